Context: an optimization exercise on an open-source flow, tuned for small area. The choices shown serve that exercise and are no tape-out recipe. Only simulation tests tie the RTL to the original design; equivalence was not proved. Runs are listed by start time; runs that overlapped did not see each other's results, and the first one shown may already differ from the original design. Not every run is shown, and edits may drop behaviour that the tests do not exercise. The clock port is modelled as an ideal driver; clocking choices that lean on that would not hold on a real chip. Power figures rest on the tool's default switching activity, not on a simulated workload.

===== flow/design.v =====
module  bcd_8421
(
    input   wire        sys_clk     ,
    input   wire        sys_rst_n   ,
    input   wire [19:0] data        ,    
    output  reg  [3:0]  unit        ,
    output  reg  [3:0]  ten         ,
    output  reg  [3:0]  hun         ,
    output  reg  [3:0]  tho         ,
    output  reg  [3:0]  t_tho       ,
    output  reg  [3:0]  h_hun       
);
reg     [4:0]   cnt_shitf   ;
reg     [43:0]  data_shift  ;
reg             shift_flag  ;
always@(posedge sys_clk or negedge sys_rst_n)
    if(sys_rst_n == 1'b0)
        cnt_shitf <= 5'd0;
    else    if((cnt_shitf == 5'd21)&&(shift_flag == 1'b1))
        cnt_shitf <= 5'd0;
    else    if(shift_flag == 1'b1 )
        cnt_shitf  <= cnt_shitf + 5'd1;
    else
        cnt_shitf <= cnt_shitf;
always@(posedge sys_clk or negedge sys_rst_n)
    if(sys_rst_n == 1'b0)
        data_shift <= 44'b0; 
    else    if(cnt_shitf == 5'd0)
        data_shift <= {24'b0,data};
    else    if(( cnt_shitf <= 20 ) && ( shift_flag == 1'b0 ))
        begin
            data_shift[23:20]    <= (data_shift[23:20]>4) ? (data_shift[23:20] + 2'd3) : (data_shift[23:20]);
            data_shift[27:24]    <= (data_shift[27:24]>4) ? (data_shift[27:24] +2'd3 ) : (data_shift[27:24]);
            data_shift[31:28]    <= (data_shift[31:28]>4) ? (data_shift[31:28] +2'd3 ) : (data_shift[31:28]);
            data_shift[35:32]    <= (data_shift[35:32]>4) ? (data_shift[35:32] +2'd3 ) : (data_shift[35:32]);
            data_shift[39:36]    <= (data_shift[39:36]>4) ? (data_shift[39:36] +2'd3 ) : (data_shift[39:36]);
            data_shift[43:40]    <= (data_shift[43:40]>4) ? (data_shift[43:40] +2'd3 ) : (data_shift[43:40]);
        end
    else    if(( cnt_shitf <= 20 ) && ( shift_flag == 1'b1 ))
        data_shift <= data_shift << 1;
    else
        data_shift <= data_shift;
always@(posedge sys_clk or negedge sys_rst_n)
    if(sys_rst_n == 1'b0)
        shift_flag <= 1'b0;
    else
        shift_flag <= ~shift_flag;
always@(posedge sys_clk or negedge sys_rst_n)
    if(sys_rst_n == 1'b0)        
        begin
            unit   <= 4'b0;
            ten    <= 4'b0;
            hun    <= 4'b0;
            tho    <= 4'b0;
            t_tho  <= 4'b0;
            h_hun  <= 4'b0;
        end
    else    if(cnt_shitf == 5'd21)
        begin
            unit   <= data_shift[23:20];
            ten    <= data_shift[27:24];
            hun    <= data_shift[31:28];
            tho    <= data_shift[35:32];
            t_tho  <= data_shift[39:36];
            h_hun  <= data_shift[43:40];
        end
endmodule
module seg_dynamic
(
    input   wire        sys_clk     ,
    input   wire        sys_rst_n   ,
    input   wire [19:0] data        ,  
    input   wire [5:0]  point       ,
    input   wire        sign        ,
    input   wire        seg_en      ,
    output  reg  [5:0]  sel         , 
    output  reg  [7:0]  seg          
);
parameter   CNT_MAX = 16'd49_999;
wire    [3:0]   unit        ;
wire    [3:0]   ten         ;
wire    [3:0]   hun         ;
wire    [3:0]   tho         ;
wire    [3:0]   t_tho       ;    
wire    [3:0]   h_hun       ;
reg     [23:0]  data_reg    ;
reg     [15:0]  cnt_1ms     ;
reg             flag_1ms    ;
reg     [2:0]   cnt_sel     ;
reg     [5:0]   sel_reg     ;
reg     [3:0]   data_disp   ;
reg             dot_disp    ;
always@(posedge sys_clk or negedge sys_rst_n)
    if(sys_rst_n == 1'b0)
        data_reg <= 24'b0;
    else    if( ( h_hun ) || ( point[5] ) )
        data_reg <= {h_hun,t_tho,tho,hun,ten,unit};  
    else    if(( ( t_tho ) || ( point[4] ) )  && ( sign == 1'b1 ) )
        data_reg <= {4'd10,t_tho,tho,hun,ten,unit};
    else    if(( ( t_tho ) || ( point[4] ) )  && ( sign == 1'b0 ) )
        data_reg <= {4'd11,t_tho,tho,hun,ten,unit};  
    else    if(( ( tho ) || ( point[3] ) )  && ( sign == 1'b1 ) )
        data_reg <= {4'd11,4'd10,tho,hun,ten,unit};
    else    if(( ( tho ) || ( point[3] ) )  && ( sign == 1'b0 ) )
        data_reg <= {4'd11,4'd11,tho,hun,ten,unit};  
    else    if(( ( hun ) || ( point[2] ) )  && ( sign == 1'b1 ) )
        data_reg <= {4'd11,4'd11,4'd10,hun,ten,unit};
    else    if(( ( hun ) || ( point[2] ) )  && ( sign == 1'b0 ) )
        data_reg <= {4'd11,4'd11,4'd11,hun,ten,unit};  
    else    if(( ( ten ) || ( point[1] ) )  && ( sign == 1'b1 ) )
        data_reg <= {4'd11,4'd11,4'd11,4'd10,ten,unit};
    else    if(( ( ten ) || ( point[1] ) )  && ( sign == 1'b0 ) )
        data_reg <= {4'd11,4'd11,4'd11,4'd11,ten,unit};  
    else    if(( ( unit ) || ( point[1] ) )  && ( sign == 1'b1 ) )
        data_reg <= {4'd11,4'd11,4'd11,4'd11,4'd10,unit};
    else    if(( ( unit ) || ( point[1] ) )  && ( sign == 1'b0 ) )
        data_reg <= {4'd11,4'd11,4'd11,4'd11,4'd11,unit};  
always@(posedge sys_clk or negedge sys_rst_n)
    if(sys_rst_n == 1'b0)
        cnt_1ms <= 16'd0;
    else    if(cnt_1ms == CNT_MAX)
        cnt_1ms <= 16'd0;
    else
        cnt_1ms <= cnt_1ms + 1'b1;
always@(posedge sys_clk or negedge sys_rst_n)
    if(sys_rst_n == 1'b0)    
        flag_1ms <= 1'b0;
    else    if(cnt_1ms == CNT_MAX)
        flag_1ms <= 1'b1;
    else
        flag_1ms <= 1'b0;
always@(posedge sys_clk or negedge sys_rst_n)
    if(sys_rst_n == 1'b0)        
        cnt_sel <= 3'd0;
    else    if((cnt_sel == 3'd5) && (flag_1ms == 1'b1))
        cnt_sel <= 3'd0;
    else    if(flag_1ms == 1'b1)
        cnt_sel <= cnt_sel + 3'd1;
    else
        cnt_sel <= cnt_sel;
always@(posedge sys_clk or negedge sys_rst_n)
    if(sys_rst_n == 1'b0)         
        sel_reg <= 6'b000_000;
    else    if((cnt_sel == 3'd0) && (flag_1ms == 1'b1))
        sel_reg <= 6'b000_001;
    else    if(flag_1ms == 1'b1)    
        sel_reg <= sel_reg << 1'b1;
    else   
        sel_reg <= sel_reg;
always@(posedge sys_clk or negedge sys_rst_n)
    if(sys_rst_n == 1'b0)  
        data_disp <= 4'b0;
    else    if((seg_en == 1'b1)&&(flag_1ms == 1'b1))
        case(cnt_sel)
            3'd0:   data_disp <= data_reg[3:0]  ;
            3'd1:   data_disp <= data_reg[7:4]  ;    
            3'd2:   data_disp <= data_reg[11:8] ;
            3'd3:   data_disp <= data_reg[15:12];
            3'd4:   data_disp <= data_reg[19:16];
            3'd5:   data_disp <= data_reg[23:20];
        default:    data_disp <= 4'b0;
        endcase
    else
        data_disp <= data_disp;
always@(posedge sys_clk or negedge sys_rst_n)
    if(sys_rst_n == 1'b0)          
        dot_disp <= 1'b1;
    else    if(flag_1ms == 1'b1)
        dot_disp <= ~point[cnt_sel];     
    else
        dot_disp <= dot_disp;
always@(posedge sys_clk or negedge sys_rst_n)
    if(sys_rst_n == 1'b0)       
        seg <= 8'b1111_1111;
    else   
        case(data_disp)
            4'd0:   seg <= {dot_disp,7'b100_0000};
            4'd1:   seg <= {dot_disp,7'b111_1001};
            4'd2:   seg <= {dot_disp,7'b010_0100};
            4'd3:   seg <= {dot_disp,7'b011_0000};
            4'd4:   seg <= {dot_disp,7'b001_1001};
            4'd5:   seg <= {dot_disp,7'b001_0010};
            4'd6:   seg <= {dot_disp,7'b000_0010};
            4'd7:   seg <= {dot_disp,7'b111_1000};
            4'd8:   seg <= {dot_disp,7'b000_0000};
            4'd9:   seg <= {dot_disp,7'b001_0000};
            4'd10:  seg <= 8'b1011_1111;
            4'd11:  seg <= 8'b1111_1111;
        default:    seg <= 8'b1100_0000;
        endcase
always@(posedge sys_clk or negedge sys_rst_n)
    if(sys_rst_n == 1'b0)   
        sel <= 6'b000_000;
    else    
        sel <= sel_reg;
bcd_8421    bcd_8421_inst
(
  .sys_clk    (sys_clk    ),
  .sys_rst_n  (sys_rst_n  ),
  .data       (data       ),  
  .unit       (unit       ),
  .ten        (ten        ),
  .hun        (hun        ),
  .tho        (tho        ),
  .t_tho      (t_tho      ),
  .h_hun      (h_hun      )
);
endmodule
module hc595_ctrl
(
    input   wire        sys_clk     ,
    input   wire        sys_rst_n   ,
    input   wire    [5:0]   sel     ,
    input   wire    [7:0]   seg     ,
    output  reg         ds          ,
    output  reg         shcp        ,
    output  reg         stcp        ,
    output  wire        oe          
);
wire    [13:0]  data    ;
reg     [1:0]   cnt     ;
reg     [3:0]   cnt_bit ;
assign data = {seg[0],seg[1],seg[2],seg[3],seg[4],seg[5],seg[6],seg[7],sel};
always@(posedge sys_clk or negedge  sys_rst_n)
    if(sys_rst_n == 1'b0)   
        cnt <= 2'd0;
    else    if(cnt == 2'd3)
        cnt <= 2'd0;
    else
        cnt <= cnt + 1'b1;
always@(posedge sys_clk or negedge  sys_rst_n)
    if(sys_rst_n == 1'b0)   
        cnt_bit <= 4'd0;
    else if((cnt_bit == 4'd13)&&(cnt == 2'd3))
        cnt_bit <= 4'd0;
    else if(cnt == 2'd3)
        cnt_bit <= cnt_bit + 1'b1;
    else
        cnt_bit <= cnt_bit;
always@(posedge sys_clk or negedge  sys_rst_n)
    if(sys_rst_n == 1'b0)   
        ds <= 1'b0;
    else    if(cnt == 2'd0)
        ds <= data[cnt_bit];
    else
        ds <= ds;
always@(posedge sys_clk or negedge  sys_rst_n)
    if(sys_rst_n == 1'b0)   
        shcp <= 1'b0;
    else    if (cnt== 2'd2)
        shcp <= 1'b1;
    else    if(cnt == 2'd0)
        shcp <= 1'b0;
    else
        shcp <= shcp;
always@(posedge sys_clk or negedge  sys_rst_n)
    if(sys_rst_n == 1'b0)   
        stcp <= 1'b0;
    else    if( (cnt_bit == 4'd0) && (cnt == 2'd0) )
        stcp <= 1'b1;
    else    if( (cnt_bit == 4'd0) && (cnt == 2'd2) )
        stcp <= 1'b0;
    else
        stcp <= stcp;
assign oe = 1'b0;
endmodule   
module seg_595_dynamic
(
    input   wire        sys_clk     ,
    input   wire        sys_rst_n   ,
    input   wire [19:0] data        ,  
    input   wire [5:0]  point       ,
    input   wire        sign        ,
    input   wire        seg_en      ,
    output  wire        ds          ,
    output  wire        shcp        ,
    output  wire        stcp        ,
    output  wire        oe          
);
wire    [5:0]   sel ;
wire    [7:0]   seg ;
seg_dynamic seg_dynamic_inst
(
   .sys_clk   (sys_clk  ),
   .sys_rst_n (sys_rst_n),
   .data      (data     ),  
   .point     (point    ),
   .sign      (sign     ),
   .seg_en    (seg_en   ),
   .sel       (sel      ), 
   .seg       (seg      )  
);
hc595_ctrl  hc595_ctrl
(
   .sys_clk   ( sys_clk   ) ,
   .sys_rst_n ( sys_rst_n ) ,
   .sel       ( sel       ) ,
   .seg       ( seg       ) ,
   .ds        ( ds        ) ,
   .shcp      ( shcp      ) ,
   .stcp      ( stcp      ) ,
   .oe        ( oe        ) 
);
endmodule

===== flow/run.sh =====
#!/bin/bash
# synth_recipe.tcl (not shown) runs the flow's synth.tcl, then flattens the netlist and writes it again
# the make line also repeats each setting of config.mk as NAME=value (left out here)
make -C /OpenROAD-flow-scripts/flow DESIGN_CONFIG=/design/flow/config.mk WORK_HOME=/design/flow/orfs CLKGATE_MAP_FILE= SYNTH_SCRIPT=/design/flow/synth_recipe.tcl finish

===== flow/config.mk =====
export PLATFORM = sky130hd
export DESIGN_NAME = seg_595_dynamic
export DESIGN_NICKNAME = seg_595_dynamic
export VERILOG_FILES = /design/flow/design.v
export SDC_FILE = /design/flow/constraint.sdc
export NUM_CORES = 4
export LEC_CHECK = 0
export CAP_MARGIN = 20
export CORE_MARGIN = 2
export CORE_UTILIZATION = 40
export SLEW_MARGIN = 20

===== flow/constraint.sdc =====
create_clock -name core_clock -period 5.0 [get_ports {sys_clk}]
set_input_delay 1.0000 -clock core_clock [delete_from_list [all_inputs] [get_ports {sys_clk}]]
set_output_delay 1.0000 -clock core_clock [all_outputs]
set_load 0.01 [all_outputs]

==> results of run 1 <==
## layer usage
layer	vias to the layer above	GRT usage (%)	share of wire [%]
li1	2680	-	-
met3	26	3.23	3.3
met2	130	27.2	48
met4	0	7.21	2.3
met5	-	0	0
met1	2659	22.0	46
## worst register-to-register path, cell delays in order, from the launching register on
cell and delay, ps:
sky130_fd_sc_hd__dfrtp_1 390, sky130_fd_sc_hd__inv_1 90, sky130_fd_sc_hd__ha_1 230, sky130_fd_sc_hd__nor4b_4 160
sky130_fd_sc_hd__buf_4 280, sky130_fd_sc_hd__a2111oi_0 800, sky130_fd_sc_hd__nor2_1 160, sky130_fd_sc_hd__nand2_1 150
sky130_fd_sc_hd__o22ai_1 100
## report_power, final
| group | internal (mW) | switching, mW |
|---|---|---|
| combinational | 0.0702 | 0.0738 |
| clock | 0.837 | 0.517 |
| sequential | 1.28 | 0.0439 |
## worst max path at each step
| stage | start | endpoint | slack [ps] | cells past startpoint |
|---|---|---|---|---|
| 2_1_floorplan | point[5] | seg_dynamic_inst.data_reg[11] | 2540 | 6 |
| 3_3_place_gp | point[5] | seg_dynamic_inst.data_reg[12] | 1910 | 6 |
| 3_5_place_dp | point[5] | seg_dynamic_inst.data_reg[16] | 1820 | 6 |
| 4_1_cts | point[5] | seg_dynamic_inst.data_reg[16] | 2270 | 6 |
| 5_1_grt | point[5] | seg_dynamic_inst.data_reg[20] | 2090 | 6 |
| 6_report | point[5] | seg_dynamic_inst.data_reg[16] | 2230 | 6 |
## kinds of logic (layout without fill, tap and decap cells)
kind of cell	count (synthesis)	count (layout)	share of synthesized area, %
muxes	34	34	5.25
AOI/OAI and AO/OA	212	212	18.2
xor gates and xnor gates	15	15	1.78
other	1	1	0.0509
adders and majority gates	26	26	4.42
DFF	152	152	51.8
buffers and inverters	83	116	4.62
and+or+nand+nor	212	212	13.8
## placed cells by master (no fill, tap or decap), types with 5 or more instances in the layout
cell	count
sky130_fd_sc_hd__dfrtp_1	143
sky130_fd_sc_hd__nand2_1	98
sky130_fd_sc_hd__o21ai_0	70
sky130_fd_sc_hd__inv_1	45
sky130_fd_sc_hd__a21oi_1	44
sky130_fd_sc_hd__clkdlybuf4s50_1	31
sky130_fd_sc_hd__nor2_1	30
sky130_fd_sc_hd__ha_1	26
sky130_fd_sc_hd__mux2i_1	24
sky130_fd_sc_hd__o22ai_1	19
sky130_fd_sc_hd__nor3_1	17
sky130_fd_sc_hd__nand3_1	17
sky130_fd_sc_hd__clkbuf_16	17
sky130_fd_sc_hd__a21o_1	13
sky130_fd_sc_hd__a22o_1	11
sky130_fd_sc_hd__o211ai_1	9
sky130_fd_sc_hd__xnor2_1	9
sky130_fd_sc_hd__nor4_1	9
sky130_fd_sc_hd__dfstp_2	9
sky130_fd_sc_hd__mux2_2	7
sky130_fd_sc_hd__buf_4	7
sky130_fd_sc_hd__and3_1	6
sky130_fd_sc_hd__xor2_1	6
sky130_fd_sc_hd__o311ai_0	6
sky130_fd_sc_hd__nor2b_1	5
sky130_fd_sc_hd__nand2b_1	5
sky130_fd_sc_hd__a311oi_1	5
sky130_fd_sc_hd__a22oi_1	5
sky130_fd_sc_hd__o22a_2	5
sky130_fd_sc_hd__o22a_1	5
sky130_fd_sc_hd__clkinvlp_4	5
## layout make-up
type	instances	area, um^2	share of cell area (%)
clock buffers	17	425	5.01
clock inverters	15	201	2.37
inverters	45	169	1.99
multi-input cells	500	3220	37.9
flip-flops and latches	152	3810	44.9
well taps	229	287	3.37
repair buffers	39	374	4.40
## metrics by stage
stage / cells / util, % / setup slack (ps)
detailed placement: 965 / 43.6 / 1820
global route: 997 / 47.1 / 2090
finish: 997 / 47.1 / 2230
global placement: 965 / 43.6 / 1910
CTS: 997 / 47.1 / 2270
floorplan: 735 / - / 2540
==> Implementation_results.wiki, run 1 <==
{| class="wikitable"
! Metric !! Value
|-
| Count of buffering cells on the critical path with inverters included || 1
|-
| Startpoint of the most critical register-to-register path || seg_dynamic_inst.bcd_8421_inst.cnt_shitf[0]
|-
| Core area || 18000 um^2
|-
| Power per cell area || 333 nW/um^2
|-
| Average via count per standard cell || 5.51
|-
| Largest net degree at the start of global routing || 62
|-
| Share of cells above drive strength 1 || 9.51%
|-
| Worst hold path startpoint || seg_dynamic_inst.sel_reg[5]
|-
| Die outline area || 19500 um^2
|-
| Wire length of the first global-routing pass || 26900 um
|-
| Max reg flops || 44
|-
| Sum of negative setup slack || 0 ps
|-
| Residual DRC count || 0
|-
| Number of hold-repair buffers added at the cts stage || 0
|-
| Tcrit/Tclk final || 55.4%
|-
| Count of nets left with antenna violations after detail routing || 0
|-
| Setup repair after global routing missed its margin || false
|-
| Ranking of synthesized cells by instance count || 143 x sky130_fd_sc_hd__dfrtp_1, 98 x sky130_fd_sc_hd__nand2_1, 70 x sky130_fd_sc_hd__o21ai_0
|-
| Number of cells upsized or downsized after cts || 0
|-
| Dominant register cell in the synthesized netlist || sky130_fd_sc_hd__dfrtp_1
|-
| Area share of the leading cell type in the synthesized netlist || 48.6%
|-
| Most common cell in the netlist || sky130_fd_sc_hd__dfrtp_1
|-
| Number of buffers created by CTS || 17
|-
| Routability Congestion || 0.843
|-
| Cell depth of the worst flop-to-flop path || 8
|-
| Final hold violations || 0
|-
| Relative max-transition margin || 26.5%
|-
| Diodes inserted || 0
|-
| Outcome || finished clean
|-
| Total number of yosys warnings || 3
|-
| Shortest period the worst path allows || 2770 ps
|-
| Remaining Overflow, GRT || 0
|-
| Setup Viol. Count Final || 0
|-
| Number of enable flip-flop cells after synthesis || 0
|-
| Buffers added on ports || 32
|-
| Per-cell routed wire length || 15.7 um
|-
| Worst-skew pair later-pin latency || 420 ps
|-
| Number of levels the H-tree was split into || 4
|-
| Class of the most critical setup path || primary input to register
|-
| Yosys cell types || 60
|-
| Sequential cell area fraction in the yosys report || 51.8%
|-
| I/O pin total || 34
|-
| Hold-critical path endpoint || seg_dynamic_inst.sel[5]
|-
| Largest cells by area after synthesis || sky130_fd_sc_hd__dfrtp_1 49%, sky130_fd_sc_hd__nand2_1 5.0%, sky130_fd_sc_hd__o21ai_0 4.8%
|-
| Worst Tran Pin Value || 1080 ps
|-
| Total GRT Usage || 16.8%
|-
| Cell chosen for the clock root || sky130_fd_sc_hd__clkbuf_16
|-
| Achievable clock frequency || 361 MHz
|-
| Slack of the worst reg-to-reg path || 2500 ps
|-
| DP HPWL || 10800 um
|-
| Cells traversed along the worst timing path || clkdlybuf4s50_1, or4_4, nor4_4, nand3_1, nor2_2, a21oi_1
|-
| DIE WIDTH || 140 um
|-
| Average instance area after synthesis || 10.0 um^2
|-
| Vias || 5495
|-
| Count of state elements after synthesis || 152
|-
| Path type of the worst min-delay path || register to register
|-
| Worst hold stages || 0
|-
| Initial core utilization || 40.9%
|-
| Post-synthesis cell type with the largest combined area || sky130_fd_sc_hd__dfrtp_1
|-
| Pins Over Slew Limit || 0
|-
| Placement-stage cell area || 7870 um^2
|-
| Synthesized Nets || 791
|-
| Routed Wire Length || 15600 um
|-
| Initial antenna violation count || 0
|-
| Clock-pin slew reported for the worst setup and hold paths after clock tree synthesis || 60 ps
|-
| Max-cap viol count || 0
|-
| Gate count after technology mapping || 735
|-
| Peak per-stage delay on the critical path || 450 ps
|-
| Signed area change from the synthesized netlist to the final layout || 15.3%
|-
| Tot Pwr || 2.83 mW
|-
| Clock tree from TritonCTS || yes
|-
| Required arrival time at the worst endpoint || 5280 ps
|-
| Leakage || 3.70 nW
|-
| Arr. time, crit path || 3060 ps
|-
| Vias in the first global route || 5516
|-
| Worst hold slack || 375 ps
|-
| Worst IR drop on VDD || 0.000251 V
|-
| Cell family with most CP delay || simple AND/OR/NAND/NOR gates
|-
| Cell with the largest stage delay on the worst path || sky130_fd_sc_hd__or4_4
|-
| Biggest fanout along the worst timing path || 12
|-
| Final nets || 811
|-
| TritonCTS sink count || 152
|-
| Buffer depth of the longest clock path || 2
|-
| Capturing point of the worst reg2reg path || seg_dynamic_inst.bcd_8421_inst.data_shift[26]
|-
| Setup repair bufs after CTS || 0
|-
| Final Cell Area || 8490 um^2
|-
| Initial detailed-routing violation count || 346
|-
| Setup crit start kind || primary input
|-
| Netlist Area Pre-Place || 7360 um^2
|-
| Fill cell count || 1638
|-
| Total number of placement rows || 49
|-
| DRT Pass-1 Iters || 5
|-
| Worst clock skew || 7.68 ps
|-
| Die extent in y || 140 um
|-
| Critical Path Sink Type || register
|-
| Fraction of registers with async set/reset || 100%
|}
==> run 2, diff against run 1 <==
==> flow/design.v (replaced) <==
module seg_595_dynamic
(
    input   wire        sys_clk     ,
    input   wire        sys_rst_n   ,
    input   wire [19:0] data        ,
    input   wire [5:0]  point       ,
    input   wire        sign        ,
    input   wire        seg_en      ,
    output  reg         ds          ,
    output  reg         shcp        ,
    output  wire        stcp        ,
    output  wire        oe
);
reg     [15:0]  tm      ;
reg             flag    ;    
reg     [3:0]   u       ;    
reg     [3:0]   cb      ;    
wire    [1:0]   cnt     = tm[1:0];
wire            tm_end  = (tm == 16'd49_999);
always@(posedge sys_clk or negedge sys_rst_n)
    if(sys_rst_n == 1'b0)
        tm <= 16'd0;
    else if(tm_end)
        tm <= 16'd0;
    else
        tm <= tm + 16'd1;
always@(posedge sys_clk or negedge sys_rst_n)
    if(sys_rst_n == 1'b0)
        flag <= 1'b0;
    else
        flag <= tm_end;
always@(posedge sys_clk or negedge sys_rst_n)
    if(sys_rst_n == 1'b0)
        u <= 4'd0;
    else if(cnt == 2'd3)
        u <= (u == 4'd10) ? 4'd0 : u + 4'd1;
always@(posedge sys_clk or negedge sys_rst_n)
    if(sys_rst_n == 1'b0)
        cb <= 4'd0;
    else if(cnt == 2'd3)
        cb <= (cb == 4'd13) ? 4'd0 : cb + 4'd1;
wire    s_load  = (u == 4'd0)  && (cnt == 2'd1);   
wire    s_done  = (u == 4'd10) && (cnt == 2'd2);   
wire    s_read  = (u == 4'd10) && (cnt == 2'd3);   
wire    s_conv  = (u != 4'd0)  && (u <= 4'd5);     
reg     [23:0]  W       ;
reg             conv    ;
wire            ld_ok   = (data != 20'd0) && (data != 20'd1_000_000);
reg     [23:0]  A       ;
integer         k       ;
always@(*) begin
    A = W;
    for(k = 0; k < 5; k = k + 1)
        if((u > k) && (W[4*k +: 4] > 4'd4))
            A[4*k +: 4] = W[4*k +: 4] + 4'd3;
    if((u == 4'd5) && (cnt == 2'd3) && (W[22:20] > 3'd4))
        A[22:20] = W[22:20] + 3'd3;
end
always@(posedge sys_clk)
    if(s_load)
        conv <= ld_ok;
always@(posedge sys_clk)
    if(s_load && ld_ok)
        W <= {data, 4'b0};
    else if(s_conv && conv)
        W <= {A[22:0], A[23]};
reg     [2:0]   rlv     ;
wire    [5:0]   wnz     ;
genvar g;
generate for(g = 0; g < 6; g = g + 1) begin: nzg
    assign wnz[g] = |W[4*g +: 4];
end endgenerate
always@(posedge sys_clk or negedge sys_rst_n)
    if(sys_rst_n == 1'b0)
        rlv <= 3'd0;
    else if(s_done)
        rlv <= !conv   ? 3'd0 :
               wnz[5]  ? 3'd6 :
               wnz[4]  ? 3'd5 :
               wnz[3]  ? 3'd4 :
               wnz[2]  ? 3'd3 :
               wnz[1]  ? 3'd2 : 3'd1;
reg     [2:0]   lv      ;
reg             sg      ;
reg             zr      ;
wire    [2:0]   plv     = point[5] ? 3'd6 :
                          point[4] ? 3'd5 :
                          point[3] ? 3'd4 :
                          point[2] ? 3'd3 :
                          point[1] ? 3'd2 : 3'd0;
wire            hold    = (rlv == 3'd0) && (plv == 3'd0);
always@(posedge sys_clk or negedge sys_rst_n)
    if(sys_rst_n == 1'b0) begin
        lv <= 3'd6;
        zr <= 1'b1;
    end else if(!hold) begin
        lv <= (rlv > plv) ? rlv : plv;
        zr <= (rlv == 3'd0);
    end
always@(posedge sys_clk)
    if(!hold)
        sg <= sign;
reg     [2:0]   q       ;
wire    [2:0]   c       = (q == 3'd6) ? 3'd0 : q;
reg     [3:0]   S       ;    
reg     [3:0]   data_disp;
reg             dot_disp;
always@(posedge sys_clk or negedge sys_rst_n)
    if(sys_rst_n == 1'b0)
        q <= 3'd6;
    else if(flag)
        q <= (q == 3'd5) ? 3'd0 : (q == 3'd6) ? 3'd1 : q + 3'd1;
always@(posedge sys_clk)
    if(s_read)
        S <= W[4*c +: 4];
always@(posedge sys_clk or negedge sys_rst_n)
    if(sys_rst_n == 1'b0)
        data_disp <= 4'd0;
    else if(seg_en && flag)
        data_disp <= (c < lv)            ? (zr ? 4'd0 : S) :
                     ((c == lv) && sg)   ? 4'd10 : 4'd11;
always@(posedge sys_clk or negedge sys_rst_n)
    if(sys_rst_n == 1'b0)
        dot_disp <= 1'b1;
    else if(flag)
        dot_disp <= ~point[c];
reg     [7:0]   seg     ;
always@(*)
    case(data_disp)
        4'd0:   seg = {dot_disp,7'b100_0000};
        4'd1:   seg = {dot_disp,7'b111_1001};
        4'd2:   seg = {dot_disp,7'b010_0100};
        4'd3:   seg = {dot_disp,7'b011_0000};
        4'd4:   seg = {dot_disp,7'b001_1001};
        4'd5:   seg = {dot_disp,7'b001_0010};
        4'd6:   seg = {dot_disp,7'b000_0010};
        4'd7:   seg = {dot_disp,7'b111_1000};
        4'd8:   seg = {dot_disp,7'b000_0000};
        4'd9:   seg = {dot_disp,7'b001_0000};
        4'd10:  seg = 8'b1011_1111;
        4'd11:  seg = 8'b1111_1111;
        default:seg = 8'b1100_0000;
    endcase
reg     [5:0]   sel     ;
always@(*)
    case(q)
        3'd0:   sel = 6'b100_000;
        3'd1:   sel = 6'b000_001;
        3'd2:   sel = 6'b000_010;
        3'd3:   sel = 6'b000_100;
        3'd4:   sel = 6'b001_000;
        3'd5:   sel = 6'b010_000;
        default:sel = 6'b000_000;
    endcase
wire    [13:0]  sdata   = {seg[0],seg[1],seg[2],seg[3],seg[4],seg[5],seg[6],seg[7],sel};
always@(posedge sys_clk or negedge sys_rst_n)
    if(sys_rst_n == 1'b0)
        ds <= 1'b0;
    else if(cnt == 2'd0)
        ds <= sdata[cb];
always@(posedge sys_clk or negedge sys_rst_n)
    if(sys_rst_n == 1'b0)
        shcp <= 1'b0;
    else
        shcp <= tm[1];
assign stcp = (cb == 4'd0) && (tm[1] ^ tm[0]);
assign oe   = 1'b0;
endmodule
==> Implementation_results.wiki, run 2 <==
{| class="wikitable"
! Metric !! Value
|-
| Outcome || finished clean
|-
| Initial core utilization || 41.0% (+0.16 points)
|-
| Number of hold-repair buffers added at the cts stage || 0 (unchanged)
|-
| Buffers added on ports || 32 (unchanged)
|-
| Worst Tran Pin Value || 962 ps (-113 ps)
|-
| Arr. time, crit path || 1830 ps (-1230 ps)
|-
| Average via count per standard cell || 5.59 (+1.4%)
|-
| Gate count after technology mapping || 493 (-33%)
|-
| Signed area change from the synthesized netlist to the final layout || 13.9%
|-
| Relative max-transition margin || 35.9% (+9.4 points)
|-
| Number of levels the H-tree was split into || 3 (-1)
|-
| I/O pin total || 34 (unchanged)
|-
| Vias in the first global route || 3604 (-35%)
|-
| Setup crit start kind || register
|-
| Compound-gate portion of the synthesized area || 18.7% (+0.47 points)
|-
| Capturing point of the worst reg2reg path || W[6]
|-
| Max-cap viol count || 0 (unchanged)
|-
| Remaining Overflow, GRT || 0 (unchanged)
|-
| Cell chosen for the clock root || sky130_fd_sc_hd__clkbuf_16
|-
| Area share of the leading cell type in the synthesized netlist || 19.2% (-29 points)
|-
| Clock tree from TritonCTS || yes
|-
| Count of nets left with antenna violations after detail routing || 0 (unchanged)
|-
| Netlist Area Pre-Place || 4700 um^2 (-36%)
|-
| Buffer depth of the longest clock path || 2 (unchanged)
|-
| Worst IR drop on VDD || 0.000153 V (-39%)
|-
| Parity-gate share of the synthesized area counting xor and xnor cells || 4.84% (+3.1 points)
|-
| Total number of yosys warnings || 1 (-2)
|-
| TritonCTS sink count || 72 (-53%)
|-
| Ranking of synthesized cells by instance count || 44 x sky130_fd_sc_hd__nand2_1, 38 x sky130_fd_sc_hd__nor2_1, 38 x sky130_fd_sc_hd__o21ai_0
|-
| Die outline area || 12600 um^2 (-35%)
|-
| Leakage || 2.17 nW (-41%)
|-
| Vias || 3684 (-33%)
|-
| Fill cell count || 1088 (-34%)
|-
| Largest net degree at the start of global routing || 43 (-31%)
|-
| Die extent in y || 112 um (-20%)
|-
| DIE WIDTH || 112 um (-20%)
|-
| Critical Path Sink Type || output pin
|-
| Initial detailed-routing violation count || 246 (-29%)
|-
| Required arrival time at the worst endpoint || 4000 ps (-1280 ps)
|-
| Core area || 11500 um^2 (-36%)
|-
| Sequential cell area fraction in the yosys report || 40.8% (-11 points)
|-
| Total GRT Usage || 17.6% (+0.80 points)
|-
| Number of cells upsized or downsized after cts || 0 (unchanged)
|-
| Final hold violations || 0 (unchanged)
|-
| Routed Wire Length || 10400 um (-33%)
|-
| Total number of placement rows || 39 (-20%)
|-
| Cells traversed along the worst timing path || inv_1, ha_1, and3_1, clkdlybuf4s50_1
|-
| Pins Over Slew Limit || 0 (unchanged)
|-
| Post-synthesis cell type with the largest combined area || sky130_fd_sc_hd__dfrtp_1
|-
| Initial antenna violation count || 0 (unchanged)
|-
| Worst hold path startpoint || tm[10]
|-
| Wire length of the first global-routing pass || 17800 um (-34%)
|-
| Setup Viol. Count Final || 0 (unchanged)
|-
| Worst hold stages || 1 (+1)
|-
| Multi-input gate area in the final layout || 2450 um^2 (-24%)
|-
| Worst-skew pair later-pin latency || 330 ps (-90 ps)
|-
| Count of state elements after synthesis || 72 (-53%)
|-
| Clock-pin slew reported for the worst setup and hold paths after clock tree synthesis || 60 ps (about the same)
|-
| Reg with most FFs || W
|-
| Path type of the worst min-delay path || register to register
|-
| Final nets || 560 (-31%)
|-
| Tot Pwr || 1.37 mW (-52%)
|-
| Area share of and/or/nand/nor cells after synthesis || 18.7% (+4.9 points)
|-
| Cell depth of the worst flop-to-flop path || 4 (-4)
|-
| Average instance area after synthesis || 9.54 um^2 (-4.8%)
|-
| Number of buffers created by CTS || 9 (-8)
|-
| Most common cell in the netlist || sky130_fd_sc_hd__nand2_1
|-
| Residual DRC count || 0 (unchanged)
|-
| Worst hold slack || 490 ps (+115 ps)
|-
| Sum of negative setup slack || 0 ps (unchanged)
|-
| Achievable clock frequency || 354 MHz (-1.9%)
|-
| Tcrit/Tclk final || 56.5% (+1.1 points)
|-
| Final Non-Filler Cells || 659 (-34%)
|-
| Diodes inserted || 0 (unchanged)
|-
| Power per cell area || 256 nW/um^2 (-23%)
|-
| Yosys cell types || 77 (+28%)
|-
| Class of the most critical setup path || register to output pin
|-
| Setup repair after global routing missed its margin || false
|-
| Synthesized Nets || 542 (-31%)
|-
| FF+latch area || 1920 um^2 (-50%)
|-
| Biggest fanout along the worst timing path || 6 (-6)
|-
| Shortest period the worst path allows || 2830 ps (+53.7 ps)
|-
| Max reg flops || 24 (-45%)
|-
| Most used cells in the layout excluding fill and tap cells || 44 x sky130_fd_sc_hd__nand2_1, 38 x sky130_fd_sc_hd__nor2_1, 37 x sky130_fd_sc_hd__inv_1, 37 x sky130_fd_sc_hd__o21ai_0, 36 x sky130_fd_sc_hd__dfrtp_1
|-
| Commonest non-fill, non-tap cell in the layout || sky130_fd_sc_hd__nand2_1
|-
| Setup repair bufs after CTS || 0 (unchanged)
|-
| Largest cells by area after synthesis || sky130_fd_sc_hd__dfrtp_1 19%, sky130_fd_sc_hd__edfxtp_1 17%, sky130_fd_sc_hd__ha_1 5.1%
|-
| DP HPWL || 7630 um (-29%)
|-
| Routability Congestion || 0.850 (+0.77%)
|-
| Proportion of synthesized area in mux cells || 4.63% (-0.62 points)
|-
| Per-cell routed wire length || 15.8 um (+0.85%)
|-
| Hold-critical path endpoint || tm[10]
|-
| Synthesized-area fraction occupied by adder cells || 5.05% (+0.64 points)
|-
| Peak per-stage delay on the critical path || 530 ps (+80 ps)
|-
| Share of cells above drive strength 1 || 8.72% (-0.78 points)
|-
| Worst clock skew || 6.47 ps (-1.20 ps)
|-
| Cell with the largest stage delay on the worst path || sky130_fd_sc_hd__clkdlybuf4s50_1
|-
| Dominant combinational cell family by area after synthesis || simple AND/OR/NAND/NOR gates
|-
| Dominant register cell in the synthesized netlist || sky130_fd_sc_hd__dfrtp_1
|-
| Slack of the worst reg-to-reg path || 2330 ps (-170 ps)
|-
| Fraction of registers with async set/reset || 58.3% (-42 points)
|-
| Startpoint of the most critical register-to-register path || u[1]
|-
| DRT Pass-1 Iters || 4 (-1)
|-
| Number of enable flip-flop cells after synthesis || 26 (+26)
|-
| Post-Place Cells || 643 (-33%)
|}
==> run 2: worst max-delay path by stage <==
stage / cells after the start / slack, ps / end / start
2_1_floorplan: 4 / 1720 / W[10] / data[6]
3_3_place_gp: 10 / 1850 / lv[0] / point[2]
3_5_place_dp: 10 / 1820 / lv[0] / point[2]
4_1_cts: 4 / 2130 / stcp / tm[0]
5_1_grt: 10 / 1970 / lv[0] / point[2]
6_report: 4 / 2170 / stcp / tm[0]
==> run 2: layout make-up <==
class / instances / share of cell area (%)
Multi-Input combinational cell: 355 / 45.7
Sequential cell: 72 / 35.8
Timing Repair Buffer: 34 / 6.17
Clock buffer: 11 / 5.14
Tap cell: 143 / 3.34
Inverter: 39 / 2.76
Clock inverter: 5 / 1.05
==> run 2: kinds of logic after synthesis <==
group                      count (synthesis)
DFF                                       72
muxes                                     16
buffers and inverters                     66
adders and majority gates                 19
AOI/OAI and AO/OA                        129
other                                      1
and+or+nand+nor                          164
xor gates and xnor gates                  26
==> run 2: report_power, final <==
| part | internal (mW) | switching [mW] |
|---|---|---|
| Combinational | 0.0290 | 0.0257 |
| Sequential | 0.612 | 0.00135 |
| Clock | 0.448 | 0.253 |
| Total | 1.09 | 0.280 |
==> run 2: worst max-delay path, delay by kind of cell, from the launching register on <==
kind,cells,cell delay (ps)
and+or+nand+nor,1,140
adders and majority gates,1,300
buffers and inverters,2,620
DFF,1,440
==> run 2: per-layer routing <==
metal,wire length [um],vias to the layer above,GRT usage [%]
li1,-,1836,-
met1,4890,1755,23.8
met2,4920,79,28.2
met3,413,14,3.67
met4,189,0,6.10
met5,0,-,0
==> run 2: through the flow <==
stage                     setup WS [ps]  util (%)  instance area (um^2)
after floorplan                    1720         -                  4700
after global placement             1850      43.8                  5020
after detailed placement           1820      43.8                  5020
after CTS                          2130      46.7                  5360
after global routing               1970      46.7                  5360
final                              2170      46.7                  5360
==> run 3, diff against run 2 <==
--- a/flow/config.mk
+++ b/flow/config.mk
@@ -8,4 +8,7 @@
 export CAP_MARGIN = 20
 export CORE_MARGIN = 2
 export CORE_UTILIZATION = 40
+export CTS_BUF_LIST = sky130_fd_sc_hd__clkbuf_16
+export CTS_CLUSTER_DIAMETER = 500
+export CTS_CLUSTER_SIZE = 100
 export SLEW_MARGIN = 20
==> Implementation_results.wiki, run 3 <==
{| class="wikitable"
! Metric !! Value
|-
| Outcome || finished clean
|-
| Number of hold-repair buffers added at the cts stage || 0 (unchanged)
|-
| DP HPWL || 7630 um (unchanged)
|-
| Ranking of synthesized cells by instance count || 44 x sky130_fd_sc_hd__nand2_1, 38 x sky130_fd_sc_hd__nor2_1, 38 x sky130_fd_sc_hd__o21ai_0
|-
| Shortest period the worst path allows || 2830 ps (unchanged)
|-
| Count of state elements after synthesis || 72 (unchanged)
|-
| Parity-gate share of the synthesized area counting xor and xnor cells || 4.84% (unchanged)
|-
| Worst hold slack || 490 ps (unchanged)
|-
| Setup repair bufs after CTS || 0 (unchanged)
|-
| Largest cells by area after synthesis || sky130_fd_sc_hd__dfrtp_1 19%, sky130_fd_sc_hd__edfxtp_1 17%, sky130_fd_sc_hd__ha_1 5.1%
|-
| Netlist Area Pre-Place || 4700 um^2 (unchanged)
|-
| Setup crit start kind || register
|-
| Launching instance or port of the critical path || tm[0]
|-
| Signed area change from the synthesized netlist to the final layout || 13.9% (unchanged)
|-
| Final hold violations || 0 (unchanged)
|-
| Relative max-transition margin || 35.9% (unchanged)
|-
| Compound-gate portion of the synthesized area || 18.7% (unchanged)
|-
| Buffer depth of the longest clock path || 2 (unchanged)
|-
| Total GRT Usage || 17.6% (unchanged)
|-
| Buffers added on ports || 32 (unchanged)
|-
| Vias in the first global route || 3604 (unchanged)
|-
| Fraction of registers with async set/reset || 58.3% (unchanged)
|-
| Clock tree from TritonCTS || yes
|-
| Synthesized-area fraction occupied by adder cells || 5.05% (unchanged)
|-
| Total number of yosys warnings || 1 (unchanged)
|-
| Number of levels the H-tree was split into || 3 (unchanged)
|-
| Most common cell in the netlist || sky130_fd_sc_hd__nand2_1
|-
| Class of the most critical setup path || register to output pin
|-
| DRT Pass-1 Iters || 4 (unchanged)
|-
| Dominant register cell in the synthesized netlist || sky130_fd_sc_hd__dfrtp_1
|-
| Worst hold path startpoint || tm[10]
|-
| Fill cell count || 1088 (unchanged)
|-
| Worst IR drop on VDD || 0.000153 V (unchanged)
|-
| Count of buffering cells on the critical path with inverters included || 2 (unchanged)
|-
| Routed Wire Length || 10400 um (unchanged)
|-
| Reg with most FFs || W
|-
| Core area || 11500 um^2 (unchanged)
|-
| Final nets || 560 (unchanged)
|-
| Routability Congestion || 0.850 (unchanged)
|-
| Share of cells above drive strength 1 || 8.72% (unchanged)
|-
| Yosys cell types || 77 (unchanged)
|-
| Number of cells upsized or downsized after cts || 0 (unchanged)
|-
| Required arrival time at the worst endpoint || 4000 ps (about the same)
|-
| Wire length of the first global-routing pass || 17800 um (unchanged)
|-
| Critical Path Sink Type || output pin
|-
| Sequential cell area fraction in the yosys report || 40.8% (unchanged)
|-
| Total number of placement rows || 39 (unchanged)
|-
| Die outline area || 12600 um^2 (unchanged)
|-
| Most used cells in the layout excluding fill and tap cells || 44 x sky130_fd_sc_hd__nand2_1, 38 x sky130_fd_sc_hd__nor2_1, 37 x sky130_fd_sc_hd__inv_1, 37 x sky130_fd_sc_hd__o21ai_0, 36 x sky130_fd_sc_hd__dfrtp_1
|-
| Power per cell area || 256 nW/um^2 (unchanged)
|-
| Startpoint of the most critical register-to-register path || u[1]
|-
| Count of nets left with antenna violations after detail routing || 0 (unchanged)
|-
| Die extent in y || 112 um (unchanged)
|-
| Sum of negative setup slack || 0 ps (unchanged)
|-
| Gate count after technology mapping || 493 (unchanged)
|-
| DIE WIDTH || 112 um (unchanged)
|-
| DP Worst Slack || 1820 ps (unchanged)
|-
| Area share of and/or/nand/nor cells after synthesis || 18.7% (unchanged)
|-
| Clock-pin slew reported for the worst setup and hold paths after clock tree synthesis || 60 ps (about the same)
|-
| Average via count per standard cell || 5.59 (unchanged)
|-
| Initial detailed-routing violation count || 246 (unchanged)
|-
| Leakage || 2.17 nW (unchanged)
|-
| Commonest non-fill, non-tap cell in the layout || sky130_fd_sc_hd__nand2_1
|-
| Peak per-stage delay on the critical path || 530 ps (about the same)
|-
| Final standard cell utilization of the core || 46.7% (unchanged)
|-
| Area share of the leading cell type in the synthesized netlist || 19.2% (unchanged)
|-
| Initial antenna violation count || 0 (unchanged)
|-
| Worst Tran Pin Value || 962 ps (unchanged)
|-
| Worst clock skew || 6.47 ps (unchanged)
|-
| Cell family with most CP delay || buffers and inverters
|-
| Residual DRC count || 0 (unchanged)
|-
| Diodes inserted || 0 (unchanged)
|-
| Cell with the largest stage delay on the worst path || sky130_fd_sc_hd__clkdlybuf4s50_1
|-
| Synthesized Nets || 542 (unchanged)
|-
| Max-cap viol count || 0 (unchanged)
|-
| Setup repair after global routing missed its margin || false
|-
| Remaining Overflow, GRT || 0 (unchanged)
|-
| Average instance area after synthesis || 9.54 um^2 (unchanged)
|-
| Setup Viol. Count Final || 0 (unchanged)
|-
| Cell chosen for the clock root || sky130_fd_sc_hd__clkbuf_16
|-
| Pins Over Slew Limit || 0 (unchanged)
|-
| Initial core utilization || 41.0% (unchanged)
|-
| Max reg flops || 24 (unchanged)
|-
| Path type of the worst min-delay path || register to register
|-
| Biggest fanout along the worst timing path || 6 (unchanged)
|-
| Setup ws final || 2170 ps (unchanged)
|-
| Worst-skew pair later-pin latency || 330 ps (about the same)
|-
| Number of enable flip-flop cells after synthesis || 26 (unchanged)
|-
| Cells traversed along the worst timing path || inv_1, ha_1, and3_1, clkdlybuf4s50_1
|-
| Proportion of synthesized area in mux cells || 4.63% (unchanged)
|-
| Per-cell routed wire length || 15.8 um (unchanged)
|-
| Dominant combinational cell family by area after synthesis || simple AND/OR/NAND/NOR gates
|-
| I/O pin total || 34 (unchanged)
|-
| Post-synthesis cell type with the largest combined area || sky130_fd_sc_hd__dfrtp_1
|-
| TritonCTS sink count || 72 (unchanged)
|-
| Number of buffers created by CTS || 9 (unchanged)
|-
| Tcrit/Tclk final || 56.5% (unchanged)
|-
| Largest net degree at the start of global routing || 43 (unchanged)
|-
| Arr. time, crit path || 1830 ps (about the same)
|-
| Vias || 3684 (unchanged)
|-
| Achievable clock frequency || 354 MHz (unchanged)
|}
[run 3: cells by family after synthesis]
group | after synthesis
XOR/XNOR | 26
multiplexers | 16
flip-flops | 72
AO/OA/AOI/OAI | 129
other | 1
adder cells (fa/ha/maj) | 19
AND/OR/NAND/NOR | 164
buffers and inverters | 66
[run 3: metal layers]
metal  global-route usage [%]  vias up  wire [um]
met2                     28.2       79       4920
met3                     3.67       14        413
met1                     23.8     1755       4890
li1                         -     1836          -
met5                        0        -          0
met4                     6.10        0        189
[run 3: metrics by stage]
| stage | area, um^2 | total power [mW] | instances |
|---|---|---|---|
| final | 5360 | 1.37 | 659 |
| after global routing | 5360 | 1.42 | 659 |
| after CTS | 5360 | 1.39 | 659 |
| after detailed placement | 5020 | 0.680 | 643 |
| after global placement | 5020 | 0.678 | 643 |
| after floorplan | 4700 | 0.642 | 493 |
[run 3: path summary, 6_finish.rpt]
check | end | slack (ps) | depth (start not counted)
setup / recovery | stcp | 2170 | 4
hold / removal | tm[10] | 490 | 1
setup reg to reg | W[6] | 2330 | 4
hold reg to reg | tm[10] | 490 | 1
max in group asynchronous | rlv[1] | 3570 | 1
min in group asynchronous | tm[5] | 810 | 1
[run 3: final cells by class]
cell class / instances / area (um^2) / share of cell area (%)
Clock inverter: 5 / 56.3 / 1.05
Tap cell: 143 / 179 / 3.34
Multi-Input combinational cell: 355 / 2450 / 45.7
Clock buffer: 11 / 275 / 5.14
Timing Repair Buffer: 34 / 330 / 6.17
Sequential cell: 72 / 1920 / 35.8
Inverter: 39 / 148 / 2.76
[run 3: report_power, final]
group          internal (mW)  total, mW  switching, mW
Combinational         0.0290     0.0547         0.0257
Clock                  0.448      0.702          0.253
Sequential             0.612      0.614        0.00135
==> run 4, diff against run 3 <==
--- a/flow/config.mk
+++ b/flow/config.mk
@@ -8,7 +8,7 @@
 export CAP_MARGIN = 20
 export CORE_MARGIN = 2
 export CORE_UTILIZATION = 40
-export CTS_BUF_LIST = sky130_fd_sc_hd__clkbuf_16
-export CTS_CLUSTER_DIAMETER = 500
-export CTS_CLUSTER_SIZE = 100
+export CTS_BUF_LIST = sky130_fd_sc_hd__clkbuf_8
+export CTS_CLUSTER_DIAMETER = 100
+export CTS_CLUSTER_SIZE = 40
 export SLEW_MARGIN = 20
==> Implementation_results.wiki, run 4 <==
{| class="wikitable"
! Metric !! Value
|-
| Outcome || finished clean
|-
| Most common cell in the netlist || sky130_fd_sc_hd__nand2_1
|-
| Met1 track utilization from global routing || 23.9% (+0.14 points)
|-
| Cells traversed along the worst timing path || inv_1, ha_1, and3_1, clkdlybuf4s50_1
|-
| Vias in the first global route || 3602 (-0.055%)
|-
| Die outline area || 12600 um^2 (unchanged)
|-
| Final Cell Area || 5260 um^2 (-1.7%)
|-
| Class of the most critical setup path || register to output pin
|-
| Global routing usage on met2 || 27.8% (-0.36 points)
|-
| Number of cells upsized or downsized after cts || 0 (unchanged)
|-
| Signed area change from the synthesized netlist to the final layout || 11.9%
|-
| Placement-stage cell area || 5020 um^2 (unchanged)
|-
| Wire length of the first global-routing pass || 17900 um (about the same)
|-
| Largest net degree at the start of global routing || 43 (unchanged)
|-
| Busiest layer in global routing || met2
|-
| Gate count after technology mapping || 493 (unchanged)
|-
| Pins Over Slew Limit || 0 (unchanged)
|-
| Initial core utilization || 41.0% (unchanged)
|-
| Count of nets left with antenna violations after detail routing || 0 (unchanged)
|-
| Worst IR drop on VDD || 0.000157 V (+2.6%)
|-
| Post-synthesis cell type with the largest combined area || sky130_fd_sc_hd__dfrtp_1
|-
| Max-cap viol count || 0 (unchanged)
|-
| Setup crit start kind || register
|-
| Number of enable flip-flop cells after synthesis || 26 (unchanged)
|-
| Dominant register cell in the synthesized netlist || sky130_fd_sc_hd__dfrtp_1
|-
| Routability Congestion || 0.850 (unchanged)
|-
| Sum of negative setup slack || 0 ps (unchanged)
|-
| Achievable clock frequency || 350 MHz (-0.96%)
|-
| Setup ws final || 2150 ps (-27.4 ps)
|-
| Most used cells in the layout excluding fill and tap cells || 44 x sky130_fd_sc_hd__nand2_1, 38 x sky130_fd_sc_hd__nor2_1, 37 x sky130_fd_sc_hd__inv_1, 37 x sky130_fd_sc_hd__o21ai_0, 36 x sky130_fd_sc_hd__dfrtp_1
|-
| Reg with most FFs || W
|-
| Fraction of registers with async set/reset || 58.3% (unchanged)
|-
| Total number of placement rows || 39 (unchanged)
|-
| Met3 track demand over resource in global routing || 3.51% (-0.16 points)
|-
| Share of cells above drive strength 1 || 8.72% (unchanged)
|-
| Required arrival time at the worst endpoint || 4000 ps (about the same)
|-
| Final hold violations || 0 (unchanged)
|-
| Multi-input gate area in the final layout || 2450 um^2 (unchanged)
|-
| Critical Path Sink Type || output pin
|-
| Leakage || 2.13 nW (-2.0%)
|-
| Worst-skew pair later-pin latency || 350 ps (+20 ps)
|-
| Number of hold-repair buffers added at the cts stage || 0 (unchanged)
|-
| Final nets || 560 (unchanged)
|-
| Cell chosen for the clock root || sky130_fd_sc_hd__clkbuf_8
|-
| DIE WIDTH || 112 um (unchanged)
|-
| Setup repair bufs after CTS || 0 (unchanged)
|-
| Buffers added on ports || 32 (unchanged)
|-
| Remaining Overflow, GRT || 0 (unchanged)
|-
| Yosys cell types || 77 (unchanged)
|-
| Die extent in y || 112 um (unchanged)
|-
| Total number of yosys warnings || 1 (unchanged)
|-
| Count of state elements after synthesis || 72 (unchanged)
|-
| Setup repair after global routing missed its margin || false
|-
| Clock-pin slew reported for the worst setup and hold paths after clock tree synthesis || 90 ps (+30 ps)
|-
| Worst clock skew || 10.8 ps (+4.35 ps)
|-
| Power per cell area || 235 nW/um^2 (-8.2%)
|-
| Cell with the largest stage delay on the worst path || sky130_fd_sc_hd__clkdlybuf4s50_1
|-
| Synthesized Nets || 542 (unchanged)
|-
| Biggest fanout along the worst timing path || 6 (unchanged)
|-
| Worst hold path startpoint || tm[10]
|-
| Vias || 3690 (+0.16%)
|-
| Tcrit/Tclk final || 57.1% (+0.55 points)
|-
| Commonest non-fill, non-tap cell in the layout || sky130_fd_sc_hd__nand2_1
|-
| Peak per-stage delay on the critical path || 530 ps (about the same)
|-
| Setup Viol. Count Final || 0 (unchanged)
|-
| DRT Pass-1 Iters || 4 (unchanged)
|-
| Total GRT Usage || 17.5% (-0.092 points)
|-
| Buffer depth of the longest clock path || 2 (unchanged)
|-
| Average via count per standard cell || 5.60 (+0.16%)
|-
| Launching instance or port of the critical path || tm[1]
|-
| FF+latch area || 1920 um^2 (unchanged)
|-
| Fill cell count || 1098 (+0.92%)
|-
| Per-cell routed wire length || 15.8 um (about the same)
|-
| Startpoint of the most critical register-to-register path || u[1]
|-
| Routed Wire Length || 10400 um (about the same)
|-
| DP HPWL || 7630 um (unchanged)
|-
| I/O pin total || 34 (unchanged)
|-
| Area share of the leading cell type in the synthesized netlist || 19.2% (unchanged)
|-
| Clock tree from TritonCTS || yes
|-
| Initial detailed-routing violation count || 254 (+3.3%)
|-
| Worst Tran Pin Value || 947 ps (-15.3 ps)
|-
| Netlist Area Pre-Place || 4700 um^2 (unchanged)
|-
| Core area || 11500 um^2 (unchanged)
|-
| Initial antenna violation count || 0 (unchanged)
|-
| Residual DRC count || 0 (unchanged)
|-
| TritonCTS sink count || 72 (unchanged)
|-
| Arr. time, crit path || 1850 ps (+20 ps)
|-
| Diodes inserted || 0 (unchanged)
|-
| DP Worst Slack || 1820 ps (unchanged)
|-
| Worst hold slack || 493 ps (+3.22 ps)
|-
| Shortest period the worst path allows || 2850 ps (+27.4 ps)
|-
| Ranking of synthesized cells by instance count || 44 x sky130_fd_sc_hd__nand2_1, 38 x sky130_fd_sc_hd__nor2_1, 38 x sky130_fd_sc_hd__o21ai_0
|-
| Slack of the worst reg-to-reg path || 2330 ps (about the same)
|-
| Path type of the worst min-delay path || register to register
|-
| Relative max-transition margin || 36.9% (+1.0 points)
|-
| Sequential cell area fraction in the yosys report || 40.8% (unchanged)
|-
| Tot Pwr || 1.24 mW (-9.8%)
|-
| Number of levels the H-tree was split into || 3 (unchanged)
|-
| Average instance area after synthesis || 9.54 um^2 (unchanged)
|-
| Number of buffers created by CTS || 9 (unchanged)
|-
| Max reg flops || 24 (unchanged)
|-
| Largest cells by area after synthesis || sky130_fd_sc_hd__dfrtp_1 19%, sky130_fd_sc_hd__edfxtp_1 17%, sky130_fd_sc_hd__ha_1 5.1%
|}
-- run 4: logic make-up after synthesis --
kind of cell    share of synthesized area, %
fa+ha+maj                               5.05
xor+xnor                                4.84
mux                                     4.63
buf+inv                                 7.16
flops                                   40.8
simple gates                            18.7
other cells                           0.0797
compound gates                          18.7
-- run 4: worst paths after layout --
kind                            depth (start not counted)           end
worst max-delay path                                    4          stcp
worst min-delay path                                    1        tm[10]
worst max register to register                          4          W[6]
worst min register to register                          1        tm[10]
max in group asynchronous                               1  data_disp[2]
min in group asynchronous                               1         tm[5]
-- run 4: stage by stage --
step / util (%) / cells
5_1_grt: 45.9 / 659
4_1_cts: 45.9 / 659
3_5_place_dp: 43.8 / 643
6_report: 45.9 / 659
2_1_floorplan: - / 493
3_3_place_gp: 43.8 / 643
-- run 4: power breakdown --
| group | internal, mW | switching [mW] | leakage, nW |
|---|---|---|---|
| Sequential | 0.611 | 0.00139 | 0.823 |
| Clock | 0.333 | 0.235 | 0.124 |
| Combinational | 0.0290 | 0.0257 | 1.18 |
-- run 4: routing by layer --
metal / part of all wire, % / wire length, um
met1: 48 / 4950
met5: 0 / 0
met3: 3.3 / 348
met4: 2.4 / 255
met2: 47 / 4860
-- run 4: critical path: cells and delay by family (launching register included) --
kind                     cells  cell delay [ps]
adder cells (fa/ha/maj)      1              300
AND/OR/NAND/NOR              1              140
buffers and inverters        2              620
flip-flops                   1              450
-- run 4: cell type report --
class	instances	share of cell area, %
Multi-Input combinational cell	355	46.5
Inverter	39	2.80
Tap cell	143	3.40
Timing Repair Buffer	34	6.28
Sequential cell	72	36.5
Clock buffer	9	2.35
Clock inverter	7	2.21
==> run 5, diff against run 4 <==
--- a/flow/design.v
+++ b/flow/design.v
@@ -11,19 +11,26 @@
     output  wire        stcp        ,
     output  wire        oe
 );
-reg     [15:0]  tm      ;
+reg     [1:0]   j       ;
+reg     [15:0]  lf      ;
 reg             flag    ;    
 reg     [3:0]   u       ;    
 reg     [3:0]   cb      ;    
-wire    [1:0]   cnt     = tm[1:0];
-wire            tm_end  = (tm == 16'd49_999);
+wire            ph0     = ~j[1] & ~j[0];
+wire            ph1     = ~j[1] &  j[0];
+wire            ph2     =  j[1] &  j[0];
+wire            ph3     =  j[1] & ~j[0];
+wire            tm_end  = (lf == 16'h1af2);
 always@(posedge sys_clk or negedge sys_rst_n)
     if(sys_rst_n == 1'b0)
-        tm <= 16'd0;
-    else if(tm_end)
-        tm <= 16'd0;
+        j <= 2'b00;
     else
-        tm <= tm + 16'd1;
+        j <= {j[0], ~j[1]};
+always@(posedge sys_clk or negedge sys_rst_n)
+    if(sys_rst_n == 1'b0)
+        lf <= 16'h35e4;
+    else
+        lf <= {lf[14:0], lf[15] ^ lf[13] ^ lf[12] ^ lf[10] ^ tm_end};
 always@(posedge sys_clk or negedge sys_rst_n)
     if(sys_rst_n == 1'b0)
         flag <= 1'b0;
@@ -32,30 +39,36 @@
 always@(posedge sys_clk or negedge sys_rst_n)
     if(sys_rst_n == 1'b0)
         u <= 4'd0;
-    else if(cnt == 2'd3)
+    else if(ph3)
         u <= (u == 4'd10) ? 4'd0 : u + 4'd1;
 always@(posedge sys_clk or negedge sys_rst_n)
     if(sys_rst_n == 1'b0)
         cb <= 4'd0;
-    else if(cnt == 2'd3)
+    else if(ph3)
         cb <= (cb == 4'd13) ? 4'd0 : cb + 4'd1;
-wire    s_load  = (u == 4'd0)  && (cnt == 2'd1);   
-wire    s_done  = (u == 4'd10) && (cnt == 2'd2);   
-wire    s_read  = (u == 4'd10) && (cnt == 2'd3);   
+wire    s_load  = (u == 4'd0)  && (ph1);   
+wire    s_done  = (u == 4'd10) && (ph2);   
+wire    s_read  = (u == 4'd10) && (ph3);   
 wire    s_conv  = (u != 4'd0)  && (u <= 4'd5);     
 reg     [23:0]  W       ;
 reg             conv    ;
 wire            ld_ok   = (data != 20'd0) && (data != 20'd1_000_000);
-reg     [23:0]  A       ;
-integer         k       ;
-always@(*) begin
-    A = W;
-    for(k = 0; k < 5; k = k + 1)
-        if((u > k) && (W[4*k +: 4] > 4'd4))
-            A[4*k +: 4] = W[4*k +: 4] + 4'd3;
-    if((u == 4'd5) && (cnt == 2'd3) && (W[22:20] > 3'd4))
-        A[22:20] = W[22:20] + 3'd3;
-end
+wire    [23:0]  A       ;
+wire    [4:0]   ge      = {u > 4'd4, u > 4'd3, u > 4'd2, u > 4'd1, u > 4'd0};
+genvar n;
+generate for(n = 0; n < 5; n = n + 1) begin: a3
+    wire [3:0] d = W[4*n +: 4];
+    wire       e = ge[n];
+    assign A[4*n+3] = d[3] | (e & d[2] & (d[1] | d[0]));
+    assign A[4*n+2] = (d[2] & ~(e & (d[1] | d[0]))) | (e & d[3] & d[0]);
+    assign A[4*n+1] = (d[1] & ~(e & d[2] & ~d[0])) | (e & d[3] & ~d[0]);
+    assign A[4*n+0] = (d[0] & ~(e & (d[2] | d[3]))) | (e & ~d[0] & (d[3] | (d[2] & d[1])));
+end endgenerate
+wire            e5      = (u == 4'd5) && (ph3);
+assign A[20]    = W[20] & ~(e5 & W[22]);
+assign A[21]    = W[21];
+assign A[22]    = W[22] & ~(e5 & W[20]);
+assign A[23]    = W[23];
 always@(posedge sys_clk)
     if(s_load)
         conv <= ld_ok;
@@ -156,13 +169,13 @@
 always@(posedge sys_clk or negedge sys_rst_n)
     if(sys_rst_n == 1'b0)
         ds <= 1'b0;
-    else if(cnt == 2'd0)
+    else if(ph0)
         ds <= sdata[cb];
 always@(posedge sys_clk or negedge sys_rst_n)
     if(sys_rst_n == 1'b0)
         shcp <= 1'b0;
     else
-        shcp <= tm[1];
-assign stcp = (cb == 4'd0) && (tm[1] ^ tm[0]);
+        shcp <= j[1];
+assign stcp = (cb == 4'd0) && j[0];
 assign oe   = 1'b0;
 endmodule
==> Implementation_results.wiki, run 5 <==
{| class="wikitable"
! Metric !! Value
|-
| Signed area change from the synthesized netlist to the final layout || 14.3%
|-
| Pins Over Slew Limit || 0 (unchanged)
|-
| Placement-stage cell area || 4510 um^2 (-10%)
|-
| Number of enable flip-flop cells after synthesis || 26 (unchanged)
|-
| Achievable clock frequency || 282 MHz (-20%)
|-
| Wire length of the first global-routing pass || 15200 um (-15%)
|-
| Worst Tran Pin Value || 979 ps (+32.0 ps)
|-
| Setup ws final || 1450 ps (-694 ps)
|-
| Synthesized Nets || 469 (-13%)
|-
| Clock-pin slew reported for the worst setup and hold paths after clock tree synthesis || 70 ps (-20 ps)
|-
| Reg with most FFs || W
|-
| Average via count per standard cell || 5.58 (-0.43%)
|-
| Power per cell area || 259 nW/um^2 (+10%)
|-
| Fill cell count || 972 (-11%)
|-
| TritonCTS sink count || 74 (+2.8%)
|-
| Routability Congestion || 0.848 (-0.24%)
|-
| Worst IR drop on VDD || 0.000121 V (-23%)
|-
| Dominant register cell in the synthesized netlist || sky130_fd_sc_hd__dfrtp_1
|-
| Most common cell in the netlist || sky130_fd_sc_hd__nand2_1
|-
| Required arrival time at the worst endpoint || 4910 ps (+910 ps)
|-
| Most used cells in the layout excluding fill and tap cells || 42 x sky130_fd_sc_hd__nand2_1, 34 x sky130_fd_sc_hd__a21oi_1, 31 x sky130_fd_sc_hd__clkdlybuf4s50_1
|-
| DRT Pass-1 Iters || 4 (unchanged)
|-
| Largest net degree at the start of global routing || 45 (+4.7%)
|-
| Relative max-transition margin || 34.7% (-2.1 points)
|-
| DP HPWL || 6820 um (-11%)
|-
| Path type of the worst min-delay path || register to register
|-
| Area share of the leading cell type in the synthesized netlist || 18.8% (-0.35 points)
|-
| Number of buffers created by CTS || 9 (unchanged)
|-
| Initial detailed-routing violation count || 220 (-13%)
|-
| FF+latch area || 1980 um^2 (+3.1%)
|-
| Initial antenna violation count || 0 (unchanged)
|-
| Setup crit start kind || primary input
|-
| Share of cells above drive strength 1 || 9.05% (+0.33 points)
|-
| Max reg flops || 24 (unchanged)
|-
| Total number of yosys warnings || 1 (unchanged)
|-
| Peak per-stage delay on the critical path || 690 ps (+160 ps)
|-
| Total GRT Usage || 17.4% (-0.095 points)
|-
| Biggest fanout along the worst timing path || 23 (+17)
|-
| Routed Wire Length || 9350 um (-10%)
|-
| Residual DRC count || 0 (unchanged)
|-
| Die outline area || 11200 um^2 (-11%)
|-
| Per-cell routed wire length || 15.9 um (+0.47%)
|-
| Die extent in y || 106 um (-5.8%)
|-
| Class of the most critical setup path || primary input to register
|-
| Largest cells by area after synthesis || sky130_fd_sc_hd__edfxtp_1 19%, sky130_fd_sc_hd__dfrtp_1 18%, sky130_fd_sc_hd__dfstp_2 8.9%
|-
| Count of nets left with antenna violations after detail routing || 0 (unchanged)
|-
| Final Non-Filler Cells || 589 (-11%)
|-
| Worst clock skew || 3.36 ps (-7.47 ps)
|-
| DP Worst Slack || 1080 ps (-739 ps)
|-
| Vias in the first global route || 3087 (-14%)
|-
| Number of hold-repair buffers added at the cts stage || 0 (unchanged)
|-
| Final nets || 485 (-13%)
|-
| Setup Viol. Count Final || 0 (unchanged)
|-
| Netlist Area Pre-Place || 4150 um^2 (-12%)
|-
| Commonest non-fill, non-tap cell in the layout || sky130_fd_sc_hd__nand2_1
|-
| Sum of negative setup slack || 0 ps (unchanged)
|-
| Setup repair after global routing missed its margin || false
|-
| Clock tree from TritonCTS || yes
|-
| Max-cap viol count || 0 (unchanged)
|-
| I/O pin total || 34 (unchanged)
|-
| Gate count after technology mapping || 432 (-12%)
|-
| Cell family with most CP delay || simple AND/OR/NAND/NOR gates
|-
| Number of cells upsized or downsized after cts || 0 (unchanged)
|-
| Yosys cell types || 68 (-12%)
|-
| Leakage || 1.79 nW (-16%)
|-
| Shortest period the worst path allows || 3550 ps (+694 ps)
|-
| Core area || 10200 um^2 (-11%)
|-
| Initial core utilization || 40.8% (-0.25 points)
|-
| Fraction of registers with async set/reset || 59.5% (+1.1 points)
|-
| Setup repair bufs after CTS || 0 (unchanged)
|-
| Final Cell Area || 4750 um^2 (-9.8%)
|-
| Number of levels the H-tree was split into || 3 (unchanged)
|-
| Total number of placement rows || 37 (-5.1%)
|-
| Ranking of synthesized cells by instance count || 42 x sky130_fd_sc_hd__nand2_1, 34 x sky130_fd_sc_hd__a21oi_1, 30 x sky130_fd_sc_hd__dfrtp_1
|-
| Multi-input gate area in the final layout || 1970 um^2 (-19%)
|-
| Cells traversed along the worst timing path || clkdlybuf4s50_1, or4_1, nor4_2, o2111ai_1, and2_1, nand2b_1
|-
| Cell with the largest stage delay on the worst path || sky130_fd_sc_hd__nand2b_1
|-
| Outcome || finished clean
|-
| Buffer depth of the longest clock path || 2 (unchanged)
|-
| Final hold violations || 0 (unchanged)
|-
| Post-Place Cells || 573 (-11%)
|-
| Cell chosen for the clock root || sky130_fd_sc_hd__clkbuf_8
|-
| Sequential cell area fraction in the yosys report || 47.7% (+6.9 points)
|-
| Post-synthesis cell type with the largest combined area || sky130_fd_sc_hd__edfxtp_1
|-
| Worst-skew pair later-pin latency || 350 ps (about the same)
|-
| Count of state elements after synthesis || 74 (+2.8%)
|-
| Critical Path Sink Type || register
|-
| Vias || 3284 (-11%)
|-
| Buffers added on ports || 32 (unchanged)
|-
| Average instance area after synthesis || 9.61 um^2 (+0.73%)
|-
| DIE WIDTH || 106 um (-5.8%)
|-
| Arr. time, crit path || 3450 ps (+1600 ps)
|-
| Tcrit/Tclk final || 70.9% (+14 points)
|-
| Remaining Overflow, GRT || 0 (unchanged)
|-
| Diodes inserted || 0 (unchanged)
|-
| Worst hold slack || 369 ps (-125 ps)
|-
| Count of buffering cells on the critical path with inverters included || 1 (-1)
|}
[run 5: path summary, 6_finish.rpt]
kind                       startpoint     end  slack [ps]  cells past startpoint
max in group asynchronous   sys_rst_n  rlv[2]        3580                      1
setup / recovery             data[17]   W[13]        1450                      6
min in group asynchronous   sys_rst_n   lf[9]         810                      1
hold reg to reg                 lf[7]   lf[8]         370                      0
hold / removal                  lf[7]   lf[8]         370                      0
setup reg to reg                 u[1]   W[13]        1520                      4
[run 5: cell type report]
class | count | share of cell area, %
Sequential cell | 74 | 41.7
Multi-Input combinational cell | 312 | 41.6
Timing Repair Buffer | 33 | 6.80
Tap cell | 136 | 3.59
Clock buffer | 9 | 2.61
Clock inverter | 7 | 2.32
Inverter | 18 | 1.42
[run 5: per-stage QoR]
step	util, %	total power [mW]
2_1_floorplan	-	0.658
6_report	46.6	1.23
5_1_grt	46.6	1.27
3_5_place_dp	44.3	0.696
3_3_place_gp	44.3	0.695
4_1_cts	46.6	1.24
[run 5: cells by family (layout without fill, tap and decap cells)]
kind of cell	after synthesis	after routing	synth area share, %
simple gates	146	146	18.7
other cells	1	1	0.0903
fa+ha+maj	7	7	2.11
mux	13	13	3.22
compound gates	139	139	22.1
xor+xnor	6	6	1.27
buf+inv	46	67	4.82
flops	74	74	47.7
[run 5: per-layer routing]
layer	share of wire [%]	up-vias	track usage, %
met2	45	60	27.0
met3	3.6	8	3.96
met5	0	-	0
met1	50	1570	23.6
li1	-	1646	-
met4	1.1	0	6.58
[run 5: report_power, final]
part	total, mW	switching [mW]	internal, mW
Sequential	0.630	0.00135	0.628
Clock	0.544	0.217	0.327
Combinational	0.0543	0.0258	0.0285
Total	1.23	0.244	0.984
==> run 6, diff against run 5 <==
==> flow/flow/run.sh (new file) <==
#!/bin/bash
# Own layout flow: the standard ORFS flow with
#  - input/output port buffers of the smallest buffer cell,
#  - clock tree synthesis without dummy loads, from clkbuf_8 buffers,
#  - after placement resizing, every cell set to the smallest-area variant of
#    its function (later repair steps upsize again where timing needs it).
# Each tool's output goes to the ORFS logs under orfs/logs; make's own output
# goes to flow_make.log here.
set -euo pipefail
W=$(pwd)
export BUFFER_PORTS_ARGS="-buffer_cell sky130_fd_sc_hd__buf_1"
export CTS_ARGS="-sink_clustering_enable -repair_clock_nets -dont_use_dummy_load -buf_list sky130_fd_sc_hd__clkbuf_8"
export POST_RESIZE_TCL="$W/flow/downsize.tcl"
bash standard.sh > "$W/flow_make.log" 2>&1
==> flow/flow/downsize.tcl (new file) <==
# Set every standard cell to the smallest-area variant with the same base name
# (e.g. mux2_2 -> mux2_1). Tap, fill and decap cells are left alone.
set db [ord::get_db]
array set best_area {}
array set best_name {}
foreach lib [$db getLibs] {
  foreach m [$lib getMasters] {
    set n [$m getName]
    if {![regexp {^(sky130_fd_sc_hd__[a-z0-9]+)_([0-9]+)$} $n -> base sz]} { continue }
    if {[regexp {lpflow|probe|tap|fill|decap|clkdly|dlygate|dlymetal} $n]} { continue }
    set a [expr {[$m getWidth] * [$m getHeight]}]
    if {![info exists best_area($base)] || $a < $best_area($base)} {
      set best_area($base) $a
      set best_name($base) $n
    }
  }
}
set count 0
foreach inst [[ord::get_db_block] getInsts] {
  set n [[$inst getMaster] getName]
  if {![regexp {^(sky130_fd_sc_hd__[a-z0-9]+)_([0-9]+)$} $n -> base sz]} { continue }
  if {![info exists best_name($base)]} { continue }
  set b $best_name($base)
  if {$b ne $n} {
    set m [[ord::get_db_block] findInst [$inst getName]]
    replace_cell [$inst getName] $b
    incr count
  }
}
puts "downsize: replaced $count cells"
==> flow/standard.sh (new file) <==
#!/bin/bash
# synth_recipe.tcl (not shown) runs the flow's synth.tcl, then flattens the netlist and writes it again
# the make line also repeats each setting of config.mk as NAME=value (left out here)
make -C /OpenROAD-flow-scripts/flow DESIGN_CONFIG=/design/flow/config.mk WORK_HOME=/design/flow/orfs CLKGATE_MAP_FILE= SYNTH_SCRIPT=/design/flow/synth_recipe.tcl "${@:-finish}"
--- a/flow/config.mk
+++ b/flow/config.mk
@@ -8,7 +8,4 @@
 export CAP_MARGIN = 20
 export CORE_MARGIN = 2
 export CORE_UTILIZATION = 40
-export CTS_BUF_LIST = sky130_fd_sc_hd__clkbuf_8
-export CTS_CLUSTER_DIAMETER = 100
-export CTS_CLUSTER_SIZE = 40
 export SLEW_MARGIN = 20
removed: flow/run.sh
==> Implementation_results.wiki, run 6 <==
{| class="wikitable"
! Metric !! Value
|-
| Buffers added on ports || 32 (unchanged)
|-
| Share of total power in the clock network || 34.2% (-10 points)
|-
| Final nets || 486 (+0.21%)
|-
| Clock tree from TritonCTS || yes
|-
| Tcrit/Tclk final || 74.9% (+4.0 points)
|-
| I/O pin total || 34 (unchanged)
|-
| Worst Tran Pin Value || 954 ps (-24.5 ps)
|-
| Remaining Overflow, GRT || 0 (unchanged)
|-
| Register share of total power || 61.9% (+11 points)
|-
| Sequential cell area fraction in the yosys report || 47.7% (unchanged)
|-
| Arr. time, crit path || 3700 ps (+250 ps)
|-
| Required arrival time at the worst endpoint || 4950 ps (+40 ps)
|-
| Per-cell routed wire length || 15.9 um (about the same)
|-
| Switching component of the power || 0.213 mW (-13%)
|-
| Die outline area || 11200 um^2 (unchanged)
|-
| DP HPWL || 6850 um (+0.42%)
|-
| Average via count per standard cell || 5.66 (+1.4%)
|-
| Average instance area after synthesis || 9.61 um^2 (unchanged)
|-
| Commonest non-fill, non-tap cell in the layout || sky130_fd_sc_hd__nand2_1
|-
| Class of the most critical setup path || register to register
|-
| Ranking of synthesized cells by instance count || 42 x sky130_fd_sc_hd__nand2_1, 34 x sky130_fd_sc_hd__a21oi_1, 30 x sky130_fd_sc_hd__dfrtp_1
|-
| Largest net degree at the start of global routing || 45 (unchanged)
|-
| Yosys cell types || 68 (unchanged)
|-
| Most common cell in the netlist || sky130_fd_sc_hd__nand2_1
|-
| Initial core utilization || 40.8% (unchanged)
|-
| Final Cell Area || 4420 um^2 (-6.8%)
|-
| Vias || 3297 (+0.40%)
|-
| Sum of negative setup slack || 0 ps (unchanged)
|-
| Placement-stage cell area || 4290 um^2 (-4.8%)
|-
| Gate count after technology mapping || 432 (unchanged)
|-
| Area share of the leading cell type in the synthesized netlist || 18.8% (unchanged)
|-
| Worst clock skew || 13.3 ps (+9.98 ps)
|-
| Vias in the first global route || 3041 (-1.5%)
|-
| Initial antenna violation count || 0 (unchanged)
|-
| Netlist Area Pre-Place || 4150 um^2 (unchanged)
|-
| Dominant register cell in the synthesized netlist || sky130_fd_sc_hd__dfrtp_1
|-
| Worst-skew pair later-pin latency || 340 ps (about the same)
|-
| Critical Path Sink Type || register
|-
| Outcome || finished clean
|-
| Number of buffers created by CTS || 9 (unchanged)
|-
| Wire length of the first global-routing pass || 15100 um (-1.0%)
|-
| Internal power summed over all cells || 0.802 mW (-18%)
|-
| Achievable clock frequency || 267 MHz (-5.3%)
|-
| Setup ws final || 1250 ps (-200 ps)
|-
| Signed area change from the synthesized netlist to the final layout || 6.51%
|-
| Buffer depth of the longest clock path || 2 (unchanged)
|-
| Share of total power in combinational logic || 3.9% (-0.5 points)
|-
| Count of nets left with antenna violations after detail routing || 0 (unchanged)
|-
| Count of state elements after synthesis || 74 (unchanged)
|-
| Worst IR drop on VDD || 0.0000819 V (-32%)
|-
| Pins Over Slew Limit || 0 (unchanged)
|-
| Number of cells upsized or downsized after cts || 0 (unchanged)
|-
| Routability Congestion || 0.833 (-1.7%)
|-
| Largest cells by area after synthesis || sky130_fd_sc_hd__edfxtp_1 19%, sky130_fd_sc_hd__dfrtp_1 18%, sky130_fd_sc_hd__dfstp_2 8.9%
|-
| Max-cap viol count || 0 (unchanged)
|-
| Shortest period the worst path allows || 3750 ps (+200 ps)
|-
| Switching part of the total power || 21.0% (+1.1 points)
|-
| Setup repair bufs after CTS || 0 (unchanged)
|-
| Clock-pin slew reported for the worst setup and hold paths after clock tree synthesis || 70 ps (about the same)
|-
| DP Worst Slack || 1080 ps (-1.71 ps)
|-
| Number of enable flip-flop cells after synthesis || 26 (unchanged)
|-
| Number of hold-repair buffers added at the cts stage || 0 (unchanged)
|-
| Most used cells in the layout excluding fill and tap cells || 42 x sky130_fd_sc_hd__nand2_1, 35 x sky130_fd_sc_hd__o21ai_0, 34 x sky130_fd_sc_hd__a21oi_1
|-
| Initial detailed-routing violation count || 237 (+7.7%)
|-
| Total GRT Usage || 17.1% (-0.22 points)
|-
| Relative max-transition margin || 36.4% (+1.6 points)
|-
| DRT Pass-1 Iters || 4 (unchanged)
|-
| Final hold violations || 0 (unchanged)
|-
| TritonCTS sink count || 74 (unchanged)
|-
| Core area || 10200 um^2 (unchanged)
|-
| Cell chosen for the clock root || sky130_fd_sc_hd__clkbuf_8
|-
| Setup Viol. Count Final || 0 (unchanged)
|-
| Setup repair after global routing missed its margin || false
|-
| Final Non-Filler Cells || 583 (-1.0%)
|-
| Fraction of registers with async set/reset || 59.5% (unchanged)
|-
| Leakage || 1.63 nW (-9.0%)
|-
| Power per cell area || 230 nW/um^2 (-11%)
|-
| Number of levels the H-tree was split into || 3 (unchanged)
|-
| Max reg flops || 24 (unchanged)
|-
| Biggest fanout along the worst timing path || 23 (unchanged)
|-
| Path type of the worst min-delay path || register to register
|-
| DIE WIDTH || 106 um (unchanged)
|-
| Diodes inserted || 0 (unchanged)
|-
| Residual DRC count || 0 (unchanged)
|-
| Setup crit start kind || register
|-
| Reg with most FFs || W
|-
| Cells traversed along the worst timing path || or4_1, nor3b_1, and2_1, nand2b_1
|-
| Die extent in y || 106 um (unchanged)
|-
| Peak per-stage delay on the critical path || 830 ps (+140 ps)
|-
| Tot Pwr || 1.01 mW (-17%)
|-
| Post-Place Cells || 574 (+0.17%)
|-
| Routed Wire Length || 9250 um (-1.0%)
|-
| Post-synthesis cell type with the largest combined area || sky130_fd_sc_hd__edfxtp_1
|-
| Total number of placement rows || 37 (unchanged)
|-
| Cell with the largest stage delay on the worst path || sky130_fd_sc_hd__nand2b_1
|-
| Share of cells above drive strength 1 || 2.24% (-6.8 points)
|-
| Total number of yosys warnings || 1 (unchanged)
|-
| Synthesized Nets || 469 (unchanged)
|}
## run 6: area by class of cell
class | instances | area, um^2
fillers | 1005 | 5760
multi-input cells | 312 | 1950
well taps | 136 | 170
inverters | 18 | 67.6
flip-flops and latches | 74 | 1980
clock buffers | 9 | 124
repair buffers | 34 | 131
## run 6: critical path, delay by kind of cell (launching register included)
family	cells	cell delay, ps
DFF	1	520
and+or+nand+nor	4	2820
## run 6: worst paths after layout
check	start	to	depth (start not counted)	slack, ps
setup / recovery	u[0]	W[21]	4	1250
hold / removal	lf[3]	lf[4]	0	380
setup reg to reg	u[0]	W[21]	4	1250
hold reg to reg	lf[3]	lf[4]	0	380
max in group asynchronous	sys_rst_n	data_disp[1]	2	3820
min in group asynchronous	sys_rst_n	lf[11]	2	770
## run 6: power groups by stage
| stage | clock, mW | sequential [mW] | combinational (mW) |
|---|---|---|---|
| 6_report | 0.347 | 0.628 | 0.0398 |
| 5_1_grt | 0.385 | 0.629 | 0.0455 |
| 4_1_cts | 0.360 | 0.628 | 0.0402 |
| 3_5_place_dp | 0 | 0.640 | 0.0400 |
| 3_3_place_gp | 0 | 0.641 | 0.0396 |
| 2_1_floorplan | 0 | 0.641 | 0.0168 |
## run 6: cells by family (layout without fill, tap and decap cells)
logic type                 Yosys count  in the layout  share of synthesized area (%)
xor gates and xnor gates             6              6                           1.27
buffers and inverters               46             61                           4.82
other                                1              1                         0.0903
DFF                                 74             74                           47.7
muxes                               13             13                           3.22
adders and majority gates            7              7                           2.11
AOI/OAI and AO/OA                  139            139                           22.1
and+or+nand+nor                    146            146                           18.7
## run 6: metrics by stage
stage          util (%)  hold WS (ps)
2_1_floorplan         -           347
3_5_place_dp       42.2           358
5_1_grt            43.4           383
4_1_cts            43.4           376
6_report           43.4           376
3_3_place_gp       42.5           357
## run 6: layer usage
metal,wire length [um],share of wire (%),global-route usage (%)
met3,304,3.3,3.22
met1,4650,50,24.1
met2,4240,46,26.9
met5,0,0,0
met4,59,0.64,5.36
==> run 7, diff against run 6 <==
--- a/flow/flow/run.sh
+++ b/flow/flow/run.sh
@@ -9,6 +9,6 @@
 set -euo pipefail
 W=$(pwd)
 export BUFFER_PORTS_ARGS="-buffer_cell sky130_fd_sc_hd__buf_1"
-export CTS_ARGS="-sink_clustering_enable -repair_clock_nets -dont_use_dummy_load -buf_list sky130_fd_sc_hd__clkbuf_8"
+export CTS_ARGS="-sink_clustering_enable -repair_clock_nets -dont_use_dummy_load -buf_list sky130_fd_sc_hd__clkbuf_16 -sink_clustering_size 50 -sink_clustering_max_diameter 300"
 export POST_RESIZE_TCL="$W/flow/downsize.tcl"
 bash standard.sh > "$W/flow_make.log" 2>&1
==> Implementation_results.wiki, run 7 <==
{| class="wikitable"
! Metric !! Value
|-
| Area share of and/or/nand/nor cells after synthesis || 18.7% (unchanged)
|-
| Number of enable flip-flop cells after synthesis || 26 (unchanged)
|-
| Initial antenna violation count || 0 (unchanged)
|-
| Relative max-transition margin || 38.2% (+1.8 points)
|-
| Reg with most FFs || W
|-
| Synthesized-area fraction occupied by adder cells || 2.11% (unchanged)
|-
| Final Non-Filler Cells || 583 (unchanged)
|-
| Vias in the first global route || 3050 (+0.30%)
|-
| Dominant register cell in the synthesized netlist || sky130_fd_sc_hd__dfrtp_1
|-
| Number of cells upsized or downsized after cts || 0 (unchanged)
|-
| Count of nets left with antenna violations after detail routing || 0 (unchanged)
|-
| Worst-skew pair later-pin latency || 330 ps (about the same)
|-
| Most common cell in the netlist || sky130_fd_sc_hd__nand2_1
|-
| Biggest fanout along the worst timing path || 23 (unchanged)
|-
| Power per cell area || 264 nW/um^2 (+15%)
|-
| Average via count per standard cell || 5.70 (+0.73%)
|-
| Parity-gate share of the synthesized area counting xor and xnor cells || 1.27% (unchanged)
|-
| Die extent in y || 106 um (unchanged)
|-
| Initial detailed-routing violation count || 247 (+4.2%)
|-
| TritonCTS sink count || 74 (unchanged)
|-
| Max reg flops || 24 (unchanged)
|-
| Largest net degree at the start of global routing || 45 (unchanged)
|-
| Busiest layer in global routing || met2
|-
| Wire length of the first global-routing pass || 15200 um (+0.55%)
|-
| Final hold violations || 0 (unchanged)
|-
| Gate count after technology mapping || 432 (unchanged)
|-
| Post-synthesis cell type with the largest combined area || sky130_fd_sc_hd__edfxtp_1
|-
| DRT Pass-1 Iters || 5 (+1)
|-
| Worst IR drop on VDD || 0.000110 V (+35%)
|-
| Final nets || 486 (unchanged)
|-
| Achievable clock frequency || 268 MHz (+0.58%)
|-
| Pins Over Slew Limit || 0 (unchanged)
|-
| Shortest period the worst path allows || 3730 ps (-21.5 ps)
|-
| Number of buffers created by CTS || 9 (unchanged)
|-
| Global routing usage on met2 || 27.0% (+0.092 points)
|-
| Residual DRC count || 0 (unchanged)
|-
| Worst Tran Pin Value || 927 ps (-27.4 ps)
|-
| Setup repair bufs after CTS || 0 (unchanged)
|-
| Setup crit start kind || register
|-
| Sum of negative setup slack || 0 ps (unchanged)
|-
| Synthesized Nets || 469 (unchanged)
|-
| Initial core utilization || 40.8% (unchanged)
|-
| Average instance area after synthesis || 9.61 um^2 (unchanged)
|-
| I/O pin total || 34 (unchanged)
|-
| Buffers added on ports || 32 (unchanged)
|-
| Number of levels the H-tree was split into || 3 (unchanged)
|-
| DIE WIDTH || 106 um (unchanged)
|-
| Number of hold-repair buffers added at the cts stage || 0 (unchanged)
|-
| Ranking of synthesized cells by instance count || 42 x sky130_fd_sc_hd__nand2_1, 34 x sky130_fd_sc_hd__a21oi_1, 30 x sky130_fd_sc_hd__dfrtp_1
|-
| Total number of placement rows || 37 (unchanged)
|-
| Most used cells in the layout excluding fill and tap cells || 42 x sky130_fd_sc_hd__nand2_1, 35 x sky130_fd_sc_hd__o21ai_0, 34 x sky130_fd_sc_hd__a21oi_1
|-
| Signed area change from the synthesized netlist to the final layout || 8.95%
|-
| Yosys cell types || 68 (unchanged)
|-
| Met1 track utilization from global routing || 24.2% (+0.098 points)
|-
| Max-cap viol count || 0 (unchanged)
|-
| DP HPWL || 6850 um (unchanged)
|-
| Path type of the worst min-delay path || register to register
|-
| Clock tree from TritonCTS || yes
|-
| Worst hold slack || 374 ps (-2.47 ps)
|-
| Dominant combinational cell family by area after synthesis || compound AO/OA/AOI/OAI gates
|-
| Class of the most critical setup path || register to register
|-
| Tcrit/Tclk final || 74.5% (-0.43 points)
|-
| Diodes inserted || 0 (unchanged)
|-
| Setup Viol. Count Final || 0 (unchanged)
|-
| Vias || 3321 (+0.73%)
|-
| Leakage || 1.67 nW (+2.8%)
|-
| Outcome || finished clean
|-
| Area share of the leading cell type in the synthesized netlist || 18.8% (unchanged)
|-
| Clock-pin slew reported for the worst setup and hold paths after clock tree synthesis || 60 ps (about the same)
|-
| Cell chosen for the clock root || sky130_fd_sc_hd__clkbuf_16
|-
| Post-Place Cells || 574 (unchanged)
|-
| Routability Congestion || 0.833 (unchanged)
|-
| Die outline area || 11200 um^2 (unchanged)
|-
| Total GRT Usage || 17.2% (+0.057 points)
|-
| Core area || 10200 um^2 (unchanged)
|-
| Total number of yosys warnings || 1 (unchanged)
|-
| Worst clock skew || 11.3 ps (-2.05 ps)
|-
| Buffer depth of the longest clock path || 2 (unchanged)
|-
| Share of cells above drive strength 1 || 2.24% (unchanged)
|-
| Per-cell routed wire length || 15.9 um (+0.43%)
|-
| Required arrival time at the worst endpoint || 4940 ps (about the same)
|-
| Critical Path Sink Type || register
|-
| Largest cells by area after synthesis || sky130_fd_sc_hd__edfxtp_1 19%, sky130_fd_sc_hd__dfrtp_1 18%, sky130_fd_sc_hd__dfstp_2 8.9%
|-
| Commonest non-fill, non-tap cell in the layout || sky130_fd_sc_hd__nand2_1
|-
| Netlist Area Pre-Place || 4150 um^2 (unchanged)
|-
| Routed Wire Length || 9290 um (+0.43%)
|-
| Met3 track demand over resource in global routing || 3.03% (-0.19 points)
|-
| Proportion of synthesized area in mux cells || 3.22% (unchanged)
|-
| Count of state elements after synthesis || 74 (unchanged)
|-
| Fraction of registers with async set/reset || 59.5% (unchanged)
|-
| Sequential cell area fraction in the yosys report || 47.7% (unchanged)
|-
| Compound-gate portion of the synthesized area || 22.1% (unchanged)
|-
| Remaining Overflow, GRT || 0 (unchanged)
|-
| Arr. time, crit path || 3670 ps (-30 ps)
|-
| Setup repair after global routing missed its margin || false
|}
==> run 7: cell families after synthesis <==
| logic type | after synthesis |
|---|---|
| buffers and inverters | 46 |
| flip-flops | 74 |
| AO/OA/AOI/OAI | 139 |
| adder cells (fa/ha/maj) | 7 |
| AND/OR/NAND/NOR | 146 |
| multiplexers | 13 |
| XOR/XNOR | 6 |
| other | 1 |
==> run 7: stage by stage <==
stage / setup slack (ps) / cell area, um^2 / total power [mW] / util [%]
4_1_cts: 1070 / 4520 / 1.20 / 44.4
6_report: 1270 / 4520 / 1.19 / 44.4
3_3_place_gp: 1470 / 4330 / 0.681 / 42.5
2_1_floorplan: 1950 / 4150 / 0.658 / -
5_1_grt: 1040 / 4520 / 1.24 / 44.4
3_5_place_dp: 1080 / 4290 / 0.680 / 42.2
==> run 7: path summary, 6_finish.rpt <==
kind                           start      endpoint  slack [ps]  cells after the start
min reg2reg                    lf[4]         lf[5]         370                      0
max reg2reg                     u[0]         W[21]        1270                      4
max                             u[0]         W[21]        1270                      4
max in group asynchronous  sys_rst_n  data_disp[1]        3800                      2
min in group asynchronous  sys_rst_n        lf[11]         780                      2
min                            lf[4]         lf[5]         370                      0
==> run 7: cell type report <==
type / count / area [um^2]
Clock buffer: 9 / 225
Fill cell: 995 / 5660
Inverter: 18 / 67.6
Multi-Input combinational cell: 312 / 1950
Sequential cell: 74 / 1980
Tap cell: 136 / 170
Timing Repair Buffer: 34 / 131
==> run 7: worst max-delay path: stages (launching register included) <==
cell                       delay, ps
sky130_fd_sc_hd__dfrtp_1         510
sky130_fd_sc_hd__or4_1           680
sky130_fd_sc_hd__nor3b_1         570
sky130_fd_sc_hd__and2_1          750
sky130_fd_sc_hd__nand2b_1        820
==> run 7: metal layers <==
| metal | vias up | routed length [um] |
|---|---|---|
| met5 | - | 0 |
| met4 | 0 | 129 |
| met3 | 11 | 390 |
| met2 | 91 | 4230 |
| met1 | 1583 | 4550 |
| li1 | 1636 | - |
==> run 7: where the power goes <==
group / internal (mW) / switching (mW) / total [mW]
Combinational: 0.0143 / 0.0256 / 0.0398
Clock: 0.315 / 0.209 / 0.524
Sequential: 0.629 / 0.00118 / 0.630
==> run 8, diff against run 7 <==
--- a/flow/flow/run.sh
+++ b/flow/flow/run.sh
@@ -9,6 +9,6 @@
 set -euo pipefail
 W=$(pwd)
 export BUFFER_PORTS_ARGS="-buffer_cell sky130_fd_sc_hd__buf_1"
-export CTS_ARGS="-sink_clustering_enable -repair_clock_nets -dont_use_dummy_load -buf_list sky130_fd_sc_hd__clkbuf_16 -sink_clustering_size 50 -sink_clustering_max_diameter 300"
+export CTS_ARGS="-sink_clustering_enable -repair_clock_nets -dont_use_dummy_load -buf_list sky130_fd_sc_hd__clkbuf_4"
 export POST_RESIZE_TCL="$W/flow/downsize.tcl"
 bash standard.sh > "$W/flow_make.log" 2>&1
==> Implementation_results.wiki, run 8 <==
{| class="wikitable"
! Metric !! Value
|-
| Initial core utilization || 40.8% (unchanged)
|-
| Global routing usage on met2 || 26.7% (-0.32 points)
|-
| Setup crit start kind || register
|-
| Count of nets left with antenna violations after detail routing || 0 (unchanged)
|-
| Setup Viol. Count Final || 0 (unchanged)
|-
| Leakage || 1.60 nW (-4.2%)
|-
| Initial antenna violation count || 0 (unchanged)
|-
| Clock-pin slew reported for the worst setup and hold paths after clock tree synthesis || 110 ps (+50 ps)
|-
| Share of cells above drive strength 1 || 2.24% (unchanged)
|-
| Setup repair after global routing missed its margin || false
|-
| Arr. time, crit path || 3700 ps (+30 ps)
|-
| Synthesized Nets || 469 (unchanged)
|-
| Worst clock skew || 22.3 ps (+11.0 ps)
|-
| Tcrit/Tclk final || 73.7% (-0.83 points)
|-
| Netlist Area Pre-Place || 4150 um^2 (unchanged)
|-
| Average instance area after synthesis || 9.61 um^2 (unchanged)
|-
| Sum of negative setup slack || 0 ps (unchanged)
|-
| Routed Wire Length || 9200 um (-1.0%)
|-
| Final Cell Area || 4370 um^2 (-3.5%)
|-
| Cell chosen for the clock root || sky130_fd_sc_hd__clkbuf_4
|-
| Largest net degree at the start of global routing || 45 (unchanged)
|-
| Ranking of synthesized cells by instance count || 42 x sky130_fd_sc_hd__nand2_1, 34 x sky130_fd_sc_hd__a21oi_1, 30 x sky130_fd_sc_hd__dfrtp_1
|-
| Most used cells in the layout excluding fill and tap cells || 42 x sky130_fd_sc_hd__nand2_1, 35 x sky130_fd_sc_hd__o21ai_0, 34 x sky130_fd_sc_hd__a21oi_1
|-
| Final hold violations || 0 (unchanged)
|-
| Busiest layer in global routing || met2
|-
| TritonCTS sink count || 74 (unchanged)
|-
| Core area || 10200 um^2 (unchanged)
|-
| Most common cell in the netlist || sky130_fd_sc_hd__nand2_1
|-
| Number of cells upsized or downsized after cts || 0 (unchanged)
|-
| Area share of the leading cell type in the synthesized netlist || 18.8% (unchanged)
|-
| Worst Tran Pin Value || 913 ps (-14.1 ps)
|-
| Count of state elements after synthesis || 74 (unchanged)
|-
| Dominant register cell in the synthesized netlist || sky130_fd_sc_hd__dfrtp_1
|-
| Vias || 3292 (-0.87%)
|-
| Met3 track demand over resource in global routing || 2.84% (-0.19 points)
|-
| Setup repair bufs after CTS || 0 (unchanged)
|-
| Commonest non-fill, non-tap cell in the layout || sky130_fd_sc_hd__nand2_1
|-
| Pins Over Slew Limit || 0 (unchanged)
|-
| Number of enable flip-flop cells after synthesis || 26 (unchanged)
|-
| Cell with the largest stage delay on the worst path || sky130_fd_sc_hd__nand2b_1
|-
| Cells traversed along the worst timing path || or4_1, nor3b_1, and2_1, nand2b_1
|-
| Total number of placement rows || 37 (unchanged)
|-
| Remaining Overflow, GRT || 0 (unchanged)
|-
| DP HPWL || 6850 um (unchanged)
|-
| Initial detailed-routing violation count || 239 (-3.2%)
|-
| Buffer depth of the longest clock path || 2 (unchanged)
|-
| Total GRT Usage || 17.1% (-0.11 points)
|-
| I/O pin total || 34 (unchanged)
|-
| Largest cells by area after synthesis || sky130_fd_sc_hd__edfxtp_1 19%, sky130_fd_sc_hd__dfrtp_1 18%, sky130_fd_sc_hd__dfstp_2 8.9%
|-
| Gate count after technology mapping || 432 (unchanged)
|-
| DRT Pass-1 Iters || 6 (+1)
|-
| Worst-skew pair later-pin latency || 410 ps (+80 ps)
|-
| Number of hold-repair buffers added at the cts stage || 0 (unchanged)
|-
| Share of total power in the clock network || 27.9% (-16 points)
|-
| Class of the most critical setup path || register to register
|-
| Worst IR drop on VDD || 0.0000718 V (-35%)
|-
| Routability Congestion || 0.833 (unchanged)
|-
| Total number of yosys warnings || 1 (unchanged)
|-
| Residual DRC count || 0 (unchanged)
|-
| Die extent in y || 106 um (unchanged)
|-
| Reg with most FFs || W
|-
| Switching part of the total power || 21.7% (+2.0 points)
|-
| Max-cap viol count || 0 (unchanged)
|-
| Met1 track utilization from global routing || 24.1% (-0.059 points)
|-
| Clock tree from TritonCTS || yes
|-
| Per-cell routed wire length || 15.8 um (-1.0%)
|-
| Switching component of the power || 0.201 mW (-15%)
|-
| Placement-stage cell area || 4290 um^2 (unchanged)
|-
| Vias in the first global route || 3004 (-1.5%)
|-
| Post-synthesis cell type with the largest combined area || sky130_fd_sc_hd__edfxtp_1
|-
| Achievable clock frequency || 271 MHz (+1.1%)
|-
| Wire length of the first global-routing pass || 15000 um (-0.96%)
|-
| Buffers added on ports || 32 (unchanged)
|-
| Relative max-transition margin || 39.1% (+0.94 points)
|-
| DIE WIDTH || 106 um (unchanged)
|-
| Sequential cell area fraction in the yosys report || 47.7% (unchanged)
|-
| Number of levels the H-tree was split into || 3 (unchanged)
|-
| Yosys cell types || 68 (unchanged)
|-
| Die outline area || 11200 um^2 (unchanged)
|-
| Critical Path Sink Type || register
|-
| Power per cell area || 212 nW/um^2 (-20%)
|-
| Required arrival time at the worst endpoint || 5020 ps (+80 ps)
|-
| Max reg flops || 24 (unchanged)
|-
| Signed area change from the synthesized netlist to the final layout || 5.15%
|-
| Register share of total power || 67.8% (+15 points)
|-
| Peak per-stage delay on the critical path || 800 ps (-20 ps)
|-
| Average via count per standard cell || 5.65 (-0.87%)
|-
| Path type of the worst min-delay path || register to register
|-
| Internal power summed over all cells || 0.725 mW (-24%)
|-
| Final nets || 486 (unchanged)
|-
| Outcome || finished clean
|-
| Biggest fanout along the worst timing path || 23 (unchanged)
|-
| Number of buffers created by CTS || 9 (unchanged)
|-
| Count of buffering cells on the critical path with inverters included || 0 (unchanged)
|-
| Diodes inserted || 0 (unchanged)
|-
| Shortest period the worst path allows || 3680 ps (-41.5 ps)
|-
| Fraction of registers with async set/reset || 59.5% (unchanged)
|-
| Share of total power in combinational logic || 4.3% (+1.0 points)
|-
| Cell family with most CP delay || simple AND/OR/NAND/NOR gates
|}
==> run 8: cell count changes in the layout (fill, tap and decap cells not counted) <==
cell / before / now
sky130_fd_sc_hd__clkbuf_16: 9 / 0
sky130_fd_sc_hd__clkbuf_4: 1 / 10
==> run 8: final timing paths <==
check	startpoint	endpoint	slack [ps]	cells past startpoint
min in group asynchronous	sys_rst_n	lf[11]	690	2
worst max register to register	u[0]	W[21]	1320	4
worst min register to register	lf[7]	lf[8]	380	0
max in group asynchronous	sys_rst_n	data_disp[1]	3890	2
worst max-delay path	u[0]	W[21]	1320	4
worst min-delay path	lf[7]	lf[8]	380	0
==> run 8: metrics by stage <==
step / hold slack (ps) / util, % / setup WS [ps] / power [mW] / std cells
4_1_cts: 381 / 42.8 / 1040 / 0.939 / 583
2_1_floorplan: 347 / - / 1950 / 0.658 / 432
3_3_place_gp: 357 / 42.5 / 1470 / 0.681 / 574
3_5_place_dp: 358 / 42.2 / 1080 / 0.680 / 574
6_report: 381 / 42.9 / 1320 / 0.926 / 583
5_1_grt: 389 / 42.9 / 968 / 0.970 / 583
==> run 8: metal layers <==
metal  up-vias  wire length, um  part of all wire, %
met2        69             4180                   45
met4         0              140                  1.5
met3         9              319                  3.5
met1      1581             4560                   50
li1       1633                -                    -
met5         -                0                    0
==> run 8: cells by family (layout without fill, tap and decap cells) <==
| family | after synthesis | count (layout) | synth area share (%) |
|---|---|---|---|
| compound gates | 139 | 139 | 22.1 |
| xor+xnor | 6 | 6 | 1.27 |
| fa+ha+maj | 7 | 7 | 2.11 |
| buf+inv | 46 | 61 | 4.82 |
| flops | 74 | 74 | 47.7 |
| mux | 13 | 13 | 3.22 |
| other cells | 1 | 1 | 0.0903 |
| simple gates | 146 | 146 | 18.7 |
==> run 8: layout make-up <==
class                      count  area [um^2]
clock buffer                   9         67.6
inverter                      18         67.6
sequential                    74         1980
fill                        1011         5820
tap                          136          170
multi-input combinational    312         1950
timing repair buffer          34          131
==> run 8: power by group through the flow <==
| stage | logic [mW] | clock network [mW] | registers [mW] |
|---|---|---|---|
| after floorplan | 0.0168 | 0 | 0.641 |
| after global placement | 0.0396 | 0 | 0.641 |
| after detailed placement | 0.0400 | 0 | 0.640 |
| after CTS | 0.0402 | 0.271 | 0.628 |
| after global routing | 0.0455 | 0.296 | 0.629 |
| final | 0.0397 | 0.258 | 0.628 |
==> run 8: worst register-to-register path, stage by stage, from the launching register on <==
cell                       delay (ps)
sky130_fd_sc_hd__dfrtp_1          530
sky130_fd_sc_hd__or4_1            680
sky130_fd_sc_hd__nor3b_1          530
sky130_fd_sc_hd__and2_1           740
sky130_fd_sc_hd__nand2b_1         810
==> run 9, diff against run 8 <==
--- a/flow/design.v
+++ b/flow/design.v
@@ -131,7 +131,7 @@
         data_disp <= 4'd0;
     else if(seg_en && flag)
         data_disp <= (c < lv)            ? (zr ? 4'd0 : S) :
-                     ((c == lv) && sg)   ? 4'd10 : 4'd11;
+                     ((c == lv) && sg)   ? 4'd14 : 4'd15;
 always@(posedge sys_clk or negedge sys_rst_n)
     if(sys_rst_n == 1'b0)
         dot_disp <= 1'b1;
@@ -150,9 +150,8 @@
         4'd7:   seg = {dot_disp,7'b111_1000};
         4'd8:   seg = {dot_disp,7'b000_0000};
         4'd9:   seg = {dot_disp,7'b001_0000};
-        4'd10:  seg = 8'b1011_1111;
-        4'd11:  seg = 8'b1111_1111;
-        default:seg = 8'b1100_0000;
+        4'd14:  seg = 8'b1011_1111;
+        default:seg = 8'b1111_1111;
     endcase
 reg     [5:0]   sel     ;
 always@(*)
--- a/flow/flow/run.sh
+++ b/flow/flow/run.sh
@@ -11,4 +11,5 @@
 export BUFFER_PORTS_ARGS="-buffer_cell sky130_fd_sc_hd__buf_1"
 export CTS_ARGS="-sink_clustering_enable -repair_clock_nets -dont_use_dummy_load -buf_list sky130_fd_sc_hd__clkbuf_4"
 export POST_RESIZE_TCL="$W/flow/downsize.tcl"
+export POST_FLOORPLAN_TCL="$W/flow/restructure.tcl"
 bash standard.sh > "$W/flow_make.log" 2>&1
==> flow/flow/restructure.tcl (new file) <==
# Re-map the combinational logic for area with OpenROAD's restructure (ABC).
set lib [lindex $::env(LIB_FILES) 0]
restructure -target area -liberty_file $lib \
  -tielo_port sky130_fd_sc_hd__conb_1/LO -tiehi_port sky130_fd_sc_hd__conb_1/HI \
  -work_dir [file join $::env(OBJECTS_DIR) rmp] -abc_logfile [file join $::env(LOG_DIR) rmp_abc.log]
==> Implementation_results.wiki, run 9 <==
{| class="wikitable"
! Metric !! Value
|-
| Outcome || aborted with a tool error
|-
| Total number of placement rows || 36 (-2.7%)
|-
| Average instance area after synthesis || 9.52 um^2 (-0.92%)
|-
| Sequential cell area fraction in the yosys report || 48.2% (+0.55 points)
|-
| Most common cell in the netlist || sky130_fd_sc_hd__nand2_1
|-
| Largest cells by area after synthesis || sky130_fd_sc_hd__edfxtp_1 19%, sky130_fd_sc_hd__dfrtp_1 18%, sky130_fd_sc_hd__dfstp_2 9.0%
|-
| Yosys cell types || 66 (-2.9%)
|-
| Ranking of synthesized cells by instance count || 43 x sky130_fd_sc_hd__nand2_1, 35 x sky130_fd_sc_hd__o21ai_0, 33 x sky130_fd_sc_hd__nor2_1
|-
| Count of state elements after synthesis || 74 (unchanged)
|-
| Netlist Area Pre-Place || 4100 um^2 (-1.1%)
|-
| Die extent in y || 105 um (-0.55%)
|-
| Total number of yosys warnings || 1 (unchanged)
|-
| Step where the flow halted || floorplan (2_1_floorplan)
|-
| Dominant register cell in the synthesized netlist || sky130_fd_sc_hd__dfrtp_1
|-
| Area share of the leading cell type in the synthesized netlist || 19.0% (+0.22 points)
|-
| Initial core utilization || 41.6% (+0.84 points)
|-
| Post-synthesis cell type with the largest combined area || sky130_fd_sc_hd__edfxtp_1
|-
| Error that halted the flow || [ERROR RMP-0003] Cannot open file /design/flow/orfs/objects/sky130hd/seg_595_dynamic/base/rmp/seg_595_dynamic0ord_abc_script.tcl for writing.
|-
| Synthesized Nets || 468 (-0.21%)
|-
| Number of enable flip-flop cells after synthesis || 26 (unchanged)
|-
| Gate count after technology mapping || 431 (-0.23%)
|-
| DIE WIDTH || 105 um (-0.55%)
|-
| Fraction of registers with async set/reset || 59.5% (unchanged)
|}
run 9: cell families after synthesis:
group | share of synthesized area [%]
buffers and inverters | 4.42
multiplexers | 1.98
AND/OR/NAND/NOR | 18.7
other | 0.0914
adder cells (fa/ha/maj) | 2.13
flip-flops | 48.2
AO/OA/AOI/OAI | 23.4
XOR/XNOR | 1.07
==> run 10, diff against run 9 <==
--- a/flow/flow/restructure.tcl
+++ b/flow/flow/restructure.tcl
@@ -1,4 +1,5 @@
 # Re-map the combinational logic for area with OpenROAD's restructure (ABC).
+file mkdir [file join $::env(OBJECTS_DIR) rmp]
 set lib [lindex $::env(LIB_FILES) 0]
 restructure -target area -liberty_file $lib \
   -tielo_port sky130_fd_sc_hd__conb_1/LO -tiehi_port sky130_fd_sc_hd__conb_1/HI \
==> Implementation_results.wiki, run 10 <==
{| class="wikitable"
! Metric !! Value
|-
| Peak per-stage delay on the critical path || 790 ps
|-
| Required arrival time at the worst endpoint || 5020 ps
|-
| Final hold violations || 0
|-
| Final nets || 487
|-
| Critical Path Sink Type || register
|-
| Startpoint of the most critical register-to-register path || u[1]
|-
| Gate count after technology mapping || 431 (unchanged)
|-
| Worst Tran Pin Value || 856 ps
|-
| Initial antenna violation count || 0
|-
| Count of state elements after synthesis || 74 (unchanged)
|-
| Met3 routed wirelength || 534 um
|-
| Cells traversed along the worst timing path || nor2_1, nand3_1, nor3_1, nand2_1, nand2_1
|-
| Initial core utilization || 41.6% (unchanged)
|-
| Crit path capture || W[23]
|-
| Critical path depth || 5
|-
| Post-synthesis cell type with the largest combined area || sky130_fd_sc_hd__edfxtp_1
|-
| Outcome || finished clean
|-
| Total number of yosys warnings || 1 (unchanged)
|-
| Top Layer Used || met4
|-
| Cell chosen for the clock root || sky130_fd_sc_hd__clkbuf_4
|-
| Cell family with most CP delay || simple AND/OR/NAND/NOR gates
|-
| Leakage || 1.42 nW
|-
| Per-cell routed wire length || 15.5 um
|-
| Worst clock skew || 31.9 ps
|-
| Clock tree from TritonCTS || yes
|-
| Commonest non-fill, non-tap cell in the layout || sky130_fd_sc_hd__clkinv_1
|-
| Average via count per standard cell || 5.69
|-
| Final standard cell utilization of the core || 42.3%
|-
| Sequential cell area fraction in the yosys report || 48.2% (unchanged)
|-
| Worst-skew pair later-pin latency || 420 ps
|-
| Cell with the largest stage delay on the worst path || sky130_fd_sc_hd__nand2_1
|-
| Shortest period the worst path allows || 3140 ps
|-
| Setup crit start kind || register
|-
| Sum of negative setup slack || 0 ps
|-
| TritonCTS sink count || 74
|-
| Final Cell Area || 4170 um^2
|-
| Number of levels the H-tree was split into || 3
|-
| Total number of placement rows || 36 (unchanged)
|-
| Biggest fanout along the worst timing path || 21
|-
| Tot Pwr || 0.925 mW
|-
| DP HPWL || 6850 um
|-
| Synthesized Nets || 468 (unchanged)
|-
| Yosys cell types || 66 (unchanged)
|-
| Count of nets left with antenna violations after detail routing || 0
|-
| Vias in the first global route || 3186
|-
| Signed area change from the synthesized netlist to the final layout || 1.59%
|-
| Routability Congestion || 0.816
|-
| Number of hold-repair buffers added at the cts stage || 0
|-
| Most numerous cell on the critical path || sky130_fd_sc_hd__nand2_1
|-
| Path type of the worst min-delay path || register to register
|-
| Number of enable flip-flop cells after synthesis || 26 (unchanged)
|-
| Most common cell in the netlist || sky130_fd_sc_hd__nand2_1
|-
| DIE WIDTH || 105 um (unchanged)
|-
| Routed Wire Length || 9090 um
|-
| I/O pin total || 34
|-
| Cell depth of the worst flop-to-flop path || 5
|-
| Residual DRC count || 0
|-
| DRT Pass-1 Iters || 5
|-
| Relative max-transition margin || 42.8%
|-
| Dominant register cell in the synthesized netlist || sky130_fd_sc_hd__dfrtp_1
|-
| Number of buffers created by CTS || 9
|-
| Total GRT Usage || 17.3%
|-
| Fraction of registers with async set/reset || 59.5% (unchanged)
|-
| Multi-input gate area in the final layout || 1530 um^2
|-
| Capturing point of the worst reg2reg path || W[23]
|-
| Largest cells by area after synthesis || sky130_fd_sc_hd__edfxtp_1 19%, sky130_fd_sc_hd__dfrtp_1 18%, sky130_fd_sc_hd__dfstp_2 9.0%
|-
| Share of cells above drive strength 1 || 2.42%
|-
| Buffer depth of the longest clock path || 2
|-
| Initial detailed-routing violation count || 198
|-
| Slack of the worst reg-to-reg path || 1860 ps
|-
| Diodes inserted || 0
|-
| Max reg flops || 24
|-
| Clock-pin slew reported for the worst setup and hold paths after clock tree synthesis || 120 ps
|-
| Wire length of the first global-routing pass || 15200 um
|-
| Most used cells in the layout excluding fill and tap cells || 74 x sky130_fd_sc_hd__clkinv_1, 42 x sky130_fd_sc_hd__nor2_1, 37 x sky130_fd_sc_hd__o22ai_1
|-
| Fill cell count || 997
|-
| Die extent in y || 105 um (unchanged)
|-
| Tcrit/Tclk final || 62.8%
|-
| Total met2 wirelength after detailed routing || 4240 um
|-
| Class of the most critical setup path || register to register
|-
| Core area || 9860 um^2
|-
| Vias || 3345
|-
| Reg with most FFs || W
|-
| Netlist Area Pre-Place || 4100 um^2 (unchanged)
|-
| Setup ws final || 1860 ps
|-
| Remaining Overflow, GRT || 0
|-
| Detailed-routing wirelength on met1 || 4260 um
|-
| Average instance area after synthesis || 9.52 um^2 (unchanged)
|-
| Count of buffering cells on the critical path with inverters included || 0
|-
| Worst IR drop on VDD || 0.0000810 V
|-
| Ranking of synthesized cells by instance count || 43 x sky130_fd_sc_hd__nand2_1, 35 x sky130_fd_sc_hd__o21ai_0, 33 x sky130_fd_sc_hd__nor2_1
|-
| Power per cell area || 222 nW/um^2
|-
| Setup repair after global routing missed its margin || false
|-
| Placement-stage cell area || 4080 um^2
|-
| Die outline area || 11100 um^2
|-
| Largest net degree at the start of global routing || 45
|-
| Pins Over Slew Limit || 0
|-
| Arr. time, crit path || 3160 ps
|-
| Area share of the leading cell type in the synthesized netlist || 19.0% (unchanged)
|-
| Buffers added on ports || 32
|-
| Number of cells upsized or downsized after cts || 0
|-
| Achievable clock frequency || 318 MHz
|-
| Max-cap viol count || 0
|-
| Setup repair bufs after CTS || 0
|-
| FF+latch area || 1980 um^2
|-
| Setup Viol. Count Final || 0
|-
| DP Worst Slack || 1680 ps
|-
| Launching instance or port of the critical path || u[1]
|}
==> run 10: logic make-up (layout without fill, tap and decap cells) <==
kind of cell | count (synthesis) | after routing | share of synthesized area [%]
AO/OA/AOI/OAI | 144 | 151 | 23.4
XOR/XNOR | 5 | 2 | 1.07
adder cells (fa/ha/maj) | 7 | 0 | 2.13
buffers and inverters | 41 | 117 | 4.42
flip-flops | 74 | 74 | 48.2
multiplexers | 8 | 0 | 1.98
other | 1 | 2 | 0.0914
AND/OR/NAND/NOR | 151 | 109 | 18.7
==> run 10: worst min-delay path by stage <==
| stage | start | end | slack [ps] | cells after the start |
|---|---|---|---|---|
| 4_1_cts | lf[6] | lf[7] | 340 | 0 |
| 2_1_floorplan | lf[1] | lf[2] | 350 | 0 |
| 3_3_place_gp | lf[7] | lf[8] | 360 | 0 |
| 3_5_place_dp | lf[14] | lf[15] | 360 | 0 |
| 5_1_grt | lf[6] | lf[7] | 350 | 0 |
| 6_report | lf[6] | lf[7] | 340 | 0 |
==> run 10: stage by stage <==
step	instances	hold WS, ps
after global routing	588	349
after detailed placement	578	360
after CTS	587	342
final	588	337
after floorplan	431	347
after global placement	578	359
==> run 10: power breakdown <==
part | total (mW) | switching (mW) | leakage [nW] | internal, mW
sequential | 0.626 | 0.00123 | 0.806 | 0.625
combinational | 0.0339 | 0.0212 | 0.576 | 0.0127
clock | 0.265 | 0.181 | 0.0414 | 0.0838
total | 0.925 | 0.203 | 1.42 | 0.722
==> run 10: layout make-up <==
cell class	instances	share of cell area [%]
clock buffers	9	1.62
inverters	74	6.66
repair buffers	34	3.48
flip-flops and latches	74	47.5
well taps	133	3.99
multi-input cells	264	36.8
==> run 10: layer usage <==
| metal | track usage (%) | up-vias |
|---|---|---|
| met1 | 23.4 | 1616 |
| met2 | 27.4 | 101 |
| met5 | 0 | - |
| li1 | - | 1622 |
| met3 | 4.58 | 6 |
| met4 | 4.86 | 0 |
==> run 11, diff against run 10 <==
--- a/flow/flow/run.sh
+++ b/flow/flow/run.sh
@@ -9,7 +9,7 @@
 set -euo pipefail
 W=$(pwd)
 export BUFFER_PORTS_ARGS="-buffer_cell sky130_fd_sc_hd__buf_1"
-export CTS_ARGS="-sink_clustering_enable -repair_clock_nets -dont_use_dummy_load -buf_list sky130_fd_sc_hd__clkbuf_4"
+export CTS_ARGS="-sink_clustering_enable -repair_clock_nets -dont_use_dummy_load -buf_list sky130_fd_sc_hd__clkbuf_4 -root_buf sky130_fd_sc_hd__clkbuf_8"
 export POST_RESIZE_TCL="$W/flow/downsize.tcl"
 export POST_FLOORPLAN_TCL="$W/flow/restructure.tcl"
 bash standard.sh > "$W/flow_make.log" 2>&1
==> Implementation_results.wiki, run 11 <==
{| class="wikitable"
! Metric !! Value
|-
| Class of the most critical setup path || register to register
|-
| Global routing usage on met2 || 27.4% (unchanged)
|-
| Residual DRC count || 0 (unchanged)
|-
| Worst-skew pair later-pin latency || 350 ps (-70 ps)
|-
| Number of levels the H-tree was split into || 3 (unchanged)
|-
| Area share of the leading cell type in the synthesized netlist || 19.0% (unchanged)
|-
| Buffer depth of the longest clock path || 2 (unchanged)
|-
| Post-synthesis cell type with the largest combined area || sky130_fd_sc_hd__edfxtp_1
|-
| Initial core utilization || 41.6% (unchanged)
|-
| Total number of placement rows || 36 (unchanged)
|-
| Sequential cell area fraction in the yosys report || 48.2% (unchanged)
|-
| Dominant register cell in the synthesized netlist || sky130_fd_sc_hd__dfrtp_1
|-
| Diodes inserted || 0 (unchanged)
|-
| Met1 track utilization from global routing || 24.0% (+0.60 points)
|-
| Placement-stage cell area || 4080 um^2 (unchanged)
|-
| Post-Place Cells || 578 (unchanged)
|-
| Largest net degree at the start of global routing || 45 (unchanged)
|-
| Cell chosen for the clock root || sky130_fd_sc_hd__clkbuf_8
|-
| Max reg flops || 24 (unchanged)
|-
| Die extent in y || 105 um (unchanged)
|-
| Vias in the first global route || 3180 (-0.19%)
|-
| Number of hold-repair buffers added at the cts stage || 0 (unchanged)
|-
| Netlist Area Pre-Place || 4100 um^2 (unchanged)
|-
| Path type of the worst min-delay path || register to register
|-
| Buffers added on ports || 32 (unchanged)
|-
| Most used cells in the layout excluding fill and tap cells || 74 x sky130_fd_sc_hd__clkinv_1, 42 x sky130_fd_sc_hd__nor2_1, 37 x sky130_fd_sc_hd__o22ai_1
|-
| Pins Over Slew Limit || 0 (unchanged)
|-
| Vias || 3354 (+0.27%)
|-
| I/O pin total || 34 (unchanged)
|-
| Total number of yosys warnings || 1 (unchanged)
|-
| Arr. time, crit path || 3070 ps (-90 ps)
|-
| Largest cells by area after synthesis || sky130_fd_sc_hd__edfxtp_1 19%, sky130_fd_sc_hd__dfrtp_1 18%, sky130_fd_sc_hd__dfstp_2 9.0%
|-
| Required arrival time at the worst endpoint || 4960 ps (-60 ps)
|-
| Reg with most FFs || W
|-
| Critical Path Sink Type || register
|-
| Ranking of synthesized cells by instance count || 43 x sky130_fd_sc_hd__nand2_1, 35 x sky130_fd_sc_hd__o21ai_0, 33 x sky130_fd_sc_hd__nor2_1
|-
| Final hold violations || 0 (unchanged)
|-
| Most common cell in the netlist || sky130_fd_sc_hd__nand2_1
|-
| Count of state elements after synthesis || 74 (unchanged)
|-
| Routed Wire Length || 9060 um (-0.32%)
|-
| Setup ws final || 1890 ps (+27.5 ps)
|-
| Signed area change from the synthesized netlist to the final layout || 2.96%
|-
| Setup crit start kind || register
|-
| Initial antenna violation count || 0 (unchanged)
|-
| Number of cells upsized or downsized after cts || 0 (unchanged)
|-
| Worst Tran Pin Value || 855 ps (-1.46 ps)
|-
| Number of buffers created by CTS || 9 (unchanged)
|-
| Wire length of the first global-routing pass || 15300 um (+0.58%)
|-
| Total GRT Usage || 17.4% (+0.13 points)
|-
| Relative max-transition margin || 42.9% (+0.098 points)
|-
| Met3 track demand over resource in global routing || 4.08% (-0.49 points)
|-
| Yosys cell types || 66 (unchanged)
|-
| Core area || 9860 um^2 (unchanged)
|-
| Worst IR drop on VDD || 0.0000873 V (+7.7%)
|-
| Worst clock skew || 17.9 ps (-14.0 ps)
|-
| Biggest fanout along the worst timing path || 21 (unchanged)
|-
| Share of cells above drive strength 1 || 2.42% (unchanged)
|-
| Final Cell Area || 4230 um^2 (+1.4%)
|-
| Leakage || 1.45 nW (+1.6%)
|-
| Clock tree from TritonCTS || yes
|-
| Tcrit/Tclk final || 62.3% (-0.55 points)
|-
| TritonCTS sink count || 74 (unchanged)
|-
| Setup Viol. Count Final || 0 (unchanged)
|-
| DRT Pass-1 Iters || 5 (unchanged)
|-
| Busiest layer in global routing || met2
|-
| DP HPWL || 6850 um (unchanged)
|-
| Per-cell routed wire length || 15.4 um (-0.32%)
|-
| Final nets || 487 (unchanged)
|-
| Gate count after technology mapping || 431 (unchanged)
|-
| Remaining Overflow, GRT || 0 (unchanged)
|-
| DP Worst Slack || 1680 ps (unchanged)
|-
| Count of nets left with antenna violations after detail routing || 0 (unchanged)
|-
| Shortest period the worst path allows || 3110 ps (-27.5 ps)
|-
| Outcome || finished clean
|-
| Final standard cell utilization of the core || 42.8% (+0.57 points)
|-
| Max-cap viol count || 0 (unchanged)
|-
| Routability Congestion || 0.816 (unchanged)
|-
| Commonest non-fill, non-tap cell in the layout || sky130_fd_sc_hd__clkinv_1
|-
| Initial detailed-routing violation count || 274 (+38%)
|-
| Clock-pin slew reported for the worst setup and hold paths after clock tree synthesis || 80 ps (-40 ps)
|-
| Fraction of registers with async set/reset || 59.5% (unchanged)
|-
| Sum of negative setup slack || 0 ps (unchanged)
|-
| Number of enable flip-flop cells after synthesis || 26 (unchanged)
|-
| Power per cell area || 240 nW/um^2 (+8.0%)
|-
| Average via count per standard cell || 5.70 (+0.27%)
|-
| Synthesized Nets || 468 (unchanged)
|-
| Die outline area || 11100 um^2 (unchanged)
|-
| Setup repair after global routing missed its margin || false
|-
| Achievable clock frequency || 321 MHz (+0.88%)
|-
| Final Non-Filler Cells || 588 (unchanged)
|-
| Average instance area after synthesis || 9.52 um^2 (unchanged)
|-
| Setup repair bufs after CTS || 0 (unchanged)
|-
| DIE WIDTH || 105 um (unchanged)
|}
==> run 11: final cells by class <==
class                      count  area, um^2
inverter                      74         278
multi-input combinational    264        1530
fill                         987        5640
sequential                    74        1980
tap                          133         166
timing repair buffer          34         145
clock buffer                   9         124
==> run 11: cell families after synthesis <==
logic type,after synthesis,share of synthesized area [%]
flops,74,48.2
other cells,1,0.0914
xor+xnor,5,1.07
compound gates,144,23.4
mux,8,1.98
simple gates,151,18.7
fa+ha+maj,7,2.13
buf+inv,41,4.42
==> run 11: worst max-delay path: stages (launching register included) <==
cell	delay, ps
sky130_fd_sc_hd__dfrtp_1	460
sky130_fd_sc_hd__nor2_1	180
sky130_fd_sc_hd__nand3_1	190
sky130_fd_sc_hd__nor3_1	620
sky130_fd_sc_hd__nand2_1	490
sky130_fd_sc_hd__nand2_1	790
==> run 11: final timing paths <==
| kind | from | to | slack [ps] | cells after the start |
|---|---|---|---|---|
| hold / removal | lf[6] | lf[7] | 350 | 0 |
| max in group asynchronous | sys_rst_n | lf[6] | 3860 | 3 |
| hold reg to reg | lf[6] | lf[7] | 350 | 0 |
| setup / recovery | u[1] | W[23] | 1890 | 5 |
| min in group asynchronous | sys_rst_n | lv[0] | 600 | 2 |
| setup reg to reg | u[1] | W[23] | 1890 | 5 |
==> run 11: metrics by stage <==
stage | power, mW | hold slack [ps]
floorplan | 0.658 | 347
global placement | 0.672 | 359
detailed placement | 0.671 | 360
CTS | 1.03 | 354
global route | 1.06 | 357
finish | 1.01 | 352
==> run 11: routing by layer <==
layer  vias to the layer above  routed length (um)
met5                         -                   0
li1                       1623                   -
met1                      1604                4270
met2                       113                4130
met3                        14                 530
met4                         0                 136
==> run 11: power breakdown <==
part	total, mW	leakage [nW]	switching (mW)	internal (mW)
logic	0.0339	0.576	0.0212	0.0127
clock network	0.352	0.0647	0.191	0.161
registers	0.627	0.806	0.00122	0.626
total	1.01	1.45	0.213	0.799
==> run 12, diff against run 11 <==
--- a/flow/flow/run.sh
+++ b/flow/flow/run.sh
@@ -9,7 +9,7 @@
 set -euo pipefail
 W=$(pwd)
 export BUFFER_PORTS_ARGS="-buffer_cell sky130_fd_sc_hd__buf_1"
-export CTS_ARGS="-sink_clustering_enable -repair_clock_nets -dont_use_dummy_load -buf_list sky130_fd_sc_hd__clkbuf_4 -root_buf sky130_fd_sc_hd__clkbuf_8"
+export CTS_ARGS="-sink_clustering_enable -repair_clock_nets -dont_use_dummy_load -buf_list sky130_fd_sc_hd__clkbuf_4 -sink_clustering_size 10 -sink_clustering_max_diameter 60"
 export POST_RESIZE_TCL="$W/flow/downsize.tcl"
 export POST_FLOORPLAN_TCL="$W/flow/restructure.tcl"
 bash standard.sh > "$W/flow_make.log" 2>&1
==> Implementation_results.wiki, run 12 <==
{| class="wikitable"
! Metric !! Value
|-
| Total number of yosys warnings || 1 (unchanged)
|-
| Required arrival time at the worst endpoint || 5020 ps (+60 ps)
|-
| Cell with the largest stage delay on the worst path || sky130_fd_sc_hd__nand2_1
|-
| Core area || 9860 um^2 (unchanged)
|-
| Setup repair bufs after CTS || 0 (unchanged)
|-
| Arr. time, crit path || 3160 ps (+90 ps)
|-
| Setup crit start kind || register
|-
| Synthesized Nets || 468 (unchanged)
|-
| Hold-critical path endpoint || lf[7]
|-
| Wire length of the first global-routing pass || 15200 um (-0.58%)
|-
| Yosys cell types || 66 (unchanged)
|-
| DRT Pass-1 Iters || 5 (unchanged)
|-
| Largest net degree at the start of global routing || 45 (unchanged)
|-
| Achievable clock frequency || 318 MHz (-0.88%)
|-
| Worst clock skew || 31.9 ps (+14.0 ps)
|-
| Final nets || 487 (unchanged)
|-
| Setup ws final || 1860 ps (-27.5 ps)
|-
| DIE WIDTH || 105 um (unchanged)
|-
| Number of enable flip-flop cells after synthesis || 26 (unchanged)
|-
| Residual DRC count || 0 (unchanged)
|-
| Average via count per standard cell || 5.69 (-0.27%)
|-
| Vias || 3345 (-0.27%)
|-
| Gate count after technology mapping || 431 (unchanged)
|-
| Clock tree from TritonCTS || yes
|-
| Power per cell area || 222 nW/um^2 (-7.4%)
|-
| Worst IR drop on VDD || 0.0000810 V (-7.2%)
|-
| Ranking of synthesized cells by instance count || 43 x sky130_fd_sc_hd__nand2_1, 35 x sky130_fd_sc_hd__o21ai_0, 33 x sky130_fd_sc_hd__nor2_1
|-
| Number of hold-repair buffers added at the cts stage || 0 (unchanged)
|-
| Cell depth of the worst flop-to-flop path || 5 (unchanged)
|-
| Tcrit/Tclk final || 62.8% (+0.55 points)
|-
| Sequential cell area fraction in the yosys report || 48.2% (unchanged)
|-
| Routability Congestion || 0.816 (unchanged)
|-
| Shortest period the worst path allows || 3140 ps (+27.5 ps)
|-
| Leakage || 1.42 nW (-1.6%)
|-
| Multi-input gate area in the final layout || 1530 um^2 (unchanged)
|-
| Number of levels the H-tree was split into || 3 (unchanged)
|-
| Per-cell routed wire length || 15.5 um (+0.32%)
|-
| Pins Over Slew Limit || 0 (unchanged)
|-
| Critical Path Sink Type || register
|-
| Capturing point of the worst reg2reg path || W[23]
|-
| Routed Wire Length || 9090 um (+0.32%)
|-
| Max reg flops || 24 (unchanged)
|-
| Initial core utilization || 41.6% (unchanged)
|-
| Share of cells above drive strength 1 || 2.42% (unchanged)
|-
| Reg with most FFs || W
|-
| Path type of the worst min-delay path || register to register
|-
| Final hold violations || 0 (unchanged)
|-
| Cell family with most CP delay || simple AND/OR/NAND/NOR gates
|-
| Setup Viol. Count Final || 0 (unchanged)
|-
| Worst-skew pair later-pin latency || 420 ps (+70 ps)
|-
| FF+latch area || 1980 um^2 (unchanged)
|-
| TritonCTS sink count || 74 (unchanged)
|-
| Clock-pin slew reported for the worst setup and hold paths after clock tree synthesis || 120 ps (+40 ps)
|-
| Met1 track utilization from global routing || 23.4% (-0.60 points)
|-
| Dominant register cell in the synthesized netlist || sky130_fd_sc_hd__dfrtp_1
|-
| Met3 track demand over resource in global routing || 4.58% (+0.49 points)
|-
| DP Worst Slack || 1680 ps (unchanged)
|-
| Worst hold path startpoint || lf[6]
|-
| Average instance area after synthesis || 9.52 um^2 (unchanged)
|-
| Buffer depth of the longest clock path || 2 (unchanged)
|-
| Count of nets left with antenna violations after detail routing || 0 (unchanged)
|-
| Outcome || finished clean
|-
| Number of buffers created by CTS || 9 (unchanged)
|-
| Worst Tran Pin Value || 856 ps (+1.46 ps)
|-
| Commonest non-fill, non-tap cell in the layout || sky130_fd_sc_hd__clkinv_1
|-
| Cell chosen for the clock root || sky130_fd_sc_hd__clkbuf_4
|-
| Die extent in y || 105 um (unchanged)
|-
| Initial antenna violation count || 0 (unchanged)
|-
| Fraction of registers with async set/reset || 59.5% (unchanged)
|-
| Startpoint of the most critical register-to-register path || u[1]
|-
| Most numerous cell on the critical path || sky130_fd_sc_hd__nand2_1
|-
| Global routing usage on met2 || 27.4% (unchanged)
|-
| Sum of negative setup slack || 0 ps (unchanged)
|-
| Buffers added on ports || 32 (unchanged)
|-
| Vias in the first global route || 3186 (+0.19%)
|-
| Number of cells upsized or downsized after cts || 0 (unchanged)
|-
| Fill cell count || 997 (+1.0%)
|-
| Slack of the worst reg-to-reg path || 1860 ps (-30 ps)
|-
| DP HPWL || 6850 um (unchanged)
|-
| Count of buffering cells on the critical path with inverters included || 0 (unchanged)
|-
| Total GRT Usage || 17.3% (-0.13 points)
|-
| Max-cap viol count || 0 (unchanged)
|-
| Total number of placement rows || 36 (unchanged)
|-
| I/O pin total || 34 (unchanged)
|-
| Tot Pwr || 0.925 mW (-8.6%)
|-
| Class of the most critical setup path || register to register
|-
| Worst hold slack || 337 ps (-14.7 ps)
|-
| Busiest layer in global routing || met2
|-
| Count of state elements after synthesis || 74 (unchanged)
|-
| Relative max-transition margin || 42.8% (-0.098 points)
|-
| Peak per-stage delay on the critical path || 790 ps (about the same)
|-
| Die outline area || 11100 um^2 (unchanged)
|-
| Diodes inserted || 0 (unchanged)
|-
| Remaining Overflow, GRT || 0 (unchanged)
|-
| Cells traversed along the worst timing path || nor2_1, nand3_1, nor3_1, nand2_1, nand2_1
|-
| Worst hold stages || 0 (unchanged)
|-
| Final standard cell utilization of the core || 42.3% (-0.57 points)
|-
| Most used cells in the layout excluding fill and tap cells || 74 x sky130_fd_sc_hd__clkinv_1, 42 x sky130_fd_sc_hd__nor2_1, 37 x sky130_fd_sc_hd__o22ai_1
|-
| Biggest fanout along the worst timing path || 21 (unchanged)
|-
| Netlist Area Pre-Place || 4100 um^2 (unchanged)
|-
| Setup repair after global routing missed its margin || false
|-
| Post-synthesis cell type with the largest combined area || sky130_fd_sc_hd__edfxtp_1
|-
| Largest cells by area after synthesis || sky130_fd_sc_hd__edfxtp_1 19%, sky130_fd_sc_hd__dfrtp_1 18%, sky130_fd_sc_hd__dfstp_2 9.0%
|-
| Signed area change from the synthesized netlist to the final layout || 1.59%
|-
| Most common cell in the netlist || sky130_fd_sc_hd__nand2_1
|-
| Area share of the leading cell type in the synthesized netlist || 19.0% (unchanged)
|-
| Initial detailed-routing violation count || 198 (-28%)
|}
==> run 12: logic make-up after synthesis <==
logic type	after synthesis	share of synthesized area, %
XOR/XNOR	5	1.07
multiplexers	8	1.98
AND/OR/NAND/NOR	151	18.7
AO/OA/AOI/OAI	144	23.4
flip-flops	74	48.2
other	1	0.0914
adder cells (fa/ha/maj)	7	2.13
buffers and inverters	41	4.42
==> run 12: report_power, final <==
group          switching, mW  internal [mW]
combinational         0.0212         0.0127
sequential           0.00123          0.625
clock                  0.181         0.0838
==> run 12: layout make-up <==
class                      count  share of cell area (%)
sequential                    74                    47.5
multi-input combinational    264                    36.8
inverter                      74                    6.66
tap                          133                    3.99
timing repair buffer          34                    3.48
clock buffer                   9                    1.62
==> run 12: routing by layer <==
layer  vias to the layer above  routed length (um)
li1                       1622                   -
met1                      1616                4260
met2                       101                4240
met3                         6                 534
met4                         0                  59
met5                         -                   0
==> run 12: worst max-delay path by stage <==
stage | cells past startpoint | slack (ps) | start | endpoint
finish | 5 | 1860 | u[1] | W[23]
detailed placement | 2 | 1680 | sys_rst_n | lf[4]
global route | 5 | 1710 | u[1] | W[15]
floorplan | 7 | 2010 | data[16] | W[10]
global placement | 7 | 1900 | data[17] | W[8]
CTS | 5 | 1920 | u[1] | W[23]
==> run 12: per-stage QoR <==
step / area, um^2 / std cells
after global routing: 4170 / 588
after global placement: 4090 / 578
after CTS: 4150 / 587
after detailed placement: 4080 / 578
after floorplan: 4100 / 431
final: 4170 / 588
==> run 13, diff against run 12 <==
--- a/flow/flow/run.sh
+++ b/flow/flow/run.sh
@@ -9,7 +9,7 @@
 set -euo pipefail
 W=$(pwd)
 export BUFFER_PORTS_ARGS="-buffer_cell sky130_fd_sc_hd__buf_1"
-export CTS_ARGS="-sink_clustering_enable -repair_clock_nets -dont_use_dummy_load -buf_list sky130_fd_sc_hd__clkbuf_4 -sink_clustering_size 10 -sink_clustering_max_diameter 60"
+export CTS_ARGS="-sink_clustering_enable -repair_clock_nets -dont_use_dummy_load -buf_list sky130_fd_sc_hd__clkbuf_16 -sink_buffer_max_cap_derate 4"
 export POST_RESIZE_TCL="$W/flow/downsize.tcl"
 export POST_FLOORPLAN_TCL="$W/flow/restructure.tcl"
 bash standard.sh > "$W/flow_make.log" 2>&1
==> Implementation_results.wiki, run 13 <==
{| class="wikitable"
! Metric !! Value
|-
| Netlist Area Pre-Place || 4100 um^2 (unchanged)
|-
| Initial core utilization || 41.6% (unchanged)
|-
| Error that halted the flow || [ERROR CTS-0109] sink_buffer_max_cap_derate needs to be between 0 and 1.0.
|-
| Total number of yosys warnings || 1 (unchanged)
|-
| Most common cell in the netlist || sky130_fd_sc_hd__nand2_1
|-
| Yosys cell types || 66 (unchanged)
|-
| Count of state elements after synthesis || 74 (unchanged)
|-
| Outcome || aborted with a tool error
|-
| Dominant register cell in the synthesized netlist || sky130_fd_sc_hd__dfrtp_1
|-
| Die extent in y || 105 um (unchanged)
|-
| Buffers added on ports || 32 (unchanged)
|-
| DIE WIDTH || 105 um (unchanged)
|-
| Area share of the leading cell type in the synthesized netlist || 19.0% (unchanged)
|-
| Largest cells by area after synthesis || sky130_fd_sc_hd__edfxtp_1 19%, sky130_fd_sc_hd__dfrtp_1 18%, sky130_fd_sc_hd__dfstp_2 9.0%
|-
| Average instance area after synthesis || 9.52 um^2 (unchanged)
|-
| Sequential cell area fraction in the yosys report || 48.2% (unchanged)
|-
| Post-synthesis cell type with the largest combined area || sky130_fd_sc_hd__edfxtp_1
|-
| Synthesized Nets || 468 (unchanged)
|-
| DP Worst Slack || 1680 ps (unchanged)
|-
| Number of enable flip-flop cells after synthesis || 26 (unchanged)
|-
| DP HPWL || 6850 um (unchanged)
|-
| Gate count after technology mapping || 431 (unchanged)
|-
| I/O pin total || 34 (unchanged)
|-
| Step where the flow halted || clock tree synthesis (4_1_cts)
|-
| Ranking of synthesized cells by instance count || 43 x sky130_fd_sc_hd__nand2_1, 35 x sky130_fd_sc_hd__o21ai_0, 33 x sky130_fd_sc_hd__nor2_1
|-
| Routability Congestion || 0.816 (unchanged)
|-
| Fraction of registers with async set/reset || 59.5% (unchanged)
|-
| Total number of placement rows || 36 (unchanged)
|}
run 13: cell counts after synthesis:
Identical to the previous run, type by type.
run 13: cells by family after synthesis:
kind of cell	count (synthesis)	share of synthesized area, %
multiplexers	8	1.98
other	1	0.0914
flip-flops	74	48.2
XOR/XNOR	5	1.07
AND/OR/NAND/NOR	151	18.7
AO/OA/AOI/OAI	144	23.4
buffers and inverters	41	4.42
adder cells (fa/ha/maj)	7	2.13
run 13: worst max path at each step:
stage	startpoint	end	slack [ps]	cells after the start
floorplan	data[16]	W[10]	2010	7
global placement	data[17]	W[8]	1900	7
detailed placement	sys_rst_n	lf[4]	1680	2
run 13: metrics by stage:
| stage | instances | util (%) | hold slack [ps] | cell area [um^2] |
|---|---|---|---|---|
| after detailed placement | 578 | 41.4 | 360 | 4080 |
| after global placement | 578 | 41.4 | 359 | 4090 |
| after floorplan | 431 | - | 347 | 4100 |
run 13: power groups by stage:
| stage | clock network [mW] | logic, mW | registers, mW |
|---|---|---|---|
| detailed placement | 0 | 0.0324 | 0.639 |
| global placement | 0 | 0.0323 | 0.640 |
| floorplan | 0 | 0.0171 | 0.641 |
==> run 14, diff against run 13 <==
--- a/flow/flow/run.sh
+++ b/flow/flow/run.sh
@@ -9,7 +9,7 @@
 set -euo pipefail
 W=$(pwd)
 export BUFFER_PORTS_ARGS="-buffer_cell sky130_fd_sc_hd__buf_1"
-export CTS_ARGS="-sink_clustering_enable -repair_clock_nets -dont_use_dummy_load -buf_list sky130_fd_sc_hd__clkbuf_16 -sink_buffer_max_cap_derate 4"
+export CTS_ARGS="-sink_clustering_enable -repair_clock_nets -dont_use_dummy_load -buf_list sky130_fd_sc_hd__clkbuf_8 -sink_buffer_max_cap_derate 2"
 export POST_RESIZE_TCL="$W/flow/downsize.tcl"
 export POST_FLOORPLAN_TCL="$W/flow/restructure.tcl"
 bash standard.sh > "$W/flow_make.log" 2>&1
==> Implementation_results.wiki, run 14 <==
{| class="wikitable"
! Metric !! Value
|-
| Outcome || aborted with a tool error
|-
| Step where the flow halted || clock tree synthesis (4_1_cts)
|-
| Error that halted the flow || [ERROR CTS-0109] sink_buffer_max_cap_derate needs to be between 0 and 1.0.
|-
| Total number of yosys warnings || 1 (unchanged)
|-
| Netlist Area Pre-Place || 4100 um^2 (unchanged)
|-
| Dominant register cell in the synthesized netlist || sky130_fd_sc_hd__dfrtp_1
|-
| Yosys cell types || 66 (unchanged)
|-
| Die extent in y || 105 um (unchanged)
|-
| DP HPWL || 6850 um (unchanged)
|-
| Initial core utilization || 41.6% (unchanged)
|-
| Number of enable flip-flop cells after synthesis || 26 (unchanged)
|-
| Post-Place Cells || 578 (unchanged)
|-
| DIE WIDTH || 105 um (unchanged)
|-
| Area share of the leading cell type in the synthesized netlist || 19.0% (unchanged)
|-
| Largest cells by area after synthesis || sky130_fd_sc_hd__edfxtp_1 19%, sky130_fd_sc_hd__dfrtp_1 18%, sky130_fd_sc_hd__dfstp_2 9.0%
|-
| Ranking of synthesized cells by instance count || 43 x sky130_fd_sc_hd__nand2_1, 35 x sky130_fd_sc_hd__o21ai_0, 33 x sky130_fd_sc_hd__nor2_1
|-
| Most common cell in the netlist || sky130_fd_sc_hd__nand2_1
|-
| Count of state elements after synthesis || 74 (unchanged)
|-
| I/O pin total || 34 (unchanged)
|-
| Buffers added on ports || 32 (unchanged)
|-
| Fraction of registers with async set/reset || 59.5% (unchanged)
|-
| Sequential cell area fraction in the yosys report || 48.2% (unchanged)
|-
| Average instance area after synthesis || 9.52 um^2 (unchanged)
|-
| Post-synthesis cell type with the largest combined area || sky130_fd_sc_hd__edfxtp_1
|-
| Gate count after technology mapping || 431 (unchanged)
|-
| Synthesized Nets || 468 (unchanged)
|-
| Total number of placement rows || 36 (unchanged)
|-
| Routability Congestion || 0.816 (unchanged)
|}
## run 14: cell counts after synthesis
No cell type changed its count.
## run 14: worst min path at each step
stage                      start      to  slack [ps]  depth (start not counted)
after floorplan            lf[1]   lf[2]         350                          0
after global placement     lf[7]   lf[8]         360                          0
after detailed placement  lf[14]  lf[15]         360                          0
## run 14: kinds of logic after synthesis
kind of cell               count (synthesis)  share of synthesized area [%]
adders and majority gates                  7                           2.13
buffers and inverters                     41                           4.42
xor gates and xnor gates                   5                           1.07
DFF                                       74                           48.2
AOI/OAI and AO/OA                        144                           23.4
muxes                                      8                           1.98
other                                      1                         0.0914
and+or+nand+nor                          151                           18.7
## run 14: power by group through the flow
stage / Sequential (mW) / Clock, mW / Combinational, mW
3_5_place_dp: 0.639 / 0 / 0.0324
3_3_place_gp: 0.640 / 0 / 0.0323
2_1_floorplan: 0.641 / 0 / 0.0171
## run 14: per-stage QoR
| step | setup slack [ps] | cell area (um^2) | util [%] |
|---|---|---|---|
| after floorplan | 2010 | 4100 | - |
| after detailed placement | 1680 | 4080 | 41.4 |
| after global placement | 1900 | 4090 | 41.4 |
==> run 15, diff against run 14 <==
--- a/flow/flow/run.sh
+++ b/flow/flow/run.sh
@@ -9,7 +9,8 @@
 set -euo pipefail
 W=$(pwd)
 export BUFFER_PORTS_ARGS="-buffer_cell sky130_fd_sc_hd__buf_1"
-export CTS_ARGS="-sink_clustering_enable -repair_clock_nets -dont_use_dummy_load -buf_list sky130_fd_sc_hd__clkbuf_8 -sink_buffer_max_cap_derate 2"
+export CTS_ARGS="-sink_clustering_enable -repair_clock_nets -dont_use_dummy_load -buf_list sky130_fd_sc_hd__clkbuf_4"
 export POST_RESIZE_TCL="$W/flow/downsize.tcl"
 export POST_FLOORPLAN_TCL="$W/flow/restructure.tcl"
+export POST_CTS_TCL="$W/flow/clkfix.tcl"
 bash standard.sh > "$W/flow_make.log" 2>&1
==> flow/flow/clkfix.tcl (new file) <==
# Upsize clock tree leaf buffers that drive many flip-flops, to keep the
# slew at the flip-flop clock pins well below the limit.
set block [ord::get_db_block]
set n 0
foreach inst [$block getInsts] {
  if {[[$inst getMaster] getName] ne "sky130_fd_sc_hd__clkbuf_4"} { continue }
  set net [[$inst findITerm X] getNet]
  if {$net eq "NULL"} { continue }
  set loads [expr {[llength [$net getITerms]] - 1}]
  if {$loads >= 10} {
    replace_cell [$inst getName] sky130_fd_sc_hd__clkbuf_8
    incr n
  }
}
puts "clkfix: upsized $n clock buffers"
if {$n > 0} {
  detailed_placement
  check_placement -verbose
}
--- a/flow/config.mk
+++ b/flow/config.mk
@@ -5,7 +5,7 @@
 export SDC_FILE = /design/flow/constraint.sdc
 export NUM_CORES = 4
 export LEC_CHECK = 0
-export CAP_MARGIN = 20
+export CAP_MARGIN = 5
 export CORE_MARGIN = 2
 export CORE_UTILIZATION = 40
-export SLEW_MARGIN = 20
+export SLEW_MARGIN = 5
==> Implementation_results.wiki, run 15 <==
{| class="wikitable"
! Metric !! Value
|-
| Required arrival time at the worst endpoint || 5020 ps
|-
| Post-synthesis cell type with the largest combined area || sky130_fd_sc_hd__edfxtp_1
|-
| Multi-input gate area in the final layout || 1530 um^2
|-
| Count of state elements after synthesis || 74 (unchanged)
|-
| Initial antenna violation count || 0
|-
| DRT Pass-1 Iters || 4
|-
| Met1 track utilization from global routing || 23.4%
|-
| Vias || 3325
|-
| Biggest fanout along the worst timing path || 21
|-
| Count of nets left with antenna violations after detail routing || 0
|-
| Most common cell in the netlist || sky130_fd_sc_hd__nand2_1
|-
| Largest net degree at the start of global routing || 45
|-
| Sequential cell area fraction in the yosys report || 48.2% (unchanged)
|-
| Cell family with most CP delay || simple AND/OR/NAND/NOR gates
|-
| Shortest period the worst path allows || 3170 ps
|-
| Sum of negative setup slack || 0 ps
|-
| Wire length of the first global-routing pass || 15300 um
|-
| I/O pin total || 34 (unchanged)
|-
| Max-cap viol count || 0
|-
| Max reg flops || 24
|-
| Fill cell count || 990
|-
| Parity-gate share of the synthesized area counting xor and xnor cells || 1.07% (unchanged)
|-
| Initial core utilization || 41.6% (unchanged)
|-
| Residual DRC count || 0
|-
| Final Non-Filler Cells || 588
|-
| Total GRT Usage || 17.3%
|-
| Die outline area || 11100 um^2
|-
| Worst Tran Pin Value || 843 ps
|-
| Pins Over Slew Limit || 0
|-
| Global routing usage on met2 || 27.4%
|-
| Routability Congestion || 0.816 (unchanged)
|-
| Largest cells by area after synthesis || sky130_fd_sc_hd__edfxtp_1 19%, sky130_fd_sc_hd__dfrtp_1 18%, sky130_fd_sc_hd__dfstp_2 9.0%
|-
| Post-Place Cells || 578 (unchanged)
|-
| FF+latch area || 1980 um^2
|-
| Synthesized Nets || 468 (unchanged)
|-
| DIE WIDTH || 105 um (unchanged)
|-
| Busiest layer in global routing || met2
|-
| Cells traversed along the worst timing path || nor2_1, nand3_1, nor3_1, nand2_1, nand2_1
|-
| Final hold violations || 0
|-
| Die extent in y || 105 um (unchanged)
|-
| Synthesized-area fraction occupied by adder cells || 2.13% (unchanged)
|-
| Commonest non-fill, non-tap cell in the layout || sky130_fd_sc_hd__clkinv_1
|-
| Class of the most critical setup path || register to register
|-
| Total number of placement rows || 36 (unchanged)
|-
| Outcome || finished clean
|-
| Average via count per standard cell || 5.65
|-
| Relative max-transition margin || 43.6%
|-
| Achievable clock frequency || 316 MHz
|-
| Final nets || 487
|-
| Peak per-stage delay on the critical path || 790 ps
|-
| Area share of and/or/nand/nor cells after synthesis || 18.7% (unchanged)
|-
| Gate count after technology mapping || 431 (unchanged)
|-
| Worst IR drop on VDD || 0.0000948 V
|-
| Diodes inserted || 0
|-
| Clock-pin slew reported for the worst setup and hold paths after clock tree synthesis || 100 ps
|-
| Core area || 9860 um^2
|-
| Average instance area after synthesis || 9.52 um^2 (unchanged)
|-
| Setup repair after global routing missed its margin || false
|-
| Setup crit start kind || register
|-
| Per-cell routed wire length || 15.4 um
|-
| Worst hold path startpoint || lf[7]
|-
| Netlist Area Pre-Place || 4100 um^2 (unchanged)
|-
| Number of enable flip-flop cells after synthesis || 26 (unchanged)
|-
| Signed area change from the synthesized netlist to the final layout || 2.04%
|-
| Ranking of synthesized cells by instance count || 43 x sky130_fd_sc_hd__nand2_1, 35 x sky130_fd_sc_hd__o21ai_0, 33 x sky130_fd_sc_hd__nor2_1
|-
| Launching instance or port of the critical path || u[1]
|-
| Worst clock skew || 28.7 ps
|-
| Reg with most FFs || W
|-
| Path type of the worst min-delay path || register to register
|-
| Proportion of synthesized area in mux cells || 1.98% (unchanged)
|-
| Most numerous cell on the critical path || sky130_fd_sc_hd__nand2_1
|-
| Area share of the leading cell type in the synthesized netlist || 19.0% (unchanged)
|-
| Dominant combinational cell family by area after synthesis || compound AO/OA/AOI/OAI gates
|-
| Arr. time, crit path || 3190 ps
|-
| Dominant register cell in the synthesized netlist || sky130_fd_sc_hd__dfrtp_1
|-
| Vias in the first global route || 3185
|-
| Leakage || 1.43 nW
|-
| Met3 track demand over resource in global routing || 4.58%
|-
| Worst hold slack || 374 ps
|-
| Power per cell area || 228 nW/um^2
|-
| Critical Path Sink Type || register
|-
| Routed Wire Length || 9060 um
|-
| Buffers added on ports || 32 (unchanged)
|-
| Tot Pwr || 0.953 mW
|-
| Clock tree from TritonCTS || yes
|-
| Total number of yosys warnings || 1 (unchanged)
|-
| Cell with the largest stage delay on the worst path || sky130_fd_sc_hd__nand2_1
|-
| DP HPWL || 6850 um (unchanged)
|-
| Yosys cell types || 66 (unchanged)
|-
| Startpoint of the most critical register-to-register path || u[1]
|-
| Compound-gate portion of the synthesized area || 23.4% (unchanged)
|-
| TritonCTS sink count || 74
|-
| Setup Viol. Count Final || 0
|-
| Most used cells in the layout excluding fill and tap cells || 74 x sky130_fd_sc_hd__clkinv_1, 42 x sky130_fd_sc_hd__nor2_1, 37 x sky130_fd_sc_hd__o22ai_1
|-
| Tcrit/Tclk final || 63.3%
|-
| Final standard cell utilization of the core || 42.5%
|-
| Count of buffering cells on the critical path with inverters included || 0
|-
| Share of cells above drive strength 1 || 2.42%
|-
| Remaining Overflow, GRT || 0
|-
| Initial detailed-routing violation count || 237
|-
| Fraction of registers with async set/reset || 59.5% (unchanged)
|-
| Worst-skew pair later-pin latency || 410 ps
|}
[run 15: cell counts after synthesis]
No cell type changed its count.
[run 15: report_power, final]
part           switching [mW]  internal (mW)  total (mW)
clock                   0.184          0.109       0.293
combinational          0.0213         0.0126      0.0339
sequential            0.00122          0.625       0.626
total                   0.207          0.747       0.953
[run 15: per-layer routing]
metal	part of all wire, %	wire (um)
met1	47	4280
met2	46	4190
met3	5.8	526
met4	0.71	64
met5	0	0
[run 15: worst paths after layout]
kind	to	slack [ps]	cells after the start
setup / recovery	W[10]	1830	5
hold / removal	lf[8]	370	0
setup reg to reg	W[10]	1830	5
hold reg to reg	lf[8]	370	0
max in group asynchronous	lf[5]	3910	3
min in group asynchronous	lv[0]	560	2
[run 15: logic make-up (layout without fill, tap and decap cells)]
family | Yosys count | in the layout
and+or+nand+nor | 151 | 109
AOI/OAI and AO/OA | 144 | 151
DFF | 74 | 74
buffers and inverters | 41 | 117
muxes | 8 | 0
adders and majority gates | 7 | 0
xor gates and xnor gates | 5 | 2
other | 1 | 2
[run 15: layout make-up]
class	count	area share, %
clock buffer	9	2.06
multi-input combinational	264	36.6
inverter	74	6.63
tap	133	3.97
timing repair buffer	34	3.47
sequential	74	47.3
[run 15: worst register-to-register path, cell delays in order, from the launching register on]
cell and delay [ps]:
sky130_fd_sc_hd__dfrtp_1 470, sky130_fd_sc_hd__nor2_1 180, sky130_fd_sc_hd__nand3_1 190, sky130_fd_sc_hd__nor3_1 630, sky130_fd_sc_hd__nand2_1 500, sky130_fd_sc_hd__nand2_1 790
[run 15: per-stage QoR]
stage,area (um^2),setup slack (ps)
2_1_floorplan,4100,2010
3_3_place_gp,4090,1900
3_5_place_dp,4080,1680
5_1_grt,4190,1700
6_report,4190,1830
==> run 16, diff against run 15 <==
--- a/flow/config.mk
+++ b/flow/config.mk
@@ -5,7 +5,7 @@
 export SDC_FILE = /design/flow/constraint.sdc
 export NUM_CORES = 4
 export LEC_CHECK = 0
-export CAP_MARGIN = 5
+export CAP_MARGIN = 20
 export CORE_MARGIN = 2
 export CORE_UTILIZATION = 40
-export SLEW_MARGIN = 5
+export SLEW_MARGIN = 20
==> Implementation_results.wiki, run 16 <==
{| class="wikitable"
! Metric !! Value
|-
| Synthesized Nets || 468 (unchanged)
|-
| Gate count after technology mapping || 431 (unchanged)
|-
| Cell with the largest stage delay on the worst path || sky130_fd_sc_hd__nand2_1
|-
| Number of enable flip-flop cells after synthesis || 26 (unchanged)
|-
| Count of state elements after synthesis || 74 (unchanged)
|-
| Buffers added on ports || 32 (unchanged)
|-
| Worst IR drop on VDD || 0.0000948 V (unchanged)
|-
| Residual DRC count || 0 (unchanged)
|-
| Largest net degree at the start of global routing || 45 (unchanged)
|-
| Relative max-transition margin || 43.6% (unchanged)
|-
| Yosys cell types || 66 (unchanged)
|-
| Wire length of the first global-routing pass || 15300 um (unchanged)
|-
| Average instance area after synthesis || 9.52 um^2 (unchanged)
|-
| Setup Viol. Count Final || 0 (unchanged)
|-
| Average via count per standard cell || 5.65 (about the same)
|-
| Largest cells by area after synthesis || sky130_fd_sc_hd__edfxtp_1 19%, sky130_fd_sc_hd__dfrtp_1 18%, sky130_fd_sc_hd__dfstp_2 9.0%
|-
| Cells traversed along the worst timing path || nor2_1, nand3_1, nor3_1, nand2_1, nand2_1
|-
| Sequential cell area fraction in the yosys report || 48.2% (unchanged)
|-
| Power per cell area || 228 nW/um^2 (about the same)
|-
| Required arrival time at the worst endpoint || 5020 ps (about the same)
|-
| Routed Wire Length || 9050 um (about the same)
|-
| Core area || 9860 um^2 (unchanged)
|-
| DIE WIDTH || 105 um (unchanged)
|-
| Initial antenna violation count || 0 (unchanged)
|-
| Pins Over Slew Limit || 0 (unchanged)
|-
| Total GRT Usage || 17.3% (unchanged)
|-
| DP HPWL || 6850 um (unchanged)
|-
| Initial core utilization || 41.6% (unchanged)
|-
| Fraction of registers with async set/reset || 59.5% (unchanged)
|-
| Cell family with most CP delay || simple AND/OR/NAND/NOR gates
|-
| Area share of the leading cell type in the synthesized netlist || 19.0% (unchanged)
|-
| Tcrit/Tclk final || 63.3% (unchanged)
|-
| Dominant register cell in the synthesized netlist || sky130_fd_sc_hd__dfrtp_1
|-
| Total number of yosys warnings || 1 (unchanged)
|-
| Per-cell routed wire length || 15.4 um (about the same)
|-
| Worst Tran Pin Value || 843 ps (unchanged)
|-
| Arr. time, crit path || 3190 ps (about the same)
|-
| DRT Pass-1 Iters || 4 (unchanged)
|-
| Routability Congestion || 0.816 (unchanged)
|-
| Placement-stage cell area || 4080 um^2 (unchanged)
|-
| Worst hold slack || 374 ps (unchanged)
|-
| Achievable clock frequency || 316 MHz (unchanged)
|-
| Path type of the worst min-delay path || register to register
|-
| Netlist Area Pre-Place || 4100 um^2 (unchanged)
|-
| I/O pin total || 34 (unchanged)
|-
| Share of cells above drive strength 1 || 2.42% (unchanged)
|-
| Worst clock skew || 28.7 ps (unchanged)
|-
| Final Cell Area || 4190 um^2 (unchanged)
|-
| Reg with most FFs || W
|-
| Remaining Overflow, GRT || 0 (unchanged)
|-
| Vias || 3322 (-0.090%)
|-
| Most numerous cell on the critical path || sky130_fd_sc_hd__nand2_1
|-
| Setup crit start kind || register
|-
| Shortest period the worst path allows || 3170 ps (unchanged)
|-
| Initial detailed-routing violation count || 237 (unchanged)
|-
| Die outline area || 11100 um^2 (unchanged)
|-
| Most common cell in the netlist || sky130_fd_sc_hd__nand2_1
|-
| Outcome || finished clean
|-
| Signed area change from the synthesized netlist to the final layout || 2.04% (unchanged)
|-
| Peak per-stage delay on the critical path || 790 ps (about the same)
|-
| Die extent in y || 105 um (unchanged)
|-
| Max-cap viol count || 0 (unchanged)
|-
| Ranking of synthesized cells by instance count || 43 x sky130_fd_sc_hd__nand2_1, 35 x sky130_fd_sc_hd__o21ai_0, 33 x sky130_fd_sc_hd__nor2_1
|-
| TritonCTS sink count || 74 (unchanged)
|-
| Class of the most critical setup path || register to register
|-
| Count of nets left with antenna violations after detail routing || 0 (unchanged)
|-
| Final nets || 487 (unchanged)
|-
| Post-synthesis cell type with the largest combined area || sky130_fd_sc_hd__edfxtp_1
|-
| Sum of negative setup slack || 0 ps (unchanged)
|-
| Leakage || 1.43 nW (about the same)
|-
| Total number of placement rows || 36 (unchanged)
|-
| Count of buffering cells on the critical path with inverters included || 0 (unchanged)
|-
| Diodes inserted || 0 (unchanged)
|-
| Critical Path Sink Type || register
|-
| Max reg flops || 24 (unchanged)
|-
| Most used cells in the layout excluding fill and tap cells || 74 x sky130_fd_sc_hd__clkinv_1, 42 x sky130_fd_sc_hd__nor2_1, 37 x sky130_fd_sc_hd__o22ai_1
|-
| Worst-skew pair later-pin latency || 410 ps (about the same)
|-
| Post-Place Cells || 578 (unchanged)
|-
| Commonest non-fill, non-tap cell in the layout || sky130_fd_sc_hd__clkinv_1
|-
| Clock tree from TritonCTS || yes
|-
| Clock-pin slew reported for the worst setup and hold paths after clock tree synthesis || 100 ps (about the same)
|-
| Final hold violations || 0 (unchanged)
|-
| Setup repair after global routing missed its margin || false
|-
| Vias in the first global route || 3185 (unchanged)
|-
| Biggest fanout along the worst timing path || 21 (unchanged)
|-
| Final Non-Filler Cells || 588 (unchanged)
|}
run 16: cell counts after synthesis:
Identical to the previous run, type by type.
run 16: kinds of logic (layout without fill, tap and decap cells):
family,count (synthesis),in the layout,share of synthesized area (%)
AO/OA/AOI/OAI,144,151,23.4
flip-flops,74,74,48.2
AND/OR/NAND/NOR,151,109,18.7
buffers and inverters,41,117,4.42
multiplexers,8,0,1.98
other,1,2,0.0914
adder cells (fa/ha/maj),7,0,2.13
XOR/XNOR,5,2,1.07
run 16: through the flow:
stage | util [%] | setup WS, ps | total power [mW]
floorplan | - | 2010 | 0.658
global placement | 41.4 | 1900 | 0.672
detailed placement | 41.4 | 1680 | 0.671
global route | 42.5 | 1700 | 0.999
finish | 42.5 | 1830 | 0.953
run 16: final timing paths:
| kind | start | end | slack [ps] | depth (start not counted) |
|---|---|---|---|---|
| max | u[1] | W[10] | 1830 | 5 |
| max reg2reg | u[1] | W[10] | 1830 | 5 |
| min reg2reg | lf[7] | lf[8] | 370 | 0 |
| max in group asynchronous | sys_rst_n | lf[5] | 3930 | 3 |
| min | lf[7] | lf[8] | 370 | 0 |
| min in group asynchronous | sys_rst_n | lv[0] | 550 | 2 |
run 16: final cells by class:
| class | instances | area (um^2) |
|---|---|---|
| inverter | 74 | 278 |
| clock buffer | 9 | 86.3 |
| tap | 133 | 166 |
| sequential | 74 | 1980 |
| fill | 990 | 5680 |
| multi-input combinational | 264 | 1530 |
| timing repair buffer | 34 | 145 |
run 16: worst reg2reg max path, cell delays in order (launching register included):
cell and delay (ps):
sky130_fd_sc_hd__dfrtp_1 470, sky130_fd_sc_hd__nor2_1 180, sky130_fd_sc_hd__nand3_1 190, sky130_fd_sc_hd__nor3_1 630, sky130_fd_sc_hd__nand2_1 500, sky130_fd_sc_hd__nand2_1 790
run 16: where the power goes:
group | leakage, nW | internal (mW) | switching (mW)
Sequential | 0.806 | 0.625 | 0.00122
Combinational | 0.576 | 0.0127 | 0.0212
Clock | 0.0492 | 0.109 | 0.184
run 16: per-layer routing:
metal / global-route usage [%] / share of wire [%] / vias up
li1: - / - / 1625
met3: 4.58 / 5.8 / 8
met5: 0 / 0 / -
met4: 4.86 / 0.71 / 0
met1: 23.4 / 47 / 1601
met2: 27.4 / 46 / 88
==> run 17, diff against run 16 <==
--- a/flow/design.v
+++ b/flow/design.v
@@ -11,21 +11,22 @@
     output  wire        stcp        ,
     output  wire        oe
 );
-reg     [1:0]   j       ;
+reg     [5:0]   t44     ;
+reg     [3:0]   cb      ;
 reg     [15:0]  lf      ;
 reg             flag    ;    
-reg     [3:0]   u       ;    
-reg     [3:0]   cb      ;    
-wire            ph0     = ~j[1] & ~j[0];
-wire            ph1     = ~j[1] &  j[0];
-wire            ph2     =  j[1] &  j[0];
-wire            ph3     =  j[1] & ~j[0];
+wire    [1:0]   cnt     = t44[1:0];
 wire            tm_end  = (lf == 16'h1af2);
 always@(posedge sys_clk or negedge sys_rst_n)
     if(sys_rst_n == 1'b0)
-        j <= 2'b00;
+        t44 <= 6'd0;
     else
-        j <= {j[0], ~j[1]};
+        t44 <= (t44 == 6'd43) ? 6'd0 : t44 + 6'd1;
+always@(posedge sys_clk or negedge sys_rst_n)
+    if(sys_rst_n == 1'b0)
+        cb <= 4'd0;
+    else if(cnt == 2'd3)
+        cb <= (cb == 4'd13) ? 4'd0 : cb + 4'd1;
 always@(posedge sys_clk or negedge sys_rst_n)
     if(sys_rst_n == 1'b0)
         lf <= 16'h35e4;
@@ -36,25 +37,15 @@
         flag <= 1'b0;
     else
         flag <= tm_end;
-always@(posedge sys_clk or negedge sys_rst_n)
-    if(sys_rst_n == 1'b0)
-        u <= 4'd0;
-    else if(ph3)
-        u <= (u == 4'd10) ? 4'd0 : u + 4'd1;
-always@(posedge sys_clk or negedge sys_rst_n)
-    if(sys_rst_n == 1'b0)
-        cb <= 4'd0;
-    else if(ph3)
-        cb <= (cb == 4'd13) ? 4'd0 : cb + 4'd1;
-wire    s_load  = (u == 4'd0)  && (ph1);   
-wire    s_done  = (u == 4'd10) && (ph2);   
-wire    s_read  = (u == 4'd10) && (ph3);   
-wire    s_conv  = (u != 4'd0)  && (u <= 4'd5);     
+wire    s_load  = (t44 == 6'd1);     
+wire    s_done  = (t44 == 6'd42);    
+wire    s_read  = (t44 == 6'd43);    
 reg     [23:0]  W       ;
 reg             conv    ;
 wire            ld_ok   = (data != 20'd0) && (data != 20'd1_000_000);
+wire            cstep   = conv && (t44 >= 6'd2) && (t44 <= 6'd21);
+wire    [4:0]   ge      = {5{cstep}} & {t44 >= 6'd18, t44 >= 6'd14, t44 >= 6'd10, t44 >= 6'd6, 1'b1};
 wire    [23:0]  A       ;
-wire    [4:0]   ge      = {u > 4'd4, u > 4'd3, u > 4'd2, u > 4'd1, u > 4'd0};
 genvar n;
 generate for(n = 0; n < 5; n = n + 1) begin: a3
     wire [3:0] d = W[4*n +: 4];
@@ -64,7 +55,7 @@
     assign A[4*n+1] = (d[1] & ~(e & d[2] & ~d[0])) | (e & d[3] & ~d[0]);
     assign A[4*n+0] = (d[0] & ~(e & (d[2] | d[3]))) | (e & ~d[0] & (d[3] | (d[2] & d[1])));
 end endgenerate
-wire            e5      = (u == 4'd5) && (ph3);
+wire            e5      = conv && (t44 == 6'd21);
 assign A[20]    = W[20] & ~(e5 & W[22]);
 assign A[21]    = W[21];
 assign A[22]    = W[22] & ~(e5 & W[20]);
@@ -74,14 +65,31 @@
         conv <= ld_ok;
 always@(posedge sys_clk)
     if(s_load && ld_ok)
-        W <= {data, 4'b0};
-    else if(s_conv && conv)
-        W <= {A[22:0], A[23]};
+        W[21:0] <= {data[17:0], 4'b0};
+    else
+        W[21:0] <= {A[20:0], cstep ? A[23] : A[21]};
+always@(posedge sys_clk)
+    if(s_load && ld_ok)
+        W[23:22] <= data[19:18];
+    else if(cstep)
+        W[23:22] <= A[22:21];
+function [23:0] digits;
+    input [23:0] w;
+    input integer r;
+    integer b;
+    begin
+        digits[23:22] = w[23:22];
+        for(b = 0; b < 22; b = b + 1)
+            digits[b] = w[(b + r) % 22];
+    end
+endfunction
+wire    [23:0]  Wd42    = digits(W, 20);     
+wire    [23:0]  Wd43    = digits(W, 21);     
 reg     [2:0]   rlv     ;
 wire    [5:0]   wnz     ;
 genvar g;
 generate for(g = 0; g < 6; g = g + 1) begin: nzg
-    assign wnz[g] = |W[4*g +: 4];
+    assign wnz[g] = |Wd42[4*g +: 4];
 end endgenerate
 always@(posedge sys_clk or negedge sys_rst_n)
     if(sys_rst_n == 1'b0)
@@ -125,7 +133,7 @@
         q <= (q == 3'd5) ? 3'd0 : (q == 3'd6) ? 3'd1 : q + 3'd1;
 always@(posedge sys_clk)
     if(s_read)
-        S <= W[4*c +: 4];
+        S <= Wd43[4*c +: 4];
 always@(posedge sys_clk or negedge sys_rst_n)
     if(sys_rst_n == 1'b0)
         data_disp <= 4'd0;
@@ -168,13 +176,13 @@
 always@(posedge sys_clk or negedge sys_rst_n)
     if(sys_rst_n == 1'b0)
         ds <= 1'b0;
-    else if(ph0)
+    else if(cnt == 2'd0)
         ds <= sdata[cb];
 always@(posedge sys_clk or negedge sys_rst_n)
     if(sys_rst_n == 1'b0)
         shcp <= 1'b0;
     else
-        shcp <= j[1];
-assign stcp = (cb == 4'd0) && j[0];
+        shcp <= t44[1];
+assign stcp = (cb == 4'd0) && (t44[1] ^ t44[0]);
 assign oe   = 1'b0;
 endmodule
==> flow/flow/libfilter.py (new file) <==
# Write a copy of a liberty file without the cells named on the command line
# (the platform's don't-use cells), for restructure's ABC mapping.
import re, sys
src, dst = sys.argv[1], sys.argv[2]
drop = set(sys.argv[3:])
text = open(src).read()
out = []
pos = 0
for m in re.finditer(r'^\s*cell\s*\(\s*"?([A-Za-z0-9_]+)"?\s*\)\s*\{', text, re.M):
    if m.start() < pos:
        continue
    name = m.group(1)
    if name not in drop:
        continue
    depth = 0
    i = m.end() - 1
    while True:
        c = text[i]
        if c == '{':
            depth += 1
        elif c == '}':
            depth -= 1
            if depth == 0:
                break
        i += 1
    out.append(text[pos:m.start()])
    pos = i + 1
out.append(text[pos:])
open(dst, 'w').write(''.join(out))
==> flow/flow/restructure.tcl (replaced) <==
# Re-map the combinational logic for area with OpenROAD's restructure (ABC).
file mkdir [file join $::env(OBJECTS_DIR) rmp]
set_dont_use $::env(DONT_USE_CELLS)
set lib [file join $::env(OBJECTS_DIR) rmp usable.lib]
exec python3 [file join [file dirname [info script]] libfilter.py] [lindex $::env(LIB_FILES) 0] $lib {*}$::env(DONT_USE_CELLS)
restructure -target area -liberty_file $lib \
  -tielo_port sky130_fd_sc_hd__conb_1/LO -tiehi_port sky130_fd_sc_hd__conb_1/HI \
  -work_dir [file join $::env(OBJECTS_DIR) rmp] -abc_logfile [file join $::env(LOG_DIR) rmp_abc.log]
==> Implementation_results.wiki, run 17 <==
{| class="wikitable"
! Metric !! Value
|-
| Outcome || finished clean
|-
| Clock-pin slew reported for the worst setup and hold paths after clock tree synthesis || 90 ps (about the same)
|-
| Buffers added on ports || 32 (unchanged)
|-
| Initial antenna violation count || 0 (unchanged)
|-
| Relative max-transition margin || 44.4% (+0.73 points)
|-
| Average via count per standard cell || 5.68 (+0.49%)
|-
| Tcrit/Tclk final || 69.0% (+5.7 points)
|-
| Path type of the worst min-delay path || register to register
|-
| Die extent in y || 107 um (+1.2%)
|-
| Slack of the worst reg-to-reg path || 1950 ps (+120 ps)
|-
| Most used cells in the layout excluding fill and tap cells || 62 x sky130_fd_sc_hd__clkinv_1, 35 x sky130_fd_sc_hd__nor2_1, 35 x sky130_fd_sc_hd__o21ai_0
|-
| Final hold violations || 0 (unchanged)
|-
| Most common cell in the netlist || sky130_fd_sc_hd__nor2_1
|-
| Arr. time, crit path || 3740 ps (+550 ps)
|-
| DP HPWL || 6780 um (-1.0%)
|-
| Most numerous cell on the critical path || sky130_fd_sc_hd__buf_1
|-
| Setup repair after global routing missed its margin || false
|-
| Final nets || 479 (-1.6%)
|-
| Critical Path Sink Type || register
|-
| Setup crit start kind || primary input
|-
| Worst IR drop on VDD || 0.000103 V (+8.5%)
|-
| Share of total power in the clock network || 27.9% (-2.8 points)
|-
| Synthesized Nets || 484 (+3.4%)
|-
| Number of enable flip-flop cells after synthesis || 8 (-69%)
|-
| Power per cell area || 255 nW/um^2 (+12%)
|-
| Initial detailed-routing violation count || 250 (+5.5%)
|-
| Achievable clock frequency || 290 MHz (-8.3%)
|-
| Share of total power in combinational logic || 8.9% (+5.3 points)
|-
| DRT Pass-1 Iters || 5 (+1)
|-
| Share of cells above drive strength 1 || 2.46% (+0.043 points)
|-
| Worst hold stages || 0 (unchanged)
|-
| Commonest non-fill, non-tap cell in the layout || sky130_fd_sc_hd__clkinv_1
|-
| Sequential cell area fraction in the yosys report || 42.8% (-5.5 points)
|-
| Netlist Area Pre-Place || 4210 um^2 (+2.5%)
|-
| Worst clock skew || 27.1 ps (-1.59 ps)
|-
| Tot Pwr || 1.03 mW (+7.8%)
|-
| Clock tree from TritonCTS || yes
|-
| Switching part of the total power || 25.3% (+3.7 points)
|-
| Routability Congestion || 0.873 (+7.0%)
|-
| Total number of placement rows || 37 (+2.8%)
|-
| Register share of total power || 63.3% (-2.4 points)
|-
| Largest net degree at the start of global routing || 45 (unchanged)
|-
| I/O pin total || 34 (unchanged)
|-
| Initial core utilization || 40.9% (-0.66 points)
|-
| Reg with most FFs || W
|-
| Worst Tran Pin Value || 826 ps (-17.7 ps)
|-
| Class of the most critical setup path || primary input to register
|-
| Cell with the largest stage delay on the worst path || sky130_fd_sc_hd__or4_1
|-
| Fraction of registers with async set/reset || 59.5% (unchanged)
|-
| Die outline area || 11400 um^2 (+2.4%)
|-
| Routed Wire Length || 9180 um (+1.4%)
|-
| Peak per-stage delay on the critical path || 530 ps (-260 ps)
|-
| Worst-skew pair later-pin latency || 410 ps (about the same)
|-
| Vias || 3310 (-0.36%)
|-
| Largest cells by area after synthesis || sky130_fd_sc_hd__dfrtp_1 18%, sky130_fd_sc_hd__dfxtp_1 10%, sky130_fd_sc_hd__dfstp_2 8.7%
|-
| Residual DRC count || 0 (unchanged)
|-
| Sum of negative setup slack || 0 ps (unchanged)
|-
| Switching component of the power || 0.261 mW (+26%)
|-
| Signed area change from the synthesized netlist to the final layout || -4.16%
|-
| Dominant register cell in the synthesized netlist || sky130_fd_sc_hd__dfrtp_1
|-
| Diodes inserted || 0 (unchanged)
|-
| Pins Over Slew Limit || 0 (unchanged)
|-
| Required arrival time at the worst endpoint || 5290 ps (+270 ps)
|-
| Internal power summed over all cells || 0.768 mW (+2.8%)
|-
| Cells traversed along the worst timing path || buf_1, or4_1, nor4_1, o2111ai_1, nand2_1, clkinv_1, buf_1, o32a_1
|-
| Area share of the leading cell type in the synthesized netlist || 17.8% (-1.2 points)
|-
| Core area || 10300 um^2 (+4.2%)
|-
| Average instance area after synthesis || 9.52 um^2 (about the same)
|-
| Total GRT Usage || 16.8% (-0.48 points)
|-
| Count of state elements after synthesis || 74 (unchanged)
|-
| Vias in the first global route || 3072 (-3.5%)
|-
| Ranking of synthesized cells by instance count || 37 x sky130_fd_sc_hd__nor2_1, 36 x sky130_fd_sc_hd__nand2_1, 30 x sky130_fd_sc_hd__dfrtp_1
|-
| DIE WIDTH || 107 um (+1.2%)
|-
| Total number of yosys warnings || 1 (unchanged)
|-
| Count of nets left with antenna violations after detail routing || 0 (unchanged)
|-
| Max-cap viol count || 0 (unchanged)
|-
| Wire length of the first global-routing pass || 15100 um (-1.2%)
|-
| Biggest fanout along the worst timing path || 21 (unchanged)
|-
| Shortest period the worst path allows || 3450 ps (+285 ps)
|-
| Remaining Overflow, GRT || 0 (unchanged)
|-
| Max reg flops || 24 (unchanged)
|-
| Per-cell routed wire length || 15.8 um (+2.3%)
|-
| Leakage || 1.36 nW (-4.9%)
|-
| Gate count after technology mapping || 442 (+2.6%)
|-
| TritonCTS sink count || 74 (unchanged)
|-
| Post-synthesis cell type with the largest combined area || sky130_fd_sc_hd__dfrtp_1
|-
| Setup Viol. Count Final || 0 (unchanged)
|-
| Yosys cell types || 72 (+9.1%)
|-
| Cell depth of the worst flop-to-flop path || 10 (+5)
|}
-- run 17: logic make-up (layout without fill, tap and decap cells) --
| kind of cell | Yosys count | in the layout | synth area share (%) |
|---|---|---|---|
| flops | 74 | 74 | 42.8 |
| mux | 33 | 0 | 9.69 |
| xor+xnor | 9 | 2 | 1.87 |
| fa+ha+maj | 12 | 0 | 3.57 |
| simple gates | 161 | 103 | 20.6 |
| buf+inv | 45 | 106 | 4.79 |
| compound gates | 107 | 160 | 16.7 |
| other cells | 1 | 2 | 0.0891 |
-- run 17: worst paths after layout --
path / startpoint / end
max in group asynchronous: sys_rst_n / lf[8]
min reg2reg: lf[5] / lf[6]
max reg2reg: q[2] / data_disp[0]
min in group asynchronous: sys_rst_n / lf[4]
min: lf[5] / lf[6]
max: data[14] / W[20]
-- run 17: critical path: cells and delay by family --
kind                   cells  cell delay, ps
buffers and inverters      3             950
AOI/OAI and AO/OA          2             630
and+or+nand+nor            3            1160
-- run 17: layout make-up --
class / count / area, um^2
clock buffers: 9 / 80.1
fillers: 1075 / 6240
inverters: 62 / 233
multi-input cells: 267 / 1600
flip-flops and latches: 74 / 1800
well taps: 136 / 170
repair buffers: 35 / 149
-- run 17: stage by stage --
step | util [%] | hold slack [ps] | cell area (um^2) | setup WS [ps] | instances
2_1_floorplan | - | 347 | 4210 | 2550 | 442
3_3_place_gp | 38.3 | 356 | 3940 | 1450 | 573
3_5_place_dp | 38.3 | 365 | 3930 | 1110 | 573
5_1_grt | 39.2 | 369 | 4030 | 1300 | 583
6_report | 39.2 | 366 | 4030 | 1550 | 583
-- run 17: layer usage --
layer | up-vias | wire, um | global-route usage [%]
li1 | 1626 | - | -
met1 | 1556 | 4330 | 23.3
met2 | 111 | 4090 | 25.3
met3 | 17 | 544 | 3.49
met4 | 0 | 223 | 7.42
met5 | - | 0 | 0
-- run 17: power groups by stage --
stage,combinational [mW],sequential [mW],clock [mW]
2_1_floorplan,0.0648,0.655,0
3_3_place_gp,0.0875,0.664,0
3_5_place_dp,0.0894,0.662,0
5_1_grt,0.105,0.653,0.325
6_report,0.0914,0.650,0.286
==> run 18, diff against run 17 <==
--- a/flow/flow/downsize.tcl
+++ b/flow/flow/downsize.tcl
@@ -1,5 +1,6 @@
 # Set every standard cell to the smallest-area variant with the same base name
-# (e.g. mux2_2 -> mux2_1). Tap, fill and decap cells are left alone.
+# (e.g. mux2_2 -> mux2_1). Tap, fill and decap cells, and drivers of nets
+# with many loads, are left alone.
 set db [ord::get_db]
 array set best_area {}
 array set best_name {}
@@ -21,6 +22,12 @@
   if {![regexp {^(sky130_fd_sc_hd__[a-z0-9]+)_([0-9]+)$} $n -> base sz]} { continue }
   if {![info exists best_name($base)]} { continue }
   set b $best_name($base)
+  # leave drivers of high-fanout nets (the reset) as the resizer sized them
+  set big 0
+  foreach it [$inst getITerms] {
+    if {[$it isOutputSignal] && [$it getNet] ne "NULL" && [llength [[$it getNet] getITerms]] > 9} { set big 1 }
+  }
+  if {$big} { continue }
   if {$b ne $n} {
     set m [[ord::get_db_block] findInst [$inst getName]]
     replace_cell [$inst getName] $b
==> Implementation_results.wiki, run 18 <==
{| class="wikitable"
! Metric !! Value
|-
| Outcome || finished clean
|-
| Dominant register cell in the synthesized netlist || sky130_fd_sc_hd__dfrtp_1
|-
| Yosys cell types || 72 (unchanged)
|-
| Final nets || 478 (-0.21%)
|-
| Worst Tran Pin Value || 844 ps (+18.8 ps)
|-
| Share of cells above drive strength 1 || 2.91% (+0.45 points)
|-
| Class of the most critical setup path || primary input to register
|-
| Clock tree from TritonCTS || yes
|-
| Post-Place Cells || 573 (unchanged)
|-
| Commonest non-fill, non-tap cell in the layout || sky130_fd_sc_hd__clkinv_1
|-
| Worst clock skew || 26.9 ps (-0.203 ps)
|-
| Routability Congestion || 0.873 (unchanged)
|-
| Buffers added on ports || 32 (unchanged)
|-
| DP HPWL || 6760 um (-0.28%)
|-
| I/O pin total || 34 (unchanged)
|-
| Setup repair after global routing missed its margin || false
|-
| Count of state elements after synthesis || 74 (unchanged)
|-
| Worst hold slack || 368 ps (+2.56 ps)
|-
| Initial core utilization || 40.9% (unchanged)
|-
| Final standard cell utilization of the core || 39.1% (-0.13 points)
|-
| Setup crit start kind || primary input
|-
| Clock-pin slew reported for the worst setup and hold paths after clock tree synthesis || 90 ps (about the same)
|-
| Die outline area || 11400 um^2 (unchanged)
|-
| Share of total power in the clock network || 27.9% (about the same)
|-
| Shortest period the worst path allows || 3210 ps (-243 ps)
|-
| Leakage || 1.36 nW (-0.35%)
|-
| Max reg flops || 24 (unchanged)
|-
| Biggest fanout along the worst timing path || 21 (unchanged)
|-
| Fraction of registers with async set/reset || 59.5% (unchanged)
|-
| Switching component of the power || 0.260 mW (about the same)
|-
| Tcrit/Tclk final || 64.2% (-4.9 points)
|-
| Most used cells in the layout excluding fill and tap cells || 62 x sky130_fd_sc_hd__clkinv_1, 35 x sky130_fd_sc_hd__nor2_1, 35 x sky130_fd_sc_hd__o21ai_0
|-
| Count of nets left with antenna violations after detail routing || 0 (unchanged)
|-
| Initial detailed-routing violation count || 175 (-30%)
|-
| Achievable clock frequency || 312 MHz (+7.6%)
|-
| Cell family with most CP delay || simple AND/OR/NAND/NOR gates
|-
| Total number of yosys warnings || 1 (unchanged)
|-
| Area share of the leading cell type in the synthesized netlist || 17.8% (unchanged)
|-
| Largest net degree at the start of global routing || 45 (unchanged)
|-
| Average instance area after synthesis || 9.52 um^2 (unchanged)
|-
| Switching part of the total power || 25.4% (about the same)
|-
| DRT Pass-1 Iters || 8 (+3)
|-
| Ranking of synthesized cells by instance count || 37 x sky130_fd_sc_hd__nor2_1, 36 x sky130_fd_sc_hd__nand2_1, 30 x sky130_fd_sc_hd__dfrtp_1
|-
| Final hold violations || 0 (unchanged)
|-
| Remaining Overflow, GRT || 0 (unchanged)
|-
| Synthesized Nets || 484 (unchanged)
|-
| Register share of total power || 63.3% (about the same)
|-
| Core area || 10300 um^2 (unchanged)
|-
| Sum of negative setup slack || 0 ps (unchanged)
|-
| Power per cell area || 255 nW/um^2 (+0.19%)
|-
| Reg with most FFs || W
|-
| Most common cell in the netlist || sky130_fd_sc_hd__nor2_1
|-
| Signed area change from the synthesized netlist to the final layout || -4.49%
|-
| Worst-skew pair later-pin latency || 420 ps (about the same)
|-
| Per-cell routed wire length || 15.7 um (-0.48%)
|-
| Number of enable flip-flop cells after synthesis || 8 (unchanged)
|-
| Setup Viol. Count Final || 0 (unchanged)
|-
| Pins Over Slew Limit || 0 (unchanged)
|-
| Relative max-transition margin || 43.1% (-1.3 points)
|-
| Final Non-Filler Cells || 582 (-0.17%)
|-
| Die extent in y || 107 um (unchanged)
|-
| Post-synthesis cell type with the largest combined area || sky130_fd_sc_hd__dfrtp_1
|-
| Average via count per standard cell || 5.71 (+0.60%)
|-
| Worst IR drop on VDD || 0.000106 V (+3.0%)
|-
| Max-cap viol count || 0 (unchanged)
|-
| Diodes inserted || 0 (unchanged)
|-
| Initial antenna violation count || 0 (unchanged)
|-
| Netlist Area Pre-Place || 4210 um^2 (unchanged)
|-
| Largest cells by area after synthesis || sky130_fd_sc_hd__dfrtp_1 18%, sky130_fd_sc_hd__dfxtp_1 10%, sky130_fd_sc_hd__dfstp_2 8.7%
|-
| Wire length of the first global-routing pass || 15000 um (-0.73%)
|-
| Gate count after technology mapping || 442 (unchanged)
|-
| Residual DRC count || 0 (unchanged)
|-
| Share of total power in combinational logic || 8.8% (about the same)
|-
| Cell with the largest stage delay on the worst path || sky130_fd_sc_hd__or4_1
|-
| DIE WIDTH || 107 um (unchanged)
|-
| Internal power summed over all cells || 0.766 mW (-0.17%)
|-
| TritonCTS sink count || 74 (unchanged)
|-
| Peak per-stage delay on the critical path || 530 ps (about the same)
|-
| Routed Wire Length || 9120 um (-0.65%)
|-
| Total number of placement rows || 37 (unchanged)
|-
| Required arrival time at the worst endpoint || 5290 ps (about the same)
|-
| Count of buffering cells on the critical path with inverters included || 3 (unchanged)
|-
| Arr. time, crit path || 3500 ps (-240 ps)
|-
| Path type of the worst min-delay path || register to register
|-
| Total GRT Usage || 16.7% (-0.099 points)
|-
| Vias in the first global route || 3082 (+0.33%)
|-
| Vias || 3324 (+0.42%)
|-
| Critical Path Sink Type || register
|-
| Sequential cell area fraction in the yosys report || 42.8% (unchanged)
|-
| Cells traversed along the worst timing path || buf_1, or4_1, nor4_1, o2111ai_1, nand2_1, clkinv_1, buf_4, o32a_1
|}
## run 18: area by class of cell
type                       count  area (um^2)
sequential                    74         1800
clock buffer                   9         80.1
inverter                      62          233
multi-input combinational    267         1600
timing repair buffer          34          135
fill                        1081         6260
tap                          136          170
## run 18: stage by stage
| stage | power [mW] | area (um^2) | setup WS (ps) |
|---|---|---|---|
| floorplan | 0.720 | 4210 | 2550 |
| global placement | 0.751 | 3940 | 1450 |
| detailed placement | 0.752 | 3940 | 1360 |
| global route | 1.08 | 4020 | 1560 |
| finish | 1.03 | 4020 | 1790 |
## run 18: layer usage
| metal | vias up | part of all wire (%) | GRT usage (%) |
|---|---|---|---|
| met4 | 0 | 2.5 | 6.68 |
| met3 | 18 | 4.9 | 4.48 |
| met5 | - | 0 | 0 |
| met1 | 1585 | 49 | 23.2 |
| met2 | 87 | 44 | 24.7 |
| li1 | 1634 | - | - |
## run 18: cells by family (layout without fill, tap and decap cells)
group / count (synthesis) / in the layout / synth area share, %
compound gates: 107 / 160 / 16.7
buf+inv: 45 / 105 / 4.79
xor+xnor: 9 / 2 / 1.87
fa+ha+maj: 12 / 0 / 3.57
other cells: 1 / 2 / 0.0891
flops: 74 / 74 / 42.8
simple gates: 161 / 103 / 20.6
mux: 33 / 0 / 9.69
## run 18: worst paths after layout
path                                end  slack, ps  startpoint  cells after the start
max                               W[20]       1790    data[14]                      8
min                               lf[6]        370       lf[5]                      0
max reg2reg                data_disp[0]       2220        q[2]                     10
min reg2reg                       lf[6]        370       lf[5]                      0
max in group asynchronous         lf[5]       3960   sys_rst_n                      2
min in group asynchronous          shcp        640   sys_rst_n                      2
## run 18: power by group through the flow
stage	clock [mW]	combinational (mW)	sequential, mW
6_report	0.286	0.0902	0.650
5_1_grt	0.326	0.103	0.653
3_5_place_dp	0	0.0901	0.662
3_3_place_gp	0	0.0875	0.664
2_1_floorplan	0	0.0648	0.655
==> run 19, diff against run 18 <==
--- a/flow/design.v
+++ b/flow/design.v
@@ -43,8 +43,9 @@
 reg     [23:0]  W       ;
 reg             conv    ;
 wire            ld_ok   = (data != 20'd0) && (data != 20'd1_000_000);
-wire            cstep   = conv && (t44 >= 6'd2) && (t44 <= 6'd21);
-wire    [4:0]   ge      = {5{cstep}} & {t44 >= 6'd18, t44 >= 6'd14, t44 >= 6'd10, t44 >= 6'd6, 1'b1};
+wire    [3:0]   u       = t44[5:2];          
+wire            cstep   = conv && (u != 4'd0) && (u <= 4'd5);
+wire    [4:0]   ge      = {5{cstep}} & {u > 4'd4, u > 4'd3, u > 4'd2, u > 4'd1, 1'b1};
 wire    [23:0]  A       ;
 genvar n;
 generate for(n = 0; n < 5; n = n + 1) begin: a3
@@ -55,7 +56,7 @@
     assign A[4*n+1] = (d[1] & ~(e & d[2] & ~d[0])) | (e & d[3] & ~d[0]);
     assign A[4*n+0] = (d[0] & ~(e & (d[2] | d[3]))) | (e & ~d[0] & (d[3] | (d[2] & d[1])));
 end endgenerate
-wire            e5      = conv && (t44 == 6'd21);
+wire            e5      = conv && (t44 == 6'd23);
 assign A[20]    = W[20] & ~(e5 & W[22]);
 assign A[21]    = W[21];
 assign A[22]    = W[22] & ~(e5 & W[20]);
@@ -65,7 +66,7 @@
         conv <= ld_ok;
 always@(posedge sys_clk)
     if(s_load && ld_ok)
-        W[21:0] <= {data[17:0], 4'b0};
+        W[21:0] <= {2'b0, data[17:0], 2'b0};   
     else
         W[21:0] <= {A[20:0], cstep ? A[23] : A[21]};
 always@(posedge sys_clk)
@@ -83,8 +84,8 @@
             digits[b] = w[(b + r) % 22];
     end
 endfunction
-wire    [23:0]  Wd42    = digits(W, 20);     
-wire    [23:0]  Wd43    = digits(W, 21);     
+wire    [23:0]  Wd42    = digits(W, 18);     
+wire    [23:0]  Wd43    = digits(W, 19);     
 reg     [2:0]   rlv     ;
 wire    [5:0]   wnz     ;
 genvar g;
==> Implementation_results.wiki, run 19 <==
{| class="wikitable"
! Metric !! Value
|-
| Netlist Area Pre-Place || 4070 um^2 (-3.4%)
|-
| Met3 routed wirelength || 432 um (-3.6%)
|-
| I/O pin total || 34 (unchanged)
|-
| Largest cells by area after synthesis || sky130_fd_sc_hd__dfrtp_1 18%, sky130_fd_sc_hd__dfxtp_1 11%, sky130_fd_sc_hd__dfstp_2 9.0%
|-
| Required arrival time at the worst endpoint || 5270 ps (-20 ps)
|-
| Tcrit/Tclk final || 59.2% (-5.0 points)
|-
| Residual DRC count || 0 (unchanged)
|-
| Initial antenna violation count || 0 (unchanged)
|-
| Per-cell routed wire length || 16.0 um (+2.0%)
|-
| Relative max-transition margin || 49.3% (+6.2 points)
|-
| Vias || 3257 (-2.0%)
|-
| Leakage || 1.37 nW (+1.0%)
|-
| Final Non-Filler Cells || 567 (-2.6%)
|-
| DRT Pass-1 Iters || 5 (-3)
|-
| FF+latch area || 1800 um^2 (unchanged)
|-
| Cells traversed along the worst timing path || buf_1, or4_1, nor4_1, o2111ai_1, nand2_1, clkinv_1, o32a_1
|-
| Initial detailed-routing violation count || 238 (+36%)
|-
| Biggest fanout along the worst timing path || 24 (+14%)
|-
| Detailed-routing wirelength on met1 || 4180 um (-6.2%)
|-
| Post-Place Cells || 558 (-2.6%)
|-
| Arr. time, crit path || 3230 ps (-270 ps)
|-
| TritonCTS sink count || 74 (unchanged)
|-
| Worst IR drop on VDD || 0.000116 V (+9.4%)
|-
| Initial core utilization || 41.4% (+0.46 points)
|-
| Post-synthesis cell type with the largest combined area || sky130_fd_sc_hd__dfrtp_1
|-
| Worst clock skew || 35.3 ps (+8.37 ps)
|-
| Die outline area || 11000 um^2 (-3.3%)
|-
| Setup Viol. Count Final || 0 (unchanged)
|-
| Buffers added on ports || 32 (unchanged)
|-
| Number of enable flip-flop cells after synthesis || 8 (unchanged)
|-
| Max reg flops || 24 (unchanged)
|-
| Dominant register cell in the synthesized netlist || sky130_fd_sc_hd__dfrtp_1
|-
| Sum of negative setup slack || 0 ps (unchanged)
|-
| Most used cells in the layout excluding fill and tap cells || 64 x sky130_fd_sc_hd__clkinv_1, 33 x sky130_fd_sc_hd__nor2_1, 31 x sky130_fd_sc_hd__buf_1
|-
| Fraction of registers with async set/reset || 59.5% (unchanged)
|-
| Setup crit start kind || primary input
|-
| Fill cell count || 1006 (-6.9%)
|-
| Cell with the largest stage delay on the worst path || sky130_fd_sc_hd__or4_1
|-
| Worst-skew pair later-pin latency || 410 ps (about the same)
|-
| Total met2 wirelength after detailed routing || 4290 um (+7.3%)
|-
| Final nets || 466 (-2.5%)
|-
| Area share of the leading cell type in the synthesized netlist || 18.5% (+0.63 points)
|-
| Count of state elements after synthesis || 74 (unchanged)
|-
| Remaining Overflow, GRT || 0 (unchanged)
|-
| Total number of placement rows || 36 (-2.7%)
|-
| Sequential cell area fraction in the yosys report || 44.3% (+1.5 points)
|-
| Most common cell in the netlist || sky130_fd_sc_hd__nor2_1
|-
| Clock-pin slew reported for the worst setup and hold paths after clock tree synthesis || 70 ps (-20 ps)
|-
| Average instance area after synthesis || 9.45 um^2 (-0.69%)
|-
| Setup repair after global routing missed its margin || false
|-
| Largest net degree at the start of global routing || 45 (unchanged)
|-
| Class of the most critical setup path || primary input to register
|-
| Die extent in y || 105 um (-1.6%)
|-
| Peak per-stage delay on the critical path || 550 ps (+20 ps)
|-
| Outcome || finished clean
|-
| Achievable clock frequency || 338 MHz (+8.4%)
|-
| Gate count after technology mapping || 430 (-2.7%)
|-
| Final hold violations || 0 (unchanged)
|-
| Total GRT Usage || 16.7% (-0.063 points)
|-
| Worst hold slack || 367 ps (-1.43 ps)
|-
| Clock tree from TritonCTS || yes
|-
| Wire length of the first global-routing pass || 14700 um (-1.7%)
|-
| Multi-input gate area in the final layout || 1530 um^2 (-4.7%)
|-
| Diodes inserted || 0 (unchanged)
|-
| Cell family with most CP delay || simple AND/OR/NAND/NOR gates
|-
| Routed Wire Length || 9070 um (-0.62%)
|-
| Signed area change from the synthesized netlist to the final layout || -2.59%
|-
| Pins Over Slew Limit || 0 (unchanged)
|-
| Count of nets left with antenna violations after detail routing || 0 (unchanged)
|-
| Core area || 9820 um^2 (-4.5%)
|-
| Max-cap viol count || 0 (unchanged)
|-
| DP HPWL || 6660 um (-1.4%)
|-
| Path type of the worst min-delay path || register to register
|-
| Power per cell area || 256 nW/um^2 (about the same)
|-
| Reg with most FFs || W
|-
| DIE WIDTH || 105 um (-1.6%)
|-
| Routability Congestion || 0.884 (+1.2%)
|-
| Worst Tran Pin Value || 750 ps (-94.2 ps)
|-
| Synthesized Nets || 471 (-2.7%)
|-
| Share of cells above drive strength 1 || 3.00% (+0.081 points)
|-
| Count of buffering cells on the critical path with inverters included || 2 (-1)
|-
| Yosys cell types || 66 (-8.3%)
|-
| Total number of yosys warnings || 1 (unchanged)
|-
| Critical Path Sink Type || register
|-
| Ranking of synthesized cells by instance count || 38 x sky130_fd_sc_hd__nor2_1, 31 x sky130_fd_sc_hd__a21oi_1, 31 x sky130_fd_sc_hd__nand2_1, 31 x sky130_fd_sc_hd__o21ai_0, 30 x sky130_fd_sc_hd__dfrtp_1
|-
| Commonest non-fill, non-tap cell in the layout || sky130_fd_sc_hd__clkinv_1
|-
| Vias in the first global route || 3100 (+0.58%)
|-
| Average via count per standard cell || 5.74 (+0.58%)
|-
| Top Layer Used || met4
|-
| Shortest period the worst path allows || 2960 ps (-249 ps)
|}
[run 19: changes by cell type after synthesis, sizes merged, moves of 5 or more]
cell   before  now
nand3      15   10
a22oi       5    0
a21oi      22   31
buf        11    6
nor4       14    4
o22ai       0    6
nand2      36   31
a31oi       5   11
o31ai      10    3
[run 19: final cells by class]
| class | instances | share of cell area, % |
|---|---|---|
| multi-input combinational | 253 | 38.5 |
| inverter | 64 | 6.07 |
| timing repair buffer | 34 | 3.41 |
| clock buffer | 9 | 2.34 |
| sequential | 74 | 45.4 |
| tap | 133 | 4.20 |
[run 19: cell families after synthesis]
group / after synthesis / share of synthesized area, %
buffers and inverters: 45 / 5.05
other: 1 / 0.0922
multiplexers: 29 / 9.05
flip-flops: 74 / 44.3
AND/OR/NAND/NOR: 138 / 16.9
XOR/XNOR: 8 / 1.72
adder cells (fa/ha/maj): 11 / 3.39
AO/OA/AOI/OAI: 124 / 19.5
[run 19: metal layers]
metal	vias up	global-route usage [%]
met5	-	0
met4	0	5.81
met3	16	3.56
met2	91	27.3
met1	1582	21.7
li1	1568	-
[run 19: worst paths after layout]
kind / startpoint / to / slack, ps / cells after the start
setup / recovery: data[14] / W[10] / 2040 / 7
hold reg to reg: lf[7] / lf[8] / 370 / 0
max in group asynchronous: sys_rst_n / lv[2] / 3940 / 2
setup reg to reg: q[2] / data_disp[0] / 2340 / 10
hold / removal: lf[7] / lf[8] / 370 / 0
min in group asynchronous: sys_rst_n / shcp / 670 / 2
[run 19: power breakdown]
group / internal, mW / leakage, nW / total [mW] / switching, mW
combinational: 0.0303 / 0.553 / 0.0748 / 0.0445
sequential: 0.621 / 0.766 / 0.635 / 0.0137
clock: 0.118 / 0.0518 / 0.303 / 0.185
[run 19: worst reg2reg max path: cells and delay by family, from the launching register on]
kind	cells	cell delay, ps
DFF	1	670
buffers and inverters	2	450
and+or+nand+nor	2	180
AOI/OAI and AO/OA	6	1250
[run 19: metrics by stage]
step / cell area [um^2] / setup WS [ps] / power (mW) / util, %
2_1_floorplan: 4070 / 2210 / 0.713 / -
3_3_place_gp: 3870 / 1770 / 0.720 / 39.4
3_5_place_dp: 3870 / 1710 / 0.721 / 39.4
5_1_grt: 3960 / 2020 / 1.06 / 40.3
6_report: 3960 / 2040 / 1.01 / 40.3
==> run 20, diff against run 19 <==
--- a/flow/flow/clkfix.tcl
+++ b/flow/flow/clkfix.tcl
@@ -7,7 +7,7 @@
   set net [[$inst findITerm X] getNet]
   if {$net eq "NULL"} { continue }
   set loads [expr {[llength [$net getITerms]] - 1}]
-  if {$loads >= 10} {
+  if {$loads >= 12} {
     replace_cell [$inst getName] sky130_fd_sc_hd__clkbuf_8
     incr n
   }
==> Implementation_results.wiki, run 20 <==
{| class="wikitable"
! Metric !! Value
|-
| Met3 track demand over resource in global routing || 4.12% (+0.56 points)
|-
| Synthesized Nets || 471 (unchanged)
|-
| Path type of the worst min-delay path || register to register
|-
| Total number of placement rows || 36 (unchanged)
|-
| Die extent in y || 105 um (unchanged)
|-
| Routability Congestion || 0.884 (unchanged)
|-
| Peak per-stage delay on the critical path || 550 ps (about the same)
|-
| Leakage || 1.37 nW (-0.38%)
|-
| DP HPWL || 6660 um (unchanged)
|-
| DRT Pass-1 Iters || 5 (unchanged)
|-
| Share of cells above drive strength 1 || 3.00% (unchanged)
|-
| Fill cell count || 1010 (+0.40%)
|-
| Worst Tran Pin Value || 747 ps (-2.65 ps)
|-
| Routed Wire Length || 8980 um (-0.96%)
|-
| Worst IR drop on VDD || 0.000115 V (-0.35%)
|-
| Diodes inserted || 0 (unchanged)
|-
| Area share of and/or/nand/nor cells after synthesis || 16.9% (unchanged)
|-
| Outcome || finished clean
|-
| Average via count per standard cell || 5.73 (-0.18%)
|-
| Largest cells by area after synthesis || sky130_fd_sc_hd__dfrtp_1 18%, sky130_fd_sc_hd__dfxtp_1 11%, sky130_fd_sc_hd__dfstp_2 9.0%
|-
| Achievable clock frequency || 337 MHz (-0.20%)
|-
| Post-synthesis cell type with the largest combined area || sky130_fd_sc_hd__dfrtp_1
|-
| Most common cell in the netlist || sky130_fd_sc_hd__nor2_1
|-
| Commonest non-fill, non-tap cell in the layout || sky130_fd_sc_hd__clkinv_1
|-
| Setup Viol. Count Final || 0 (unchanged)
|-
| Fraction of registers with async set/reset || 59.5% (unchanged)
|-
| Cell with the largest stage delay on the worst path || sky130_fd_sc_hd__or4_1
|-
| Ranking of synthesized cells by instance count || 38 x sky130_fd_sc_hd__nor2_1, 31 x sky130_fd_sc_hd__a21oi_1, 31 x sky130_fd_sc_hd__nand2_1, 31 x sky130_fd_sc_hd__o21ai_0, 30 x sky130_fd_sc_hd__dfrtp_1
|-
| Required arrival time at the worst endpoint || 5270 ps (about the same)
|-
| Setup crit start kind || primary input
|-
| Average instance area after synthesis || 9.45 um^2 (unchanged)
|-
| Max reg flops || 24 (unchanged)
|-
| Relative max-transition margin || 49.5% (+0.18 points)
|-
| Met1 track utilization from global routing || 21.7% (unchanged)
|-
| Largest net degree at the start of global routing || 45 (unchanged)
|-
| Global routing usage on met2 || 27.3% (unchanged)
|-
| Count of nets left with antenna violations after detail routing || 0 (unchanged)
|-
| Worst-skew pair later-pin latency || 410 ps (about the same)
|-
| Max-cap viol count || 0 (unchanged)
|-
| Final hold violations || 0 (unchanged)
|-
| DIE WIDTH || 105 um (unchanged)
|-
| Parity-gate share of the synthesized area counting xor and xnor cells || 1.72% (unchanged)
|-
| Dominant register cell in the synthesized netlist || sky130_fd_sc_hd__dfrtp_1
|-
| Per-cell routed wire length || 15.8 um (-0.96%)
|-
| Die outline area || 11000 um^2 (unchanged)
|-
| Setup repair after global routing missed its margin || false
|-
| Sequential cell area fraction in the yosys report || 44.3% (unchanged)
|-
| Pins Over Slew Limit || 0 (unchanged)
|-
| Cell depth of the worst flop-to-flop path || 10 (unchanged)
|-
| Core area || 9820 um^2 (unchanged)
|-
| Cells traversed along the worst timing path || buf_1, or4_1, nor4_1, o2111ai_1, nand2_1, clkinv_1, o32a_1
|-
| Gate count after technology mapping || 430 (unchanged)
|-
| Worst clock skew || 33.9 ps (-1.39 ps)
|-
| Power per cell area || 251 nW/um^2 (-1.8%)
|-
| Vias in the first global route || 3092 (-0.26%)
|-
| Vias || 3251 (-0.18%)
|-
| Reg with most FFs || W
|-
| Initial core utilization || 41.4% (unchanged)
|-
| Critical Path Sink Type || register
|-
| Buffers added on ports || 32 (unchanged)
|-
| Final standard cell utilization of the core || 40.2% (-0.13 points)
|-
| Initial detailed-routing violation count || 213 (-11%)
|-
| Clock-pin slew reported for the worst setup and hold paths after clock tree synthesis || 100 ps (+30 ps)
|-
| Worst hold stages || 0 (unchanged)
|-
| Class of the most critical setup path || primary input to register
|-
| Tcrit/Tclk final || 59.3% (+0.12 points)
|-
| Dominant combinational cell family by area after synthesis || compound AO/OA/AOI/OAI gates
|-
| Clock tree from TritonCTS || yes
|-
| Number of enable flip-flop cells after synthesis || 8 (unchanged)
|-
| Signed area change from the synthesized netlist to the final layout || -2.89%
|-
| Final nets || 466 (unchanged)
|-
| Biggest fanout along the worst timing path || 24 (unchanged)
|-
| Netlist Area Pre-Place || 4070 um^2 (unchanged)
|-
| Total number of yosys warnings || 1 (unchanged)
|-
| Yosys cell types || 66 (unchanged)
|-
| Arr. time, crit path || 3240 ps (about the same)
|-
| Area share of the leading cell type in the synthesized netlist || 18.5% (unchanged)
|-
| Sum of negative setup slack || 0 ps (unchanged)
|-
| TritonCTS sink count || 74 (unchanged)
|-
| Residual DRC count || 0 (unchanged)
|-
| Most used cells in the layout excluding fill and tap cells || 64 x sky130_fd_sc_hd__clkinv_1, 33 x sky130_fd_sc_hd__nor2_1, 31 x sky130_fd_sc_hd__buf_1
|-
| Synthesized-area fraction occupied by adder cells || 3.39% (unchanged)
|-
| Shortest period the worst path allows || 2970 ps (+5.94 ps)
|-
| Compound-gate portion of the synthesized area || 19.5% (unchanged)
|-
| Proportion of synthesized area in mux cells || 9.05% (unchanged)
|-
| Total GRT Usage || 16.7% (unchanged)
|-
| Remaining Overflow, GRT || 0 (unchanged)
|-
| Busiest layer in global routing || met2
|-
| Wire length of the first global-routing pass || 14700 um (unchanged)
|-
| I/O pin total || 34 (unchanged)
|-
| Initial antenna violation count || 0 (unchanged)
|-
| Count of state elements after synthesis || 74 (unchanged)
|}
run 20: changes by cell type in the layout (fill, tap and decap cells not counted):
cell and change:
sky130_fd_sc_hd__clkbuf_4 +2, sky130_fd_sc_hd__clkbuf_8 -2
run 20: kinds of logic (layout without fill, tap and decap cells):
family | after synthesis | count (layout)
other | 1 | 2
XOR/XNOR | 8 | 2
AO/OA/AOI/OAI | 124 | 147
AND/OR/NAND/NOR | 138 | 102
flip-flops | 74 | 74
multiplexers | 29 | 0
adder cells (fa/ha/maj) | 11 | 0
buffers and inverters | 45 | 107
run 20: area by class of cell:
| type | instances | area [um^2] | area share (%) |
|---|---|---|---|
| Inverter | 64 | 240 | 6.09 |
| Tap cell | 133 | 166 | 4.22 |
| Multi-Input combinational cell | 253 | 1530 | 38.7 |
| Timing Repair Buffer | 34 | 135 | 3.42 |
| Clock buffer | 9 | 80.1 | 2.03 |
| Sequential cell | 74 | 1800 | 45.6 |
run 20: routing by layer:
| metal | vias to the layer above | wire [um] |
|---|---|---|
| li1 | 1565 | - |
| met1 | 1574 | 4110 |
| met2 | 96 | 4260 |
| met3 | 16 | 477 |
| met4 | 0 | 133 |
| met5 | - | 0 |
run 20: worst paths after layout:
check / from / to / slack, ps
min in group asynchronous: sys_rst_n / data_disp[2] / 660
setup / recovery: data[14] / W[12] / 2030
hold reg to reg: lf[6] / lf[7] / 350
setup reg to reg: q[2] / data_disp[0] / 2390
hold / removal: lf[6] / lf[7] / 350
max in group asynchronous: sys_rst_n / q[2] / 3930
run 20: through the flow:
step | power (mW) | hold WS [ps] | setup slack, ps | instances | instance area (um^2)
3_3_place_gp | 0.720 | 358 | 1770 | 558 | 3870
3_5_place_dp | 0.721 | 365 | 1710 | 558 | 3870
2_1_floorplan | 0.713 | 347 | 2210 | 430 | 4070
6_report | 0.990 | 355 | 2030 | 567 | 3950
5_1_grt | 1.05 | 368 | 2010 | 567 | 3950
run 20: where the power goes:
| group | total, mW | switching (mW) | internal [mW] |
|---|---|---|---|
| logic | 0.0749 | 0.0446 | 0.0303 |
| clock network | 0.280 | 0.180 | 0.101 |
| registers | 0.635 | 0.0139 | 0.621 |
| total | 0.990 | 0.238 | 0.752 |
run 20: critical path, delay by kind of cell:
| family | cells | cell delay, ps |
|---|---|---|
| AND/OR/NAND/NOR | 3 | 890 |
| AO/OA/AOI/OAI | 2 | 730 |
| buffers and inverters | 2 | 610 |
==> run 21, diff against run 20 <==
--- a/flow/flow/clkfix.tcl
+++ b/flow/flow/clkfix.tcl
@@ -7,7 +7,7 @@
   set net [[$inst findITerm X] getNet]
   if {$net eq "NULL"} { continue }
   set loads [expr {[llength [$net getITerms]] - 1}]
-  if {$loads >= 12} {
+  if {$loads >= 11} {
     replace_cell [$inst getName] sky130_fd_sc_hd__clkbuf_8
     incr n
   }
==> Implementation_results.wiki, run 21 <==
{| class="wikitable"
! Metric !! Value
|-
| Outcome || finished clean
|-
| Count of nets left with antenna violations after detail routing || 0 (unchanged)
|-
| Number of enable flip-flop cells after synthesis || 8 (unchanged)
|-
| Initial antenna violation count || 0 (unchanged)
|-
| Residual DRC count || 0 (unchanged)
|-
| Netlist Area Pre-Place || 4070 um^2 (unchanged)
|-
| Setup Viol. Count Final || 0 (unchanged)
|-
| Pins Over Slew Limit || 0 (unchanged)
|-
| Sum of negative setup slack || 0 ps (unchanged)
|-
| Signed area change from the synthesized netlist to the final layout || -2.74%
|-
| Routed Wire Length || 9010 um (+0.38%)
|-
| Max-cap viol count || 0 (unchanged)
|-
| Core area || 9820 um^2 (unchanged)
|-
| Final standard cell utilization of the core || 40.3% (+0.064 points)
|-
| Fill cell count || 1008 (-0.20%)
|-
| Commonest non-fill, non-tap cell in the layout || sky130_fd_sc_hd__clkinv_1
|-
| Ranking of synthesized cells by instance count || 38 x sky130_fd_sc_hd__nor2_1, 31 x sky130_fd_sc_hd__a21oi_1, 31 x sky130_fd_sc_hd__nand2_1, 31 x sky130_fd_sc_hd__o21ai_0, 30 x sky130_fd_sc_hd__dfrtp_1
|-
| Average instance area after synthesis || 9.45 um^2 (unchanged)
|-
| Gate count after technology mapping || 430 (unchanged)
|-
| Vias in the first global route || 3092 (unchanged)
|-
| Buffers added on ports || 32 (unchanged)
|-
| DIE WIDTH || 105 um (unchanged)
|-
| Total number of placement rows || 36 (unchanged)
|-
| Worst clock skew || 30.3 ps (-3.54 ps)
|-
| Relative max-transition margin || 49.9% (+0.43 points)
|-
| Power per cell area || 253 nW/um^2 (+0.94%)
|-
| Average via count per standard cell || 5.70 (-0.65%)
|-
| Leakage || 1.37 nW (+0.19%)
|-
| Reg with most FFs || W
|-
| Dominant register cell in the synthesized netlist || sky130_fd_sc_hd__dfrtp_1
|-
| Top Layer Used || met4
|-
| Post-synthesis cell type with the largest combined area || sky130_fd_sc_hd__dfrtp_1
|-
| Detailed-routing wirelength on met1 || 4110 um (about the same)
|-
| Setup crit start kind || primary input
|-
| Biggest fanout along the worst timing path || 24 (unchanged)
|-
| Die outline area || 11000 um^2 (unchanged)
|-
| Setup repair after global routing missed its margin || false
|-
| Most common cell in the netlist || sky130_fd_sc_hd__nor2_1
|-
| Clock tree from TritonCTS || yes
|-
| Critical Path Sink Type || register
|-
| Vias || 3230 (-0.65%)
|-
| Wire length of the first global-routing pass || 14700 um (unchanged)
|-
| Final nets || 466 (unchanged)
|-
| Remaining Overflow, GRT || 0 (unchanged)
|-
| Clock-pin slew reported for the worst setup and hold paths after clock tree synthesis || 100 ps (about the same)
|-
| Fraction of registers with async set/reset || 59.5% (unchanged)
|-
| Path type of the worst min-delay path || register to register
|-
| I/O pin total || 34 (unchanged)
|-
| Final Non-Filler Cells || 567 (unchanged)
|-
| Arr. time, crit path || 3230 ps (about the same)
|-
| Synthesized Nets || 471 (unchanged)
|-
| Initial detailed-routing violation count || 213 (unchanged)
|-
| Total number of yosys warnings || 1 (unchanged)
|-
| Die extent in y || 105 um (unchanged)
|-
| Worst hold slack || 355 ps (-0.106 ps)
|-
| Largest cells by area after synthesis || sky130_fd_sc_hd__dfrtp_1 18%, sky130_fd_sc_hd__dfxtp_1 11%, sky130_fd_sc_hd__dfstp_2 9.0%
|-
| Class of the most critical setup path || primary input to register
|-
| Count of state elements after synthesis || 74 (unchanged)
|-
| Met3 routed wirelength || 486 um (+1.9%)
|-
| DP HPWL || 6660 um (unchanged)
|-
| Area share of the leading cell type in the synthesized netlist || 18.5% (unchanged)
|-
| Total GRT Usage || 16.7% (unchanged)
|-
| Post-Place Cells || 558 (unchanged)
|-
| Achievable clock frequency || 339 MHz (+0.39%)
|-
| Diodes inserted || 0 (unchanged)
|-
| Total met2 wirelength after detailed routing || 4300 um (+0.87%)
|-
| Worst Tran Pin Value || 741 ps (-6.41 ps)
|-
| Final hold violations || 0 (unchanged)
|-
| Largest net degree at the start of global routing || 45 (unchanged)
|-
| DRT Pass-1 Iters || 4 (-1)
|-
| Tcrit/Tclk final || 59.1% (-0.23 points)
|-
| Routability Congestion || 0.884 (unchanged)
|-
| Per-cell routed wire length || 15.9 um (+0.38%)
|-
| Sequential cell area fraction in the yosys report || 44.3% (unchanged)
|-
| Share of cells above drive strength 1 || 3.00% (unchanged)
|-
| Most used cells in the layout excluding fill and tap cells || 64 x sky130_fd_sc_hd__clkinv_1, 33 x sky130_fd_sc_hd__nor2_1, 31 x sky130_fd_sc_hd__buf_1
|-
| Worst-skew pair later-pin latency || 410 ps (about the same)
|-
| Tot Pwr || 1.00 mW (+1.1%)
|-
| Max reg flops || 24 (unchanged)
|-
| Yosys cell types || 66 (unchanged)
|-
| TritonCTS sink count || 74 (unchanged)
|-
| Required arrival time at the worst endpoint || 5280 ps (about the same)
|-
| Shortest period the worst path allows || 2950 ps (-11.6 ps)
|-
| Initial core utilization || 41.4% (unchanged)
|-
| Worst IR drop on VDD || 0.000115 V (-0.23%)
|}
[run 21: cell counts after synthesis]
No cell type changed its count.
[run 21: per-stage QoR]
stage | instance area [um^2] | worst slack, ps
after floorplan | 4070 | 2210
after global placement | 3870 | 1770
after detailed placement | 3870 | 1710
after global routing | 3950 | 2020
final | 3950 | 2050
[run 21: worst max-delay path, stage by stage]
cell                        delay, ps
sky130_fd_sc_hd__buf_1            100
sky130_fd_sc_hd__or4_1            550
sky130_fd_sc_hd__nor4_1           220
sky130_fd_sc_hd__o2111ai_1        190
sky130_fd_sc_hd__nand2_1          120
sky130_fd_sc_hd__clkinv_1         510
sky130_fd_sc_hd__o32a_1           540
[run 21: kinds of logic (layout without fill, tap and decap cells)]
family | Yosys count | after routing | synth area share (%)
xor gates and xnor gates | 8 | 2 | 1.72
and+or+nand+nor | 138 | 102 | 16.9
muxes | 29 | 0 | 9.05
DFF | 74 | 74 | 44.3
AOI/OAI and AO/OA | 124 | 147 | 19.5
buffers and inverters | 45 | 107 | 5.05
adders and majority gates | 11 | 0 | 3.39
other | 1 | 2 | 0.0922
[run 21: report_power, final]
| group | internal (mW) | switching [mW] |
|---|---|---|
| logic | 0.0303 | 0.0444 |
| clock network | 0.109 | 0.183 |
| registers | 0.621 | 0.0138 |
| total | 0.761 | 0.241 |
[run 21: worst paths after layout]
check | slack [ps] | cells after the start | to | startpoint
setup / recovery | 2050 | 7 | W[12] | data[14]
hold reg to reg | 350 | 0 | lf[7] | lf[6]
hold / removal | 350 | 0 | lf[7] | lf[6]
setup reg to reg | 2320 | 10 | data_disp[0] | q[2]
max in group asynchronous | 3930 | 2 | zr | sys_rst_n
min in group asynchronous | 660 | 2 | t44[4] | sys_rst_n
[run 21: area by class of cell]
class	instances	area [um^2]	share of cell area (%)
clock buffer	9	86.3	2.18
inverter	64	240	6.08
multi-input combinational	253	1530	38.6
sequential	74	1800	45.5
tap	133	166	4.21
timing repair buffer	34	135	3.42
[run 21: metal layers]
| metal | up-vias | track usage [%] |
|---|---|---|
| met1 | 1559 | 21.7 |
| met5 | - | 0 |
| met2 | 96 | 27.3 |
| met3 | 10 | 4.12 |
| li1 | 1565 | - |
| met4 | 0 | 4.95 |

port drivers added, routing unchanged:
The results above use ideal ports. As a check the final layouts listed here were re-extracted and re-timed, cells and wires unchanged.
Step 1 assumes that a clkbuf_16 drives the clock port and a buf_2 every other input.
Step 2, shift: input delay + t, output delay - t, t = (earliest + latest rising clock arrival at the registers) / 2. This alone moves slack from input paths to output paths.
a / b / c = no drivers / after step 1 / after step 2; a / b = the first two.
| run | t (ns) | slack for setup (ns) | worst setup path after step 2 | worst data-port slew with drivers (ns) | pins driven straight from the clock port |
|---|---|---|---|---|---|
| run 1 | 0.461 | 2.228 / 2.252 / 1.791 | input to register | 0.05 | 1 |
| run 2 | 0.366 | 2.174 / 2.134 / 1.831 | input to register | 0.03 | 1 |
| run 3 | 0.366 | 2.174 / 2.134 / 1.831 | input to register | 0.03 | 1 |
| run 4 | 0.377 | 2.147 / 2.115 / 1.841 | input to register | 0.03 | 1 |
| run 5 | 0.380 | 1.453 / 1.466 / 1.086 | input to register | 0.03 | 1 |
| run 6 | 0.364 | 1.253 / 1.253 / 1.253 | register to register | 0.04 | 1 |
| run 7 | 0.362 | 1.274 / 1.274 / 1.274 | register to register | 0.04 | 1 |
| run 8 | 0.428 | 1.316 / 1.316 / 1.316 | register to register | 0.04 | 1 |
| run 10 | 0.429 | 1.859 / 1.859 / 1.810 | input to register | 0.04 | 1 |
| run 11 | 0.368 | 1.887 / 1.887 / 1.796 | input to register | 0.04 | 1 |
| run 12 | 0.429 | 1.859 / 1.859 / 1.810 | input to register | 0.04 | 1 |
| run 15 | 0.427 | 1.833 / 1.833 / 1.791 | input to register | 0.04 | 1 |
| run 16 | 0.427 | 1.833 / 1.833 / 1.791 | input to register | 0.04 | 1 |
| run 17 | 0.430 | 1.549 / 1.557 / 1.126 | input to register | 0.04 | 1 |
| run 18 | 0.436 | 1.791 / 1.801 / 1.365 | input to register | 0.03 | 1 |
| run 19 | 0.426 | 2.040 / 2.050 / 1.623 | input to register | 0.04 | 1 |
| run 20 | 0.419 | 2.034 / 2.045 / 1.626 | input to register | 0.04 | 1 |
| run 21 | 0.422 | 2.046 / 2.057 / 1.635 | input to register | 0.04 | 1 |
After both steps every run listed still meets setup and hold. For run 1, which loses most, drivers alone change the setup slack by +0.024 ns; drivers and shift together by -0.437 ns.
